From an optimization exercise on the open Yosys and OpenROAD flow, aimed at small area; shortcuts taken in it are not production practice. RTL that was checked went through simulation tests only; none was proved equivalent to the original. The runs stand in the order in which they began. Some may have run side by side, so a run need not build on the results above it, and the first need not be the original design. Not every run is shown, and edits may drop behaviour that the tests do not exercise. No functional check of the RTL was part of runs 1 to 3, 13 to 15 and 17. Power figures rest on the tool's default switching activity, not on a simulated workload.

## flow/run.sh

```bash
#!/bin/bash
# synth_recipe.tcl (not shown) runs the flow's synth.tcl, then flattens the netlist and writes it again
# the make line also repeats each setting of config.mk as NAME=value (left out here)
make -C /OpenROAD-flow-scripts/flow DESIGN_CONFIG=/design/flow/config.mk WORK_HOME=/design/flow/orfs CLKGATE_MAP_FILE= SYNTH_SCRIPT=/design/flow/synth_recipe.tcl finish
```

## flow/config.mk

```make
export PLATFORM = sky130hd
export DESIGN_NAME = cic32
export DESIGN_NICKNAME = cic32
export VERILOG_FILES = /design/flow/design.v
export SDC_FILE = /design/flow/constraint.sdc
export NUM_CORES = 4
export LEC_CHECK = 0
export CAP_MARGIN = 20
export CORE_MARGIN = 2
export CORE_UTILIZATION = 40
export SETUP_SLACK_MARGIN = 0.3
export SLEW_MARGIN = 20
```

## flow/constraint.sdc

```tcl
create_clock -name core_clock -period 2.6 [get_ports {i_clk_high}]
set_input_delay 0.5200 -clock core_clock [delete_from_list [all_inputs] [get_ports {i_clk_high}]]
set_output_delay 0.5200 -clock core_clock [all_outputs]
set_load 0.01 [all_outputs]
```

## flow/design.v

```verilog
module cic32
    (
        input i_clk_high,
        input i_reset,
        input [7:0] i_signal,
        output reg o_clk_low,
        output [9:0] o_signal
    );
    localparam hold   = 1'b0;
    localparam sample = 1'b1;
    reg [1:0] r_main_ST;
    reg [4:0] r_counter;
    reg [7:0] r_signal_in;
    reg [25:0] r_intergrator_0;
    reg [20:0] r_intergrator_1;
    reg [15:0] r_intergrator_2;
    reg [13:0] r_intergrator_2_decimation_1;
    reg [13:0] r_intergrator_2_decimation_2;
    reg [13:0] r_comb_0;
    reg [13:0] r_comb_1;
    reg [12:0] r_comb_1_decimation_1;
    reg [12:0] r_comb_1_decimation_2;
    reg [12:0] r_comb_2;
    reg [11:0] r_comb_2_decimation_1;
    reg [11:0] r_comb_2_decimation_2;
    reg [11:0] r_comb_3;
    always @(posedge i_clk_high or posedge i_reset)
        begin
            if(i_reset)
                begin
                    r_counter <= 5'b0;
                    r_main_ST <= hold;
                    o_clk_low <= 1'b0;
                end
            else
                begin
                    if (r_counter == 5'd31)
                        begin
                            r_counter <= 5'b0;
                            r_main_ST <= sample;
                            o_clk_low <= 1'b1;
                        end
                    else
                        begin
                            r_counter <= r_counter + 1;
                            r_main_ST <= hold;
                            o_clk_low <= 1'b0;
                        end
                end
        end
    always @(posedge i_clk_high or posedge i_reset)
        if (i_reset)
        begin
            r_signal_in     <= 8'b0;
            r_intergrator_0 <= 26'b0;
            r_intergrator_1 <= 21'b0;
            r_intergrator_2 <= 16'b0;
        end
        else
        begin
            r_signal_in     <= i_signal;
            r_intergrator_0 <= r_intergrator_0 + r_signal_in;
            r_intergrator_1 <= r_intergrator_1 + r_intergrator_0[25:5];
            r_intergrator_2 <= r_intergrator_2 + r_intergrator_1[20:5];
        end
    always @(posedge i_clk_high or posedge i_reset)
        if (i_reset)
        begin
            r_comb_0 <= 14'b0;
            r_intergrator_2_decimation_1 <= 14'b0;
            r_intergrator_2_decimation_2 <= 14'b0;
            r_comb_1 <= 14'b0;
            r_comb_1_decimation_1 <= 13'b0;
            r_comb_1_decimation_2 <= 13'b0;
            r_comb_2 <= 13'b0;
            r_comb_2_decimation_1 <= 12'b0;
            r_comb_2_decimation_2 <= 12'b0;
            r_comb_3 <= 12'b0;
        end
        else
        begin
            if (r_main_ST == sample)
                begin
                    r_comb_0 <= r_intergrator_2[15:2];
                    r_intergrator_2_decimation_1 <= r_comb_0;
                    r_intergrator_2_decimation_2 <= r_intergrator_2_decimation_1;
                    r_comb_1 <= r_comb_0 - r_intergrator_2_decimation_2;
                    r_comb_1_decimation_1 <= r_comb_1[13:1];
                    r_comb_1_decimation_2 <= r_comb_1_decimation_1;
                    r_comb_2 <= r_comb_1[13:1] - r_comb_1_decimation_2;
                    r_comb_2_decimation_1 <= r_comb_2[12:1];
                    r_comb_2_decimation_2 <= r_comb_2_decimation_1;
                    r_comb_3 <= r_comb_2[12:1] - r_comb_2_decimation_2;
                end
        end
    assign o_signal = r_comb_3[11:2];
endmodule
```

==> results of run 1 <==
==> metal layers <==
metal / global-route usage / up-vias / wire length, um
met3: 0.02104 / 26 / 456
met4: 0.03894 / 0 / 384
met5: 0 / - / 0
met2: 0.2452 / 73 / 9240
met1: 0.1852 / 3477 / 9142
li1: - / 3608 / -
==> state kept, by name, indices dropped and copies added (netlist names) <==
name	flops
r_comb_2_decimation_1	12
r_intergrator_2_decimation_1	14
r_comb_3	10
r_comb_0	14
r_main_ST	1
r_intergrator_1	21
r_comb_2_decimation_2	12
r_comb_1_decimation_1	13
r_counter	5
r_intergrator_2_decimation_2	14
r_intergrator_2	16
r_signal_in	8
r_comb_2	12
r_intergrator_0	26
r_comb_1	13
r_comb_1_decimation_2	13
==> kinds of logic (layout without fill, tap and decap cells) <==
family                     after synthesis  count (layout)
xor gates and xnor gates                78              78
AOI/OAI and AO/OA                      239             239
adders and majority gates               83              83
DFF                                    204             204
and+or+nand+nor                        213             213
muxes                                   73              73
buffers and inverters                   84             147
==> layout make-up <==
class                   instances  area (sq um)
clock inverters                11         65.06
well taps                     335         419.2
repair buffers                 45         450.4
clock buffers                  34         719.4
fillers                      2449         13850
inverters                      57         217.7
multi-input cells             686          5305
flip-flops and latches        204          5109
==> power by group <==
group          switching [uW]  internal [uW]
registers                 281           3600
logic                    1900           1640
clock network            1320           1930
total                    3500           7170
==> layout by cell type, fill, tap and decap left out, drive strengths merged, types with 7 or more instances in the layout <==
master / netlist / layout
a211oi: 10 / 10
a21o: 31 / 31
a21oi: 51 / 51
a31oi: 9 / 9
and3: 10 / 10
buf: 4 / 25
clkbuf: 23 / 34
clkdlybuf4s50: 0 / 20
clkinv: 0 / 9
dfrtp: 204 / 204
ha: 78 / 78
inv: 57 / 57
mux2: 72 / 72
nand2: 72 / 72
nand3: 21 / 21
nand4: 12 / 12
nor2: 40 / 40
nor3: 16 / 16
o211ai: 7 / 7
o21a: 11 / 11
o21ai: 69 / 69
o21bai: 8 / 8
xnor2: 49 / 49
xor2: 29 / 29
==> worst max-delay path, cell delays in order, from the launching register on <==
cell      delay, ps
dfrtp_1         400
ha_4            180
fa_2            360
a21o_1          220
a221oi_4        320
o21ai_4         130
a31o_4          270
buf_4           140
xor2_1          130
==> per-stage QoR <==
step,setup TNS (ps),std cells,area (sq um)
after global routing,0,1372,12290
after detailed placement,0,1320,11370
after floorplan,-115110,974,10650
after CTS,0,1367,12180
final,0,1372,12290
after global placement,0,1320,11370
==> timing repair <==
action,in CTS,in global routing
setup buffers,2,5
gates resized for setup,5,19
gates cloned,0,0
hold buffers,0,0
setup endpoints to repair,6,25
pin swaps,3,11
==> final timing paths <==
check / startpoint / end / slack, ps / depth (start not counted)
setup / recovery: r_intergrator_0[5]$_DFF_PP0_ / r_intergrator_1[12]$_DFF_PP0_ / 330 / 8
setup reg to reg: r_intergrator_0[5]$_DFF_PP0_ / r_intergrator_1[12]$_DFF_PP0_ / 330 / 8
hold reg to reg: r_counter[0]$_DFF_PP0_ / r_counter[0]$_DFF_PP0_ / 460 / 1
hold / removal: i_reset / r_intergrator_2[15]$_DFF_PP0_ / 390 / 2
min in group core_clock: i_signal[6] / r_signal_in[6]$_DFF_PP0_ / 450 / 1
max in group asynchronous: i_reset / r_intergrator_2_decimation_1[0]$_DFFE_PP0P_ / 1580 / 3
==> flow_summary_export.csv, run 1 <==
group,metric,value,unit
flow_run,cap_violations,0,
synthesis,synth_top_family_by_area,"compound AO/OA/AOI/OAI gates",
setup_path,required,2980,ps
drt,wl_per_cell,14.01,um
clock_tree,clk_path_buf_depth,3,
synthesis,synthMuxAreaShare,0.07708,
sta,timing.final.ws_setup,327.5,ps
sta,tightest_slew,604.4,ps
placed_design,dp_hpwl,13420,um
synthesis,synth_edf_count,0,
global_route,grt_pass1_wl,33620,um
sta,slew_headroom,0.5907,
floorplanning,die_w,167.2,um
synthesis,yosysMostFrequentCell,"dfrtp_1",
synthesis,synth_area_leader_cell,"dfrtp_1",
clock_tree,clk_pin_slew,60,ps
clock_tree,htreeDepth,1,
synthesis,ys.warnings.count,1,
global_route,track_usage,0.1414,
sta,skew,20.70,ps
pwr,p_per_area,868.1,nW/um^2
setup_path,crit_fanout,4,
synthesis,netlist_instances,974,
sta,max_freq,440.1,MHz
clock_tree,cts_root_buffer,"clkbuf_16",
global_route,grt_pass1_vias,7093,
cells_and_area,utilization,0.4701,
sta,min_period,2272,ps
sta,period_share,0.8740,
global_route,grt_max_degree,122,
cells_and_area,area_delta_synth_final,15.37,%
clock_tree,numCtsBuffers,25,
pwr,peakVddDrop,0.7588,mV
synthesis,syn_avg_cell_area,10.93,sq um
synthesis,synth-simple-area-share,0.09905,
clock_tree,tritoncts,"built",
synthesis,ys_ff_latch,204,
drt,postRouteAntennaNets,0,
synthesis,synth_fa_ha_area_frac,0.1010,
cells_and_area,drive_gt1_frac,0.1639,
synthesis,syn-num-nets,1067,
clock_tree,clkSinkCount,204,
drt,drt_iter0_markers,287,
setup_path,start_kind,"flip-flop",
synthesis,async_flop_share,1.000,
placed_design,dp_slack,192.9,ps
drt,drc,0,
sta,grt_setup_unrepaired,"yes",
synthesis,synth_cell_types,66,
status,status,"finished clean",
sta,final_hold_viol_count,0,
synthesis,synth_top_area_share,0.4794,
cells_and_area,nNetsFinal,1112,
pwr,p_leak,0.005855,uW
setup_path,worstSetupEndpointType,"flip-flop",
synthesis,ys.flop_type,"dfrtp_1",
sta,hold_ws,393.6,ps
sta,setup_violations,0,
synthesis,synth_compound_area_frac,0.1496,
drt,vias,7184,
min_path,worstHoldPathType,"in -> async",
drt,drt-pass1-iter-count,15,
floorplanning,initial_core_util,0.4075,
floorplanning,die_h,167.2,um
placed_design,port_buffers,20,
synthesis,synth_commonest_cells,"204 x dfrtp_1, 78 x ha_1, 72 x mux2_2, 72 x nand2_1, 65 x o21ai_0",
floorplanning,io_pins,21,
floorplanning,die-area,27940,sq um
pwr,fin_total_pwr,10660,uW
floorplanning,placementRows,59,
setup_path,path_class,"reg -> reg",
drt,wl,19220,um
global_route,antenna_found_initial,0,
synthesis,netlist_area,10650,sq um
sta,final-max-slew-violation-count,0,
floorplanning,core_area,26130,sq um
drt,via_per_inst,5.236,
synthesis,synth_area_leaders,"dfrtp_1 48%, ha_1 9.2%, mux2_2 7.6%",
cells_and_area,diodes,0,
global_route,grt-ovfl-total,0,
synthesis,ys_seq_area_frac,0.4794,
setup_path,crit_arrival,2650,ps
synthesis,synth_xor_area_frac,0.06415,
placed_design,gp_congestion,0.8130,
clock_tree,insertion_delay,520,ps
==> run 2, diff against run 1 <==
==> flow/design.v (replaced) <==
module cic32
    (
        input i_clk_high,
        input i_reset,
        input [7:0] i_signal,
        output reg o_clk_low,
        output [9:0] o_signal
    );
    reg [4:0] r_counter;
    reg [2:0] r_frames;             
    wire      w_last = (r_counter == 5'd31);
    always @(posedge i_clk_high or posedge i_reset)
        if (i_reset) begin
            r_counter <= 5'd0;
            o_clk_low <= 1'b0;
            r_frames  <= 3'd0;
        end else begin
            r_counter <= r_counter + 5'd1;
            o_clk_low <= w_last;
            if (w_last && r_frames != 3'd5)
                r_frames <= r_frames + 3'd1;
        end
    reg [25:0] r_int0;
    reg [20:0] r_int1;
    reg [15:0] r_int2;
    always @(posedge i_clk_high or posedge i_reset)
        if (i_reset) begin
            r_int0 <= 26'd0;
            r_int1 <= 21'd0;
            r_int2 <= 16'd0;
        end else begin
            r_int0 <= r_int0 + {18'd0, i_signal};
            r_int1 <= r_int1 + r_int0[25:5];
            r_int2 <= r_int2 + r_int1[20:5];
        end
    reg [47:0] r_xr;
    integer i;
    always @(posedge i_clk_high) begin
        r_xr <= {r_xr[46:0], r_xr[47]};
        if (w_last)
            for (i = 0; i < 14; i = i + 1)
                r_xr[13 - i] <= r_int2[2 + i];
    end
    wire w_old = (r_frames >= 3'd3);    
    wire w_p1  = (r_counter == 5'd1);
    wire w_p2  = (r_counter == 5'd2);
    wire w_p3  = (r_counter == 5'd3);
    reg  r_k1, r_k2, r_k3;
    wire a1 = r_xr[14];
    wire b1 = ~(r_xr[30] & w_old);
    wire c1 = w_p1 | r_k1;
    wire s1 = a1 ^ b1 ^ c1;
    reg [63:0] r_cr;
    wire w_wr1 = (r_counter >= 5'd2) && (r_counter <= 5'd14);
    wire w_wr2 = (r_counter >= 5'd3) && (r_counter <= 5'd14);
    wire a2 = s1;
    wire b2 = ~(r_cr[63] & w_old);
    wire c2 = w_p2 | r_k2;
    wire s2 = a2 ^ b2 ^ c2;
    wire a3 = s2;
    wire b3 = ~(r_cr[15] & w_old);
    wire c3 = w_p3 | r_k3;
    wire s3 = a3 ^ b3 ^ c3;
    always @(posedge i_clk_high) begin
        r_k1 <= (a1 & b1) | (a1 & c1) | (b1 & c1);
        r_k2 <= (a2 & b2) | (a2 & c2) | (b2 & c2);
        r_k3 <= (a3 & b3) | (a3 & c3) | (b3 & c3);
        r_cr <= {r_cr[62:0], r_cr[63]};
        if (w_wr1) r_cr[0]  <= s1;
        if (w_wr2) r_cr[16] <= s2;
    end
    reg [41:0] r_or;
    wire w_wr3 = (r_counter >= 5'd5) && (r_counter <= 5'd14);
    always @(posedge i_clk_high) begin
        r_or <= {r_or[40:0], r_or[41]};
        if (w_wr3) r_or[0] <= s3;
    end
    wire w_valid = (r_frames == 3'd5);
    genvar g;
    generate
        for (g = 0; g < 10; g = g + 1) begin : g_out
            assign o_signal[g] = r_or[38 - g] & w_valid;
        end
    endgenerate
endmodule
==> flow_summary_export.csv, run 2 <==
group,metric,value,unit
sta,final-max-slew-violation-count,0,
synthesis,ys.flop_type,"dfxtp_1",
global_route,grt-ovfl-total,0,
drt,drc,0,
sta,period_share,1.096,
clock_tree,clk_pin_slew,60,ps
setup_path,start_kind,"flip-flop",
pwr,combPwrFrac,0.294,
cells_and_area,largest_registers,"r_cr (64), r_xr (48), r_or (42)",
global_route,grt_max_degree,73,
synthesis,synth_xor_area_frac,0.06648,
synthesis,ys_ff_latch,229,
floorplanning,io_pins,21,
flow_run,cap_violations,0,
cells_and_area,diodes,0,
clock_tree,numCtsBuffers,23,
synthesis,ys_seq_area_frac,0.6362,
placed_design,dp_hpwl,8166,um
synthesis,ys.warnings.count,1,
sta,max_freq,351.1,MHz
clock_tree,tritoncts,"built",
cells_and_area,fin_area,9475,sq um
cells_and_area,final_cell_mix,"157 x dfxtp_1, 72 x dfrtp_1, 43 x xnor2_1",
clock_tree,insertion_delay,500,ps
cells_and_area,drive_gt1_frac,0.1905,
placed_design,dp.cells,900,
pwr,intPower,7361,uW
status,status,"complete, but fails checks",
setup_path,crit_slowest_cell,"fa_1",
drt,drt_iter0_markers,203,
synthesis,synth_area_leaders,"dfxtp_1 40%, dfrtp_1 23%, ha_1 8.0%",
synthesis,synth-simple-area-share,0.06938,
drt,drt-pass1-iter-count,5,
sta,slew_headroom,0.7251,
pwr,peakVddDrop,0.5039,mV
drt,wl,12770,um
synthesis,synth_fa_ha_area_frac,0.09594,
setup_path,path_cells,"ha_2, ha_4, a211o_1, nand2_2, fa_1, fa_1, fa_1, mux2_4",
min_path,hold_depth,2,
global_route,grt_pass1_wl,21820,um
cells_and_area,layout_commonest_cell,"dfxtp_1",
setup_path,r2r_slack,-250,ps
synthesis,synth_edf_count,0,
sta,skew,11.46,ps
synthesis,syn_avg_cell_area,12.76,sq um
sta,timing.final.ws_setup,-248.4,ps
floorplanning,die_h,143.4,um
clock_tree,clkSinkCount,229,
drt,postRouteAntennaNets,0,
pwr,sw_frac_of_total,0.2995,
sta,final_hold_viol_count,0,
synthesis,synth_area_leader_cell,"dfxtp_1",
synthesis,netlist_area,7772,sq um
floorplanning,placementRows,50,
placed_design,place_area,8424,sq um
sta,tightest_slew,412.4,ps
synthesis,netlist_instances,609,
synthesis,synthMuxAreaShare,0.02463,
clock_tree,htreeDepth,1,
synthesis,synth_top_area_share,0.4044,
synthesis,yosysMostFrequentCell,"dfxtp_1",
cells_and_area,largest_register_ffs,64,
sta,setup_violations,1,
global_route,track_usage,0.1300,
drt,vias,4515,
setup_path,reg2regPathDepth,8,
setup_path,crit_fanout,2,
cells_and_area,area_delta_synth_final,21.91,%
setup_path,path_class,"reg -> reg",
sta,grt_setup_unrepaired,"yes",
setup_path,worstSetupEndpointType,"flip-flop",
setup_path,worst_path_most_repeated_cell,"fa_1",
global_route,grt_pass1_vias,4683,
pwr,p_leak,0.004110,uW
setup_path,crit_arrival,3240,ps
setup_path,required,2990,ps
sta,min_period,2848,ps
floorplanning,initial_core_util,0.4114,
clock_tree,cts_hold_buf,0,
status,violations,"negative setup slack",
pwr,p_per_area,1109,nW/um^2
cells_and_area,stdcell_count,953,
placed_design,port_buffers,20,
drt,via_per_inst,4.738,
floorplanning,die-area,20560,sq um
pwr,pwr-share-clk,0.290,
synthesis,synth_compound_area_frac,0.09337,
floorplanning,die_w,143.4,um
cells_and_area,regMostFlops,"r_cr",
synthesis,synth_cell_types,49,
synthesis,synth_commonest_cells,"157 x dfxtp_1, 72 x dfrtp_1, 50 x ha_1",
synthesis,synth_top_family_by_area,"adder cells",
pwr,p_seq_frac,0.416,
floorplanning,core_area,18890,sq um
placed_design,gp_congestion,0.7812,
clock_tree,cts_root_buffer,"clkbuf_16",
drt,wl_per_cell,13.39,um
synthesis,syn-num-nets,675,
cells_and_area,nNetsFinal,742,
min_path,worstHoldPathType,"in -> reg",
global_route,antenna_found_initial,0,
setup_path,max_stage_delay,540,ps
pwr,switchingPower,3147,uW
clock_tree,clk_path_buf_depth,3,
synthesis,async_flop_share,0.3144,
-- run 2: through the flow --
step             util  TNS [ps]  worst slack, ps  power [uW]  hold WS [ps]
2_1_floorplan       -    -171.8           -171.8        6369         309.6
3_3_place_gp   0.4459     -2222           -241.9        6896         309.9
3_5_place_dp   0.4459     -3179           -319.0        6970         312.1
4_1_cts        0.4888     -1382           -271.6       10230         325.9
5_1_grt        0.5015     -1561           -339.0       11190         274.9
6_report       0.5015    -248.4           -248.4       10510         282.8
-- run 2: metal layers --
layer  global-route usage  up-vias  part of all wire
met2               0.2088       82              0.46
met4              0.05005        0             0.029
met1               0.1745     2157              0.48
met5                    0        -                 0
met3              0.02499       35             0.034
li1                     -     2241                 -
-- run 2: worst paths after layout --
kind / from / to
setup / recovery: r_frames[1]$_DFFE_PP0P_ / r_or[0]$_DFF_P_
max in group asynchronous: i_reset / r_counter[4]$_DFF_PP0_
hold / removal: i_signal[0] / r_int0[0]$_DFF_PP0_
min in group asynchronous: i_reset / r_int0[9]$_DFF_PP0_
hold reg to reg: r_xr[39]$_DFF_P_ / r_xr[40]$_DFF_P_
setup reg to reg: r_frames[1]$_DFFE_PP0P_ / r_or[0]$_DFF_P_
-- run 2: power by group through the flow --
stage          Sequential [uW]  Combinational, uW  Clock [uW]
3_5_place_dp              4410               2560           0
4_1_cts                   4340               2730        3160
6_report                  4370               3090        3050
2_1_floorplan             4310               2060           0
3_3_place_gp              4390               2500           0
5_1_grt                   4430               3460        3300
-- run 2: critical path: cells and delay by family, from the launching register on --
| kind | cells | cell delay, ps |
|---|---|---|
| flops | 1 | 380 |
| simple gates | 1 | 80 |
| fa+ha+maj | 5 | 1750 |
| mux | 1 | 270 |
| compound gates | 1 | 260 |
-- run 2: area by class of cell --
type | count | area [sq um]
Fill cell | 1689 | 9418
Inverter | 24 | 93.84
Clock buffer | 34 | 656.9
Timing Repair Buffer | 47 | 429.2
Sequential cell | 229 | 4945
Tap cell | 260 | 325.3
Multi-Input combinational cell | 351 | 2975
Clock inverter | 8 | 50.05
-- run 2: cells by family after synthesis --
kind of cell	Yosys count
flops	229
simple gates	109
xor+xnor	59
compound gates	110
mux	17
buf+inv	29
fa+ha+maj	56
-- run 2: timing repair --
item / 4_1_cts / 5_1_grt
setup buffers: 6 / 5
gates resized for setup: 12 / 42
setup endpoints to repair: 27 / 36
pin swaps: 9 / 18
==> run 3, diff against run 2 <==
--- a/flow/config.mk
+++ b/flow/config.mk
@@ -5,8 +5,10 @@
 export SDC_FILE = /design/flow/constraint.sdc
 export NUM_CORES = 4
 export LEC_CHECK = 0
+export ABC_AREA = 1
 export CAP_MARGIN = 20
 export CORE_MARGIN = 2
 export CORE_UTILIZATION = 40
-export SETUP_SLACK_MARGIN = 0.3
+export CTS_BUF_LIST = sky130_fd_sc_hd__clkbuf_4 sky130_fd_sc_hd__clkbuf_8
+export SETUP_SLACK_MARGIN = 0.0
 export SLEW_MARGIN = 20
==> flow_summary_export.csv, run 3 <==
group,metric,value,unit
status,status,"complete, but fails checks",
status,violations,"negative setup slack",
floorplanning,initial_core_util,0.4098,
clock_tree,clk_path_buf_depth,3,
sta,max_freq,380.2,MHz
synthesis,syn_avg_cell_area,9.381,sq um
placed_design,port_buffers,20,
clock_tree,numCtsBuffers,39,
drt,vias,5955,
setup_path,worst_path_most_repeated_cell,"fa_1",
synthesis,ys.flop_type,"dfxtp_1",
cells_and_area,drive_gt1_frac,0.1152,
sta,setup_violations,1,
synthesis,async_flop_share,0.3144,
global_route,grt_max_degree,73,
setup_path,start_kind,"flip-flop",
sta,hold_ws,313.6,ps
sta,final_hold_viol_count,0,
clock_tree,htreeDepth,2,
placed_design,dp_hpwl,11820,um
floorplanning,die_h,151.2,um
setup_path,reg2regPathDepth,10,
synthesis,synth_area_leaders,"dfxtp_1 36%, dfrtp_1 21%, nand2_1 11%",
cells_and_area,utilization,0.4832,
drt,wl,16370,um
global_route,grt_pass1_vias,5739,
setup_path,r2r_slack,-30,ps
cells_and_area,largest_registers,"r_cr (64), r_xr (48), r_or (42)",
synthesis,synth_edf_count,0,
placed_design,dp.cells,1226,
cells_and_area,diodes,0,
setup_path,r2r-end,"r_or[0]$_DFF_P_",
cells_and_area,largest_register_ffs,64,
floorplanning,die_w,151.2,um
setup_path,required,3070,ps
synthesis,synth_commonest_cells,"252 x nand2_1, 157 x dfxtp_1, 114 x inv_1",
cells_and_area,area_delta_synth_final,17.91,%
sta,tightest_slew,531.3,ps
synthesis,synth_area_leader_cell,"dfxtp_1",
sta,grt_setup_unrepaired,"yes",
setup_path,r2r_start,"r_frames[0]$_DFFE_PP0P_",
setup_path,crit_fanout,2,
cells_and_area,layout_commonest_cell,"nand2_1",
setup_path,crit_slowest_cell,"fa_1",
pwr,p_per_area,1085,nW/um^2
synthesis,syn-num-nets,990,
floorplanning,io_pins,21,
global_route,antenna_found_initial,0,
drt,drc,0,
cells_and_area,nNetsFinal,1060,
synthesis,netlist_instances,924,
drt,via_per_inst,4.584,
sta,skew,28.37,ps
setup_path,critPathBufInv,1,
sta,final-max-slew-violation-count,0,
drt,postRouteAntennaNets,0,
global_route,grt-ovfl-total,0,
sta,timing.final.ws_setup,-29.90,ps
setup_path,path_class,"reg -> reg",
setup_path,cp_top_family,"adder cells",
floorplanning,core_area,21150,sq um
synthesis,synth_top_area_share,0.3626,
setup_path,max_stage_delay,510,ps
clock_tree,insertion_delay,540,ps
floorplanning,die-area,22860,sq um
min_path,worstHoldPathType,"reg -> reg",
drt,drt-pass1-iter-count,5,
pwr,peakVddDrop,0.4147,mV
min_path,min_from,"r_cr[9]$_DFF_P_",
sta,min_period,2630,ps
clock_tree,clk_pin_slew,60,ps
cells_and_area,regMostFlops,"r_cr",
synthesis,synth_cell_types,32,
synthesis,ys.warnings.count,1,
cells_and_area,final_cell_mix,"251 x nand2_1, 157 x dfxtp_1, 113 x inv_1",
clock_tree,clkSinkCount,229,
floorplanning,placementRows,53,
drt,wl_per_cell,12.61,um
placed_design,dp_slack,-73.94,ps
clock_tree,tritoncts,"built",
synthesis,ys_seq_area_frac,0.5704,
clock_tree,cts_hold_buf,0,
flow_run,cap_violations,0,
min_path,whs_endpoint,"r_cr[10]$_DFF_P_",
synthesis,yosysMostFrequentCell,"nand2_1",
setup_path,worstSetupEndpointType,"flip-flop",
synthesis,netlist_area,8668,sq um
setup_path,path_cells,"ha_2, ha_2, nor2_1, o21ai_1, nand2_1, fa_1, fa_1, fa_1, inv_1, o21ai_1",
drt,drt_iter0_markers,363,
cells_and_area,fillCellCount,1984,
global_route,grt_pass1_wl,27860,um
setup_path,crit_arrival,3100,ps
clock_tree,cts_root_buffer,"clkbuf_8",
synthesis,ys_ff_latch,229,
pwr,p_leak,0.004937,uW
sta,period_share,1.012,
min_path,hold_depth,0,
global_route,track_usage,0.1549,
sta,slew_headroom,0.6434,
placed_design,gp_congestion,0.8822,
cells_and_area,stdcell_count,1299,
## run 3: changes by cell type after synthesis, sizes merged, moves of 10 or more
cell | before | now
inv | 24 | 116
nand2 | 32 | 255
and3 | 21 | 0
nand3b | 0 | 10
xnor2 | 45 | 4
nor2 | 23 | 66
xor2 | 14 | 27
nand3 | 10 | 56
## run 3: area by class of cell
class	instances	area (sq um)	area share
timing repair buffer	32	294.0	0.02877
sequential	229	4945	0.4838
multi-input combinational	576	3287	0.3216
clock buffer	58	748.2	0.07320
tap	275	344.1	0.03366
clock inverter	13	167.7	0.01640
inverter	116	435.4	0.04260
## run 3: kinds of logic after synthesis
logic type	count (synthesis)	synth area share
simple gates	415	0.2041
flops	229	0.5704
buf+inv	119	0.05182
compound gates	60	0.03811
fa+ha+maj	56	0.08603
xor+xnor	31	0.03132
mux	14	0.01819
## run 3: worst max path at each step
stage | startpoint | end | slack [ps] | depth (start not counted)
global route | r_frames[1]$_DFFE_PP0P_ | r_or[0]$_DFF_P_ | -140 | 10
finish | r_frames[0]$_DFFE_PP0P_ | r_or[0]$_DFF_P_ | -30 | 10
global placement | r_frames[1]$_DFFE_PP0P_ | r_or[0]$_DFF_P_ | -30 | 10
detailed placement | r_frames[0]$_DFFE_PP0P_ | r_or[0]$_DFF_P_ | -70 | 10
CTS | r_frames[0]$_DFFE_PP0P_ | r_or[0]$_DFF_P_ | -70 | 10
floorplan | r_frames[1]$_DFFE_PP0P_ | r_or[0]$_DFF_P_ | 4 | 10
## run 3: what timing repair did
action                     CTS  global route
gates resized for setup     13             1
setup endpoints to repair   11             2
pin swaps                    3             2
setup buffers                1             1
## run 3: metrics by stage
step | cell area, sq um | setup TNS [ps] | power [uW]
after floorplan | 8671 | 0 | 6785
after global placement | 9289 | -32.18 | 7509
after detailed placement | 9289 | -73.94 | 7549
after CTS | 10210 | -116.4 | 11240
after global routing | 10220 | -141.8 | 11930
final | 10220 | -29.90 | 11090
## run 3: power breakdown
part	switching, uW	internal [uW]
registers	325	4110
clock network	1440	2170
logic	1950	1100
## run 3: metal layers
metal / GRT usage / share of wire
met5: 0 / 0
met4: 0.05841 / 0.024
met3: 0.03313 / 0.050
met2: 0.2314 / 0.42
met1: 0.2202 / 0.50
==> run 4, diff against run 3 <==
--- a/flow/design.v
+++ b/flow/design.v
@@ -43,34 +43,36 @@
     end
     wire w_old = (r_frames >= 3'd3);    
     wire w_p1  = (r_counter == 5'd1);
-    wire w_p2  = (r_counter == 5'd2);
     wire w_p3  = (r_counter == 5'd3);
-    reg  r_k1, r_k2, r_k3;
+    wire w_p5  = (r_counter == 5'd5);
+    reg  r_k1, r_k2, r_k3, r_s1, r_s2;
     wire a1 = r_xr[14];
     wire b1 = ~(r_xr[30] & w_old);
     wire c1 = w_p1 | r_k1;
     wire s1 = a1 ^ b1 ^ c1;
     reg [63:0] r_cr;
-    wire w_wr1 = (r_counter >= 5'd2) && (r_counter <= 5'd14);
-    wire w_wr2 = (r_counter >= 5'd3) && (r_counter <= 5'd14);
-    wire a2 = s1;
+    wire w_wr1 = (r_counter >= 5'd3) && (r_counter <= 5'd15);
+    wire w_wr2 = (r_counter >= 5'd5) && (r_counter <= 5'd16);
+    wire a2 = r_s1;
     wire b2 = ~(r_cr[63] & w_old);
-    wire c2 = w_p2 | r_k2;
+    wire c2 = w_p3 | r_k2;
     wire s2 = a2 ^ b2 ^ c2;
-    wire a3 = s2;
+    wire a3 = r_s2;
     wire b3 = ~(r_cr[15] & w_old);
-    wire c3 = w_p3 | r_k3;
+    wire c3 = w_p5 | r_k3;
     wire s3 = a3 ^ b3 ^ c3;
     always @(posedge i_clk_high) begin
+        r_s1 <= s1;
+        r_s2 <= s2;
         r_k1 <= (a1 & b1) | (a1 & c1) | (b1 & c1);
         r_k2 <= (a2 & b2) | (a2 & c2) | (b2 & c2);
         r_k3 <= (a3 & b3) | (a3 & c3) | (b3 & c3);
         r_cr <= {r_cr[62:0], r_cr[63]};
-        if (w_wr1) r_cr[0]  <= s1;
-        if (w_wr2) r_cr[16] <= s2;
+        if (w_wr1) r_cr[0]  <= r_s1;
+        if (w_wr2) r_cr[16] <= r_s2;
     end
     reg [41:0] r_or;
-    wire w_wr3 = (r_counter >= 5'd5) && (r_counter <= 5'd14);
+    wire w_wr3 = (r_counter >= 5'd7) && (r_counter <= 5'd16);
     always @(posedge i_clk_high) begin
         r_or <= {r_or[40:0], r_or[41]};
         if (w_wr3) r_or[0] <= s3;
@@ -79,7 +81,7 @@
     genvar g;
     generate
         for (g = 0; g < 10; g = g + 1) begin : g_out
-            assign o_signal[g] = r_or[38 - g] & w_valid;
+            assign o_signal[g] = r_or[36 - g] & w_valid;
         end
     endgenerate
 endmodule
==> flow/config.mk (replaced) <==
export PLATFORM = sky130hd
export DESIGN_NAME = cic32
export DESIGN_NICKNAME = cic32
export VERILOG_FILES = /design/flow/design.v
export SDC_FILE = /design/flow/constraint.sdc
export NUM_CORES = 4
export LEC_CHECK = 0
export CAP_MARGIN = 20
export CORE_MARGIN = 2
export CORE_UTILIZATION = 40
export SETUP_SLACK_MARGIN = 0.3
export SLEW_MARGIN = 20
==> flow_summary_export.csv, run 4 <==
group,metric,value,unit
cells_and_area,final_cell_mix,"159 x dfxtp_1, 72 x dfrtp_1, 48 x ha_1",
sta,final-max-slew-violation-count,0,
floorplanning,die-area,21080,sq um
drt,drc,0,
flow_run,cap_violations,0,
floorplanning,die_h,145.2,um
cells_and_area,largest_register_ffs,64,
sta,grt_setup_unrepaired,"yes",
sta,period_share,0.8755,
sta,setup_violations,0,
synthesis,ys.flop_type,"dfxtp_1",
setup_path,crit_fanout,3,
cells_and_area,regMostFlops,"r_cr",
setup_path,crit_arrival,2660,ps
cells_and_area,layout_commonest_cell,"dfxtp_1",
drt,drt-pass1-iter-count,4,
clock_tree,insertion_delay,510,ps
min_path,worstHoldPathType,"reg -> reg",
synthesis,synth_edf_count,0,
global_route,grt_pass1_wl,21980,um
pwr,peakVddDrop,0.5958,mV
setup_path,path_class,"reg -> reg",
synthesis,syn_avg_cell_area,12.86,sq um
clock_tree,numCtsBuffers,24,
global_route,antenna_found_initial,0,
synthesis,netlist_area,7975,sq um
global_route,grt-ovfl-total,0,
placed_design,port_buffers,20,
cells_and_area,drive_gt1_frac,0.1399,
synthesis,yosysMostFrequentCell,"dfxtp_1",
pwr,p_per_area,1123,nW/um^2
drt,vias,4574,
clock_tree,clkSinkCount,231,
cells_and_area,stdcell_count,951,
setup_path,required,2990,ps
synthesis,synth_area_leader_cell,"dfxtp_1",
synthesis,synth_top_area_share,0.3991,
status,status,"finished clean",
synthesis,ys_seq_area_frac,0.6250,
clock_tree,htreeDepth,1,
cells_and_area,utilization,0.4848,
setup_path,r2r_slack,320,ps
sta,min_period,2276,ps
synthesis,synth_area_leaders,"dfxtp_1 40%, dfrtp_1 23%, ha_1 8.0%",
cells_and_area,multiInputGateArea,2937,sq um
clock_tree,clk_path_buf_depth,3,
cells_and_area,regArea,4985,sq um
cells_and_area,largest_registers,"r_cr (64), r_xr (48), r_or (42)",
floorplanning,core_area,19530,sq um
clock_tree,clk_pin_slew,60,ps
placed_design,dp_hpwl,8634,um
setup_path,start_kind,"flip-flop",
setup_path,worstSetupEndpointType,"flip-flop",
drt,wl,12800,um
synthesis,async_flop_share,0.3117,
drt,drt_iter0_markers,119,
synthesis,synth_cell_types,56,
drt,wl_per_cell,13.46,um
floorplanning,initial_core_util,0.4084,
cells_and_area,nNetsFinal,735,
floorplanning,placementRows,51,
sta,tightest_slew,657.0,ps
synthesis,netlist_instances,620,
sta,skew,12.01,ps
sta,slew_headroom,0.5611,
synthesis,ys.warnings.count,1,
cells_and_area,diodes,0,
synthesis,synth_commonest_cells,"159 x dfxtp_1, 72 x dfrtp_1, 51 x ha_1",
clock_tree,cts_root_buffer,"clkbuf_16",
global_route,grt_max_degree,37,
synthesis,ys_ff_latch,231,
placed_design,gp_congestion,0.8716,
global_route,track_usage,0.1234,
drt,postRouteAntennaNets,0,
sta,max_freq,439.3,MHz
cells_and_area,fillCellCount,1751,
pwr,p_leak,0.004228,uW
synthesis,syn-num-nets,687,
global_route,grt_pass1_vias,4647,
floorplanning,die_w,145.2,um
cells_and_area,area_delta_synth_final,18.70,%
floorplanning,io_pins,21,
placed_design,dp.cells,900,
clock_tree,tritoncts,"built",
drt,via_per_inst,4.810,
sta,final_hold_viol_count,0,
-- run 4: changes by cell type in the layout (fill, tap and decap cells not counted), sizes merged, moves of 7 or more --
cell,previous run,this run
inv,118,22
xor2,27,13
o211ai,0,8
and3,0,17
nand3,56,13
clkbuf,58,37
nand3b,10,0
nor2,66,11
a31oi,0,10
nor3,14,7
xnor2,4,46
a21o,3,22
nand2,255,29
-- run 4: timing repair --
item / CTS / global route
pin swaps: 4 / 11
endpoints found under the setup margin: 15 / 13
resized for setup: 16 / 11
setup buffers: 2 / 5
hold buffers: 0 / 0
-- run 4: worst paths after layout --
check                                          from                    to  depth (start not counted)
worst min-delay path               r_xr[41]$_DFF_P_      r_xr[42]$_DFF_P_                          0
worst max register to register  r_int0[5]$_DFF_PP0_  r_int1[20]$_DFF_PP0_                          8
worst max-delay path            r_int0[5]$_DFF_PP0_  r_int1[20]$_DFF_PP0_                          8
worst min register to register     r_xr[41]$_DFF_P_      r_xr[42]$_DFF_P_                          0
max in group asynchronous                   i_reset   r_int1[3]$_DFF_PP0_                          3
min in group asynchronous                   i_reset   r_int2[2]$_DFF_PP0_                          2
-- run 4: where the power goes --
part	leakage (uW)	switching (uW)	internal [uW]
logic	0.00162	1560	1320
registers	0.00220	262	4080
clock network	0.000407	1350	2050
total	0.00423	3180	7450
-- run 4: cells by family (layout without fill, tap and decap cells) --
group / count (synthesis) / in the layout / share of synthesized area
flops: 231 / 231 / 0.6250
compound gates: 122 / 122 / 0.1105
simple gates: 101 / 101 / 0.06480
xor+xnor: 59 / 59 / 0.06480
fa+ha+maj: 57 / 57 / 0.09507
buf+inv: 33 / 99 / 0.01585
mux: 17 / 17 / 0.02400
-- run 4: cell type report --
class / instances / area share
Clock buffer: 37 / 0.08076
Clock inverter: 7 / 0.006080
Inverter: 21 / 0.008723
Multi-Input combinational cell: 356 / 0.3102
Sequential cell: 231 / 0.5266
Tap cell: 265 / 0.03503
Timing Repair Buffer: 34 / 0.03265
-- run 4: stage by stage --
| step | setup slack, ps | instance area (sq um) | power (uW) | setup TNS [ps] | hold WS, ps |
|---|---|---|---|---|---|
| after floorplan | 460.1 | 7979 | 6504 | 0 | 309.6 |
| after global placement | -64.30 | 8528 | 7001 | -450.4 | 311.1 |
| after detailed placement | -173.5 | 8528 | 7096 | -1176 | 312.1 |
| after CTS | 306.2 | 9380 | 10640 | 0 | 319.0 |
| after global routing | 259.7 | 9467 | 11270 | 0 | 325.7 |
| final | 323.7 | 9467 | 10630 | 0 | 320.6 |
-- run 4: layer usage --
metal | vias to the layer above | wire [um] | GRT usage
met5 | - | 0 | 0
met1 | 2211 | 6140 | 0.1647
li1 | 2275 | - | -
met4 | 0 | 341 | 0.04608
met2 | 63 | 5884 | 0.1976
met3 | 25 | 434 | 0.02673
-- run 4: worst max-delay path, stage by stage, from the launching register on --
cell,delay (ps)
dfrtp_1,420
ha_4,180
fa_2,380
a211oi_2,260
o21ai_2,140
o2111ai_4,280
a21oi_4,110
a221oi_2,280
xnor2_1,100
==> run 5, diff against run 4 <==
--- a/flow/config.mk
+++ b/flow/config.mk
@@ -8,5 +8,6 @@
 export CAP_MARGIN = 20
 export CORE_MARGIN = 2
 export CORE_UTILIZATION = 40
-export SETUP_SLACK_MARGIN = 0.3
+export CTS_BUF_LIST = sky130_fd_sc_hd__clkbuf_4 sky130_fd_sc_hd__clkbuf_8
+export SETUP_SLACK_MARGIN = 0.05
 export SLEW_MARGIN = 20
==> flow_summary_export.csv, run 5 <==
group,metric,value,unit
drt,via_per_inst,4.779,
min_path,hold_depth,0,
drt,drt_iter0_markers,194,
global_route,grt_pass1_vias,4706,
synthesis,synth_top_area_share,0.3991,
global_route,antenna_found_initial,0,
min_path,worstHoldPathType,"reg -> reg",
setup_path,r2r-end,"r_int1[20]$_DFF_PP0_",
clock_tree,numCtsBuffers,37,
global_route,grt_max_degree,73,
cells_and_area,regMostFlops,"r_cr",
drt,wl,12870,um
setup_path,worstSetupEndpointType,"output port",
synthesis,synth_area_leader_cell,"dfxtp_1",
synthesis,ys_ff_latch,231,
setup_path,reg2regPathDepth,8,
synthesis,synth_edf_count,0,
cells_and_area,utilization,0.4763,
synthesis,ys.flop_type,"dfxtp_1",
sta,setup_tns,0,ps
floorplanning,die_w,145.2,um
cells_and_area,stdcell_count,964,
sta,min_period,2442,ps
sta,slew_headroom,0.6599,
placed_design,gp_congestion,0.8866,
drt,vias,4607,
synthesis,ys_seq_area_frac,0.6250,
cells_and_area,area_delta_synth_final,16.61,%
flow_run,cap_violations,0,
setup_path,path_class,"reg -> out",
clock_tree,htreeDepth,2,
synthesis,async_flop_share,0.3117,
floorplanning,core_area,19530,sq um
floorplanning,io_pins,21,
cells_and_area,drive_gt1_frac,0.1531,
pwr,p_per_area,1095,nW/um^2
pwr,peakVddDrop,0.5404,mV
min_path,min_from,"r_cr[43]$_DFF_P_",
synthesis,ys.warnings.count,1,
cells_and_area,nNetsFinal,742,
synthesis,netlist_area,7975,sq um
clock_tree,cts_root_buffer,"clkbuf_8",
cells_and_area,final_cell_mix,"159 x dfxtp_1, 72 x dfrtp_1, 50 x ha_1",
placed_design,dp_hpwl,8474,um
min_path,whs_endpoint,"r_cr[44]$_DFF_P_",
sta,setup_violations,0,
placed_design,place_area,8532,sq um
placed_design,port_buffers,20,
floorplanning,initial_core_util,0.4084,
synthesis,yosysMostFrequentCell,"dfxtp_1",
clock_tree,insertion_delay,510,ps
drt,postRouteAntennaNets,0,
synthesis,synth_area_leaders,"dfxtp_1 40%, dfrtp_1 23%, ha_1 8.0%",
setup_path,r2r_start,"r_int0[5]$_DFF_PP0_",
floorplanning,die-area,21080,sq um
sta,max_freq,409.5,MHz
cells_and_area,diodes,0,
synthesis,netlist_instances,620,
floorplanning,die_h,145.2,um
sta,skew,19.55,ps
global_route,track_usage,0.1280,
setup_path,start_kind,"flip-flop",
sta,grt_setup_unrepaired,"no",
placed_design,dp.cells,901,
drt,drc,0,
cells_and_area,largest_registers,"r_cr (64), r_xr (48), r_or (42)",
sta,final_hold_viol_count,0,
global_route,grt-ovfl-total,0,
cells_and_area,fin_area,9300,sq um
setup_path,crit_fanout,12,
setup_path,required,2080,ps
drt,drt-pass1-iter-count,4,
clock_tree,tritoncts,"built",
clock_tree,clk_pin_slew,60,ps
sta,tightest_slew,510.1,ps
cells_and_area,largest_register_ffs,64,
synthesis,synth_cell_types,56,
clock_tree,clkSinkCount,231,
setup_path,crit_arrival,1920,ps
clock_tree,clk_path_buf_depth,3,
floorplanning,placementRows,51,
global_route,grt_pass1_wl,22430,um
setup_path,r2r_slack,260,ps
synthesis,synth_commonest_cells,"159 x dfxtp_1, 72 x dfrtp_1, 51 x ha_1",
status,status,"finished clean",
sta,final-max-slew-violation-count,0,
clock_tree,post-cts-setup-buffers,0,
synthesis,syn-num-nets,687,
sta,period_share,0.9392,
drt,wl_per_cell,13.35,um
pwr,p_leak,0.004142,uW
cells_and_area,layout_commonest_cell,"dfxtp_1",
synthesis,syn_avg_cell_area,12.86,sq um
-- run 5: cell counts after synthesis --
No cell type changed its count.
-- run 5: area by class of cell --
cell class	instances	area (sq um)
clock inverter	5	57.56
timing repair buffer	28	272.8
multi-input combinational	356	2877
sequential	231	4985
inverter	21	78.83
fill	1759	10230
clock buffer	58	698.2
tap	265	331.6
-- run 5: metal layers --
metal	up-vias	wire (um)	track usage
met5	-	0	0
met4	0	345	0.05539
met3	29	510	0.03145
met2	71	5629	0.1917
met1	2208	6384	0.1765
li1	2299	-	-
-- run 5: kinds of logic after synthesis --
kind of cell	share of synthesized area
AOI/OAI and AO/OA	0.1105
muxes	0.02400
DFF	0.6250
xor gates and xnor gates	0.06480
and+or+nand+nor	0.06480
adders and majority gates	0.09507
buffers and inverters	0.01585
-- run 5: repair_timing --
action                     4_1_cts  5_1_grt
hold buffers                     0        0
resized for setup                2        0
setup endpoints to repair       10        1
pin swaps                        0        1
-- run 5: worst max-delay path by stage --
stage               slack, ps  cells past startpoint                    start                    to
global placement          -60                     11              i_signal[0]  r_int0[22]$_DFF_PP0_
finish                    160                      4  r_frames[1]$_DFFE_PP0P_           o_signal[5]
CTS                       110                      4  r_frames[1]$_DFFE_PP0P_           o_signal[5]
detailed placement        -90                     11              i_signal[0]  r_int0[24]$_DFF_PP0_
global route               60                      4  r_frames[1]$_DFFE_PP0P_           o_signal[3]
floorplan                 260                      1                  i_reset   o_clk_low$_DFF_PP0_
-- run 5: stage by stage --
step / worst slack, ps / total power, uW / hold slack (ps)
4_1_cts: 112.6 / 10340 / 321.1
2_1_floorplan: 255.1 / 6504 / 309.6
6_report: 158.1 / 10180 / 321.7
3_5_place_dp: -86.35 / 7154 / 312.1
5_1_grt: 56.71 / 10870 / 323.4
3_3_place_gp: -57.21 / 7040 / 311.2
-- run 5: worst max-delay path: stages (launching register included) --
cell and delay, ps:
dfrtp_1 410, inv_1 100, ha_4 190, and3_1 180
clkdlybuf4s50_1 540
-- run 5: where the power goes --
group / switching, uW / internal (uW) / total, uW
Combinational: 1510 / 1230 / 2750
Sequential: 257 / 4090 / 4340
Clock: 1290 / 1800 / 3090
Total: 3060 / 7120 / 10200
==> run 6, diff against run 5 <==
--- a/flow/design.v
+++ b/flow/design.v
@@ -23,23 +23,219 @@
     reg [25:0] r_int0;
     reg [20:0] r_int1;
     reg [15:0] r_int2;
+    reg r_c0_8;    
+    reg r_c0_13;    
+    reg r_c0_18;    
+    reg r_c0_23;    
+    reg r_c1_3;    
+    reg r_c1_8;    
+    reg r_c1_13;    
+    reg r_c1_18;    
+    reg r_c2_3;    
+    reg r_c2_8;    
+    reg r_c2_13;    
+    wire [25:0] w_in0 = {18'd0, i_signal};
+    wire [20:0] w_in1 = r_int0[25:5];
+    wire [15:0] w_in2 = r_int1[20:5];
+    wire [25:0] w_s0;
+    wire [25:0] w_k0;    
+    assign w_s0[0] = r_int0[0] ^ w_in0[0];
+    assign w_k0[0] = r_int0[0] & w_in0[0];
+    assign w_s0[1] = r_int0[1] ^ w_in0[1] ^ w_k0[0];
+    assign w_k0[1] = (r_int0[1] & w_in0[1]) | (r_int0[1] & w_k0[0]) | (w_in0[1] & w_k0[0]);
+    assign w_s0[2] = r_int0[2] ^ w_in0[2] ^ w_k0[1];
+    assign w_k0[2] = (r_int0[2] & w_in0[2]) | (r_int0[2] & w_k0[1]) | (w_in0[2] & w_k0[1]);
+    assign w_s0[3] = r_int0[3] ^ w_in0[3] ^ w_k0[2];
+    assign w_k0[3] = (r_int0[3] & w_in0[3]) | (r_int0[3] & w_k0[2]) | (w_in0[3] & w_k0[2]);
+    assign w_s0[4] = r_int0[4] ^ w_in0[4] ^ w_k0[3];
+    assign w_k0[4] = (r_int0[4] & w_in0[4]) | (r_int0[4] & w_k0[3]) | (w_in0[4] & w_k0[3]);
+    assign w_s0[5] = r_int0[5] ^ w_in0[5] ^ w_k0[4];
+    assign w_k0[5] = (r_int0[5] & w_in0[5]) | (r_int0[5] & w_k0[4]) | (w_in0[5] & w_k0[4]);
+    assign w_s0[6] = r_int0[6] ^ w_in0[6] ^ w_k0[5];
+    assign w_k0[6] = (r_int0[6] & w_in0[6]) | (r_int0[6] & w_k0[5]) | (w_in0[6] & w_k0[5]);
+    assign w_s0[7] = r_int0[7] ^ w_in0[7] ^ w_k0[6];
+    assign w_k0[7] = (r_int0[7] & w_in0[7]) | (r_int0[7] & w_k0[6]) | (w_in0[7] & w_k0[6]);
+    assign w_s0[8] = r_int0[8] ^ r_c0_8;
+    assign w_k0[8] = r_int0[8] & r_c0_8;
+    assign w_s0[9] = r_int0[9] ^ w_k0[8];
+    assign w_k0[9] = r_int0[9] & w_k0[8];
+    assign w_s0[10] = r_int0[10] ^ w_k0[9];
+    assign w_k0[10] = r_int0[10] & w_k0[9];
+    assign w_s0[11] = r_int0[11] ^ w_k0[10];
+    assign w_k0[11] = r_int0[11] & w_k0[10];
+    assign w_s0[12] = r_int0[12] ^ w_k0[11];
+    assign w_k0[12] = r_int0[12] & w_k0[11];
+    assign w_s0[13] = r_int0[13] ^ r_c0_13;
+    assign w_k0[13] = r_int0[13] & r_c0_13;
+    assign w_s0[14] = r_int0[14] ^ w_k0[13];
+    assign w_k0[14] = r_int0[14] & w_k0[13];
+    assign w_s0[15] = r_int0[15] ^ w_k0[14];
+    assign w_k0[15] = r_int0[15] & w_k0[14];
+    assign w_s0[16] = r_int0[16] ^ w_k0[15];
+    assign w_k0[16] = r_int0[16] & w_k0[15];
+    assign w_s0[17] = r_int0[17] ^ w_k0[16];
+    assign w_k0[17] = r_int0[17] & w_k0[16];
+    assign w_s0[18] = r_int0[18] ^ r_c0_18;
+    assign w_k0[18] = r_int0[18] & r_c0_18;
+    assign w_s0[19] = r_int0[19] ^ w_k0[18];
+    assign w_k0[19] = r_int0[19] & w_k0[18];
+    assign w_s0[20] = r_int0[20] ^ w_k0[19];
+    assign w_k0[20] = r_int0[20] & w_k0[19];
+    assign w_s0[21] = r_int0[21] ^ w_k0[20];
+    assign w_k0[21] = r_int0[21] & w_k0[20];
+    assign w_s0[22] = r_int0[22] ^ w_k0[21];
+    assign w_k0[22] = r_int0[22] & w_k0[21];
+    assign w_s0[23] = r_int0[23] ^ r_c0_23;
+    assign w_k0[23] = r_int0[23] & r_c0_23;
+    assign w_s0[24] = r_int0[24] ^ w_k0[23];
+    assign w_k0[24] = r_int0[24] & w_k0[23];
+    assign w_s0[25] = r_int0[25] ^ w_k0[24];
+    assign w_k0[25] = r_int0[25] & w_k0[24];
+    wire [20:0] w_s1;
+    wire [20:0] w_k1;    
+    assign w_s1[0] = r_int1[0] ^ w_in1[0];
+    assign w_k1[0] = r_int1[0] & w_in1[0];
+    assign w_s1[1] = r_int1[1] ^ w_in1[1] ^ w_k1[0];
+    assign w_k1[1] = (r_int1[1] & w_in1[1]) | (r_int1[1] & w_k1[0]) | (w_in1[1] & w_k1[0]);
+    assign w_s1[2] = r_int1[2] ^ w_in1[2] ^ w_k1[1];
+    assign w_k1[2] = (r_int1[2] & w_in1[2]) | (r_int1[2] & w_k1[1]) | (w_in1[2] & w_k1[1]);
+    assign w_s1[3] = r_int1[3] ^ w_in1[3] ^ r_c1_3;
+    assign w_k1[3] = (r_int1[3] & w_in1[3]) | (r_int1[3] & r_c1_3) | (w_in1[3] & r_c1_3);
+    assign w_s1[4] = r_int1[4] ^ w_in1[4] ^ w_k1[3];
+    assign w_k1[4] = (r_int1[4] & w_in1[4]) | (r_int1[4] & w_k1[3]) | (w_in1[4] & w_k1[3]);
+    assign w_s1[5] = r_int1[5] ^ w_in1[5] ^ w_k1[4];
+    assign w_k1[5] = (r_int1[5] & w_in1[5]) | (r_int1[5] & w_k1[4]) | (w_in1[5] & w_k1[4]);
+    assign w_s1[6] = r_int1[6] ^ w_in1[6] ^ w_k1[5];
+    assign w_k1[6] = (r_int1[6] & w_in1[6]) | (r_int1[6] & w_k1[5]) | (w_in1[6] & w_k1[5]);
+    assign w_s1[7] = r_int1[7] ^ w_in1[7] ^ w_k1[6];
+    assign w_k1[7] = (r_int1[7] & w_in1[7]) | (r_int1[7] & w_k1[6]) | (w_in1[7] & w_k1[6]);
+    assign w_s1[8] = r_int1[8] ^ w_in1[8] ^ r_c1_8;
+    assign w_k1[8] = (r_int1[8] & w_in1[8]) | (r_int1[8] & r_c1_8) | (w_in1[8] & r_c1_8);
+    assign w_s1[9] = r_int1[9] ^ w_in1[9] ^ w_k1[8];
+    assign w_k1[9] = (r_int1[9] & w_in1[9]) | (r_int1[9] & w_k1[8]) | (w_in1[9] & w_k1[8]);
+    assign w_s1[10] = r_int1[10] ^ w_in1[10] ^ w_k1[9];
+    assign w_k1[10] = (r_int1[10] & w_in1[10]) | (r_int1[10] & w_k1[9]) | (w_in1[10] & w_k1[9]);
+    assign w_s1[11] = r_int1[11] ^ w_in1[11] ^ w_k1[10];
+    assign w_k1[11] = (r_int1[11] & w_in1[11]) | (r_int1[11] & w_k1[10]) | (w_in1[11] & w_k1[10]);
+    assign w_s1[12] = r_int1[12] ^ w_in1[12] ^ w_k1[11];
+    assign w_k1[12] = (r_int1[12] & w_in1[12]) | (r_int1[12] & w_k1[11]) | (w_in1[12] & w_k1[11]);
+    assign w_s1[13] = r_int1[13] ^ w_in1[13] ^ r_c1_13;
+    assign w_k1[13] = (r_int1[13] & w_in1[13]) | (r_int1[13] & r_c1_13) | (w_in1[13] & r_c1_13);
+    assign w_s1[14] = r_int1[14] ^ w_in1[14] ^ w_k1[13];
+    assign w_k1[14] = (r_int1[14] & w_in1[14]) | (r_int1[14] & w_k1[13]) | (w_in1[14] & w_k1[13]);
+    assign w_s1[15] = r_int1[15] ^ w_in1[15] ^ w_k1[14];
+    assign w_k1[15] = (r_int1[15] & w_in1[15]) | (r_int1[15] & w_k1[14]) | (w_in1[15] & w_k1[14]);
+    assign w_s1[16] = r_int1[16] ^ w_in1[16] ^ w_k1[15];
+    assign w_k1[16] = (r_int1[16] & w_in1[16]) | (r_int1[16] & w_k1[15]) | (w_in1[16] & w_k1[15]);
+    assign w_s1[17] = r_int1[17] ^ w_in1[17] ^ w_k1[16];
+    assign w_k1[17] = (r_int1[17] & w_in1[17]) | (r_int1[17] & w_k1[16]) | (w_in1[17] & w_k1[16]);
+    assign w_s1[18] = r_int1[18] ^ w_in1[18] ^ r_c1_18;
+    assign w_k1[18] = (r_int1[18] & w_in1[18]) | (r_int1[18] & r_c1_18) | (w_in1[18] & r_c1_18);
+    assign w_s1[19] = r_int1[19] ^ w_in1[19] ^ w_k1[18];
+    assign w_k1[19] = (r_int1[19] & w_in1[19]) | (r_int1[19] & w_k1[18]) | (w_in1[19] & w_k1[18]);
+    assign w_s1[20] = r_int1[20] ^ w_in1[20] ^ w_k1[19];
+    assign w_k1[20] = (r_int1[20] & w_in1[20]) | (r_int1[20] & w_k1[19]) | (w_in1[20] & w_k1[19]);
+    wire [15:0] w_s2;
+    wire [15:0] w_k2;    
+    assign w_s2[0] = r_int2[0] ^ w_in2[0];
+    assign w_k2[0] = r_int2[0] & w_in2[0];
+    assign w_s2[1] = r_int2[1] ^ w_in2[1] ^ w_k2[0];
+    assign w_k2[1] = (r_int2[1] & w_in2[1]) | (r_int2[1] & w_k2[0]) | (w_in2[1] & w_k2[0]);
+    assign w_s2[2] = r_int2[2] ^ w_in2[2] ^ w_k2[1];
+    assign w_k2[2] = (r_int2[2] & w_in2[2]) | (r_int2[2] & w_k2[1]) | (w_in2[2] & w_k2[1]);
+    assign w_s2[3] = r_int2[3] ^ w_in2[3] ^ r_c2_3;
+    assign w_k2[3] = (r_int2[3] & w_in2[3]) | (r_int2[3] & r_c2_3) | (w_in2[3] & r_c2_3);
+    assign w_s2[4] = r_int2[4] ^ w_in2[4] ^ w_k2[3];
+    assign w_k2[4] = (r_int2[4] & w_in2[4]) | (r_int2[4] & w_k2[3]) | (w_in2[4] & w_k2[3]);
+    assign w_s2[5] = r_int2[5] ^ w_in2[5] ^ w_k2[4];
+    assign w_k2[5] = (r_int2[5] & w_in2[5]) | (r_int2[5] & w_k2[4]) | (w_in2[5] & w_k2[4]);
+    assign w_s2[6] = r_int2[6] ^ w_in2[6] ^ w_k2[5];
+    assign w_k2[6] = (r_int2[6] & w_in2[6]) | (r_int2[6] & w_k2[5]) | (w_in2[6] & w_k2[5]);
+    assign w_s2[7] = r_int2[7] ^ w_in2[7] ^ w_k2[6];
+    assign w_k2[7] = (r_int2[7] & w_in2[7]) | (r_int2[7] & w_k2[6]) | (w_in2[7] & w_k2[6]);
+    assign w_s2[8] = r_int2[8] ^ w_in2[8] ^ r_c2_8;
+    assign w_k2[8] = (r_int2[8] & w_in2[8]) | (r_int2[8] & r_c2_8) | (w_in2[8] & r_c2_8);
+    assign w_s2[9] = r_int2[9] ^ w_in2[9] ^ w_k2[8];
+    assign w_k2[9] = (r_int2[9] & w_in2[9]) | (r_int2[9] & w_k2[8]) | (w_in2[9] & w_k2[8]);
+    assign w_s2[10] = r_int2[10] ^ w_in2[10] ^ w_k2[9];
+    assign w_k2[10] = (r_int2[10] & w_in2[10]) | (r_int2[10] & w_k2[9]) | (w_in2[10] & w_k2[9]);
+    assign w_s2[11] = r_int2[11] ^ w_in2[11] ^ w_k2[10];
+    assign w_k2[11] = (r_int2[11] & w_in2[11]) | (r_int2[11] & w_k2[10]) | (w_in2[11] & w_k2[10]);
+    assign w_s2[12] = r_int2[12] ^ w_in2[12] ^ w_k2[11];
+    assign w_k2[12] = (r_int2[12] & w_in2[12]) | (r_int2[12] & w_k2[11]) | (w_in2[12] & w_k2[11]);
+    assign w_s2[13] = r_int2[13] ^ w_in2[13] ^ r_c2_13;
+    assign w_k2[13] = (r_int2[13] & w_in2[13]) | (r_int2[13] & r_c2_13) | (w_in2[13] & r_c2_13);
+    assign w_s2[14] = r_int2[14] ^ w_in2[14] ^ w_k2[13];
+    assign w_k2[14] = (r_int2[14] & w_in2[14]) | (r_int2[14] & w_k2[13]) | (w_in2[14] & w_k2[13]);
+    assign w_s2[15] = r_int2[15] ^ w_in2[15] ^ w_k2[14];
+    assign w_k2[15] = (r_int2[15] & w_in2[15]) | (r_int2[15] & w_k2[14]) | (w_in2[15] & w_k2[14]);
     always @(posedge i_clk_high or posedge i_reset)
         if (i_reset) begin
             r_int0 <= 26'd0;
+            r_c0_8 <= 1'b0;
+            r_c0_13 <= 1'b0;
+            r_c0_18 <= 1'b0;
+            r_c0_23 <= 1'b0;
             r_int1 <= 21'd0;
+            r_c1_3 <= 1'b0;
+            r_c1_8 <= 1'b0;
+            r_c1_13 <= 1'b0;
+            r_c1_18 <= 1'b0;
             r_int2 <= 16'd0;
+            r_c2_3 <= 1'b0;
+            r_c2_8 <= 1'b0;
+            r_c2_13 <= 1'b0;
         end else begin
-            r_int0 <= r_int0 + {18'd0, i_signal};
-            r_int1 <= r_int1 + r_int0[25:5];
-            r_int2 <= r_int2 + r_int1[20:5];
+            {r_c0_8, r_int0[7:0]} <= {1'b0, r_int0[7:0]} + {1'b0, w_in0[7:0]} + 1'b0;
+            r_int0[12:8] <= w_s0[12:8];
+            r_c0_13 <= w_k0[12];
+            r_int0[17:13] <= w_s0[17:13];
+            r_c0_18 <= w_k0[17];
+            r_int0[22:18] <= w_s0[22:18];
+            r_c0_23 <= w_k0[22];
+            r_int0[25:23] <= w_s0[25:23];
+            r_int1[2:0] <= w_s1[2:0];
+            r_c1_3 <= w_k1[2];
+            r_int1[7:3] <= w_s1[7:3];
+            r_c1_8 <= w_k1[7];
+            r_int1[12:8] <= w_s1[12:8];
+            r_c1_13 <= w_k1[12];
+            r_int1[17:13] <= w_s1[17:13];
+            r_c1_18 <= w_k1[17];
+            r_int1[20:18] <= w_s1[20:18];
+            r_int2[2:0] <= w_s2[2:0];
+            r_c2_3 <= w_k2[2];
+            r_int2[7:3] <= w_s2[7:3];
+            r_c2_8 <= w_k2[7];
+            r_int2[12:8] <= w_s2[12:8];
+            r_c2_13 <= w_k2[12];
+            r_int2[15:13] <= w_s2[15:13];
         end
     reg [47:0] r_xr;
-    integer i;
     always @(posedge i_clk_high) begin
         r_xr <= {r_xr[46:0], r_xr[47]};
-        if (w_last)
-            for (i = 0; i < 14; i = i + 1)
-                r_xr[13 - i] <= r_int2[2 + i];
+        if (r_counter == 5'd0) begin
+            r_xr[14] <= r_int2[2];
+        end
+        if (r_counter == 5'd1) begin
+            r_xr[14] <= r_int2[3];
+            r_xr[13] <= r_int2[4];
+            r_xr[12] <= r_int2[5];
+            r_xr[11] <= r_int2[6];
+            r_xr[10] <= r_int2[7];
+        end
+        if (r_counter == 5'd2) begin
+            r_xr[10] <= r_int2[8];
+            r_xr[9] <= r_int2[9];
+            r_xr[8] <= r_int2[10];
+            r_xr[7] <= r_int2[11];
+            r_xr[6] <= r_int2[12];
+        end
+        if (r_counter == 5'd3) begin
+            r_xr[6] <= r_int2[13];
+            r_xr[5] <= r_int2[14];
+            r_xr[4] <= r_int2[15];
+        end
     end
     wire w_old = (r_frames >= 3'd3);    
     wire w_p1  = (r_counter == 5'd1);
==> flow_summary_export.csv, run 6 <==
group,metric,value,unit
synthesis,netlist_area,7438,sq um
placed_design,gp_congestion,0.7685,
flow_run,cap_violations,0,
drt,wl,9327,um
global_route,grt-ovfl-total,0,
sta,period_share,0.9349,
min_path,worstHoldPathType,"reg -> reg",
sta,tightest_slew,459.3,ps
global_route,grt_pass1_vias,3826,
cells_and_area,nNetsFinal,642,
cells_and_area,fillCellCount,1574,
pwr,p_leak,0.004130,uW
drt,via_per_inst,4.180,
cells_and_area,layout_commonest_cell,"dfxtp_1",
synthesis,syn-num-nets,584,
clock_tree,clkSinkCount,242,
synthesis,synth_compound_area_frac,0.02204,
synthesis,synthMuxAreaShare,0.01648,
synthesis,ys_ff_latch,242,
drt,drt_iter0_markers,132,
synthesis,synth_xor_area_frac,0.01648,
cells_and_area,largest_registers,"r_cr (64), r_xr (48), r_or (42)",
min_path,whs_endpoint,"r_cr[3]$_DFF_P_",
clock_tree,htreeDepth,2,
setup_path,critPathLaunch,"r_frames[1]$_DFFE_PP0P_",
setup_path,crit_arrival,1910,ps
floorplanning,placementRows,49,
cells_and_area,diodes,0,
sta,skew,22.70,ps
sta,timing.final.ws_setup,169.2,ps
clock_tree,insertion_delay,520,ps
synthesis,ys.flop_type,"dfxtp_1",
floorplanning,initial_core_util,0.4113,
drt,wl_per_cell,11.42,um
sta,max_freq,411.4,MHz
clock_tree,post-cts-setup-buffers,0,
setup_path,required,2080,ps
setup_path,worstSetupEndpointType,"output port",
sta,slew_headroom,0.6917,
sta,setup_tns,0,ps
synthesis,synth_top_area_share,0.4279,
clock_tree,tritoncts,"built",
synthesis,yosysMostFrequentCell,"dfxtp_1",
pwr,peakVddDrop,0.4878,mV
floorplanning,core_area,18090,sq um
synthesis,syn_avg_cell_area,14.85,sq um
min_path,hold_depth,0,
clock_tree,cts_root_buffer,"clkbuf_8",
min_path,min_from,"r_cr[2]$_DFF_P_",
drt,vias,3415,
clock_tree,clk_path_buf_depth,3,
sta,grt_setup_unrepaired,"no",
cells_and_area,regArea,5260,sq um
cells_and_area,area_delta_synth_final,17.95,%
global_route,grt_pass1_wl,17130,um
synthesis,synth_cell_types,34,
synthesis,synth_area_leader_cell,"dfxtp_1",
floorplanning,io_pins,21,
sta,setup_violations,0,
global_route,track_usage,0.1059,
floorplanning,die-area,19700,sq um
clock_tree,clk_pin_slew,60,ps
synthesis,synth_fa_ha_area_frac,0.1601,
status,status,"finished clean",
setup_path,reg2regPathDepth,9,
placed_design,dp_hpwl,5720,um
setup_path,r2r_start,"r_int1[8]$_DFF_PP0_",
clock_tree,numCtsBuffers,39,
synthesis,ys.warnings.count,1,
setup_path,r2r_slack,170,ps
cells_and_area,final_cell_mix,"159 x dfxtp_1, 83 x dfrtp_1, 77 x inv_1",
sta,min_period,2431,ps
drt,drt-pass1-iter-count,4,
setup_path,crit_fanout,12,
synthesis,netlist_instances,501,
synthesis,synth_area_leaders,"dfxtp_1 43%, dfrtp_1 28%, fa_1 10%",
synthesis,synth_top_family_by_area,"adder cells",
cells_and_area,drive_gt1_frac,0.1514,
global_route,antenna_found_initial,0,
pwr,p_per_area,1034,nW/um^2
setup_path,path_class,"reg -> out",
synthesis,synth_edf_count,0,
synthesis,synth-simple-area-share,0.03499,
cells_and_area,regMostFlops,"r_cr",
drt,drc,0,
placed_design,dp_slack,121.9,ps
synthesis,synth_commonest_cells,"159 x dfxtp_1, 83 x dfrtp_1, 80 x inv_1",
setup_path,start_kind,"flip-flop",
setup_path,r2r-end,"r_int2[7]$_DFF_PP0_",
placed_design,port_buffers,20,
floorplanning,die_w,140.4,um
cells_and_area,largest_register_ffs,64,
synthesis,async_flop_share,0.3430,
cells_and_area,multiInputGateArea,1876,sq um
sta,final_hold_viol_count,0,
clock_tree,cts_hold_buf,0,
synthesis,ys_seq_area_frac,0.7071,
floorplanning,die_h,140.4,um
cells_and_area,utilization,0.4851,
global_route,grt_max_degree,84,
drt,postRouteAntennaNets,0,
sta,final-max-slew-violation-count,0,
## run 6: worst max-delay path by stage
stage | endpoint | depth (start not counted)
floorplan | r_int2[12]$_DFF_PP0_ | 9
global placement | r_int2[12]$_DFF_PP0_ | 9
detailed placement | r_int2[12]$_DFF_PP0_ | 9
CTS | o_signal[2] | 4
global route | r_int2[7]$_DFF_PP0_ | 9
finish | o_signal[9] | 4
## run 6: critical path, stage by stage, from the launching register on
cell and delay (ps):
dfrtp_1 410, inv_1 110, ha_4 190, and3_1 170, clkdlybuf4s50_1 540
## run 6: kinds of logic after synthesis
kind of cell	after synthesis
adders and majority gates	73
buffers and inverters	84
DFF	242
muxes	11
xor gates and xnor gates	14
and+or+nand+nor	49
AOI/OAI and AO/OA	28
## run 6: stage by stage
step	hold WS, ps	total power (uW)	std cells	area, sq um
floorplan	309.6	5519	501	7442
global placement	310.3	5745	747	7931
detailed placement	312.1	5866	747	7931
CTS	314.3	9250	817	8761
global route	325.0	9752	817	8773
finish	310.7	9068	817	8773
## run 6: layout make-up
cell class,instances,area share
inverter,80,0.03465
clock buffer,62,0.08514
tap,229,0.03266
clock inverter,8,0.009127
multi-input combinational,175,0.2138
sequential,242,0.5995
timing repair buffer,21,0.02510
## run 6: power by group
| group | internal, uW | switching, uW | total [uW] |
|---|---|---|---|
| clock | 1940 | 1380 | 3320 |
| sequential | 4340 | 266 | 4610 |
| combinational | 528 | 615 | 1140 |
| total | 6810 | 2260 | 9070 |
## run 6: metal layers
| metal | vias up | part of all wire | track usage |
|---|---|---|---|
| met5 | - | 0 | 0 |
| met4 | 0 | 0.025 | 0.05157 |
| met3 | 25 | 0.050 | 0.03350 |
| met2 | 57 | 0.45 | 0.1631 |
| met1 | 1657 | 0.47 | 0.1363 |
| li1 | 1676 | - | - |
## run 6: what timing repair did
| action | in CTS | in global routing |
|---|---|---|
| pin swaps | 0 | 0 |
| gates cloned | 0 | 0 |
| gates resized for setup | 1 | 4 |
| endpoints found under the setup margin | 10 | 14 |
==> run 7, diff against run 6 <==
==> flow/flow/run.sh (new file) <==
#!/bin/bash
cp standard.sh standard_copy.txt
export CTS_ARGS="-sink_clustering_enable -repair_clock_nets -dont_use_dummy_load -buf_list {sky130_fd_sc_hd__clkbuf_4 sky130_fd_sc_hd__clkbuf_8}"
bash standard.sh > standard.log 2>&1
==> flow/standard.sh (new file) <==
#!/bin/bash
# synth_recipe.tcl (not shown) runs the flow's synth.tcl, then flattens the netlist and writes it again
# the make line also repeats each setting of config.mk as NAME=value (left out here)
make -C /OpenROAD-flow-scripts/flow DESIGN_CONFIG=/design/flow/config.mk WORK_HOME=/design/flow/orfs CLKGATE_MAP_FILE= SYNTH_SCRIPT=/design/flow/synth_recipe.tcl "${@:-finish}"
removed: flow/run.sh
==> flow_summary_export.csv, run 7 <==
group,metric,value,unit
status,status,"finished clean",
clock_tree,cts_resized,1,
clock_tree,clk_pin_slew,50,ps
synthesis,synth_top_area_share,0.4279,
cells_and_area,largest_registers,"r_cr (64), r_xr (48), r_or (42)",
pwr,p_leak,0.003968,uW
global_route,grt_pass1_vias,3723,
cells_and_area,largest_register_ffs,64,
drt,wl_met3,497,um
global_route,grt-ovfl-total,0,
sta,final-max-slew-violation-count,0,
clock_tree,numCtsBuffers,39,
cells_and_area,fin_area,8481,sq um
synthesis,synth_area_leaders,"dfxtp_1 43%, dfrtp_1 28%, fa_1 10%",
clock_tree,post-cts-setup-buffers,0,
global_route,grt_pass1_wl,16590,um
synthesis,syn-num-nets,584,
setup_path,required,3000,ps
sta,setup_tns,0,ps
global_route,antenna_found_initial,0,
drt,wl,9024,um
drt,vias,3355,
cells_and_area,nNetsFinal,642,
synthesis,ys.warnings.count,1,
min_path,worstHoldPathType,"reg -> reg",
pwr,fin_total_pwr,8258,uW
clock_tree,clkSinkCount,242,
synthesis,synth_area_leader_cell,"dfxtp_1",
drt,via_per_inst,4.268,
floorplanning,die_w,140.4,um
global_route,track_usage,0.1037,
cells_and_area,diodes,0,
synthesis,synth_cell_types,34,
drt,dr.max_layer_used,"met4",
cells_and_area,drive_gt1_frac,0.1023,
floorplanning,placementRows,49,
drt,wl_met2,3976,um
synthesis,netlist_instances,501,
setup_path,worstSetupEndpointType,"flip-flop",
pwr,p_per_area,973.7,nW/um^2
floorplanning,initial_core_util,0.4113,
setup_path,start_kind,"flip-flop",
synthesis,synth_edf_count,0,
clock_tree,cts_hold_buf,0,
cells_and_area,layout_commonest_cell,"dfxtp_1",
sta,max_freq,411.4,MHz
cells_and_area,regMostFlops,"r_cr",
synthesis,async_flop_share,0.3430,
synthesis,ys.flop_type,"dfxtp_1",
sta,hold_ws,284.4,ps
flow_run,cap_violations,0,
clock_tree,cts_root_buffer,"clkbuf_8",
drt,drt-pass1-iter-count,4,
placed_design,dp_hpwl,5720,um
global_route,grt_max_degree,84,
synthesis,syn_avg_cell_area,14.85,sq um
setup_path,crit_slowest_cell,"fa_1",
synthesis,ys_seq_area_frac,0.7071,
synthesis,synth_commonest_cells,"159 x dfxtp_1, 83 x dfrtp_1, 80 x inv_1",
setup_path,path_class,"reg -> reg",
placed_design,place_area,7931,sq um
setup_path,worst_path_most_repeated_cell,"fa_1",
clock_tree,insertion_delay,520,ps
drt,drc,0,
setup_path,crit_fanout,2,
sta,final_hold_viol_count,0,
drt,wl_per_cell,11.48,um
floorplanning,die_h,140.4,um
placed_design,port_buffers,20,
floorplanning,die-area,19700,sq um
floorplanning,core_area,18090,sq um
pwr,peakVddDrop,0.3962,mV
clock_tree,tritoncts,"built",
floorplanning,io_pins,21,
clock_tree,htreeDepth,2,
setup_path,path_cells,"inv_1, fa_1, inv_1, fa_1, fa_1, fa_1, inv_1, fa_1, inv_1",
sta,slew_headroom,0.6937,
cells_and_area,final_cell_mix,"159 x dfxtp_1, 83 x dfrtp_1, 77 x inv_1",
sta,tightest_slew,456.3,ps
drt,postRouteAntennaNets,0,
cells_and_area,area_delta_synth_final,14.01,%
synthesis,netlist_area,7438,sq um
synthesis,ys_ff_latch,242,
sta,period_share,0.9348,
setup_path,crit_arrival,2830,ps
setup_path,max_stage_delay,400,ps
sta,skew,53.70,ps
sta,setup_violations,0,
sta,grt_setup_unrepaired,"yes",
synthesis,yosysMostFrequentCell,"dfxtp_1",
sta,min_period,2431,ps
clock_tree,clk_path_buf_depth,3,
placed_design,gp_congestion,0.7685,
drt,wl_met1,4275,um
drt,drt_iter0_markers,144,
run 7: cell types whose count changed in the layout (fill, tap and decap cells not counted), sizes merged:
| cell | before | now |
|---|---|---|
| clkinv | 4 | 0 |
| inv | 81 | 79 |
| bufinv | 1 | 0 |
| clkinvlp | 2 | 1 |
| clkbuf | 62 | 39 |
run 7: where the power goes:
part | internal (uW) | switching, uW
logic | 526 | 615
clock network | 1320 | 1190
registers | 4340 | 263
total | 6190 | 2070
run 7: layout make-up:
class / count / area, sq um
timing repair buffer: 21 / 220.2
tap: 229 / 286.5
sequential: 242 / 5260
clock buffer: 39 / 536.8
multi-input combinational: 175 / 1873
fill: 1594 / 9605
inverter: 80 / 304.0
run 7: worst paths after layout:
| check | from | end | slack [ps] | cells after the start |
|---|---|---|---|---|
| setup / recovery | r_int2[3]$_DFF_PP0_ | r_int2[7]$_DFF_PP0_ | 170 | 9 |
| hold / removal | r_xr[47]$_DFF_P_ | r_xr[0]$_DFF_P_ | 280 | 0 |
| setup reg to reg | r_int2[3]$_DFF_PP0_ | r_int2[7]$_DFF_PP0_ | 170 | 9 |
| hold reg to reg | r_xr[47]$_DFF_P_ | r_xr[0]$_DFF_P_ | 280 | 0 |
| max in group asynchronous | i_reset | r_int0[4]$_DFF_PP0_ | 1740 | 3 |
| min in group asynchronous | i_reset | r_int2[15]$_DFF_PP0_ | 500 | 3 |
run 7: cell families after synthesis:
family,count (synthesis),synth area share
mux,11,0.01648
buf+inv,84,0.04272
simple gates,49,0.03499
xor+xnor,14,0.01648
fa+ha+maj,73,0.1601
flops,242,0.7071
compound gates,28,0.02204
run 7: routing by layer:
| metal | up-vias | GRT usage |
|---|---|---|
| met2 | 64 | 0.1551 |
| met1 | 1624 | 0.1339 |
| met4 | 0 | 0.05742 |
| li1 | 1643 | - |
| met5 | - | 0 |
| met3 | 24 | 0.03385 |
run 7: critical path, delay by kind of cell, from the launching register on:
kind	cells	cell delay [ps]
adder cells (fa/ha/maj)	5	1720
flip-flops	1	370
buffers and inverters	4	260
run 7: metrics by stage:
step / util / setup slack [ps] / std cells
finish: 0.4689 / 169.5 / 786
global route: 0.4689 / 36.27 / 786
CTS: 0.4684 / 63.85 / 786
detailed placement: 0.4385 / 121.9 / 747
global placement: 0.4385 / 205.8 / 747
floorplan: - / 266.0 / 501
==> run 8, diff against run 7 <==
==> flow/flow/run.sh (replaced) <==
#!/bin/bash
export CTS_ARGS="-sink_clustering_enable -repair_clock_nets -dont_use_dummy_load -sink_clustering_size 30 -sink_clustering_max_diameter 100 -buf_list {sky130_fd_sc_hd__clkbuf_16}"
bash standard.sh > standard.log 2>&1
==> flow_summary_export.csv, run 8 <==
group,metric,value,unit
clock_tree,clkSinkCount,242,
global_route,grt-ovfl-total,0,
cells_and_area,diodes,0,
pwr,pwr-share-clk,0.244,
clock_tree,cts_root_buffer,"clkbuf_16",
clock_tree,numCtsBuffers,12,
setup_path,start_kind,"flip-flop",
drt,drt_iter0_markers,93,
drt,wl_per_cell,11.25,um
setup_path,crit_arrival,2850,ps
sta,grt_setup_unrepaired,"yes",
global_route,antenna_found_initial,0,
synthesis,netlist_instances,501,
pwr,sw_frac_of_total,0.2507,
floorplanning,die_h,140.4,um
setup_path,worstSetupEndpointType,"flip-flop",
sta,slew_headroom,0.6917,
sta,max_freq,411.9,MHz
clock_tree,tritoncts,"built",
cells_and_area,nNetsFinal,616,
setup_path,critical_path_depth,9,
pwr,p_leak,0.003839,uW
global_route,grt_pass1_wl,15660,um
setup_path,r2r-end,"r_int2[12]$_DFF_PP0_",
global_route,grt_pass1_vias,3423,
min_path,worstHoldPathType,"reg -> reg",
cells_and_area,largest_register_ffs,64,
sta,setup_violations,0,
drt,drc,0,
cells_and_area,largest_registers,"r_cr (64), r_xr (48), r_or (42)",
cells_and_area,drive_gt1_frac,0.06026,
cells_and_area,fin_area,8254,sq um
setup_path,critPathBufInv,4,
drt,via_per_inst,4.246,
clock_tree,insertion_delay,470,ps
clock_tree,cts_hold_buf,0,
floorplanning,placementRows,49,
synthesis,synth_area_leader_cell,"dfxtp_1",
synthesis,ys.warnings.count,1,
min_path,hold_depth,0,
synthesis,synth_edf_count,0,
drt,postRouteAntennaNets,0,
setup_path,path_class,"reg -> reg",
pwr,p_per_area,919.9,nW/um^2
clock_tree,htreeDepth,1,
floorplanning,initial_core_util,0.4113,
sta,timing.final.ws_setup,172.1,ps
cells_and_area,layout_commonest_cell,"dfxtp_1",
synthesis,synth_commonest_cells,"159 x dfxtp_1, 83 x dfrtp_1, 80 x inv_1",
setup_path,worst_path_most_repeated_cell,"fa_1",
setup_path,required,3020,ps
pwr,p_seq_frac,0.605,
floorplanning,die_w,140.4,um
drt,wl,8548,um
setup_path,reg2regPathDepth,9,
synthesis,ys_seq_area_frac,0.7071,
floorplanning,io_pins,21,
synthesis,syn_avg_cell_area,14.85,sq um
synthesis,synth_top_area_share,0.4279,
global_route,grt_max_degree,84,
setup_path,cp_top_family,"adder cells",
min_path,whs_endpoint,"r_xr[24]$_DFF_P_",
cells_and_area,final_cell_mix,"159 x dfxtp_1, 83 x dfrtp_1, 77 x inv_1",
floorplanning,die-area,19700,sq um
setup_path,r2r_start,"r_int1[13]$_DFF_PP0_",
synthesis,syn-num-nets,584,
setup_path,r2r_slack,170,ps
synthesis,yosysMostFrequentCell,"dfxtp_1",
placed_design,gp_congestion,0.7685,
sta,tightest_slew,459.3,ps
placed_design,dp_hpwl,5720,um
drt,drt-pass1-iter-count,4,
setup_path,max_stage_delay,420,ps
cells_and_area,area_delta_synth_final,10.97,%
cells_and_area,regMostFlops,"r_cr",
setup_path,crit_fanout,2,
synthesis,ys.flop_type,"dfxtp_1",
sta,final_hold_viol_count,0,
floorplanning,core_area,18090,sq um
setup_path,crit_slowest_cell,"fa_1",
pwr,switchingPower,1904,uW
flow_run,cap_violations,0,
synthesis,ys_ff_latch,242,
setup_path,path_cells,"inv_2, fa_1, inv_1, fa_1, fa_1, fa_1, inv_1, fa_1, inv_1",
pwr,peakVddDrop,0.5649,mV
drt,vias,3227,
pwr,intPower,5689,uW
placed_design,dp_slack,121.9,ps
synthesis,async_flop_share,0.3430,
pwr,fin_total_pwr,7593,uW
pwr,combPwrFrac,0.151,
clock_tree,clk_pin_slew,100,ps
placed_design,port_buffers,20,
clock_tree,clk_path_buf_depth,3,
sta,period_share,0.9338,
synthesis,netlist_area,7438,sq um
status,status,"finished clean",
sta,min_period,2428,ps
synthesis,synth_area_leaders,"dfxtp_1 43%, dfrtp_1 28%, fa_1 10%",
synthesis,synth_cell_types,34,
sta,hold_ws,320.8,ps
sta,setup_tns,0,ps
sta,skew,72.39,ps
placed_design,place_area,7931,sq um
global_route,track_usage,0.09650,
sta,final-max-slew-violation-count,0,
min_path,min_from,"r_xr[23]$_DFF_P_",
## run 8: cell count changes in the layout (fill, tap and decap cells not counted), sizes merged
cell,before,now
clkbuf,39,12
buf,1,2
## run 8: worst max-delay path by stage
stage | to | startpoint | slack (ps)
6_report | r_int2[12]$_DFF_PP0_ | r_int1[13]$_DFF_PP0_ | 170
5_1_grt | r_int2[12]$_DFF_PP0_ | r_int2[8]$_DFF_PP0_ | 40
4_1_cts | r_int2[12]$_DFF_PP0_ | r_int1[13]$_DFF_PP0_ | 90
3_5_place_dp | r_int2[12]$_DFF_PP0_ | r_int1[13]$_DFF_PP0_ | 120
3_3_place_gp | r_int2[12]$_DFF_PP0_ | r_int1[13]$_DFF_PP0_ | 210
2_1_floorplan | r_int2[12]$_DFF_PP0_ | r_int1[13]$_DFF_PP0_ | 270
## run 8: cell type report
class | count | area, sq um
Timing Repair Buffer | 22 | 227.7
Multi-Input combinational cell | 175 | 1876
Clock buffer | 12 | 300.3
Sequential cell | 242 | 5260
Inverter | 80 | 304.0
Tap cell | 229 | 286.5
Fill cell | 1605 | 9832
## run 8: cell families (layout without fill, tap and decap cells)
family                     count (synthesis)  after routing  synth area share
muxes                                     11             11           0.01648
adders and majority gates                 73             73            0.1601
and+or+nand+nor                           49             49           0.03499
DFF                                      242            242            0.7071
xor gates and xnor gates                  14             14           0.01648
buffers and inverters                     84            114           0.04272
AOI/OAI and AO/OA                         28             28           0.02204
## run 8: repair_timing
item                                    4_1_cts  5_1_grt
pin swaps                                     0        0
buffers inserted                              0        1
gates resized for setup                       1        4
endpoints found under the setup margin        5       12
## run 8: power groups by stage
stage               combinational, uW  sequential, uW  clock, uW
finish                           1150            4590       1860
global route                     1440            4680       2090
CTS                              1190            4610       1960
detailed placement               1180            4690          0
global placement                 1070            4670          0
floorplan                         919            4600          0
## run 8: through the flow
stage,utilization,cells
floorplan,-,501
global placement,0.4385,747
detailed placement,0.4385,747
CTS,0.4553,759
global route,0.4564,760
finish,0.4564,760
## run 8: routing by layer
metal,up-vias,track usage,share of wire
li1,1598,-,-
met1,1579,0.1339,0.49
met2,37,0.1496,0.44
met3,13,0.02496,0.041
met4,0,0.03030,0.024
met5,-,0,0
==> run 9, diff against run 8 <==
==> flow/flow/run.sh (replaced) <==
#!/bin/bash
export CTS_ARGS="-sink_clustering_enable -repair_clock_nets -dont_use_dummy_load -sink_clustering_size 20 -sink_clustering_max_diameter 80 -buf_list {sky130_fd_sc_hd__clkbuf_8}"
bash standard.sh > standard.log 2>&1
==> flow_summary_export.csv, run 9 <==
group,metric,value,unit
status,status,"finished clean",
cells_and_area,drive_gt1_frac,0.06903,
setup_path,required,3040,ps
floorplanning,io_pins,21,
cells_and_area,largest_register_ffs,64,
setup_path,start_kind,"flip-flop",
clock_tree,cts_root_buffer,"clkbuf_8",
drt,via_per_inst,4.227,
drt,postRouteAntennaNets,0,
synthesis,synth_cell_types,34,
synthesis,netlist_area,7438,sq um
synthesis,ys.flop_type,"dfxtp_1",
synthesis,ys_ff_latch,242,
flow_run,cap_violations,0,
global_route,track_usage,0.09746,
synthesis,synth_area_leader_cell,"dfxtp_1",
setup_path,crit_arrival,2870,ps
sta,setup_violations,0,
synthesis,ys.warnings.count,1,
synthesis,ys_seq_area_frac,0.7071,
setup_path,crit_fanout,2,
global_route,grt-ovfl-total,0,
clock_tree,clkSinkCount,242,
cells_and_area,nNetsFinal,621,
synthesis,synth_edf_count,0,
floorplanning,placementRows,49,
global_route,grt_pass1_vias,3435,
setup_path,worstSetupEndpointType,"flip-flop",
cells_and_area,layout_commonest_cell,"dfxtp_1",
pwr,peakVddDrop,0.4212,mV
sta,max_freq,410.7,MHz
clock_tree,clk_pin_slew,110,ps
cells_and_area,final_cell_mix,"159 x dfxtp_1, 83 x dfrtp_1, 77 x inv_1",
sta,grt_setup_unrepaired,"no",
min_path,worstHoldPathType,"reg -> reg",
setup_path,path_class,"reg -> reg",
placed_design,gp_congestion,0.7685,
drt,drt-pass1-iter-count,4,
cells_and_area,utilization,0.4524,
synthesis,synth_top_area_share,0.4279,
drt,drt_iter0_markers,88,
synthesis,synth_area_leaders,"dfxtp_1 43%, dfrtp_1 28%, fa_1 10%",
cells_and_area,area_delta_synth_final,9.992,%
clock_tree,tritoncts,"built",
sta,min_period,2435,ps
cells_and_area,multiInputGateArea,1876,sq um
sta,final_hold_viol_count,0,
sta,slew_headroom,0.6917,
pwr,p_per_area,894.9,nW/um^2
cells_and_area,diodes,0,
clock_tree,numCtsBuffers,16,
cells_and_area,stdcell_count,765,
floorplanning,core_area,18090,sq um
clock_tree,htreeDepth,1,
cells_and_area,regMostFlops,"r_cr",
drt,wl,8647,um
floorplanning,die-area,19700,sq um
floorplanning,die_h,140.4,um
cells_and_area,regArea,5260,sq um
synthesis,netlist_instances,501,
synthesis,async_flop_share,0.3430,
sta,final-max-slew-violation-count,0,
pwr,p_leak,0.003811,uW
placed_design,port_buffers,20,
sta,setup_tns,0,ps
drt,vias,3234,
synthesis,yosysMostFrequentCell,"dfxtp_1",
sta,tightest_slew,459.3,ps
global_route,antenna_found_initial,0,
sta,period_share,0.9366,
synthesis,syn-num-nets,584,
synthesis,synth_commonest_cells,"159 x dfxtp_1, 83 x dfrtp_1, 80 x inv_1",
clock_tree,insertion_delay,490,ps
pwr,fin_total_pwr,7322,uW
clock_tree,clk_path_buf_depth,3,
drt,wl_per_cell,11.30,um
floorplanning,die_w,140.4,um
global_route,grt_max_degree,84,
floorplanning,initial_core_util,0.4113,
placed_design,dp.cells,747,
placed_design,dp_hpwl,5720,um
sta,skew,47.73,ps
global_route,grt_pass1_wl,15870,um
cells_and_area,largest_registers,"r_cr (64), r_xr (48), r_or (42)",
synthesis,syn_avg_cell_area,14.85,sq um
drt,drc,0,
cells_and_area,fillCellCount,1619,
run 9: final cells by class:
| cell class | count | area share |
|---|---|---|
| Sequential cell | 242 | 0.6429 |
| Timing Repair Buffer | 23 | 0.02875 |
| Clock buffer | 16 | 0.02692 |
| Tap cell | 229 | 0.03502 |
| Multi-Input combinational cell | 175 | 0.2292 |
| Inverter | 80 | 0.03716 |
run 9: metrics by stage:
step / setup slack (ps) / hold slack (ps) / area, sq um
after floorplan: 266.0 / 309.6 / 7442
after global placement: 205.8 / 310.3 / 7931
after detailed placement: 121.9 / 312.1 / 7931
after CTS: 51.04 / 323.5 / 8154
after global routing: 53.03 / 343.0 / 8182
final: 164.9 / 334.3 / 8182
run 9: worst max-delay path: stages (launching register included):
cell     delay, ps
dfrtp_1        400
inv_1           80
fa_1           170
inv_1           50
fa_1           390
fa_1           390
fa_1           370
inv_1           70
fa_1           400
inv_1           60
run 9: power by group:
group          switching [uW]  leakage (uW)  total [uW]  internal, uW
combinational             620       0.00135        1160           539
sequential                262       0.00235        4590          4330
clock                    1010      0.000115        1570           560
run 9: cell families (layout without fill, tap and decap cells):
group | count (synthesis) | after routing | synth area share
flip-flops | 242 | 242 | 0.7071
AND/OR/NAND/NOR | 49 | 49 | 0.03499
adder cells (fa/ha/maj) | 73 | 73 | 0.1601
multiplexers | 11 | 11 | 0.01648
AO/OA/AOI/OAI | 28 | 28 | 0.02204
buffers and inverters | 84 | 119 | 0.04272
XOR/XNOR | 14 | 14 | 0.01648
run 9: repair_timing:
action,in CTS,in global routing
hold buffers,0,0
setup endpoints to repair,10,14
setup buffers,0,2
resized for setup,1,4
pin swaps,0,0
run 9: path summary, 6_finish.rpt:
kind	slack (ps)	cells after the start	startpoint	endpoint
hold / removal	330	0	r_cr[18]$_DFF_P_	r_cr[19]$_DFF_P_
min in group asynchronous	480	3	i_reset	r_c0_23$_DFF_PP0_
hold reg to reg	330	0	r_cr[18]$_DFF_P_	r_cr[19]$_DFF_P_
max in group asynchronous	1740	3	i_reset	r_int0[21]$_DFF_PP0_
setup reg to reg	160	9	r_int2[3]$_DFF_PP0_	r_int2[7]$_DFF_PP0_
setup / recovery	160	9	r_int2[3]$_DFF_PP0_	r_int2[7]$_DFF_PP0_
run 9: per-layer routing:
layer / GRT usage / vias up / wire length (um)
met3: 0.02735 / 16 / 372
met1: 0.1346 / 1572 / 4292
li1: - / 1599 / -
met2: 0.1512 / 47 / 3758
met4: 0.02871 / 0 / 223
met5: 0 / - / 0
==> run 10, diff against run 9 <==
==> flow/flow/run.sh (replaced) <==
#!/bin/bash
# The standard layout with three changes:
#  - after the standard synthesis, full adders that Yosys mapped with all
#    inputs and outputs inverted are flipped (fa is self-dual) so the inverters
#    cancel (flow/fa_polarity.py; registers are not touched);
#  - CTS adds no dummy loads and clusters up to 20 sinks per leaf buffer;
#  - ports are buffered with buf_2 instead of delay cells.
set -euo pipefail
export CTS_ARGS="-sink_clustering_enable -repair_clock_nets -dont_use_dummy_load -sink_clustering_size 20 -sink_clustering_max_diameter 80 -buf_list {sky130_fd_sc_hd__clkbuf_8}"
export BUFFER_PORTS_ARGS="-buffer_cell sky130_fd_sc_hd__buf_2"
bash standard.sh synth > synth.log 2>&1
R=orfs/results/sky130hd/cic32/base
cp $R/1_2_yosys.v standard_synth.v
python3 flow/fa_polarity.py standard_synth.v $R/1_2_yosys.v > fa_polarity.log 2>&1
rm -f $R/1_synth.odb $R/1_synth.sdc
bash standard.sh > layout.log 2>&1
==> flow/flow/fa_polarity.py (new file) <==
#!/usr/bin/env python3
"""Remove inverters around full adders in a Yosys netlist.

Yosys's extract_fa sometimes maps a full adder as fa(~a, ~b, ~c) followed by
inverters on SUM and COUT. A full adder is self-dual (fa(~a,~b,~c) gives
~SUM, ~COUT), so such a cell can take the uninverted inputs and the inverters
move to its outputs, where they often cancel against the next cell's input
inverters. This pass flips a full adder whenever that lowers the number of
inverters, then removes double inversions and unused inverters. Registers are
left untouched.

usage: fa_polarity.py IN.v OUT.v
"""
import re
import sys

OUTPINS = {'Y', 'X', 'Q', 'Q_N', 'SUM', 'COUT', 'HI', 'LO'}
INV = 'sky130_fd_sc_hd__inv_1'

src = open(sys.argv[1]).read()
cell_re = re.compile(r'^(\s*)(sky130_fd_sc_hd__\w+)\s+(\S+)\s*\((.*?)\);\s*$', re.S | re.M)
pin_re = re.compile(r'\.(\w+)\(\s*([^()]*?)\s*\)')

cells = {}
order = []
for m in cell_re.finditer(src):
    typ, name, body = m.group(2), m.group(3), m.group(4)
    pins = {p: n for p, n in pin_re.findall(body)}
    cells[name] = [typ, pins]
    order.append(name)
first = cell_re.search(src).start()
last_end = [m.end() for m in cell_re.finditer(src)][-1]
head, tail = src[:first], src[last_end:]

# nets that must stay as they are: ports and anything used in assigns
keep = set()
for line in (head + tail).splitlines():
    line = line.strip()
    if line.startswith('assign'):
        for tok in re.findall(r'(\\\S+\s|[A-Za-z_][\w$]*(?:\[\d+\])?)', line[6:]):
            keep.add(tok.strip())
    if line.startswith(('input', 'output', 'inout')):
        nm = line.rstrip(';').split()[-1]
        keep.add(nm)
# port buses: keep every bit
portnames = set(re.findall(r'^\s*(?:input|output|inout)\s+(?:\[[^\]]*\]\s*)?(\S+?);', head + tail, re.M))

def is_kept(net):
    base = net.split('[')[0].strip()
    return net in keep or base in portnames or base in keep

newnets = []
cnt = [0]

def newnet():
    cnt[0] += 1
    n = '_fapol%d_' % cnt[0]
    newnets.append(n)
    return n

def build():
    drv, loads = {}, {}
    for name, (typ, pins) in cells.items():
        for p, n in pins.items():
            if p in OUTPINS:
                drv[n] = (name, p)
            else:
                loads.setdefault(n, []).append((name, p))
    return drv, loads

def cleanup():
    changed = True
    while changed:
        changed = False
        drv, loads = build()
        for name in list(cells):
            if name not in cells:
                continue
            typ, pins = cells[name]
            if typ != INV:
                continue
            out, inp = pins['Y'], pins['A']
            if is_kept(out):
                continue
            if not loads.get(out):
                del cells[name]
                changed = True
                continue
            d = drv.get(inp)
            if d and cells[d[0]][0] == INV:
                src_net = cells[d[0]][1]['A']
                for (c, p) in loads[out]:
                    cells[c][1][p] = src_net
                del cells[name]
                changed = True
        if changed:
            continue

def ninv():
    return sum(1 for t, _ in cells.values() if t == INV)

def flip(fa):
    typ, pins = cells[fa]
    drv, loads = build()
    for p in ('A', 'B', 'CIN'):
        d = drv.get(pins[p])
        if not d or cells[d[0]][0] != INV:
            # feed an inverter of the current input
            n = newnet()
            cells['_fapol_i%d_' % cnt[0]] = [INV, {'A': pins[p], 'Y': n}]
            pins[p] = n
        else:
            pins[p] = cells[d[0]][1]['A']
    for p in ('SUM', 'COUT'):
        old = pins[p]
        n = newnet()
        pins[p] = n
        cells['_fapol_o%d_' % cnt[0]] = [INV, {'A': n, 'Y': old}]

import copy
cleanup()
start = ninv()
improved = True
while improved:
    improved = False
    for name in list(cells):
        if name not in cells or not cells[name][0].startswith('sky130_fd_sc_hd__fa_'):
            continue
        saved = (copy.deepcopy(cells), list(newnets), cnt[0])
        before = ninv()
        flip(name)
        cleanup()
        if ninv() < before:
            improved = True
        else:
            cells.clear(); cells.update(saved[0]); newnets[:] = saved[1]; cnt[0] = saved[2]
sys.stderr.write('fa_polarity: inverters %d -> %d\n' % (start, ninv()))

out = []
for name, (typ, pins) in cells.items():
    body = ',\n'.join('    .%s(%s%s)' % (p, n, ' ' if n.startswith('\\') else '') for p, n in pins.items())
    out.append('  %s %s (\n%s\n  );' % (typ, name, body))
wires = ''.join('  wire %s;\n' % n for n in newnets)
open(sys.argv[2], 'w').write(head.rstrip() + '\n' + wires + '\n'.join(out) + '\n' + tail)
==> flow_summary_export.csv, run 10 <==
group,metric,value,unit
status,status,"finished clean",
floorplanning,core_area,17780,sq um
synthesis,syn_avg_cell_area,16.56,sq um
sta,min_period,2502,ps
sta,final-max-slew-violation-count,0,
clock_tree,insertion_delay,490,ps
pwr,switchingPower,1836,uW
synthesis,syn-num-nets,517,
min_path,worstHoldPathType,"in -> reg",
pwr,p_seq_frac,0.645,
drt,drt_iter0_markers,105,
cells_and_area,largest_registers,"r_cr (64), r_xr (48), r_or (42)",
sta,slew_headroom,0.7238,
sta,final_hold_viol_count,0,
drt,drc,0,
clock_tree,numCtsBuffers,16,
placed_design,port_buffers,20,
synthesis,ys.warnings.count,1,
floorplanning,die_w,138.0,um
synthesis,netlist_area,7187,sq um
drt,postRouteAntennaNets,0,
placed_design,gp_congestion,0.7803,
pwr,sw_frac_of_total,0.2537,
drt,wl,8781,um
pwr,intPower,5402,uW
cells_and_area,fin_area,7873,sq um
sta,grt_setup_unrepaired,"yes",
sta,max_freq,399.7,MHz
floorplanning,die-area,19060,sq um
setup_path,crit_arrival,2870,ps
global_route,grt_pass1_vias,3295,
pwr,p_leak,0.003575,uW
placed_design,dp_slack,-6.936,ps
global_route,grt-ovfl-total,0,
sta,skew,49.87,ps
cells_and_area,regMostFlops,"r_cr",
setup_path,max_stage_delay,430,ps
cells_and_area,final_cell_mix,"159 x dfxtp_1, 83 x dfrtp_1, 36 x ha_1",
clock_tree,htreeDepth,1,
clock_tree,clk_pin_slew,120,ps
global_route,track_usage,0.1003,
pwr,combPwrFrac,0.138,
floorplanning,io_pins,21,
cells_and_area,layout_commonest_cell,"dfxtp_1",
pwr,peakVddDrop,0.5626,mV
global_route,antenna_found_initial,0,
pwr,pwr-share-clk,0.217,
setup_path,path_cells,"fa_2, fa_2, fa_1, fa_1, fa_1",
clock_tree,tritoncts,"built",
setup_path,path_class,"reg -> reg",
cells_and_area,drive_gt1_frac,0.1441,
sta,setup_violations,0,
setup_path,worstSetupEndpointType,"flip-flop",
floorplanning,initial_core_util,0.4042,
placed_design,place_area,7587,sq um
setup_path,start_kind,"flip-flop",
clock_tree,cts_root_buffer,"clkbuf_8",
cells_and_area,nNetsFinal,557,
floorplanning,placementRows,49,
pwr,fin_total_pwr,7237,uW
drt,vias,3033,
cells_and_area,utilization,0.4428,
sta,hold_ws,248.9,ps
cells_and_area,largest_register_ffs,64,
setup_path,worst_path_most_repeated_cell,"fa_1",
clock_tree,clkSinkCount,242,
cells_and_area,area_delta_synth_final,9.540,%
drt,via_per_inst,4.327,
global_route,grt_max_degree,46,
drt,wl_per_cell,12.53,um
global_route,grt_pass1_wl,15880,um
setup_path,required,2970,ps
flow_run,cap_violations,0,
clock_tree,clk_path_buf_depth,3,
floorplanning,die_h,138.0,um
pwr,p_per_area,919.3,nW/um^2
sta,timing.final.ws_setup,98.26,ps
setup_path,crit_fanout,2,
sta,period_share,0.9622,
synthesis,netlist_instances,434,
drt,drt-pass1-iter-count,4,
cells_and_area,diodes,0,
placed_design,dp_hpwl,5830,um
setup_path,crit_slowest_cell,"fa_1",
sta,tightest_slew,411.5,ps
[run 10: routing by layer]
metal	wire length, um	GRT usage
met5	0	0
met4	184	0.02793
met3	353	0.02736
met2	3874	0.1532
met1	4368	0.1425
[run 10: final cells by class]
| class | instances | area (sq um) |
|---|---|---|
| clock buffers | 16 | 220.2 |
| fillers | 1599 | 9907 |
| inverters | 13 | 52.55 |
| multi-input cells | 175 | 1893 |
| flip-flops and latches | 242 | 5260 |
| well taps | 229 | 286.5 |
| repair buffers | 26 | 160.2 |
[run 10: final timing paths]
path,from,to,slack [ps],depth (start not counted)
setup / recovery,r_int0[8]$_DFF_PP0_,r_int1[7]$_DFF_PP0_,100,5
hold / removal,i_signal[0],r_int0[0]$_DFF_PP0_,250,2
setup reg to reg,r_int0[8]$_DFF_PP0_,r_int1[7]$_DFF_PP0_,100,5
hold reg to reg,r_cr[2]$_DFF_P_,r_cr[3]$_DFF_P_,320,0
max in group asynchronous,i_reset,r_int1[4]$_DFF_PP0_,1410,4
min in group asynchronous,i_reset,r_int0[0]$_DFF_PP0_,560,3
[run 10: worst max-delay path, delay by kind of cell, from the launching register on]
family | cells | cell delay, ps
adders and majority gates | 5 | 1960
DFF | 1 | 420
[run 10: through the flow]
stage / TNS [ps] / cells
4_1_cts: 0 / 700
3_3_place_gp: 0 / 681
5_1_grt: 0 / 701
6_report: 0 / 701
2_1_floorplan: 0 / 434
3_5_place_dp: -6.936 / 681
[run 10: timing repair]
item,CTS,global route
gates resized for setup,7,6
hold buffers,1,0
endpoints found under the setup margin,7,8
gates cloned,0,0
endpoints found under the hold margin,11,0
setup buffers,2,1
[run 10: power by group through the flow]
stage / Clock (uW) / Sequential, uW / Combinational, uW
floorplan: 0 / 4650 / 716
global placement: 0 / 4740 / 871
detailed placement: 0 / 4760 / 968
CTS: 1670 / 4690 / 1010
global route: 1800 / 4750 / 1220
finish: 1570 / 4670 / 996
==> run 11, diff against run 10 <==
--- a/flow/design.v
+++ b/flow/design.v
@@ -211,9 +211,9 @@
             r_c2_13 <= w_k2[12];
             r_int2[15:13] <= w_s2[15:13];
         end
-    reg [47:0] r_xr;
+    reg [45:0] r_xr;
     always @(posedge i_clk_high) begin
-        r_xr <= {r_xr[46:0], r_xr[47]};
+        r_xr <= {r_xr[44:0], r_xr[45]};
         if (r_counter == 5'd0) begin
             r_xr[14] <= r_int2[2];
         end
@@ -243,7 +243,7 @@
     wire w_p5  = (r_counter == 5'd5);
     reg  r_k1, r_k2, r_k3, r_s1, r_s2;
     wire a1 = r_xr[14];
-    wire b1 = ~(r_xr[30] & w_old);
+    wire b1 = ~(r_xr[32] & w_old);
     wire c1 = w_p1 | r_k1;
     wire s1 = a1 ^ b1 ^ c1;
     reg [63:0] r_cr;
@@ -271,13 +271,13 @@
     wire w_wr3 = (r_counter >= 5'd7) && (r_counter <= 5'd16);
     always @(posedge i_clk_high) begin
         r_or <= {r_or[40:0], r_or[41]};
-        if (w_wr3) r_or[0] <= s3;
+        if (w_wr3) r_or[0] <= ~s3;
     end
     wire w_valid = (r_frames == 3'd5);
     genvar g;
     generate
         for (g = 0; g < 10; g = g + 1) begin : g_out
-            assign o_signal[g] = r_or[36 - g] & w_valid;
+            assign o_signal[g] = ~(r_or[36 - g] | ~w_valid);
         end
     endgenerate
 endmodule
==> flow/flow/run.sh (replaced) <==
#!/bin/bash
# The standard layout with three changes:
#  - after the standard synthesis, full adders that Yosys mapped with all
#    inputs and outputs inverted are flipped (fa is self-dual) so the inverters
#    cancel (flow/fa_polarity.py; registers are not touched);
#  - CTS adds no dummy loads and clusters up to 16 sinks per leaf buffer;
#  - ports are buffered with buf_2 instead of delay cells.
set -euo pipefail
export CTS_ARGS="-sink_clustering_enable -repair_clock_nets -dont_use_dummy_load -sink_clustering_size 16 -sink_clustering_max_diameter 70 -buf_list {sky130_fd_sc_hd__clkbuf_8}"
export BUFFER_PORTS_ARGS="-buffer_cell sky130_fd_sc_hd__buf_2"
bash standard.sh synth > synth.log 2>&1
R=orfs/results/sky130hd/cic32/base
cp $R/1_2_yosys.v standard_synth.v
python3 flow/fa_polarity.py standard_synth.v $R/1_2_yosys.v > fa_polarity.log 2>&1
rm -f $R/1_synth.odb $R/1_synth.sdc
bash standard.sh > layout.log 2>&1
--- a/flow/config.mk
+++ b/flow/config.mk
@@ -8,6 +8,5 @@
 export CAP_MARGIN = 20
 export CORE_MARGIN = 2
 export CORE_UTILIZATION = 40
-export CTS_BUF_LIST = sky130_fd_sc_hd__clkbuf_4 sky130_fd_sc_hd__clkbuf_8
-export SETUP_SLACK_MARGIN = 0.05
+export SETUP_SLACK_MARGIN = 0.0
 export SLEW_MARGIN = 20
==> flow_summary_export.csv, run 11 <==
group,metric,value,unit
placed_design,dp_slack,-26.18,ps
pwr,p_per_area,920.4,nW/um^2
cells_and_area,utilization,0.4498,
cells_and_area,regMostFlops,"r_cr",
global_route,track_usage,0.09800,
setup_path,max_stage_delay,440,ps
sta,timing.final.ws_setup,70.88,ps
sta,skew,10.30,ps
pwr,fin_total_pwr,7185,uW
setup_path,worst_path_most_repeated_cell,"fa_1",
pwr,p_leak,0.003523,uW
floorplanning,io_pins,21,
cells_and_area,fillCellCount,1515,
floorplanning,die-area,18910,sq um
synthesis,syn_avg_cell_area,16.58,sq um
placed_design,port_buffers,20,
floorplanning,die_h,137.5,um
floorplanning,initial_core_util,0.4108,
clock_tree,insertion_delay,500,ps
placed_design,gp_congestion,0.7204,
cells_and_area,final_cell_mix,"157 x dfxtp_1, 83 x dfrtp_1, 36 x ha_1",
cells_and_area,largest_registers,"r_cr (64), r_xr (46), r_or (42)",
drt,postRouteAntennaNets,0,
setup_path,r2r_start,"r_int0[8]$_DFF_PP0_",
clock_tree,cts_root_buffer,"clkbuf_8",
drt,drt_iter0_markers,77,
clock_tree,tritoncts,"built",
setup_path,crit_slowest_cell,"fa_1",
floorplanning,die_w,137.5,um
clock_tree,clk_pin_slew,100,ps
setup_path,crit_arrival,2910,ps
drt,wl,8422,um
setup_path,worstSetupEndpointType,"flip-flop",
sta,period_share,0.9727,
sta,slew_headroom,0.5802,
synthesis,syn-num-nets,513,
setup_path,crit_fanout,2,
drt,wl_per_cell,12.15,um
global_route,grt_max_degree,32,
synthesis,ys.warnings.count,1,
drt,vias,2971,
global_route,grt-ovfl-total,0,
sta,final-max-slew-violation-count,0,
global_route,antenna_found_initial,0,
drt,drt-pass1-iter-count,4,
clock_tree,clk_path_buf_depth,3,
global_route,grt_pass1_wl,14630,um
placed_design,dp.cells,673,
clock_tree,numCtsBuffers,18,
floorplanning,core_area,17360,sq um
global_route,grt_pass1_vias,3159,
cells_and_area,stdcell_count,693,
synthesis,netlist_instances,430,
cells_and_area,layout_commonest_cell,"dfxtp_1",
pwr,peakVddDrop,0.4486,mV
sta,max_freq,395.4,MHz
setup_path,reg2regPathDepth,5,
flow_run,cap_violations,0,
sta,tightest_slew,628.4,ps
sta,final_hold_viol_count,0,
min_path,worstHoldPathType,"in -> async",
sta,min_period,2529,ps
floorplanning,placementRows,48,
cells_and_area,area_delta_synth_final,9.495,%
setup_path,path_class,"reg -> reg",
cells_and_area,drive_gt1_frac,0.1432,
setup_path,required,2980,ps
cells_and_area,nNetsFinal,553,
setup_path,r2r_slack,70,ps
clock_tree,htreeDepth,1,
setup_path,critPathLaunch,"r_int0[8]$_DFF_PP0_",
cells_and_area,largest_register_ffs,64,
setup_path,start_kind,"flip-flop",
synthesis,netlist_area,7129,sq um
drt,drc,0,
drt,via_per_inst,4.287,
sta,setup_violations,0,
status,status,"finished clean",
cells_and_area,diodes,0,
clock_tree,clkSinkCount,240,
setup_path,path_cells,"fa_1, fa_2, fa_1, fa_1, fa_1",
placed_design,dp_hpwl,5643,um
[run 11: worst max-delay path: cells and delay by family, from the launching register on]
kind | cells | cell delay, ps
adders and majority gates | 5 | 2000
DFF | 1 | 410
[run 11: layout make-up]
class / instances / area, sq um / area share
sequential: 240 / 5220 / 0.6687
multi-input combinational: 171 / 1851 / 0.2371
tap: 225 / 281.5 / 0.03606
clock buffer: 18 / 247.7 / 0.03174
timing repair buffer: 25 / 150.1 / 0.01923
inverter: 14 / 56.30 / 0.007213
[run 11: worst paths after layout]
path / end
max: r_int1[7]$_DFF_PP0_
min: r_c0_23$_DFF_PP0_
max reg2reg: r_int1[7]$_DFF_PP0_
min reg2reg: r_or[3]$_DFF_P_
max in group asynchronous: r_counter[2]$_DFF_PP0_
min in group core_clock: r_int0[0]$_DFF_PP0_
[run 11: metrics by stage]
| step | hold WS, ps | cell area [sq um] | setup TNS, ps |
|---|---|---|---|
| finish | 89.79 | 7806 | 0 |
| global route | 116.1 | 7806 | -6.647 |
| CTS | 79.28 | 7781 | 0 |
| detailed placement | 312.1 | 7518 | -26.18 |
| global placement | 312.9 | 7518 | 0 |
| floorplan | 309.6 | 7133 | 0 |
[run 11: per-layer routing]
metal,up-vias,track usage,routed length (um)
met5,-,0,0
met4,0,0.03494,248
met2,39,0.1476,3671
met3,21,0.02502,309
met1,1466,0.1379,4193
li1,1445,-,-
[run 11: power by group]
group          total, uW  leakage, uW  switching, uW  internal [uW]
Combinational        920      0.00106            443            477
Clock               1650     0.000129           1020            625
Sequential          4610      0.00233            315           4300
[run 11: repair_timing]
item / 4_1_cts / 5_1_grt
buffers inserted: 1 / 1
resized for setup: 3 / 7
hold buffers: 0 / 0
endpoints found under the setup margin: 4 / 5
==> run 12, diff against run 11 <==
==> flow/flow/run.sh (replaced) <==
#!/bin/bash
# The standard layout with three changes:
#  - after the standard synthesis, full adders that Yosys mapped with all
#    inputs and outputs inverted are flipped (fa is self-dual) so the inverters
#    cancel (flow/fa_polarity.py; registers are not touched);
#  - CTS adds no dummy loads and clusters up to 20 sinks per leaf buffer;
#  - ports are buffered with buf_1 instead of delay cells.
set -euo pipefail
export CTS_ARGS="-sink_clustering_enable -repair_clock_nets -dont_use_dummy_load -sink_clustering_size 20 -sink_clustering_max_diameter 80 -buf_list {sky130_fd_sc_hd__clkbuf_8}"
export BUFFER_PORTS_ARGS="-buffer_cell sky130_fd_sc_hd__buf_1"
bash standard.sh synth > synth.log 2>&1
R=orfs/results/sky130hd/cic32/base
cp $R/1_2_yosys.v standard_synth.v
python3 flow/fa_polarity.py standard_synth.v $R/1_2_yosys.v > fa_polarity.log 2>&1
rm -f $R/1_synth.odb $R/1_synth.sdc
bash standard.sh > layout.log 2>&1
==> flow_summary_export.csv, run 12 <==
group,metric,value,unit
floorplanning,die-area,18910,sq um
setup_path,r2r-end,"r_int2[7]$_DFF_PP0_",
cells_and_area,layout_commonest_cell,"dfxtp_1",
global_route,grt-ovfl-total,0,
setup_path,cp_top_family,"adder cells",
setup_path,r2r_start,"r_int1[8]$_DFF_PP0_",
flow_run,cap_violations,0,
sta,max_freq,391.2,MHz
sta,hold_ws,86.01,ps
sta,setup_tns,0,ps
drt,wl_per_cell,11.94,um
cells_and_area,largest_registers,"r_cr (64), r_xr (46), r_or (42)",
global_route,grt_pass1_wl,14690,um
synthesis,netlist_instances,430,
global_route,antenna_found_initial,0,
floorplanning,die_h,137.5,um
clock_tree,insertion_delay,490,ps
sta,final-max-slew-violation-count,0,
cells_and_area,regMostFlops,"r_cr",
sta,final_hold_viol_count,0,
sta,tightest_slew,615.4,ps
setup_path,crit_arrival,2920,ps
setup_path,r2r_slack,40,ps
sta,timing.final.ws_setup,43.94,ps
setup_path,start_kind,"flip-flop",
cells_and_area,final_cell_mix,"157 x dfxtp_1, 83 x dfrtp_1, 36 x ha_1",
sta,grt_setup_unrepaired,"yes",
synthesis,syn-num-nets,513,
sta,period_share,0.9831,
clock_tree,tritoncts,"built",
drt,wl,8226,um
placed_design,dp_hpwl,5616,um
synthesis,syn_avg_cell_area,16.58,sq um
placed_design,port_buffers,20,
clock_tree,htreeDepth,1,
setup_path,max_stage_delay,450,ps
clock_tree,clkSinkCount,240,
cells_and_area,area_delta_synth_final,8.284,%
setup_path,path_cells,"fa_1, fa_2, fa_1, fa_1, fa_1",
setup_path,worst_path_most_repeated_cell,"fa_1",
setup_path,crit_fanout,2,
clock_tree,clk_pin_slew,120,ps
clock_tree,cts_root_buffer,"clkbuf_8",
drt,drt_iter0_markers,101,
setup_path,reg2regPathDepth,5,
global_route,track_usage,0.09789,
placed_design,dp_slack,-15.57,ps
floorplanning,initial_core_util,0.4108,
clock_tree,clk_path_buf_depth,3,
cells_and_area,utilization,0.4448,
setup_path,critPathLaunch,"r_int1[8]$_DFF_PP0_",
min_path,worstHoldPathType,"in -> async",
setup_path,required,2960,ps
placed_design,place_area,7486,sq um
drt,drt-pass1-iter-count,3,
setup_path,path_class,"reg -> reg",
cells_and_area,fin_area,7720,sq um
clock_tree,numCtsBuffers,15,
drt,via_per_inst,4.290,
placed_design,gp_congestion,0.7081,
sta,slew_headroom,0.5889,
synthesis,netlist_area,7129,sq um
floorplanning,die_w,137.5,um
setup_path,critPathBufInv,0,
setup_path,crit_slowest_cell,"fa_1",
sta,min_period,2556,ps
cells_and_area,drive_gt1_frac,0.08190,
setup_path,worstSetupEndpointType,"flip-flop",
pwr,p_leak,0.003432,uW
floorplanning,core_area,17360,sq um
cells_and_area,fillCellCount,1536,
floorplanning,io_pins,21,
sta,setup_violations,0,
pwr,p_per_area,913.9,nW/um^2
cells_and_area,nNetsFinal,549,
sta,skew,18.39,ps
global_route,grt_max_degree,46,
drt,drc,0,
cells_and_area,largest_register_ffs,64,
setup_path,crit_path_end,"r_int2[7]$_DFF_PP0_",
cells_and_area,diodes,0,
status,status,"finished clean",
setup_path,critical_path_depth,5,
synthesis,ys.warnings.count,1,
drt,postRouteAntennaNets,0,
pwr,peakVddDrop,0.4487,mV
global_route,grt_pass1_vias,3058,
cells_and_area,regArea,5220,sq um
floorplanning,placementRows,48,
cells_and_area,multiInputGateArea,1838,sq um
drt,vias,2956,
## run 12: through the flow
step           cells  power (uW)
2_1_floorplan    430        5327
3_3_place_gp     672        5540
3_5_place_dp     672        5676
4_1_cts          688        7213
5_1_grt          689        7599
6_report         689        7055
## run 12: cell type report
class,count,area share
clock buffers,15,0.02674
inverters,14,0.007293
multi-input cells,171,0.2381
flip-flops and latches,240,0.6762
well taps,225,0.03647
repair buffers,24,0.01524
## run 12: worst min-delay path by stage
stage                                 from                 endpoint  slack, ps  cells past startpoint
after global placement    r_or[26]$_DFF_P_         r_or[27]$_DFF_P_        310                      0
after detailed placement  r_xr[26]$_DFF_P_         r_xr[27]$_DFF_P_        310                      0
after global routing               i_reset  r_frames[1]$_DFFE_PP0P_        100                      2
final                              i_reset     r_int0[24]$_DFF_PP0_         90                      2
after CTS                          i_reset      o_clk_low$_DFF_PP0_         80                      2
after floorplan            r_cr[9]$_DFF_P_         r_cr[10]$_DFF_P_        310                      0
## run 12: layer usage
| metal | vias to the layer above | GRT usage | routed length (um) |
|---|---|---|---|
| li1 | 1440 | - | - |
| met3 | 19 | 0.02502 | 350 |
| met1 | 1461 | 0.1414 | 4097 |
| met2 | 36 | 0.1465 | 3584 |
| met5 | - | 0 | 0 |
| met4 | 0 | 0.02806 | 195 |
## run 12: where the power goes
group	switching (uW)	internal (uW)	leakage [uW]
logic	449	476	0.000994
clock network	988	526	0.000108
registers	317	4300	0.00233
## run 12: repair_timing
action                     CTS  global route
setup endpoints to repair    2             6
setup buffers                1             1
hold endpoints to repair     0             0
hold buffers                 0             0
gates resized for setup      1             4
==> run 13, diff against run 12 <==
--- a/flow/design.v
+++ b/flow/design.v
@@ -240,35 +240,34 @@
     wire w_old = (r_frames >= 3'd3);    
     wire w_p1  = (r_counter == 5'd1);
     wire w_p3  = (r_counter == 5'd3);
-    wire w_p5  = (r_counter == 5'd5);
-    reg  r_k1, r_k2, r_k3, r_s1, r_s2;
+    wire w_p4  = (r_counter == 5'd4);
+    reg  r_k1, r_k2, r_k3, r_s1;
     wire a1 = r_xr[14];
     wire b1 = ~(r_xr[32] & w_old);
     wire c1 = w_p1 | r_k1;
     wire s1 = a1 ^ b1 ^ c1;
     reg [63:0] r_cr;
     wire w_wr1 = (r_counter >= 5'd3) && (r_counter <= 5'd15);
-    wire w_wr2 = (r_counter >= 5'd5) && (r_counter <= 5'd16);
+    wire w_wr2 = (r_counter >= 5'd4) && (r_counter <= 5'd15);
     wire a2 = r_s1;
     wire b2 = ~(r_cr[63] & w_old);
     wire c2 = w_p3 | r_k2;
     wire s2 = a2 ^ b2 ^ c2;
-    wire a3 = r_s2;
+    wire a3 = s2;
     wire b3 = ~(r_cr[15] & w_old);
-    wire c3 = w_p5 | r_k3;
+    wire c3 = w_p4 | r_k3;
     wire s3 = a3 ^ b3 ^ c3;
     always @(posedge i_clk_high) begin
         r_s1 <= s1;
-        r_s2 <= s2;
         r_k1 <= (a1 & b1) | (a1 & c1) | (b1 & c1);
         r_k2 <= (a2 & b2) | (a2 & c2) | (b2 & c2);
         r_k3 <= (a3 & b3) | (a3 & c3) | (b3 & c3);
         r_cr <= {r_cr[62:0], r_cr[63]};
         if (w_wr1) r_cr[0]  <= r_s1;
-        if (w_wr2) r_cr[16] <= r_s2;
+        if (w_wr2) r_cr[16] <= s2;
     end
     reg [41:0] r_or;
-    wire w_wr3 = (r_counter >= 5'd7) && (r_counter <= 5'd16);
+    wire w_wr3 = (r_counter >= 5'd6) && (r_counter <= 5'd15);
     always @(posedge i_clk_high) begin
         r_or <= {r_or[40:0], r_or[41]};
         if (w_wr3) r_or[0] <= ~s3;
@@ -277,7 +276,7 @@
     genvar g;
     generate
         for (g = 0; g < 10; g = g + 1) begin : g_out
-            assign o_signal[g] = ~(r_or[36 - g] | ~w_valid);
+            assign o_signal[g] = ~(r_or[37 - g] | ~w_valid);
         end
     endgenerate
 endmodule
==> flow_summary_export.csv, run 13 <==
group,metric,value,unit
status,status,"finished clean",
cells_and_area,largest_registers,"r_cr (64), r_xr (46), r_or (42)",
floorplanning,die-area,18860,sq um
setup_path,max_stage_delay,440,ps
cells_and_area,drive_gt1_frac,0.09227,
setup_path,worst_path_most_repeated_cell,"fa_1",
drt,postRouteAntennaNets,0,
synthesis,ys.warnings.count,1,
cells_and_area,fin_area,7726,sq um
setup_path,path_class,"reg -> reg",
sta,tightest_slew,584.3,ps
global_route,track_usage,0.09816,
clock_tree,numCtsBuffers,15,
floorplanning,placementRows,48,
drt,drt-pass1-iter-count,4,
pwr,intPower,5316,uW
placed_design,place_area,7490,sq um
setup_path,crit_slowest_cell,"fa_1",
placed_design,dp_hpwl,5568,um
placed_design,gp_congestion,0.7546,
setup_path,crit_fanout,2,
global_route,grt_max_degree,43,
drt,wl,8433,um
clock_tree,clk_path_buf_depth,3,
pwr,switchingPower,1824,uW
placed_design,dp.cells,675,
sta,min_period,2529,ps
setup_path,path_cells,"fa_1, fa_1, fa_2, fa_1, fa_1",
sta,grt_setup_unrepaired,"no",
floorplanning,io_pins,21,
clock_tree,clkSinkCount,239,
pwr,sw_frac_of_total,0.2554,
sta,max_freq,395.4,MHz
pwr,peakVddDrop,0.5017,mV
cells_and_area,nNetsFinal,551,
drt,drt_iter0_markers,78,
floorplanning,die_w,137.3,um
setup_path,start_kind,"flip-flop",
min_path,worstHoldPathType,"in -> async",
global_route,grt_pass1_vias,3077,
pwr,p_per_area,924.0,nW/um^2
synthesis,netlist_area,7109,sq um
clock_tree,cts_hold_buf,0,
global_route,grt_pass1_wl,14790,um
sta,final-max-slew-violation-count,0,
cells_and_area,diodes,0,
setup_path,worstSetupEndpointType,"flip-flop",
synthesis,netlist_instances,429,
synthesis,syn-num-nets,512,
cells_and_area,stdcell_count,691,
pwr,pwr-share-clk,0.215,
global_route,antenna_found_initial,0,
sta,skew,22.49,ps
flow_run,cap_violations,0,
synthesis,syn_avg_cell_area,16.57,sq um
drt,vias,3019,
clock_tree,cts_root_buffer,"clkbuf_8",
cells_and_area,largest_register_ffs,64,
sta,slew_headroom,0.6097,
clock_tree,htreeDepth,1,
drt,via_per_inst,4.369,
drt,drc,0,
floorplanning,core_area,17360,sq um
cells_and_area,final_cell_mix,"156 x dfxtp_1, 83 x dfrtp_1, 36 x ha_1",
pwr,combPwrFrac,0.141,
global_route,grt-ovfl-total,0,
sta,setup_violations,0,
sta,period_share,0.9727,
cells_and_area,regMostFlops,"r_cr",
pwr,p_seq_frac,0.644,
drt,wl_per_cell,12.20,um
floorplanning,die_h,137.3,um
placed_design,dp_slack,-19.40,ps
cells_and_area,layout_commonest_cell,"dfxtp_1",
placed_design,port_buffers,20,
setup_path,crit_arrival,2880,ps
sta,hold_ws,93.63,ps
sta,final_hold_viol_count,0,
clock_tree,clk_pin_slew,110,ps
cells_and_area,area_delta_synth_final,8.677,%
sta,timing.final.ws_setup,70.96,ps
setup_path,required,2950,ps
floorplanning,initial_core_util,0.4096,
pwr,p_leak,0.003454,uW
clock_tree,insertion_delay,490,ps
clock_tree,tritoncts,"built",
==> run 13: path summary, 6_finish.rpt <==
| check | to | cells after the start | from | slack, ps |
|---|---|---|---|---|
| worst max-delay path | r_int1[17]$_DFF_PP0_ | 5 | r_int0[18]$_DFF_PP0_ | 70 |
| worst min-delay path | r_int0[24]$_DFF_PP0_ | 2 | i_reset | 90 |
| worst max register to register | r_int1[17]$_DFF_PP0_ | 5 | r_int0[18]$_DFF_PP0_ | 70 |
| worst min register to register | r_xr[31]$_DFF_P_ | 0 | r_xr[30]$_DFF_P_ | 320 |
| max in group asynchronous | r_int2[6]$_DFF_PP0_ | 3 | i_reset | 1890 |
| min in group core_clock | r_int0[0]$_DFF_PP0_ | 2 | i_signal[0] | 270 |
==> run 13: power by group through the flow <==
stage                     logic [uW]  registers [uW]  clock network, uW
final                           1010            4600               1530
after CTS                       1030            4620               1620
after global placement           933            4680                  0
after floorplan                  779            4610                  0
after global routing            1240            4690               1750
after detailed placement        1020            4690                  0
==> run 13: cell type report <==
class	instances	area (sq um)
clock buffer	15	206.4
tap	225	281.5
fill	1518	9630
multi-input combinational	173	1861
sequential	239	5200
timing repair buffer	24	117.6
inverter	15	60.06
==> run 13: worst max-delay path: cells and delay by family, from the launching register on <==
kind / cells / cell delay, ps
adders and majority gates: 5 / 2000
DFF: 1 / 420
==> run 13: timing repair <==
| item | CTS | global route |
|---|---|---|
| endpoints found under the setup margin | 1 | 6 |
| gates resized for setup | 1 | 8 |
| buffers inserted | 0 | 1 |
| gates cloned | 0 | 0 |
==> run 13: layer usage <==
metal	part of all wire	up-vias	global-route usage
li1	-	1464	-
met1	0.51	1501	0.1438
met2	0.43	38	0.1448
met3	0.037	16	0.02244
met4	0.024	0	0.03150
met5	0	-	0
==> run 13: stage by stage <==
stage / TNS (ps) / power [uW] / util
2_1_floorplan: 0 / 5386 / -
3_3_place_gp: 0 / 5610 / 0.4315
3_5_place_dp: -19.40 / 5713 / 0.4315
4_1_cts: 0 / 7266 / 0.4436
5_1_grt: 0 / 7690 / 0.4451
6_report: 0 / 7139 / 0.4451
==> run 14, diff against run 13 <==
--- a/flow/config.mk
+++ b/flow/config.mk
@@ -7,6 +7,7 @@
 export LEC_CHECK = 0
 export CAP_MARGIN = 20
 export CORE_MARGIN = 2
-export CORE_UTILIZATION = 40
+export CORE_UTILIZATION = 65
+export PLACE_DENSITY = 0.75
 export SETUP_SLACK_MARGIN = 0.0
 export SLEW_MARGIN = 20
==> flow_summary_export.csv, run 14 <==
group,metric,value,unit
global_route,track_usage,0.1615,
synthesis,netlist_area,7109,sq um
cells_and_area,drive_gt1_frac,0.09871,
cells_and_area,diodes,0,
cells_and_area,area_delta_synth_final,7.251,%
cells_and_area,multiInputGateArea,1863,sq um
global_route,grt_max_degree,84,
setup_path,path_cells,"fa_2, fa_1, fa_2, fa_1, fa_1",
sta,final-max-slew-violation-count,0,
setup_path,path_class,"reg -> reg",
placed_design,dp.cells,589,
cells_and_area,stdcell_count,606,
clock_tree,clk_pin_slew,110,ps
setup_path,reg2regPathDepth,5,
cells_and_area,largest_register_ffs,64,
synthesis,netlist_instances,429,
setup_path,r2r_slack,90,ps
global_route,grt-ovfl-total,0,
setup_path,worstSetupEndpointType,"flip-flop",
sta,period_share,0.9652,
cells_and_area,final_cell_mix,"156 x dfxtp_1, 81 x dfrtp_1, 36 x ha_1",
placed_design,gp_congestion,0.7810,
setup_path,critPathLaunch,"r_int1[13]$_DFF_PP0_",
floorplanning,die_w,108.6,um
sta,skew,20.07,ps
sta,grt_setup_unrepaired,"no",
drt,drt-pass1-iter-count,4,
cells_and_area,largest_registers,"r_cr (64), r_xr (46), r_or (42)",
pwr,p_leak,0.003450,uW
setup_path,crit_slowest_cell,"dfrtp_2",
setup_path,required,2950,ps
sta,tightest_slew,442.5,ps
pwr,p_per_area,937.2,nW/um^2
placed_design,dp_hpwl,5661,um
cells_and_area,regArea,5202,sq um
flow_run,cap_violations,0,
global_route,grt_pass1_vias,3181,
status,status,"finished clean",
setup_path,r2r-end,"r_int1[17]$_DFF_PP0_",
placed_design,place_area,7376,sq um
min_path,worstHoldPathType,"in -> async",
drt,via_per_inst,4.988,
cells_and_area,fillCellCount,741,
sta,slew_headroom,0.7050,
placed_design,port_buffers,20,
setup_path,crit_arrival,2860,ps
cells_and_area,nNetsFinal,551,
drt,wl_per_cell,14.06,um
floorplanning,initial_core_util,0.6616,
setup_path,start_kind,"flip-flop",
cells_and_area,layout_commonest_cell,"dfxtp_1",
pwr,peakVddDrop,0.6696,mV
clock_tree,cts_root_buffer,"clkbuf_8",
pwr,fin_total_pwr,7146,uW
clock_tree,clkSinkCount,239,
floorplanning,die-area,11790,sq um
floorplanning,die_h,108.6,um
global_route,antenna_found_initial,0,
sta,setup_violations,0,
sta,min_period,2509,ps
synthesis,syn-num-nets,512,
drt,vias,3023,
synthesis,syn_avg_cell_area,16.57,sq um
clock_tree,clk_path_buf_depth,3,
setup_path,r2r_start,"r_int1[13]$_DFF_PP0_",
setup_path,crit_fanout,2,
sta,final_hold_viol_count,0,
floorplanning,core_area,10750,sq um
clock_tree,numCtsBuffers,15,
drt,drt_iter0_markers,151,
cells_and_area,fin_area,7625,sq um
global_route,grt_pass1_wl,14940,um
floorplanning,io_pins,21,
floorplanning,placementRows,38,
drt,postRouteAntennaNets,0,
setup_path,max_stage_delay,450,ps
sta,hold_ws,126.2,ps
sta,max_freq,398.5,MHz
setup_path,worst_path_most_repeated_cell,"fa_1",
synthesis,ys.warnings.count,1,
clock_tree,tritoncts,"built",
sta,timing.final.ws_setup,90.60,ps
clock_tree,htreeDepth,1,
clock_tree,insertion_delay,480,ps
cells_and_area,regMostFlops,"r_cr",
placed_design,dp_slack,-14.55,ps
drt,wl,8523,um
setup_path,crit_path_end,"r_int1[17]$_DFF_PP0_",
drt,drc,0,
[run 14: changes by cell type in the layout (fill, tap and decap cells not counted)]
cell | before | now
fa_1 | 28 | 27
fa_2 | 9 | 10
dfrtp_2 | 0 | 2
dfrtp_1 | 83 | 81
[run 14: report_power, final]
part	internal, uW	leakage (uW)	switching, uW
logic	517	0.00103	501
clock network	527	0.000108	993
registers	4280	0.00232	329
total	5320	0.00345	1820
[run 14: area by class of cell]
cell class / instances / area share
flip-flops and latches: 239 / 0.6823
repair buffers: 24 / 0.01543
well taps: 140 / 0.02297
inverters: 15 / 0.007877
clock buffers: 15 / 0.02708
multi-input cells: 173 / 0.2443
[run 14: what timing repair did]
action	CTS	global route
gates resized for setup	1	11
endpoints found under the setup margin	1	9
hold buffers	0	0
setup buffers	1	1
[run 14: layer usage]
metal | up-vias | share of wire | track usage
met5 | - | 0 | 0
met4 | 0 | 0.019 | 0.04853
met3 | 18 | 0.037 | 0.03074
met2 | 36 | 0.45 | 0.2420
met1 | 1502 | 0.50 | 0.2447
li1 | 1467 | - | -
[run 14: critical path: cells and delay by family, from the launching register on]
kind,cells,cell delay (ps)
adder cells (fa/ha/maj),5,1940
flip-flops,1,450
[run 14: worst min path at each step]
stage	slack (ps)	cells past startpoint	endpoint
finish	130	3	r_int0[23]$_DFF_PP0_
global route	160	3	r_int0[23]$_DFF_PP0_
CTS	140	3	r_int2[12]$_DFF_PP0_
detailed placement	310	0	r_or[6]$_DFF_P_
global placement	310	0	r_or[1]$_DFF_P_
floorplan	310	0	r_cr[10]$_DFF_P_
[run 14: through the flow]
stage,setup TNS [ps],util
floorplan,0,-
global placement,0,0.6864
detailed placement,-14.55,0.6864
CTS,0,0.7066
global route,0,0.7096
finish,0,0.7096
==> run 15, diff against run 14 <==
--- a/flow/design.v
+++ b/flow/design.v
@@ -212,62 +212,58 @@
             r_int2[15:13] <= w_s2[15:13];
         end
     reg [45:0] r_xr;
+    wire w_clear = (r_counter >= 5'd1) && (r_counter <= 5'd18);
+    wire w_ld1 = (r_counter == 5'd0);
+    wire w_ld2 = (r_counter == 5'd1);
+    wire w_ld3 = (r_counter == 5'd2);
+    wire w_ld4 = (r_counter == 5'd3);
     always @(posedge i_clk_high) begin
         r_xr <= {r_xr[44:0], r_xr[45]};
-        if (r_counter == 5'd0) begin
-            r_xr[14] <= r_int2[2];
-        end
-        if (r_counter == 5'd1) begin
-            r_xr[14] <= r_int2[3];
-            r_xr[13] <= r_int2[4];
-            r_xr[12] <= r_int2[5];
-            r_xr[11] <= r_int2[6];
-            r_xr[10] <= r_int2[7];
-        end
-        if (r_counter == 5'd2) begin
-            r_xr[10] <= r_int2[8];
-            r_xr[9] <= r_int2[9];
-            r_xr[8] <= r_int2[10];
-            r_xr[7] <= r_int2[11];
-            r_xr[6] <= r_int2[12];
-        end
-        if (r_counter == 5'd3) begin
-            r_xr[6] <= r_int2[13];
-            r_xr[5] <= r_int2[14];
-            r_xr[4] <= r_int2[15];
-        end
+        r_xr[33] <= r_xr[32] & ~w_clear;
+        r_xr[4] <= r_xr[3] | (r_int2[15] & w_ld4);
+        r_xr[5] <= r_xr[4] | (r_int2[14] & w_ld4);
+        r_xr[6] <= r_xr[5] | (r_int2[12] & w_ld3) | (r_int2[13] & w_ld4);
+        r_xr[7] <= r_xr[6] | (r_int2[11] & w_ld3);
+        r_xr[8] <= r_xr[7] | (r_int2[10] & w_ld3);
+        r_xr[9] <= r_xr[8] | (r_int2[9] & w_ld3);
+        r_xr[10] <= r_xr[9] | (r_int2[7] & w_ld2) | (r_int2[8] & w_ld3);
+        r_xr[11] <= r_xr[10] | (r_int2[6] & w_ld2);
+        r_xr[12] <= r_xr[11] | (r_int2[5] & w_ld2);
+        r_xr[13] <= r_xr[12] | (r_int2[4] & w_ld2);
+        r_xr[14] <= r_xr[13] | (r_int2[2] & w_ld1) | (r_int2[3] & w_ld2);
     end
     wire w_old = (r_frames >= 3'd3);    
     wire w_p1  = (r_counter == 5'd1);
     wire w_p3  = (r_counter == 5'd3);
-    wire w_p4  = (r_counter == 5'd4);
-    reg  r_k1, r_k2, r_k3, r_s1;
+    wire w_p5  = (r_counter == 5'd5);
+    reg  r_k1, r_k2, r_k3, r_s1, r_s2;
     wire a1 = r_xr[14];
     wire b1 = ~(r_xr[32] & w_old);
     wire c1 = w_p1 | r_k1;
     wire s1 = a1 ^ b1 ^ c1;
     reg [63:0] r_cr;
     wire w_wr1 = (r_counter >= 5'd3) && (r_counter <= 5'd15);
-    wire w_wr2 = (r_counter >= 5'd4) && (r_counter <= 5'd15);
+    wire w_wr2 = (r_counter >= 5'd5) && (r_counter <= 5'd16);
     wire a2 = r_s1;
     wire b2 = ~(r_cr[63] & w_old);
     wire c2 = w_p3 | r_k2;
     wire s2 = a2 ^ b2 ^ c2;
-    wire a3 = s2;
+    wire a3 = r_s2;
     wire b3 = ~(r_cr[15] & w_old);
-    wire c3 = w_p4 | r_k3;
+    wire c3 = w_p5 | r_k3;
     wire s3 = a3 ^ b3 ^ c3;
     always @(posedge i_clk_high) begin
         r_s1 <= s1;
+        r_s2 <= s2;
         r_k1 <= (a1 & b1) | (a1 & c1) | (b1 & c1);
         r_k2 <= (a2 & b2) | (a2 & c2) | (b2 & c2);
         r_k3 <= (a3 & b3) | (a3 & c3) | (b3 & c3);
         r_cr <= {r_cr[62:0], r_cr[63]};
         if (w_wr1) r_cr[0]  <= r_s1;
-        if (w_wr2) r_cr[16] <= s2;
+        if (w_wr2) r_cr[16] <= r_s2;
     end
     reg [41:0] r_or;
-    wire w_wr3 = (r_counter >= 5'd6) && (r_counter <= 5'd15);
+    wire w_wr3 = (r_counter >= 5'd7) && (r_counter <= 5'd16);
     always @(posedge i_clk_high) begin
         r_or <= {r_or[40:0], r_or[41]};
         if (w_wr3) r_or[0] <= ~s3;
@@ -276,7 +272,7 @@
     genvar g;
     generate
         for (g = 0; g < 10; g = g + 1) begin : g_out
-            assign o_signal[g] = ~(r_or[37 - g] | ~w_valid);
+            assign o_signal[g] = ~(r_or[36 - g] | ~w_valid);
         end
     endgenerate
 endmodule
--- a/flow/config.mk
+++ b/flow/config.mk
@@ -7,7 +7,6 @@
 export LEC_CHECK = 0
 export CAP_MARGIN = 20
 export CORE_MARGIN = 2
-export CORE_UTILIZATION = 65
-export PLACE_DENSITY = 0.75
+export CORE_UTILIZATION = 40
 export SETUP_SLACK_MARGIN = 0.0
 export SLEW_MARGIN = 20
==> flow_summary_export.csv, run 15 <==
group,metric,value,unit
global_route,antenna_found_initial,0,
clock_tree,tritoncts,"built",
drt,wl_met2,3723,um
synthesis,netlist_area,7102,sq um
clock_tree,clk_pin_slew,120,ps
drt,wl_met1,4375,um
cells_and_area,drive_gt1_frac,0.08658,
setup_path,path_class,"reg -> reg",
global_route,grt_pass1_wl,15280,um
setup_path,start_kind,"flip-flop",
clock_tree,clk_path_buf_depth,3,
drt,via_per_inst,4.364,
flow_run,cap_violations,0,
global_route,grt_max_degree,42,
drt,vias,2998,
cells_and_area,area_delta_synth_final,8.686,%
drt,dr.max_layer_used,"met4",
setup_path,required,2980,ps
clock_tree,clkSinkCount,240,
setup_path,crit_fanout,2,
sta,tightest_slew,406.3,ps
sta,setup_violations,0,
drt,drt-pass1-iter-count,4,
synthesis,ys.warnings.count,1,
sta,min_period,2536,ps
clock_tree,cts_hold_buf,0,
synthesis,netlist_instances,425,
drt,drc,0,
synthesis,syn_avg_cell_area,16.71,sq um
setup_path,crit_arrival,2920,ps
cells_and_area,regArea,5220,sq um
placed_design,gp_congestion,0.7963,
sta,final-max-slew-violation-count,0,
pwr,p_leak,0.003462,uW
placed_design,port_buffers,20,
clock_tree,numCtsBuffers,16,
cells_and_area,largest_registers,"r_cr (64), r_xr (46), r_or (42)",
pwr,peakVddDrop,0.6185,mV
sta,max_freq,394.3,MHz
clock_tree,cts_root_buffer,"clkbuf_8",
cells_and_area,final_cell_mix,"157 x dfxtp_1, 83 x dfrtp_1, 36 x ha_1",
cells_and_area,diodes,0,
drt,wl_met3,288,um
floorplanning,initial_core_util,0.4092,
cells_and_area,fin_area,7719,sq um
status,status,"finished clean",
drt,wl,8715,um
sta,slew_headroom,0.7273,
placed_design,dp_hpwl,5759,um
cells_and_area,multiInputGateArea,1815,sq um
clock_tree,insertion_delay,490,ps
cells_and_area,nNetsFinal,547,
sta,period_share,0.9754,
cells_and_area,layout_commonest_cell,"dfxtp_1",
floorplanning,placementRows,48,
cells_and_area,regMostFlops,"r_cr",
drt,postRouteAntennaNets,0,
sta,final_hold_viol_count,0,
cells_and_area,stdcell_count,687,
floorplanning,die_h,137.2,um
drt,wl_per_cell,12.69,um
setup_path,worstSetupEndpointType,"flip-flop",
floorplanning,io_pins,21,
clock_tree,htreeDepth,1,
sta,skew,43.68,ps
cells_and_area,largest_register_ffs,64,
placed_design,dp.cells,669,
floorplanning,die_w,137.2,um
floorplanning,core_area,17360,sq um
global_route,grt_pass1_vias,3186,
global_route,grt-ovfl-total,0,
floorplanning,die-area,18840,sq um
pwr,p_per_area,923.4,nW/um^2
min_path,worstHoldPathType,"in -> async",
drt,drt_iter0_markers,156,
synthesis,syn-num-nets,508,
global_route,track_usage,0.1026,
placed_design,place_area,7466,sq um
cells_and_area,fillCellCount,1494,
[run 15: power breakdown]
group          internal, uW  switching, uW  total [uW]
Sequential             4300            322        4620
Combinational           472            458         930
Clock                   560           1020        1580
[run 15: metrics by stage]
| stage | utilization | total power (uW) | TNS [ps] | setup slack (ps) | hold slack [ps] |
|---|---|---|---|---|---|
| floorplan | - | 5330 | 0 | 83.63 | 309.6 |
| global placement | 0.4301 | 5558 | 0 | 33.61 | 312.8 |
| detailed placement | 0.4301 | 5653 | 0 | 20.21 | 312.1 |
| CTS | 0.4434 | 7249 | 0 | 3.026 | 1.059 |
| global route | 0.4447 | 7643 | -10.81 | -10.81 | 20.39 |
| finish | 0.4447 | 7127 | 0 | 63.93 | 2.540 |
[run 15: what timing repair did]
action / CTS / global route
setup endpoints to repair: 1 / 6
buffers inserted: 1 / 1
resized for setup: 1 / 6
[run 15: layout make-up]
| class | count | area share |
|---|---|---|
| Clock buffer | 16 | 0.02853 |
| Timing Repair Buffer | 26 | 0.01718 |
| Tap cell | 225 | 0.03647 |
| Multi-Input combinational cell | 168 | 0.2352 |
| Inverter | 12 | 0.006322 |
| Sequential cell | 240 | 0.6763 |
[run 15: path summary, 6_finish.rpt]
path	slack (ps)	cells past startpoint	startpoint	endpoint
min reg2reg	320	0	r_cr[24]$_DFF_P_	r_cr[25]$_DFF_P_
max	60	5	r_int0[13]$_DFF_PP0_	r_int1[12]$_DFF_PP0_
max in group asynchronous	2050	3	i_reset	r_c2_13$_DFF_PP0_
max reg2reg	60	5	r_int0[13]$_DFF_PP0_	r_int1[12]$_DFF_PP0_
min	3	2	i_reset	r_int0[20]$_DFF_PP0_
min in group core_clock	250	2	i_signal[0]	r_int0[0]$_DFF_PP0_
[run 15: worst max-delay path, cell delays in order (launching register included)]
cell     delay [ps]
dfrtp_1         420
fa_1            450
fa_2            350
fa_1            380
fa_1            390
fa_1            430
[run 15: layer usage]
layer  GRT usage  vias up
met4     0.04296        0
met2      0.1493       39
met3     0.02465       22
met5           0        -
li1            -     1443
met1      0.1475     1494
==> run 16, diff against run 15 <==
--- a/flow/design.v
+++ b/flow/design.v
@@ -212,25 +212,30 @@
             r_int2[15:13] <= w_s2[15:13];
         end
     reg [45:0] r_xr;
-    wire w_clear = (r_counter >= 5'd1) && (r_counter <= 5'd18);
-    wire w_ld1 = (r_counter == 5'd0);
-    wire w_ld2 = (r_counter == 5'd1);
-    wire w_ld3 = (r_counter == 5'd2);
-    wire w_ld4 = (r_counter == 5'd3);
     always @(posedge i_clk_high) begin
         r_xr <= {r_xr[44:0], r_xr[45]};
-        r_xr[33] <= r_xr[32] & ~w_clear;
-        r_xr[4] <= r_xr[3] | (r_int2[15] & w_ld4);
-        r_xr[5] <= r_xr[4] | (r_int2[14] & w_ld4);
-        r_xr[6] <= r_xr[5] | (r_int2[12] & w_ld3) | (r_int2[13] & w_ld4);
-        r_xr[7] <= r_xr[6] | (r_int2[11] & w_ld3);
-        r_xr[8] <= r_xr[7] | (r_int2[10] & w_ld3);
-        r_xr[9] <= r_xr[8] | (r_int2[9] & w_ld3);
-        r_xr[10] <= r_xr[9] | (r_int2[7] & w_ld2) | (r_int2[8] & w_ld3);
-        r_xr[11] <= r_xr[10] | (r_int2[6] & w_ld2);
-        r_xr[12] <= r_xr[11] | (r_int2[5] & w_ld2);
-        r_xr[13] <= r_xr[12] | (r_int2[4] & w_ld2);
-        r_xr[14] <= r_xr[13] | (r_int2[2] & w_ld1) | (r_int2[3] & w_ld2);
+        if (r_counter == 5'd0) begin
+            r_xr[14] <= r_int2[2];
+        end
+        if (r_counter == 5'd1) begin
+            r_xr[14] <= r_int2[3];
+            r_xr[13] <= r_int2[4];
+            r_xr[12] <= r_int2[5];
+            r_xr[11] <= r_int2[6];
+            r_xr[10] <= r_int2[7];
+        end
+        if (r_counter == 5'd2) begin
+            r_xr[10] <= r_int2[8];
+            r_xr[9] <= r_int2[9];
+            r_xr[8] <= r_int2[10];
+            r_xr[7] <= r_int2[11];
+            r_xr[6] <= r_int2[12];
+        end
+        if (r_counter == 5'd3) begin
+            r_xr[6] <= r_int2[13];
+            r_xr[5] <= r_int2[14];
+            r_xr[4] <= r_int2[15];
+        end
     end
     wire w_old = (r_frames >= 3'd3);    
     wire w_p1  = (r_counter == 5'd1);
==> flow/flow/run.sh (replaced) <==
#!/bin/bash
# The standard layout with three changes:
#  - after the standard synthesis, full adders that Yosys mapped with all
#    inputs and outputs inverted are flipped (fa is self-dual) so the inverters
#    cancel (flow/fa_polarity.py; registers are not touched);
#  - CTS adds no dummy loads and clusters up to 18 sinks per leaf buffer;
#  - ports are buffered with buf_1 instead of delay cells.
set -euo pipefail
export CTS_ARGS="-sink_clustering_enable -repair_clock_nets -dont_use_dummy_load -sink_clustering_size 18 -sink_clustering_max_diameter 60 -buf_list {sky130_fd_sc_hd__clkbuf_8}"
export BUFFER_PORTS_ARGS="-buffer_cell sky130_fd_sc_hd__buf_1"
bash standard.sh synth > synth.log 2>&1
R=orfs/results/sky130hd/cic32/base
cp $R/1_2_yosys.v standard_synth.v
python3 flow/fa_polarity.py standard_synth.v $R/1_2_yosys.v > fa_polarity.log 2>&1
rm -f $R/1_synth.odb $R/1_synth.sdc
bash standard.sh > layout.log 2>&1
==> flow_summary_export.csv, run 16 <==
group,metric,value,unit
status,status,"finished clean",
setup_path,cp_top_family,"adder cells",
drt,via_per_inst,4.294,
setup_path,r2r-end,"r_int1[17]$_DFF_PP0_",
cells_and_area,area_delta_synth_final,8.775,%
setup_path,path_cells,"fa_1, fa_1, fa_2, fa_1, fa_1",
cells_and_area,layout_commonest_cell,"dfxtp_1",
placed_design,gp_congestion,0.7081,
clock_tree,clkSinkCount,240,
pwr,p_per_area,920.8,nW/um^2
floorplanning,initial_core_util,0.4108,
setup_path,reg2regPathDepth,5,
global_route,grt_max_degree,46,
floorplanning,io_pins,21,
global_route,grt_pass1_vias,3093,
sta,final_hold_viol_count,0,
sta,setup_violations,0,
sta,final-max-slew-violation-count,0,
sta,grt_setup_unrepaired,"no",
sta,hold_ws,89.94,ps
global_route,grt_pass1_wl,14810,um
floorplanning,core_area,17360,sq um
placed_design,dp_hpwl,5616,um
clock_tree,cts_hold_buf,0,
cells_and_area,largest_registers,"r_cr (64), r_xr (46), r_or (42)",
global_route,antenna_found_initial,0,
cells_and_area,largest_register_ffs,64,
cells_and_area,fin_area,7755,sq um
clock_tree,clk_pin_slew,100,ps
floorplanning,die-area,18910,sq um
clock_tree,tritoncts,"built",
synthesis,ys.warnings.count,1,
min_path,worstHoldPathType,"in -> async",
pwr,fin_total_pwr,7141,uW
flow_run,cap_violations,0,
synthesis,syn-num-nets,513,
drt,wl,8259,um
setup_path,crit_fanout,2,
clock_tree,insertion_delay,490,ps
setup_path,worst_path_most_repeated_cell,"fa_1",
drt,drt-pass1-iter-count,3,
setup_path,max_stage_delay,440,ps
cells_and_area,final_cell_mix,"157 x dfxtp_1, 83 x dfrtp_1, 36 x ha_1",
global_route,grt-ovfl-total,0,
placed_design,port_buffers,20,
setup_path,required,2950,ps
drt,vias,2967,
placed_design,place_area,7486,sq um
cells_and_area,drive_gt1_frac,0.09227,
setup_path,start_kind,"flip-flop",
floorplanning,die_h,137.5,um
clock_tree,clk_path_buf_depth,3,
drt,postRouteAntennaNets,0,
cells_and_area,nNetsFinal,551,
pwr,p_leak,0.003444,uW
clock_tree,cts_root_buffer,"clkbuf_8",
sta,min_period,2535,ps
cells_and_area,stdcell_count,691,
floorplanning,placementRows,48,
setup_path,path_class,"reg -> reg",
pwr,peakVddDrop,0.5527,mV
synthesis,syn_avg_cell_area,16.58,sq um
setup_path,crit_slowest_cell,"dfrtp_1",
clock_tree,numCtsBuffers,17,
global_route,track_usage,0.09853,
setup_path,crit_arrival,2880,ps
placed_design,dp.cells,672,
cells_and_area,regMostFlops,"r_cr",
setup_path,r2r_slack,70,ps
sta,period_share,0.9749,
clock_tree,htreeDepth,1,
drt,drc,0,
drt,wl_per_cell,11.95,um
sta,slew_headroom,0.5856,
setup_path,worstSetupEndpointType,"flip-flop",
synthesis,netlist_area,7129,sq um
setup_path,critPathBufInv,0,
cells_and_area,utilization,0.4468,
cells_and_area,diodes,0,
sta,skew,36.05,ps
sta,tightest_slew,620.2,ps
synthesis,netlist_instances,430,
setup_path,r2r_start,"r_int1[13]$_DFF_PP0_",
floorplanning,die_w,137.5,um
sta,max_freq,394.5,MHz
drt,drt_iter0_markers,109,
[run 16: how the worst max path moves through the flow]
stage                    startpoint                   end  depth (start not counted)
5_1_grt        r_int0[13]$_DFF_PP0_  r_int1[12]$_DFF_PP0_                          5
4_1_cts        r_int1[13]$_DFF_PP0_  r_int1[17]$_DFF_PP0_                          5
3_5_place_dp    r_int1[8]$_DFF_PP0_   r_int2[7]$_DFF_PP0_                          5
6_report       r_int1[13]$_DFF_PP0_  r_int1[17]$_DFF_PP0_                          5
3_3_place_gp    r_int1[8]$_DFF_PP0_   r_int2[7]$_DFF_PP0_                          5
2_1_floorplan  r_int1[13]$_DFF_PP0_  r_int2[12]$_DFF_PP0_                          5
[run 16: worst reg2reg max path: cells and delay by family (launching register included)]
kind	cells	cell delay [ps]
fa+ha+maj	5	1980
flops	1	440
[run 16: stage by stage]
stage / worst slack, ps / TNS, ps
6_report: 65.15 / 0
5_1_grt: 16.68 / 0
4_1_cts: 13.17 / 0
3_5_place_dp: -15.57 / -15.57
3_3_place_gp: 36.45 / 0
2_1_floorplan: 83.63 / 0
[run 16: power breakdown]
part,internal (uW),leakage (uW),total [uW],switching [uW]
Sequential,4300,0.00233,4620,321
Clock,593,0.000122,1590,998
Combinational,481,0.000991,929,448
[run 16: what timing repair did]
item / CTS / global route
gates cloned: 0 / 0
setup endpoints to repair: 3 / 5
gates resized for setup: 3 / 5
pin swaps: 0 / 0
buffers inserted: 1 / 1
[run 16: area by class of cell]
type / instances / area [sq um]
fillers: 1526 / 9602
flip-flops and latches: 240 / 5220
multi-input cells: 171 / 1846
well taps: 225 / 281.5
clock buffers: 17 / 234.0
repair buffers: 24 / 117.6
inverters: 14 / 56.30
[run 16: routing by layer]
metal | routed length [um] | global-route usage | up-vias
li1 | - | - | 1444
met1 | 4110 | 0.1414 | 1474
met2 | 3618 | 0.1490 | 35
met3 | 338 | 0.02612 | 14
met4 | 191 | 0.02577 | 0
met5 | 0 | 0 | -
==> run 17, diff against run 16 <==
--- a/flow/design.v
+++ b/flow/design.v
@@ -212,63 +212,57 @@
             r_int2[15:13] <= w_s2[15:13];
         end
     reg [45:0] r_xr;
+    wire w_clear = (r_counter >= 5'd1) && (r_counter <= 5'd18);
+    wire w_ld1 = (r_counter == 5'd0);
+    wire w_ld2 = (r_counter == 5'd1);
+    wire w_ld3 = (r_counter == 5'd2);
+    wire w_ld4 = (r_counter == 5'd3);
     always @(posedge i_clk_high) begin
         r_xr <= {r_xr[44:0], r_xr[45]};
-        if (r_counter == 5'd0) begin
-            r_xr[14] <= r_int2[2];
-        end
-        if (r_counter == 5'd1) begin
-            r_xr[14] <= r_int2[3];
-            r_xr[13] <= r_int2[4];
-            r_xr[12] <= r_int2[5];
-            r_xr[11] <= r_int2[6];
-            r_xr[10] <= r_int2[7];
-        end
-        if (r_counter == 5'd2) begin
-            r_xr[10] <= r_int2[8];
-            r_xr[9] <= r_int2[9];
-            r_xr[8] <= r_int2[10];
-            r_xr[7] <= r_int2[11];
-            r_xr[6] <= r_int2[12];
-        end
-        if (r_counter == 5'd3) begin
-            r_xr[6] <= r_int2[13];
-            r_xr[5] <= r_int2[14];
-            r_xr[4] <= r_int2[15];
-        end
+        r_xr[33] <= r_xr[32] & ~w_clear;
+        r_xr[4] <= r_xr[3] | (r_int2[15] & w_ld4);
+        r_xr[5] <= r_xr[4] | (r_int2[14] & w_ld4);
+        r_xr[6] <= r_xr[5] | (r_int2[12] & w_ld3) | (r_int2[13] & w_ld4);
+        r_xr[7] <= r_xr[6] | (r_int2[11] & w_ld3);
+        r_xr[8] <= r_xr[7] | (r_int2[10] & w_ld3);
+        r_xr[9] <= r_xr[8] | (r_int2[9] & w_ld3);
+        r_xr[10] <= r_xr[9] | (r_int2[7] & w_ld2) | (r_int2[8] & w_ld3);
+        r_xr[11] <= r_xr[10] | (r_int2[6] & w_ld2);
+        r_xr[12] <= r_xr[11] | (r_int2[5] & w_ld2);
+        r_xr[13] <= r_xr[12] | (r_int2[4] & w_ld2);
+        r_xr[14] <= r_xr[13] | (r_int2[2] & w_ld1) | (r_int2[3] & w_ld2);
     end
     wire w_old = (r_frames >= 3'd3);    
     wire w_p1  = (r_counter == 5'd1);
     wire w_p3  = (r_counter == 5'd3);
-    wire w_p5  = (r_counter == 5'd5);
-    reg  r_k1, r_k2, r_k3, r_s1, r_s2;
+    wire w_p4  = (r_counter == 5'd4);
+    reg  r_k1, r_k2, r_k3, r_s1;
     wire a1 = r_xr[14];
     wire b1 = ~(r_xr[32] & w_old);
     wire c1 = w_p1 | r_k1;
     wire s1 = a1 ^ b1 ^ c1;
     reg [63:0] r_cr;
     wire w_wr1 = (r_counter >= 5'd3) && (r_counter <= 5'd15);
-    wire w_wr2 = (r_counter >= 5'd5) && (r_counter <= 5'd16);
+    wire w_wr2 = (r_counter >= 5'd4) && (r_counter <= 5'd15);
     wire a2 = r_s1;
     wire b2 = ~(r_cr[63] & w_old);
     wire c2 = w_p3 | r_k2;
     wire s2 = a2 ^ b2 ^ c2;
-    wire a3 = r_s2;
+    wire a3 = s2;
     wire b3 = ~(r_cr[15] & w_old);
-    wire c3 = w_p5 | r_k3;
+    wire c3 = w_p4 | r_k3;
     wire s3 = a3 ^ b3 ^ c3;
     always @(posedge i_clk_high) begin
         r_s1 <= s1;
-        r_s2 <= s2;
         r_k1 <= (a1 & b1) | (a1 & c1) | (b1 & c1);
         r_k2 <= (a2 & b2) | (a2 & c2) | (b2 & c2);
         r_k3 <= (a3 & b3) | (a3 & c3) | (b3 & c3);
         r_cr <= {r_cr[62:0], r_cr[63]};
         if (w_wr1) r_cr[0]  <= r_s1;
-        if (w_wr2) r_cr[16] <= r_s2;
+        if (w_wr2) r_cr[16] <= s2;
     end
     reg [41:0] r_or;
-    wire w_wr3 = (r_counter >= 5'd7) && (r_counter <= 5'd16);
+    wire w_wr3 = (r_counter >= 5'd6) && (r_counter <= 5'd15);
     always @(posedge i_clk_high) begin
         r_or <= {r_or[40:0], r_or[41]};
         if (w_wr3) r_or[0] <= ~s3;
@@ -277,7 +271,7 @@
     genvar g;
     generate
         for (g = 0; g < 10; g = g + 1) begin : g_out
-            assign o_signal[g] = ~(r_or[36 - g] | ~w_valid);
+            assign o_signal[g] = ~(r_or[37 - g] | ~w_valid);
         end
     endgenerate
 endmodule
==> flow/flow/run.sh (replaced) <==
#!/bin/bash
# The standard layout with three changes:
#  - after the standard synthesis, full adders that Yosys mapped with all
#    inputs and outputs inverted are flipped (fa is self-dual) so the inverters
#    cancel (flow/fa_polarity.py; registers are not touched);
#  - CTS adds no dummy loads and clusters up to 20 sinks per leaf buffer;
#  - ports are buffered with buf_1 instead of delay cells.
set -euo pipefail
export CTS_ARGS="-sink_clustering_enable -repair_clock_nets -dont_use_dummy_load -sink_clustering_size 20 -sink_clustering_max_diameter 80 -buf_list {sky130_fd_sc_hd__clkbuf_8}"
export BUFFER_PORTS_ARGS="-buffer_cell sky130_fd_sc_hd__buf_1"
bash standard.sh synth > synth.log 2>&1
R=orfs/results/sky130hd/cic32/base
cp $R/1_2_yosys.v standard_synth.v
python3 flow/fa_polarity.py standard_synth.v $R/1_2_yosys.v > fa_polarity.log 2>&1
rm -f $R/1_synth.odb $R/1_synth.sdc
bash standard.sh > layout.log 2>&1
==> flow_summary_export.csv, run 17 <==
group,metric,value,unit
placed_design,dp_hpwl,5849,um
cells_and_area,nNetsFinal,543,
sta,setup_violations,0,
floorplanning,die_h,137.1,um
setup_path,crit_arrival,2910,ps
sta,hold_ws,135.1,ps
clock_tree,tritoncts,"built",
drt,via_per_inst,4.353,
drt,postRouteAntennaNets,0,
sta,grt_setup_unrepaired,"no",
setup_path,path_class,"reg -> reg",
clock_tree,cts_root_buffer,"clkbuf_8",
synthesis,syn-num-nets,502,
clock_tree,cts_hold_buf,0,
floorplanning,placementRows,48,
clock_tree,insertion_delay,490,ps
clock_tree,clk_path_buf_depth,3,
cells_and_area,regMostFlops,"r_cr",
floorplanning,die-area,18810,sq um
setup_path,reg2regPathDepth,5,
drt,vias,2973,
drt,wl,8668,um
global_route,track_usage,0.1014,
synthesis,netlist_instances,419,
floorplanning,die_w,137.1,um
setup_path,max_stage_delay,440,ps
flow_run,cap_violations,0,
setup_path,crit_fanout,2,
cells_and_area,largest_register_ffs,64,
setup_path,worst_path_most_repeated_cell,"fa_1",
sta,setup_tns,0,ps
setup_path,r2r_start,"r_int1[8]$_DFF_PP0_",
setup_path,required,2980,ps
clock_tree,clkSinkCount,239,
floorplanning,core_area,17300,sq um
floorplanning,initial_core_util,0.4099,
cells_and_area,stdcell_count,683,
sta,tightest_slew,727.2,ps
pwr,fin_total_pwr,7113,uW
setup_path,r2r_slack,60,ps
synthesis,netlist_area,7091,sq um
clock_tree,clk_pin_slew,120,ps
pwr,peakVddDrop,0.4091,mV
synthesis,ys.warnings.count,1,
cells_and_area,drive_gt1_frac,0.1070,
placed_design,gp_congestion,0.7394,
setup_path,worstSetupEndpointType,"flip-flop",
pwr,p_leak,0.003451,uW
clock_tree,numCtsBuffers,16,
min_path,worstHoldPathType,"in -> async",
status,status,"finished clean",
sta,period_share,0.9756,
synthesis,syn_avg_cell_area,16.92,sq um
drt,drt_iter0_markers,108,
cells_and_area,fillCellCount,1511,
global_route,grt_max_degree,33,
sta,final_hold_viol_count,0,
cells_and_area,largest_registers,"r_cr (64), r_xr (46), r_or (42)",
cells_and_area,layout_commonest_cell,"dfxtp_1",
placed_design,dp.cells,663,
sta,slew_headroom,0.5142,
sta,final-max-slew-violation-count,0,
setup_path,start_kind,"flip-flop",
global_route,antenna_found_initial,0,
setup_path,path_cells,"fa_1, fa_2, fa_1, fa_1, fa_1",
global_route,grt-ovfl-total,0,
sta,max_freq,394.2,MHz
sta,skew,54.56,ps
setup_path,cp_top_family,"adder cells",
setup_path,critPathBufInv,0,
pwr,p_per_area,919.0,nW/um^2
global_route,grt_pass1_wl,15150,um
cells_and_area,area_delta_synth_final,9.158,%
floorplanning,io_pins,21,
cells_and_area,diodes,0,
drt,wl_per_cell,12.69,um
drt,drc,0,
placed_design,port_buffers,20,
setup_path,crit_slowest_cell,"dfrtp_1",
drt,drt-pass1-iter-count,4,
global_route,grt_pass1_vias,3171,
cells_and_area,final_cell_mix,"156 x dfxtp_1, 83 x dfrtp_1, 36 x ha_1",
setup_path,r2r-end,"r_int2[7]$_DFF_PP0_",
sta,min_period,2537,ps
clock_tree,htreeDepth,1,
## run 17: area by class of cell
type                            count  area [sq um]  share of cell area
Timing Repair Buffer               29         167.7             0.02166
Sequential cell                   239          5200              0.6718
Clock buffer                       16         220.2             0.02845
Inverter                           12         48.80            0.006305
Tap cell                          225         281.5             0.03637
Multi-Input combinational cell    162          1822              0.2354
## run 17: power breakdown
part | internal, uW | switching (uW)
logic | 483 | 469
clock network | 559 | 992
registers | 4280 | 326
## run 17: worst max path at each step
stage                                       start              endpoint  cells past startpoint
after floorplan               r_int1[8]$_DFF_PP0_   r_int2[7]$_DFF_PP0_                      5
after global placement       r_int1[13]$_DFF_PP0_  r_int2[12]$_DFF_PP0_                      5
after CTS                 r_frames[0]$_DFFE_PP0P_       r_or[0]$_DFF_P_                      8
final                         r_int1[8]$_DFF_PP0_   r_int2[7]$_DFF_PP0_                      5
after detailed placement     r_int1[13]$_DFF_PP0_  r_int2[12]$_DFF_PP0_                      5
after global routing          r_int1[8]$_DFF_PP0_   r_int2[7]$_DFF_PP0_                      5
## run 17: worst register-to-register path: stages, from the launching register on
cell and delay [ps]:
dfrtp_1 440, fa_1 440, fa_2 350, fa_1 380, fa_1 380, fa_1 430
## run 17: repair_timing
item | in CTS | in global routing
endpoints found under the hold margin | 0 | 0
gates resized for setup | 3 | 3
endpoints found under the setup margin | 3 | 4
setup buffers | 1 | 3
## run 17: per-stage QoR
stage,instance area (sq um),utilization,setup WS (ps)
6_report,7740,0.4475,63.39
5_1_grt,7740,0.4475,1.531
4_1_cts,7710,0.4457,7.062
3_5_place_dp,7475,0.4321,9.837
3_3_place_gp,7475,0.4321,38.34
2_1_floorplan,7094,-,83.63
## run 17: layer usage
| metal | GRT usage | up-vias | wire length (um) |
|---|---|---|---|
| li1 | - | 1433 | - |
| met1 | 0.1427 | 1481 | 4239 |
| met2 | 0.1556 | 41 | 3899 |
| met3 | 0.02333 | 18 | 321 |
| met4 | 0.03379 | 0 | 206 |
| met5 | 0 | - | 0 |

separate check: timing with driven ports:
The flow's constraints put no driver on any port. The routed layouts listed below were extracted and timed again, unchanged, in two steps. Step 1: set_driving_cell puts a clkbuf_16 on i_clk_high and a buf_2 on each other input, an assumption about the parent block. Step 2 moves the port delays by t, midway between the first and last clock arrival at a register: inputs arrive t later, outputs are due t later. That takes back most of the time a late clock gives input paths. a / b / c = ideal ports / drivers / drivers and shift; a / b = the first two.
run | t, ns | slack for setup (ns) | worst hold slack (ns) | worst setup path at the end | latest minus earliest clock arrival (ns)
run 1 | 0.560 | 0.328 / 0.328 / 0.328 | 0.394 / 0.364 / 0.460 | register to register | 0.022 / 0.022
run 2 | 0.541 | -0.248 / -0.248 / -0.248 | 0.283 / 0.257 / 0.324 | register to register | 0.011 / 0.012
run 3 | 0.562 | -0.030 / -0.030 / -0.030 | 0.314 / 0.314 / 0.314 | register to register | 0.030 / 0.029
run 4 | 0.554 | 0.324 / 0.324 / -0.045 | 0.321 / 0.321 / 0.321 | input to register | 0.012 / 0.012
run 5 | 0.535 | 0.158 / 0.119 / -0.097 | 0.322 / 0.322 / 0.322 | input to register | 0.020 / 0.020
run 6 | 0.547 | 0.169 / 0.132 / 0.146 | 0.311 / 0.311 / 0.311 | input to register | 0.026 / 0.026
run 7 | 0.530 | 0.169 / 0.149 / 0.129 | 0.284 / 0.284 / 0.284 | input to register | 0.067 / 0.067
run 8 | 0.481 | 0.172 / 0.165 / 0.172 | 0.321 / 0.321 / 0.321 | register to register | 0.074 / 0.074
run 9 | 0.502 | 0.165 / 0.139 / 0.165 | 0.334 / 0.334 / 0.334 | register to register | 0.049 / 0.049
run 10 | 0.506 | 0.098 / 0.098 / 0.098 | 0.249 / 0.232 / 0.324 | register to register | 0.065 / 0.066
run 11 | 0.528 | 0.071 / 0.071 / 0.071 | 0.090 / 0.075 / 0.329 | register to register | 0.014 / 0.014
run 12 | 0.516 | 0.044 / 0.044 / 0.044 | 0.086 / 0.074 / 0.329 | register to register | 0.019 / 0.019
run 13 | 0.514 | 0.071 / 0.071 / 0.071 | 0.094 / 0.077 / 0.319 | register to register | 0.024 / 0.024
run 14 | 0.506 | 0.091 / 0.091 / 0.091 | 0.126 / 0.111 / 0.321 | register to register | 0.022 / 0.023
run 15 | 0.514 | 0.064 / 0.064 / 0.064 | 0.003 / -0.014 / 0.317 | register to register | 0.048 / 0.049
run 16 | 0.504 | 0.065 / 0.065 / 0.065 | 0.090 / 0.077 / 0.302 | register to register | 0.036 / 0.036
run 17 | 0.500 | 0.063 / 0.063 / 0.063 | 0.135 / 0.124 / 0.290 | register to register | 0.055 / 0.054
Met with ideal ports but missed after step 2: setup timing in run 4 and run 5. The setup slack of run 4, which loses most, moves by 0.000 ns with the drivers and by -0.369 ns with both steps.
